Source: an optimization exercise on an open RTL-to-GDS flow (aim: small area and a short achievable clock period). Production flows keep margins and buffers that such runs may drop.
Where RTL was checked, it was by simulation tests only, not by an equivalence proof against the original.
Order is by start time. A run may have started before the one above it ended, and the first run may already hold edits.
Not every run is shown, and edits may drop behaviour that the tests do not exercise.
The RTL of runs 2 to 6, 8, 10, 11, 13 to 17 and 21 was laid out without a check of its function.
Power is estimated from default activity; no workload was simulated.

<file path="flow/constraint.sdc">
create_clock -name core_clock -period 5.5 [get_ports {clk}]
set_input_delay 1.1000 -clock core_clock [delete_from_list [all_inputs] [get_ports {clk}]]
set_output_delay 1.1000 -clock core_clock [all_outputs]
set_load 0.01 [all_outputs]
</file>
<file path="flow/run.sh">
#!/bin/bash
# synth_recipe.tcl (not shown) runs the flow's synth.tcl, then flattens the netlist and writes it again
# the make line also repeats each setting of config.mk as NAME=value (left out here)
make -C /OpenROAD-flow-scripts/flow DESIGN_CONFIG=/design/flow/config.mk WORK_HOME=/design/flow/orfs CLKGATE_MAP_FILE= SYNTH_SCRIPT=/design/flow/synth_recipe.tcl finish
</file>
<file path="flow/config.mk">
export PLATFORM = sky130hd
export DESIGN_NAME = div_uu
export DESIGN_NICKNAME = div_uu
export VERILOG_FILES = /design/flow/design.v
export SDC_FILE = /design/flow/constraint.sdc
export NUM_CORES = 4
export LEC_CHECK = 0
export CAP_MARGIN = 20
export CORE_MARGIN = 2
export CORE_UTILIZATION = 40
export SLEW_MARGIN = 20
</file>
<file path="flow/design.v">
module div_uu(clk, rst, ena, iready, z, d, q, s, div0, ovf, oready);
	parameter z_width = 64;
	parameter d_width = z_width /2;
	input clk;                
	input rst;                
	input ena;                
	input  [z_width -1:0] z;  
	input  [d_width -1:0] d;  
	output [d_width -1:0] q;  
	output [d_width -1:0] s;  
	input iready;
	output div0;
	output ovf;
	output oready;
	reg [d_width-1:0] q;
	reg [d_width-1:0] s;
	reg div0;
	reg ovf;
	reg oready;
	function [z_width:0] gen_s;
		input [z_width:0] si;
		input [z_width:0] di;
	begin
	  if(si[z_width])
	    gen_s = {si[z_width-1:0], 1'b0} + di;
	  else
	    gen_s = {si[z_width-1:0], 1'b0} - di;
	end
	endfunction
	function [d_width-1:0] gen_q;
		input [d_width-1:0] qi;
		input [z_width:0] si;
	begin
	  gen_q = {qi[d_width-2:0], ~si[z_width]};
	end
	endfunction
	function [d_width-1:0] assign_s;
		input [z_width:0] si;
		input [z_width:0] di;
		reg [z_width:0] tmp;
	begin
	  if(si[z_width])
	    tmp = si + di;
	  else
	    tmp = si;
	  assign_s = tmp[z_width-1:z_width-d_width];
	end
	endfunction
	reg [d_width-1:0] q_pipe  [d_width-1:0];
	reg [z_width:0] s_pipe  [d_width:0];
	reg [z_width:0] d_pipe  [d_width:0];
	reg [0:0] v_pipe [d_width:0];
	reg [d_width:0] div0_pipe, ovf_pipe;
	integer v0, n0, n1, n2, n3;
	always @(posedge clk)
		if (rst)
			v_pipe[0] <= 1'b0;
		else if (ena)
			v_pipe[0] <= iready;
	always @(posedge clk)
		if (rst)
			for(v0=1; v0 < d_width; v0=v0+1)
				v_pipe[v0] <= 1'b0;
		else if (ena)
			for(v0=1; v0 < d_width; v0=v0+1)
				v_pipe[v0] <= v_pipe[v0-1];
	always @(d)
	  d_pipe[0] <= {1'b0, d, {(z_width-d_width){1'b0}} };
	always @(posedge clk)
	  if(ena)
	    for(n0=1; n0 <= d_width; n0=n0+1)
	       d_pipe[n0] <= d_pipe[n0-1];
	always @(z)
	  s_pipe[0] <= z;
	always @(posedge clk)
	  if(ena)
	    for(n1=1; n1 <= d_width; n1=n1+1)
	       s_pipe[n1] <= gen_s(s_pipe[n1-1], d_pipe[n1-1]);
	always @(posedge clk)
	  q_pipe[0] <= 0;
	always @(posedge clk)
	  if(ena)
	    for(n2=1; n2 < d_width; n2=n2+1)
	       q_pipe[n2] <= gen_q(q_pipe[n2-1], s_pipe[n2]);
	always @(z or d)
	begin
	  ovf_pipe[0]  <= !(z[z_width-1:d_width] < d);
	  div0_pipe[0] <= ~|d;
	end
	always @(posedge clk)
	  if(ena)
	    for(n3=1; n3 <= d_width; n3=n3+1)
	    begin
	        ovf_pipe[n3] <= ovf_pipe[n3-1];
	        div0_pipe[n3] <= div0_pipe[n3-1];
	    end
	always @(posedge clk)
	  if(ena)
	    ovf <= ovf_pipe[d_width];
	always @(posedge clk)
	  if(ena)
	    div0 <= div0_pipe[d_width];
	always @(posedge clk) begin
	  if(ena) begin
		oready <= v_pipe[d_width-1];
	    q <= gen_q(q_pipe[d_width-1], s_pipe[d_width]);
	  end
	  if(rst)
		oready <= 1'b0;
	end
	always @(posedge clk)
	  if(ena)
	    s <= assign_s(s_pipe[d_width], d_pipe[d_width]);
endmodule
</file>
==> results.py, run 1 <==
metrics = {
    "sta": {
        "timing.hold.ws_ns": 0.387,
        "fmax_ghz": 0.198,
        "clock-skew-final_ns": 0.0633,
        "hold_viol_final": 0,
        "setup_tns_ns": 0,
        "post-route-period-util_pct": 91.8,
        "worstMarginPinSlew_ns": 0.958,
        "slew_headroom_pct": 35.6,
        "fin_crit_ns": 5.05,
        "drv_slew": 0,
        "rsz0062_at_grt": "false",
        "finalSetupViolations": 0,
    },
    "synthesis": {
        "syn_area_um2": 171000,
        "yosys.cell_count.top_type": "edfxtp_1",
        "yosys.area.top_type_share_pct": 56.2,
        "synth.avg_cell_area_um2": 12.1,
        "yosysWarningCount": 5,
        "yosysTopAreaCell": "edfxtp_1",
        "syn-instance-count": 14100,
        "ys_ff_latch": 3235,
        "synth-edff-count": 3202,
        "ys_async_sr_fraction_pct": 0,
        "syn_nets": 15400,
        "synth_flop_cell": "edfxtp_1",
        "synth_common_cells": "3202 x edfxtp_1, 1367 x a21oi_1, 1194 x nor2_1",
        "synthTopCellsByArea": "edfxtp_1 56%, ha_1 8.4%, xor2_1 5.1%, xnor2_1 4.5%, a21oi_1 4.0%",
        "synth_cell_types": 93,
        "ys_seq_area_share_pct": 56.5,
    },
    "final_layout": {
        "final_nets": 15900,
        "finalCoreUtilization_pct": 45.3,
        "drive_gt1_share_pct": 6.05,
        "areaGrowthSynthToFinish_pct": 12.8,
        "final_cells": 20600,
    },
    "cts": {
        "clock_path_buffers": 4,
        "cts_sinks": 3235,
        "cts_setup_buffers": 0,
        "clkLatencyLatePin_ns": 0.96,
        "cts_tree": "yes",
        "path_clk_slew_ns": 0.06,
        "root_buffer": "clkbuf_16",
        "cts_buffers": 367,
        "htreeDepth": 5,
        "cts-hold-fix-buffers": 0,
    },
    "global_route": {
        "grt_use_total_pct": 17.5,
        "first_global_vias": 106000,
        "grt_max_degree": 166,
        "grtUsageMet1_pct": 23.7,
        "grt-busiest-layer": "met2",
        "antenna_found_initial": 18,
        "grt_pass1_wl_mm": 608,
        "grtUsageMet3_pct": 2.50,
        "grt_overflow": 0,
        "globalRouteMet2Util_pct": 29.3,
    },
    "detailed_routing": {
        "vias_per_cell": 5.34,
        "avgRoutedWirePerCell_um": 18.9,
        "drt_first_pass_iters": 6,
        "postRouteWirelength_mm": 390,
        "route.detailed.drc": 0,
        "final_antenna_net_count": 0,
        "routed-via-count": 110000,
        "drtIter0Drc": 8342,
    },
    "placed_design": {
        "placed_cells_incl_taps": 19900,
        "port_buffers": 166,
        "gp_congestion": 0.904,
        "dpl.hpwl_mm": 292,
    },
    "floorplanning": {
        "row_count": 240,
        "pin_count": 167,
        "die_area_um2": 433000,
        "die_w_um": 658,
        "coreArea_um2": 427000,
        "dieHeight_um": 658,
        "initial_core_util_pct": 40.1,
    },
    "critical_path": {
        "path_class": "reg2reg",
        "cp-start-kind": "register",
        "critPathArrivalTime_ns": 5.73,
        "crit_path_max_fanout": 7,
        "worstSetupEndpointType": "register",
        "worstPathRequired_ns": 6.18,
    },
    "hold_path": {
        "hp-class": "reg2reg",
    },
    "flow_run": {
        "maxCapViolations": 0,
    },
    "outcome": {
        "outcome": "no timing/DRC/antenna violations",
    },
}
==> logic make-up after synthesis <==
| family | Yosys count | synth area share (%) |
|---|---|---|
| AOI/OAI and AO/OA | 3610 | 13.3 |
| DFF | 3235 | 56.5 |
| xor gates and xnor gates | 1874 | 9.59 |
| buffers and inverters | 731 | 1.61 |
| muxes | 98 | 0.612 |
| and+or+nand+nor | 3365 | 9.59 |
| adders and majority gates | 1181 | 8.77 |
==> sequential cells by signal, indices dropped and copies added, names as in the netlist <==
name	cells
s_pipe	1552
v_pipe	32
ovf_pipe	32
oready	1
ovf	1
d_pipe	1024
q_pipe	496
s	32
q	32
div0_pipe	32
div0	1
==> stage by stage <==
stage          worst slack [ns]  instance area, um2
6_report                  0.453              193000
5_1_grt                  0.0495              193000
4_1_cts                   0.404              193000
3_5_place_dp              0.485              181000
3_3_place_gp              0.457              181000
2_1_floorplan             0.756              171000
==> path summary, 6_finish.rpt <==
path,from,end,slack (ns),cells after the start
max,d_pipe[20][41],s_pipe[21][61],0.45,16
min,s_pipe[7][30],s_pipe[8][31],0.39,0
max reg2reg,d_pipe[20][41],s_pipe[21][61],0.45,16
min reg2reg,s_pipe[7][30],s_pipe[8][31],0.39,0
==> cells in the final DEF (no fill, tap or decap), types with 61 or more instances in the layout <==
cell type,n
nor4_1,138
nand3_1,177
o21bai_1,171
a21oi_1,1367
o211ai_1,75
clkbuf_16,372
clkinv_2,61
buf_4,186
xor2_1,1000
or3_1,84
a211oi_1,103
nand2_1,557
o21ai_0,509
a21o_1,612
clkdlybuf4s50_1,164
inv_1,496
and3_1,120
nand4_1,117
nor2_1,1194
o21a_1,126
nor2b_1,107
and2_1,89
ha_1,1148
a31oi_1,183
edfxtp_1,3202
nor3_1,402
nand2b_1,142
xnor2_1,874
clkinv_1,70
==> per-layer routing <==
metal  vias up  routed length, um  share of wire, %
li1      54200                  -                 -
met1     52900             176000                45
met2      2349             184000                47
met3       566              18800               4.8
met4         4              11500               3.0
met5         -                 23            0.0059
==> critical path, stage by stage (launching register included) <==
cell	delay, ns
edfxtp_1	0.50
or3_1	0.41
nor4b_1	0.60
nand2_1	0.17
nor3b_1	0.66
a21oi_1	0.17
xor2_1	0.18
ha_1	0.22
a21o_1	0.26
a21o_1	0.20
a21o_1	0.20
a21o_1	0.18
a21o_1	0.17
a21o_1	0.18
a221o_1	0.34
a31oi_1	0.24
xnor2_1	0.09
==> timing repair <==
action,4_1_cts,5_1_grt
gates resized for setup,0,2
endpoints found under the hold margin,0,0
endpoints found under the setup margin,0,3
==> final cells by class <==
class,count,area [um2]
flip-flops and latches,3235,96800
inverters,497,1870
multi-input cells,10100,71700
fillers,38800,234000
clock buffers,428,9550
diodes,6,15.0
well taps,5687,7120
clock inverters,239,2480
repair buffers,382,3670
Power of run 1 is not shown: the default activity estimate is doubtful for this run.
==> run 2, diff against run 1 <==
==> flow/design.v (replaced) <==
module div_uu(clk, rst, ena, iready, z, d, q, s, div0, ovf, oready);
  input         clk, rst, ena, iready;
  input  [63:0] z;
  input  [31:0] d;
  output [31:0] q, s;
  output        div0, ovf, oready;
  reg    [31:0] q, s;
  reg           div0, ovf, oready;
  wire [31:0] r0 = z[63:32];
  wire [31:0] x0 = z[31:0];
  wire [31:0] d0 = d;
  wire        o0 = ~(z[63:32] < d);
  wire        v0 = iready;
  reg [31:0] r0q, x0q, d0q;
  reg        o0q, v0q;
  always @(posedge clk) begin
    if (ena) begin
      r0q <= r0; x0q <= x0; d0q <= d0; o0q <= o0;
    end
    if (rst) v0q <= 1'b0;
    else if (ena) v0q <= v0;
  end
  wire [32:0] t1 = {r0q, x0q[31]} - {1'b0, d0q};
  wire [31:0] r1 = t1[32] ? {r0q[30:0], x0q[31]} : t1[31:0];
  wire [31:0] x1 = {x0q[30:0], ~t1[32]};
  wire [31:0] d1 = d0q;
  wire        o1 = o0q;
  wire        v1 = v0q;
  reg [31:0] r1q, x1q, d1q;
  reg        o1q, v1q;
  always @(posedge clk) begin
    if (ena) begin
      r1q <= r1; x1q <= x1; d1q <= d1; o1q <= o1;
    end
    if (rst) v1q <= 1'b0;
    else if (ena) v1q <= v1;
  end
  wire [32:0] t2 = {r1q, x1q[31]} - {1'b0, d1q};
  wire [31:0] r2 = t2[32] ? {r1q[30:0], x1q[31]} : t2[31:0];
  wire [31:0] x2 = {x1q[30:0], ~t2[32]};
  wire [31:0] d2 = d1q;
  wire        o2 = o1q;
  wire        v2 = v1q;
  reg [31:0] r2q, x2q, d2q;
  reg        o2q, v2q;
  always @(posedge clk) begin
    if (ena) begin
      r2q <= r2; x2q <= x2; d2q <= d2; o2q <= o2;
    end
    if (rst) v2q <= 1'b0;
    else if (ena) v2q <= v2;
  end
  wire [32:0] t3 = {r2q, x2q[31]} - {1'b0, d2q};
  wire [31:0] r3 = t3[32] ? {r2q[30:0], x2q[31]} : t3[31:0];
  wire [31:0] x3 = {x2q[30:0], ~t3[32]};
  wire [31:0] d3 = d2q;
  wire        o3 = o2q;
  wire        v3 = v2q;
  reg [31:0] r3q, x3q, d3q;
  reg        o3q, v3q;
  always @(posedge clk) begin
    if (ena) begin
      r3q <= r3; x3q <= x3; d3q <= d3; o3q <= o3;
    end
    if (rst) v3q <= 1'b0;
    else if (ena) v3q <= v3;
  end
  wire [32:0] t4 = {r3q, x3q[31]} - {1'b0, d3q};
  wire [31:0] r4 = t4[32] ? {r3q[30:0], x3q[31]} : t4[31:0];
  wire [31:0] x4 = {x3q[30:0], ~t4[32]};
  wire [31:0] d4 = d3q;
  wire        o4 = o3q;
  wire        v4 = v3q;
  reg [31:0] r4q, x4q, d4q;
  reg        o4q, v4q;
  always @(posedge clk) begin
    if (ena) begin
      r4q <= r4; x4q <= x4; d4q <= d4; o4q <= o4;
    end
    if (rst) v4q <= 1'b0;
    else if (ena) v4q <= v4;
  end
  wire [32:0] t5 = {r4q, x4q[31]} - {1'b0, d4q};
  wire [31:0] r5 = t5[32] ? {r4q[30:0], x4q[31]} : t5[31:0];
  wire [31:0] x5 = {x4q[30:0], ~t5[32]};
  wire [31:0] d5 = d4q;
  wire        o5 = o4q;
  wire        v5 = v4q;
  reg [31:0] r5q, x5q, d5q;
  reg        o5q, v5q;
  always @(posedge clk) begin
    if (ena) begin
      r5q <= r5; x5q <= x5; d5q <= d5; o5q <= o5;
    end
    if (rst) v5q <= 1'b0;
    else if (ena) v5q <= v5;
  end
  wire [32:0] t6 = {r5q, x5q[31]} - {1'b0, d5q};
  wire [31:0] r6 = t6[32] ? {r5q[30:0], x5q[31]} : t6[31:0];
  wire [31:0] x6 = {x5q[30:0], ~t6[32]};
  wire [31:0] d6 = d5q;
  wire        o6 = o5q;
  wire        v6 = v5q;
  reg [31:0] r6q, x6q, d6q;
  reg        o6q, v6q;
  always @(posedge clk) begin
    if (ena) begin
      r6q <= r6; x6q <= x6; d6q <= d6; o6q <= o6;
    end
    if (rst) v6q <= 1'b0;
    else if (ena) v6q <= v6;
  end
  wire [32:0] t7 = {r6q, x6q[31]} - {1'b0, d6q};
  wire [31:0] r7 = t7[32] ? {r6q[30:0], x6q[31]} : t7[31:0];
  wire [31:0] x7 = {x6q[30:0], ~t7[32]};
  wire [31:0] d7 = d6q;
  wire        o7 = o6q;
  wire        v7 = v6q;
  reg [31:0] r7q, x7q, d7q;
  reg        o7q, v7q;
  always @(posedge clk) begin
    if (ena) begin
      r7q <= r7; x7q <= x7; d7q <= d7; o7q <= o7;
    end
    if (rst) v7q <= 1'b0;
    else if (ena) v7q <= v7;
  end
  wire [32:0] t8 = {r7q, x7q[31]} - {1'b0, d7q};
  wire [31:0] r8 = t8[32] ? {r7q[30:0], x7q[31]} : t8[31:0];
  wire [31:0] x8 = {x7q[30:0], ~t8[32]};
  wire [31:0] d8 = d7q;
  wire        o8 = o7q;
  wire        v8 = v7q;
  reg [31:0] r8q, x8q, d8q;
  reg        o8q, v8q;
  always @(posedge clk) begin
    if (ena) begin
      r8q <= r8; x8q <= x8; d8q <= d8; o8q <= o8;
    end
    if (rst) v8q <= 1'b0;
    else if (ena) v8q <= v8;
  end
  wire [32:0] t9 = {r8q, x8q[31]} - {1'b0, d8q};
  wire [31:0] r9 = t9[32] ? {r8q[30:0], x8q[31]} : t9[31:0];
  wire [31:0] x9 = {x8q[30:0], ~t9[32]};
  wire [31:0] d9 = d8q;
  wire        o9 = o8q;
  wire        v9 = v8q;
  reg [31:0] r9q, x9q, d9q;
  reg        o9q, v9q;
  always @(posedge clk) begin
    if (ena) begin
      r9q <= r9; x9q <= x9; d9q <= d9; o9q <= o9;
    end
    if (rst) v9q <= 1'b0;
    else if (ena) v9q <= v9;
  end
  wire [32:0] t10 = {r9q, x9q[31]} - {1'b0, d9q};
  wire [31:0] r10 = t10[32] ? {r9q[30:0], x9q[31]} : t10[31:0];
  wire [31:0] x10 = {x9q[30:0], ~t10[32]};
  wire [31:0] d10 = d9q;
  wire        o10 = o9q;
  wire        v10 = v9q;
  reg [31:0] r10q, x10q, d10q;
  reg        o10q, v10q;
  always @(posedge clk) begin
    if (ena) begin
      r10q <= r10; x10q <= x10; d10q <= d10; o10q <= o10;
    end
    if (rst) v10q <= 1'b0;
    else if (ena) v10q <= v10;
  end
  wire [32:0] t11 = {r10q, x10q[31]} - {1'b0, d10q};
  wire [31:0] r11 = t11[32] ? {r10q[30:0], x10q[31]} : t11[31:0];
  wire [31:0] x11 = {x10q[30:0], ~t11[32]};
  wire [31:0] d11 = d10q;
  wire        o11 = o10q;
  wire        v11 = v10q;
  reg [31:0] r11q, x11q, d11q;
  reg        o11q, v11q;
  always @(posedge clk) begin
    if (ena) begin
      r11q <= r11; x11q <= x11; d11q <= d11; o11q <= o11;
    end
    if (rst) v11q <= 1'b0;
    else if (ena) v11q <= v11;
  end
  wire [32:0] t12 = {r11q, x11q[31]} - {1'b0, d11q};
  wire [31:0] r12 = t12[32] ? {r11q[30:0], x11q[31]} : t12[31:0];
  wire [31:0] x12 = {x11q[30:0], ~t12[32]};
  wire [31:0] d12 = d11q;
  wire        o12 = o11q;
  wire        v12 = v11q;
  reg [31:0] r12q, x12q, d12q;
  reg        o12q, v12q;
  always @(posedge clk) begin
    if (ena) begin
      r12q <= r12; x12q <= x12; d12q <= d12; o12q <= o12;
    end
    if (rst) v12q <= 1'b0;
    else if (ena) v12q <= v12;
  end
  wire [32:0] t13 = {r12q, x12q[31]} - {1'b0, d12q};
  wire [31:0] r13 = t13[32] ? {r12q[30:0], x12q[31]} : t13[31:0];
  wire [31:0] x13 = {x12q[30:0], ~t13[32]};
  wire [31:0] d13 = d12q;
  wire        o13 = o12q;
  wire        v13 = v12q;
  reg [31:0] r13q, x13q, d13q;
  reg        o13q, v13q;
  always @(posedge clk) begin
    if (ena) begin
      r13q <= r13; x13q <= x13; d13q <= d13; o13q <= o13;
    end
    if (rst) v13q <= 1'b0;
    else if (ena) v13q <= v13;
  end
  wire [32:0] t14 = {r13q, x13q[31]} - {1'b0, d13q};
  wire [31:0] r14 = t14[32] ? {r13q[30:0], x13q[31]} : t14[31:0];
  wire [31:0] x14 = {x13q[30:0], ~t14[32]};
  wire [31:0] d14 = d13q;
  wire        o14 = o13q;
  wire        v14 = v13q;
  reg [31:0] r14q, x14q, d14q;
  reg        o14q, v14q;
  always @(posedge clk) begin
    if (ena) begin
      r14q <= r14; x14q <= x14; d14q <= d14; o14q <= o14;
    end
    if (rst) v14q <= 1'b0;
    else if (ena) v14q <= v14;
  end
  wire [32:0] t15 = {r14q, x14q[31]} - {1'b0, d14q};
  wire [31:0] r15 = t15[32] ? {r14q[30:0], x14q[31]} : t15[31:0];
  wire [31:0] x15 = {x14q[30:0], ~t15[32]};
  wire [31:0] d15 = d14q;
  wire        o15 = o14q;
  wire        v15 = v14q;
  reg [31:0] r15q, x15q, d15q;
  reg        o15q, v15q;
  always @(posedge clk) begin
    if (ena) begin
      r15q <= r15; x15q <= x15; d15q <= d15; o15q <= o15;
    end
    if (rst) v15q <= 1'b0;
    else if (ena) v15q <= v15;
  end
  wire [32:0] t16 = {r15q, x15q[31]} - {1'b0, d15q};
  wire [31:0] r16 = t16[32] ? {r15q[30:0], x15q[31]} : t16[31:0];
  wire [31:0] x16 = {x15q[30:0], ~t16[32]};
  wire [31:0] d16 = d15q;
  wire        o16 = o15q;
  wire        v16 = v15q;
  reg [31:0] r16q, x16q, d16q;
  reg        o16q, v16q;
  always @(posedge clk) begin
    if (ena) begin
      r16q <= r16; x16q <= x16; d16q <= d16; o16q <= o16;
    end
    if (rst) v16q <= 1'b0;
    else if (ena) v16q <= v16;
  end
  wire [32:0] t17 = {r16q, x16q[31]} - {1'b0, d16q};
  wire [31:0] r17 = t17[32] ? {r16q[30:0], x16q[31]} : t17[31:0];
  wire [31:0] x17 = {x16q[30:0], ~t17[32]};
  wire [31:0] d17 = d16q;
  wire        o17 = o16q;
  wire        v17 = v16q;
  reg [31:0] r17q, x17q, d17q;
  reg        o17q, v17q;
  always @(posedge clk) begin
    if (ena) begin
      r17q <= r17; x17q <= x17; d17q <= d17; o17q <= o17;
    end
    if (rst) v17q <= 1'b0;
    else if (ena) v17q <= v17;
  end
  wire [32:0] t18 = {r17q, x17q[31]} - {1'b0, d17q};
  wire [31:0] r18 = t18[32] ? {r17q[30:0], x17q[31]} : t18[31:0];
  wire [31:0] x18 = {x17q[30:0], ~t18[32]};
  wire [31:0] d18 = d17q;
  wire        o18 = o17q;
  wire        v18 = v17q;
  reg [31:0] r18q, x18q, d18q;
  reg        o18q, v18q;
  always @(posedge clk) begin
    if (ena) begin
      r18q <= r18; x18q <= x18; d18q <= d18; o18q <= o18;
    end
    if (rst) v18q <= 1'b0;
    else if (ena) v18q <= v18;
  end
  wire [32:0] t19 = {r18q, x18q[31]} - {1'b0, d18q};
  wire [31:0] r19 = t19[32] ? {r18q[30:0], x18q[31]} : t19[31:0];
  wire [31:0] x19 = {x18q[30:0], ~t19[32]};
  wire [31:0] d19 = d18q;
  wire        o19 = o18q;
  wire        v19 = v18q;
  reg [31:0] r19q, x19q, d19q;
  reg        o19q, v19q;
  always @(posedge clk) begin
    if (ena) begin
      r19q <= r19; x19q <= x19; d19q <= d19; o19q <= o19;
    end
    if (rst) v19q <= 1'b0;
    else if (ena) v19q <= v19;
  end
  wire [32:0] t20 = {r19q, x19q[31]} - {1'b0, d19q};
  wire [31:0] r20 = t20[32] ? {r19q[30:0], x19q[31]} : t20[31:0];
  wire [31:0] x20 = {x19q[30:0], ~t20[32]};
  wire [31:0] d20 = d19q;
  wire        o20 = o19q;
  wire        v20 = v19q;
  reg [31:0] r20q, x20q, d20q;
  reg        o20q, v20q;
  always @(posedge clk) begin
    if (ena) begin
      r20q <= r20; x20q <= x20; d20q <= d20; o20q <= o20;
    end
    if (rst) v20q <= 1'b0;
    else if (ena) v20q <= v20;
  end
  wire [32:0] t21 = {r20q, x20q[31]} - {1'b0, d20q};
  wire [31:0] r21 = t21[32] ? {r20q[30:0], x20q[31]} : t21[31:0];
  wire [31:0] x21 = {x20q[30:0], ~t21[32]};
  wire [31:0] d21 = d20q;
  wire        o21 = o20q;
  wire        v21 = v20q;
  reg [31:0] r21q, x21q, d21q;
  reg        o21q, v21q;
  always @(posedge clk) begin
    if (ena) begin
      r21q <= r21; x21q <= x21; d21q <= d21; o21q <= o21;
    end
    if (rst) v21q <= 1'b0;
    else if (ena) v21q <= v21;
  end
  wire [32:0] t22 = {r21q, x21q[31]} - {1'b0, d21q};
  wire [31:0] r22 = t22[32] ? {r21q[30:0], x21q[31]} : t22[31:0];
  wire [31:0] x22 = {x21q[30:0], ~t22[32]};
  wire [31:0] d22 = d21q;
  wire        o22 = o21q;
  wire        v22 = v21q;
  reg [31:0] r22q, x22q, d22q;
  reg        o22q, v22q;
  always @(posedge clk) begin
    if (ena) begin
      r22q <= r22; x22q <= x22; d22q <= d22; o22q <= o22;
    end
    if (rst) v22q <= 1'b0;
    else if (ena) v22q <= v22;
  end
  wire [32:0] t23 = {r22q, x22q[31]} - {1'b0, d22q};
  wire [31:0] r23 = t23[32] ? {r22q[30:0], x22q[31]} : t23[31:0];
  wire [31:0] x23 = {x22q[30:0], ~t23[32]};
  wire [31:0] d23 = d22q;
  wire        o23 = o22q;
  wire        v23 = v22q;
  reg [31:0] r23q, x23q, d23q;
  reg        o23q, v23q;
  always @(posedge clk) begin
    if (ena) begin
      r23q <= r23; x23q <= x23; d23q <= d23; o23q <= o23;
    end
    if (rst) v23q <= 1'b0;
    else if (ena) v23q <= v23;
  end
  wire [32:0] t24 = {r23q, x23q[31]} - {1'b0, d23q};
  wire [31:0] r24 = t24[32] ? {r23q[30:0], x23q[31]} : t24[31:0];
  wire [31:0] x24 = {x23q[30:0], ~t24[32]};
  wire [31:0] d24 = d23q;
  wire        o24 = o23q;
  wire        v24 = v23q;
  reg [31:0] r24q, x24q, d24q;
  reg        o24q, v24q;
  always @(posedge clk) begin
    if (ena) begin
      r24q <= r24; x24q <= x24; d24q <= d24; o24q <= o24;
    end
    if (rst) v24q <= 1'b0;
    else if (ena) v24q <= v24;
  end
  wire [32:0] t25 = {r24q, x24q[31]} - {1'b0, d24q};
  wire [31:0] r25 = t25[32] ? {r24q[30:0], x24q[31]} : t25[31:0];
  wire [31:0] x25 = {x24q[30:0], ~t25[32]};
  wire [31:0] d25 = d24q;
  wire        o25 = o24q;
  wire        v25 = v24q;
  reg [31:0] r25q, x25q, d25q;
  reg        o25q, v25q;
  always @(posedge clk) begin
    if (ena) begin
      r25q <= r25; x25q <= x25; d25q <= d25; o25q <= o25;
    end
    if (rst) v25q <= 1'b0;
    else if (ena) v25q <= v25;
  end
  wire [32:0] t26 = {r25q, x25q[31]} - {1'b0, d25q};
  wire [31:0] r26 = t26[32] ? {r25q[30:0], x25q[31]} : t26[31:0];
  wire [31:0] x26 = {x25q[30:0], ~t26[32]};
  wire [31:0] d26 = d25q;
  wire        o26 = o25q;
  wire        v26 = v25q;
  reg [31:0] r26q, x26q, d26q;
  reg        o26q, v26q;
  always @(posedge clk) begin
    if (ena) begin
      r26q <= r26; x26q <= x26; d26q <= d26; o26q <= o26;
    end
    if (rst) v26q <= 1'b0;
    else if (ena) v26q <= v26;
  end
  wire [32:0] t27 = {r26q, x26q[31]} - {1'b0, d26q};
  wire [31:0] r27 = t27[32] ? {r26q[30:0], x26q[31]} : t27[31:0];
  wire [31:0] x27 = {x26q[30:0], ~t27[32]};
  wire [31:0] d27 = d26q;
  wire        o27 = o26q;
  wire        v27 = v26q;
  reg [31:0] r27q, x27q, d27q;
  reg        o27q, v27q;
  always @(posedge clk) begin
    if (ena) begin
      r27q <= r27; x27q <= x27; d27q <= d27; o27q <= o27;
    end
    if (rst) v27q <= 1'b0;
    else if (ena) v27q <= v27;
  end
  wire [32:0] t28 = {r27q, x27q[31]} - {1'b0, d27q};
  wire [31:0] r28 = t28[32] ? {r27q[30:0], x27q[31]} : t28[31:0];
  wire [31:0] x28 = {x27q[30:0], ~t28[32]};
  wire [31:0] d28 = d27q;
  wire        o28 = o27q;
  wire        v28 = v27q;
  reg [31:0] r28q, x28q, d28q;
  reg        o28q, v28q;
  always @(posedge clk) begin
    if (ena) begin
      r28q <= r28; x28q <= x28; d28q <= d28; o28q <= o28;
    end
    if (rst) v28q <= 1'b0;
    else if (ena) v28q <= v28;
  end
  wire [32:0] t29 = {r28q, x28q[31]} - {1'b0, d28q};
  wire [31:0] r29 = t29[32] ? {r28q[30:0], x28q[31]} : t29[31:0];
  wire [31:0] x29 = {x28q[30:0], ~t29[32]};
  wire [31:0] d29 = d28q;
  wire        o29 = o28q;
  wire        v29 = v28q;
  reg [31:0] r29q, x29q, d29q;
  reg        o29q, v29q;
  always @(posedge clk) begin
    if (ena) begin
      r29q <= r29; x29q <= x29; d29q <= d29; o29q <= o29;
    end
    if (rst) v29q <= 1'b0;
    else if (ena) v29q <= v29;
  end
  wire [32:0] t30 = {r29q, x29q[31]} - {1'b0, d29q};
  wire [31:0] r30 = t30[32] ? {r29q[30:0], x29q[31]} : t30[31:0];
  wire [31:0] x30 = {x29q[30:0], ~t30[32]};
  wire [31:0] d30 = d29q;
  wire        o30 = o29q;
  wire        v30 = v29q;
  reg [31:0] r30q, x30q, d30q;
  reg        o30q, v30q;
  always @(posedge clk) begin
    if (ena) begin
      r30q <= r30; x30q <= x30; d30q <= d30; o30q <= o30;
    end
    if (rst) v30q <= 1'b0;
    else if (ena) v30q <= v30;
  end
  wire [32:0] t31 = {r30q, x30q[31]} - {1'b0, d30q};
  wire [31:0] r31 = t31[32] ? {r30q[30:0], x30q[31]} : t31[31:0];
  wire [31:0] x31 = {x30q[30:0], ~t31[32]};
  wire [31:0] d31 = d30q;
  wire        o31 = o30q;
  wire        v31 = v30q;
  reg [31:0] r31q, x31q, d31q;
  reg        o31q, v31q;
  always @(posedge clk) begin
    if (ena) begin
      r31q <= r31; x31q <= x31; d31q <= d31; o31q <= o31;
    end
    if (rst) v31q <= 1'b0;
    else if (ena) v31q <= v31;
  end
  wire [32:0] t32 = {r31q, x31q[31]} - {1'b0, d31q};
  wire [31:0] r32 = t32[32] ? {r31q[30:0], x31q[31]} : t32[31:0];
  wire [31:0] x32 = {x31q[30:0], ~t32[32]};
  wire [31:0] d32 = d31q;
  wire        o32 = o31q;
  wire        v32 = v31q;
  always @(posedge clk) begin
    if (ena) begin
      q <= x32; s <= r32; ovf <= o32; div0 <= ~|d32;
    end
    if (rst) oready <= 1'b0;
    else if (ena) oready <= v32;
  end
endmodule
--- a/flow/config.mk
+++ b/flow/config.mk
@@ -9,3 +9,4 @@
 export CORE_MARGIN = 2
 export CORE_UTILIZATION = 40
+export SETUP_SLACK_MARGIN = 2.5
 export SLEW_MARGIN = 20
==> results.py, run 2 <==
metrics = {
    "synthesis": {
        "synthTopCellsByArea": "edfxtp_1 58%, ha_1 8.0%, mux2_2 5.2%, xnor2_1 3.2%, inv_1 2.9%",
        "ys_ff_latch": 3203,
        "synth_common_cells": "3170 x edfxtp_1, 1287 x inv_1, 1055 x ha_1",
        "ys_seq_area_share_pct": 58.2,
        "syn-instance-count": 12800,
        "synth_flop_cell": "edfxtp_1",
        "syn_area_um2": 165000,
        "ys_async_sr_fraction_pct": 0,
        "yosys.area.top_type_share_pct": 57.8,
        "synth_cell_types": 97,
        "yosysTopAreaCell": "edfxtp_1",
        "synth.avg_cell_area_um2": 12.9,
        "yosys.cell_count.top_type": "edfxtp_1",
        "yosysWarningCount": 1,
        "synth-edff-count": 3170,
        "syn_nets": 14000,
    },
    "sta": {
        "clock-skew-final_ns": 0.0447,
        "drv_slew": 0,
        "finalSetupViolations": 0,
        "fmax_ghz": 0.242,
        "post-route-period-util_pct": 75.2,
        "slew_headroom_pct": 27.8,
        "hold_viol_final": 0,
        "worstMarginPinSlew_ns": 1.08,
        "rsz0062_at_grt": "true",
        "fin_crit_ns": 4.14,
        "setup_tns_ns": 0,
    },
    "detailed_routing": {
        "drt_first_pass_iters": 6,
        "routed-via-count": 102000,
        "vias_per_cell": 5.17,
        "postRouteWirelength_mm": 363,
        "final_antenna_net_count": 0,
        "route.detailed.drc": 0,
        "avgRoutedWirePerCell_um": 18.5,
        "drtIter0Drc": 4644,
    },
    "critical_path": {
        "worstPathRequired_ns": 6.18,
        "r2r-start": "d0q[2]",
        "rr_worst_depth": 17,
        "worstSetupEndpointType": "register",
        "critPathArrivalTime_ns": 4.82,
        "r2r_slack_ns": 1.36,
        "r2r-end": "r1q[21]",
        "path_class": "reg2reg",
        "cp-start-kind": "register",
        "crit_path_max_fanout": 7,
    },
    "floorplanning": {
        "row_count": 235,
        "pin_count": 167,
        "dieHeight_um": 645,
        "initial_core_util_pct": 40.2,
        "coreArea_um2": 410000,
        "die_area_um2": 417000,
        "die_w_um": 645,
    },
    "placed_design": {
        "gp_congestion": 0.874,
        "port_buffers": 166,
        "dpl.hpwl_mm": 232,
    },
    "cts": {
        "cts_buffers": 363,
        "path_clk_slew_ns": 0.06,
        "cts_sinks": 3203,
        "htreeDepth": 5,
        "clock_path_buffers": 4,
        "cts_tree": "yes",
        "cts-hold-fix-buffers": 0,
        "clkLatencyLatePin_ns": 0.95,
        "root_buffer": "clkbuf_16",
    },
    "final_layout": {
        "drive_gt1_share_pct": 20.8,
        "areaGrowthSynthToFinish_pct": 23.1,
        "final_nets": 15100,
        "layout_common_cells": "3170 x edfxtp_1, 1249 x inv_1, 956 x ha_1, 907 x mux2_4, 832 x a21oi_1",
        "mostFrequentLayoutCell": "edfxtp_1",
        "fillCellCount": 35100,
    },
    "hold_path": {
        "hp-class": "in2reg",
        "min-delay-start": "d[1]",
        "min_to": "d0q[1]",
        "holdPathStages": 1,
    },
    "outcome": {
        "outcome": "no timing/DRC/antenna violations",
    },
    "global_route": {
        "grt_overflow": 0,
        "grt_use_total_pct": 16.9,
        "first_global_vias": 107000,
        "grt_pass1_wl_mm": 557,
        "antenna_found_initial": 4,
        "grt_max_degree": 178,
    },
    "flow_run": {
        "maxCapViolations": 0,
    },
}
## run 2: logic make-up (layout without fill, tap and decap cells)
logic type	after synthesis	in the layout	share of synthesized area, %
flops	3203	3203	58.2
buf+inv	1565	2960	3.68
other cells	0	11	0
fa+ha+maj	1087	1087	8.41
mux	1057	1057	7.21
compound gates	2860	2860	11.3
xor+xnor	887	887	4.73
simple gates	2134	2138	6.43
## run 2: metrics by stage
step,instance area [um2],setup WS [ns],hold slack [ns],cells,util (%)
6_report,203000,1.36,0.379,19700,49.5
5_1_grt,203000,1.25,0.309,19700,49.5
4_1_cts,200000,1.32,0.389,19500,48.9
3_5_place_dp,177000,0.912,0.405,18300,43.3
3_3_place_gp,177000,0.891,0.400,18300,43.3
2_1_floorplan,169000,1.72,0.400,12800,-
## run 2: how the worst max path moves through the flow
stage	startpoint	cells past startpoint	endpoint	slack, ns
6_report	d0q[2]	17	r1q[21]	1.36
5_1_grt	d2q[0]	16	r3q[20]	1.25
4_1_cts	x0q[31]	18	r1q[23]	1.32
3_5_place_dp	d5q[0]	14	r6q[24]	0.91
3_3_place_gp	x17q[31]	16	r18q[10]	0.89
2_1_floorplan	x0q[31]	15	r1q[10]	1.72
## run 2: final cells by class
| cell class | instances | area, um2 | share of cell area, % |
|---|---|---|---|
| sequential | 3203 | 95900 | 47.3 |
| multi-input combinational | 8029 | 70500 | 34.8 |
| timing repair buffer | 1008 | 13000 | 6.40 |
| clock buffer | 444 | 9550 | 4.71 |
| tap | 5451 | 6820 | 3.37 |
| inverter | 1287 | 4830 | 2.39 |
| clock inverter | 221 | 2110 | 1.04 |
| antenna | 11 | 27.5 | 0.0136 |
## run 2: layer usage
metal | track usage (%) | vias up | wire [um]
met5 | 0 | - | 0
li1 | - | 49700 | -
met1 | 12.7 | 49100 | 106000
met3 | 2.01 | 1096 | 9060
met4 | 11.7 | 0 | 28100
met2 | 37.4 | 1665 | 220000
## run 2: timing repair
action / 4_1_cts / 5_1_grt
resized for setup: 841 / 260
cloned: 114 / 3
pin swaps: 211 / 161
buffers inserted: 461 / 141
endpoints found under the setup margin: 1069 / 1059
## run 2: critical path, cell delays in order, from the launching register on
cell and delay [ns]:
edfxtp_1 0.40, inv_2 0.09, ha_4 0.21, nor2b_2 0.15
o21a_1 0.18, o21a_1 0.21, o21a_2 0.24, a221o_2 0.42
a2111oi_4 0.39, nor2_2 0.11, o41ai_4 0.22, buf_4 0.20
o41ai_4 0.09, xor2_4 0.18, buf_12 0.17, buf_12 0.13
buf_16 0.15, mux2_4 0.29
Power of run 2 is not shown: the default activity estimate is doubtful for this run.
--- run 3: outline of the changes from run 2 ---
flow/design.v: 501 -> 6725 lines; modules unchanged: 0
  div_uu: edited, 501 -> 6725 lines, shown in part
==> module div_uu, changes in run 3, first 44 of 6896 lines <==
@@ -21,5 +21,204 @@
     else if (ena) v0q <= v0;
   end
-  wire [32:0] t1 = {r0q, x0q[31]} - {1'b0, d0q};
+  wire [32:0] a1 = {r0q, x0q[31]};
+  wire [32:0] n1 = {1'b1, ~d0q};
+  wire [32:0] gg1 = a1 & n1;
+  wire [32:0] pp1 = a1 ^ n1;
+  wire x1_g0_1 = gg1[1] | (pp1[1] & (a1[0] | n1[0]));
+  wire x1_p0_1 = pp1[1] & pp1[0];
+  wire x1_g0_3 = gg1[3] | (pp1[3] & gg1[2]);
+  wire x1_p0_3 = pp1[3] & pp1[2];
+  wire x1_g0_5 = gg1[5] | (pp1[5] & gg1[4]);
+  wire x1_p0_5 = pp1[5] & pp1[4];
+  wire x1_g0_7 = gg1[7] | (pp1[7] & gg1[6]);
+  wire x1_p0_7 = pp1[7] & pp1[6];
+  wire x1_g0_9 = gg1[9] | (pp1[9] & gg1[8]);
+  wire x1_p0_9 = pp1[9] & pp1[8];
+  wire x1_g0_11 = gg1[11] | (pp1[11] & gg1[10]);
+  wire x1_p0_11 = pp1[11] & pp1[10];
+  wire x1_g0_13 = gg1[13] | (pp1[13] & gg1[12]);
+  wire x1_p0_13 = pp1[13] & pp1[12];
+  wire x1_g0_15 = gg1[15] | (pp1[15] & gg1[14]);
+  wire x1_p0_15 = pp1[15] & pp1[14];
+  wire x1_g0_17 = gg1[17] | (pp1[17] & gg1[16]);
+  wire x1_p0_17 = pp1[17] & pp1[16];
+  wire x1_g0_19 = gg1[19] | (pp1[19] & gg1[18]);
+  wire x1_p0_19 = pp1[19] & pp1[18];
+  wire x1_g0_21 = gg1[21] | (pp1[21] & gg1[20]);
+  wire x1_p0_21 = pp1[21] & pp1[20];
+  wire x1_g0_23 = gg1[23] | (pp1[23] & gg1[22]);
+  wire x1_p0_23 = pp1[23] & pp1[22];
+  wire x1_g0_25 = gg1[25] | (pp1[25] & gg1[24]);
+  wire x1_p0_25 = pp1[25] & pp1[24];
+  wire x1_g0_27 = gg1[27] | (pp1[27] & gg1[26]);
+  wire x1_p0_27 = pp1[27] & pp1[26];
+  wire x1_g0_29 = gg1[29] | (pp1[29] & gg1[28]);
+  wire x1_p0_29 = pp1[29] & pp1[28];
+  wire x1_g0_31 = gg1[31] | (pp1[31] & gg1[30]);
+  wire x1_p0_31 = pp1[31] & pp1[30];
+  wire x1_g1_2 = gg1[2] | (pp1[2] & x1_g0_1);
+  wire x1_p1_2 = pp1[2] & x1_p0_1;
+  wire x1_g1_3 = x1_g0_3 | (x1_p0_3 & x1_g0_1);
+  wire x1_p1_3 = x1_p0_3 & x1_p0_1;
--- a/flow/config.mk
+++ b/flow/config.mk
@@ -9,4 +9,4 @@
 export CORE_MARGIN = 2
 export CORE_UTILIZATION = 40
-export SETUP_SLACK_MARGIN = 2.5
+export SETUP_SLACK_MARGIN = 1.0
 export SLEW_MARGIN = 20
==> results.py, run 3 <==
metrics = {
    "critical_path": {
        "startpoint": "x22q[31]",
        "crit_path_max_fanout": 7,
        "endpoint": "r24q[30]",
        "worstPathRequired_ns": 6.08,
        "cp-start-kind": "register",
        "r2r-end": "r24q[30]",
        "cp_slowest_stage_delay_ns": 0.39,
        "cp_num_cells": 30,
        "rr_worst_depth": 30,
        "critical_path_buf_inv_count": 7,
        "worstSetupEndpointType": "register",
        "critical_path.top_delay_family": "compound AO/OA/AOI/OAI gates",
        "path_class": "reg2reg",
        "r2r-start": "x22q[31]",
        "critPathArrivalTime_ns": 7.25,
        "critPathSlowestCell": "edfxtp_1",
        "r2r_slack_ns": -1.17,
    },
    "synthesis": {
        "synth_flop_cell": "edfxtp_1",
        "ys_seq_area_share_pct": 48.1,
        "yosysWarningCount": 1,
        "synth_cell_types": 99,
        "yosysTopAreaCell": "edfxtp_1",
        "synth-edff-count": 1618,
        "synth_common_cells": "1618 x edfxtp_1, 1023 x ha_1, 798 x inv_1",
        "syn_nets": 10000,
        "ys_ff_latch": 1635,
        "synthTopCellsByArea": "edfxtp_1 48%, ha_1 13%, mux2_2 4.8%, xnor2_1 3.9%, fa_1 3.2%",
        "yosys.cell_count.top_type": "edfxtp_1",
        "syn_area_um2": 102000,
        "synth.avg_cell_area_um2": 11.6,
        "yosys.area.top_type_share_pct": 47.8,
        "ys_async_sr_fraction_pct": 0,
        "syn-instance-count": 8752,
    },
    "final_layout": {
        "areaGrowthSynthToFinish_pct": 39.8,
        "multiInputGateArea_um2": 53000,
        "layout_common_cells": "2938 x buf_4, 1618 x edfxtp_1, 953 x ha_1, 772 x inv_1, 556 x a21oi_1",
        "fillCellCount": 20900,
        "mostFrequentLayoutCell": "buf_4",
        "final_nets": 13300,
        "drive_gt1_share_pct": 36.3,
        "seq_area_um2": 48900,
        "finalCoreUtilization_pct": 56.1,
    },
    "sta": {
        "fin_crit_ns": 6.67,
        "finalSetupViolations": 528,
        "drv_slew": 0,
        "clock-skew-final_ns": 0.0736,
        "slew_headroom_pct": 37.6,
        "fmax_ghz": 0.150,
        "worstMarginPinSlew_ns": 0.936,
        "hold_viol_final": 0,
        "timing.hold.ws_ns": 0.375,
        "setup_tns_ns": -381.81,
        "post-route-period-util_pct": 121,
        "rsz0062_at_grt": "true",
        "fin_ws_ns": -1.17,
    },
    "global_route": {
        "grt_use_total_pct": 19.1,
        "first_global_vias": 80600,
        "antenna_found_initial": 1,
        "grt_max_degree": 171,
        "grt_pass1_wl_mm": 403,
        "grt_overflow": 0,
    },
    "cts": {
        "path_clk_slew_ns": 0.06,
        "root_buffer": "clkbuf_16",
        "cts_tree": "yes",
        "cts-hold-fix-buffers": 0,
        "htreeDepth": 4,
        "clkLatencyLatePin_ns": 0.83,
        "clock_path_buffers": 3,
        "cts_buffers": 188,
        "cts_sinks": 1635,
    },
    "placed_design": {
        "dpl.hpwl_mm": 191,
        "gp_congestion": 0.897,
        "port_buffers": 166,
        "pre_cts_ws_ns": -1.44,
    },
    "floorplanning": {
        "die_area_um2": 258000,
        "initial_core_util_pct": 40.1,
        "die_w_um": 508,
        "dieHeight_um": 508,
        "coreArea_um2": 253000,
        "pin_count": 167,
        "row_count": 185,
    },
    "detailed_routing": {
        "final_antenna_net_count": 0,
        "drt_first_pass_iters": 5,
        "routed-via-count": 77500,
        "route.detailed.drc": 0,
        "avgRoutedWirePerCell_um": 16.3,
        "vias_per_cell": 4.97,
        "postRouteWirelength_mm": 254,
        "drtIter0Drc": 3762,
    },
    "flow_run": {
        "maxCapViolations": 0,
    },
    "outcome": {
        "violations": "setup timing",
        "outcome": "failed layout checks",
    },
    "hold_path": {
        "hp-class": "reg2reg",
    },
}
run 3: changes by cell type after synthesis, sizes merged, moves of 78 or more:
cell | previous run | this run
a21o | 546 | 292
xnor2 | 611 | 447
a21oi | 902 | 634
nand3 | 187 | 81
inv | 1287 | 807
a31oi | 119 | 41
clkbuf | 194 | 81
mux2 | 942 | 461
fa | 32 | 160
edfxtp | 3170 | 1618
run 3: stage by stage:
stage	cell area [um2]	instances
floorplan	104000	8752
global placement	131000	15000
detailed placement	131000	15000
CTS	140000	15500
global route	142000	15600
finish	142000	15600
run 3: layer usage:
| layer | global-route usage (%) | vias to the layer above | routed length [um] |
|---|---|---|---|
| li1 | - | 38800 | - |
| met1 | 22.3 | 37200 | 105000 |
| met2 | 35.7 | 1052 | 132000 |
| met3 | 2.14 | 446 | 7260 |
| met4 | 6.91 | 0 | 9840 |
| met5 | 0 | - | 0 |
run 3: area by class of cell:
class	count	area share (%)
Timing Repair inverter	4	0.0519
Clock inverter	128	1.02
Inverter	809	2.22
Tap cell	3366	2.96
Multi-Input combinational cell	6163	37.2
Sequential cell	1635	34.4
Timing Repair Buffer	3265	18.7
Clock buffer	218	3.40
Antenna cell	1	0.00176
run 3: logic make-up after synthesis:
kind of cell / share of synthesized area (%)
AND/OR/NAND/NOR: 7.87
multiplexers: 6.09
buffers and inverters: 3.65
XOR/XNOR: 5.92
AO/OA/AOI/OAI: 12.6
adder cells (fa/ha/maj): 15.7
flip-flops: 48.1
run 3: worst min-delay path by stage:
stage | start | to | cells after the start
floorplan | o8q | o10q | 0
global placement | o4q | o6q | 0
detailed placement | o8q | o10q | 0
CTS | x8q[26] | x10q[28] | 0
global route | x8q[26] | x10q[28] | 0
finish | x8q[26] | x10q[28] | 0
run 3: timing repair:
item	CTS	global route
setup endpoints to repair	528	528
pin swaps	162	173
cloned	16	13
gates resized for setup	332	347
setup buffers	118	82
Power of run 3 is not shown: default switching activity piles up to over one toggle a cycle in this logic, so the estimate is an artifact.
## Run 4: large edit since run 3, in outline
flow/design.v: 6725 -> 11303 lines; modules unchanged: 0
  div_uu: edited, 6725 -> 11218 lines, shown in part
  g0_ab: new, 5 lines
  g1_ab: new, 5 lines
  g2_abc: new, 5 lines
  g3_ab: new, 5 lines
  g4_a: new, 5 lines
  g5_abc: new, 5 lines
  g6_ab: new, 5 lines
  g7_a: new, 5 lines
  g8_ab: new, 5 lines
  g9_ab: new, 5 lines
  g10_acb: new, 5 lines
  g11_ab: new, 5 lines
  g12_ab: new, 5 lines
  g13_ab: new, 5 lines
  g14_abc: new, 5 lines
  g15_ab: new, 5 lines
  g16_ab: new, 5 lines
==> module div_uu, changes in run 4, first 45 of 17895 lines <==
@@ -7,6719 +7,11212 @@
   reg    [31:0] q, s;
   reg           div0, ovf, oready;
-  wire [31:0] r0 = z[63:32];
-  wire [31:0] x0 = z[31:0];
-  wire [31:0] d0 = d;
-  wire        o0 = ~(z[63:32] < d);
-  wire        v0 = iready;
-  reg [31:0] r0q, x0q, d0q;
-  reg        o0q, v0q;
+  wire n1; g0_ab un1(z[32], d[0], n1);
+  wire n2; g1_ab un2(z[33], d[1], n2);
+  wire n3; g0_ab un3(z[33], d[1], n3);
+  wire n4; g1_ab un4(z[34], d[2], n4);
+  wire n5; g0_ab un5(z[34], d[2], n5);
+  wire n6; g1_ab un6(z[35], d[3], n6);
+  wire n7; g0_ab un7(z[35], d[3], n7);
+  wire n8; g1_ab un8(z[36], d[4], n8);
+  wire n9; g0_ab un9(z[36], d[4], n9);
+  wire n10; g1_ab un10(z[37], d[5], n10);
+  wire n11; g0_ab un11(z[37], d[5], n11);
+  wire n12; g1_ab un12(z[38], d[6], n12);
+  wire n13; g0_ab un13(z[38], d[6], n13);
+  wire n14; g1_ab un14(z[39], d[7], n14);
+  wire n15; g0_ab un15(z[39], d[7], n15);
+  wire n16; g1_ab un16(z[40], d[8], n16);
+  wire n17; g0_ab un17(z[40], d[8], n17);
+  wire n18; g1_ab un18(z[41], d[9], n18);
+  wire n19; g0_ab un19(z[41], d[9], n19);
+  wire n20; g1_ab un20(z[42], d[10], n20);
+  wire n21; g0_ab un21(z[42], d[10], n21);
+  wire n22; g1_ab un22(z[43], d[11], n22);
+  wire n23; g0_ab un23(z[43], d[11], n23);
+  wire n24; g1_ab un24(z[44], d[12], n24);
+  wire n25; g0_ab un25(z[44], d[12], n25);
+  wire n26; g1_ab un26(z[45], d[13], n26);
+  wire n27; g0_ab un27(z[45], d[13], n27);
+  wire n28; g1_ab un28(z[46], d[14], n28);
+  wire n29; g0_ab un29(z[46], d[14], n29);
+  wire n30; g1_ab un30(z[47], d[15], n30);
+  wire n31; g0_ab un31(z[47], d[15], n31);
+  wire n32; g1_ab un32(z[48], d[16], n32);
+  wire n33; g0_ab un33(z[48], d[16], n33);
+  wire n34; g1_ab un34(z[49], d[17], n34);
+  wire n35; g0_ab un35(z[49], d[17], n35);
==> module g0_ab as of run 4 <==
module g0_ab(a, b, y);
  input a, b;
  output y;
  assign y = ~((a | ~b));
endmodule
==> module g1_ab as of run 4 <==
module g1_ab(a, b, y);
  input a, b;
  output y;
  assign y = ~((a & ~b));
endmodule
==> module g2_abc as of run 4 <==
module g2_abc(a, b, c, y);
  input a, b, c;
  output y;
  assign y = (~a | (~b & ~c));
endmodule
==> module g3_ab as of run 4 <==
module g3_ab(a, b, y);
  input a, b;
  output y;
  assign y = (~a & ~b);
endmodule
==> module g4_a as of run 4 <==
module g4_a(a, y);
  input a;
  output y;
  assign y = ~(a);
endmodule
==> module g5_abc as of run 4 <==
module g5_abc(a, b, c, y);
  input a, b, c;
  output y;
  assign y = ~((a | (b & c)));
endmodule
==> module g6_ab as of run 4 <==
module g6_ab(a, b, y);
  input a, b;
  output y;
  assign y = ~((a & b));
endmodule
==> module g7_a as of run 4 <==
module g7_a(a, y);
  input a;
  output y;
  assign y = ~a;
endmodule
==> module g8_ab as of run 4 <==
module g8_ab(a, b, y);
  input a, b;
  output y;
  assign y = ~((a | b));
endmodule
==> module g9_ab as of run 4 <==
module g9_ab(a, b, y);
  input a, b;
  output y;
  assign y = (a ^ ~b);
endmodule
==> module g10_acb as of run 4 <==
module g10_acb(a, b, c, y);
  input a, b, c;
  output y;
  assign y = ~((a ? c : b));
endmodule
==> module g11_ab as of run 4 <==
module g11_ab(a, b, y);
  input a, b;
  output y;
  assign y = (a ^ b);
endmodule
==> module g12_ab as of run 4 <==
module g12_ab(a, b, y);
  input a, b;
  output y;
  assign y = (~a | ~b);
endmodule
==> module g13_ab as of run 4 <==
module g13_ab(a, b, y);
  input a, b;
  output y;
  assign y = (~a ^ ~b);
endmodule
==> module g14_abc as of run 4 <==
module g14_abc(a, b, c, y);
  input a, b, c;
  output y;
  assign y = ~((a ? b : c));
endmodule
==> module g15_ab as of run 4 <==
module g15_ab(a, b, y);
  input a, b;
  output y;
  assign y = ~((a ^ ~b));
endmodule
==> module g16_ab as of run 4 <==
module g16_ab(a, b, y);
  input a, b;
  output y;
  assign y = ~((a ^ b));
endmodule
--- a/flow/config.mk
+++ b/flow/config.mk
@@ -11,2 +11,4 @@
 export SETUP_SLACK_MARGIN = 1.0
 export SLEW_MARGIN = 20
+export SYNTH_HIERARCHICAL = 1
+export SYNTH_MINIMUM_KEEP_SIZE = 0
==> results.py, run 4 <==
metrics = {
    "synthesis": {
        "synth_cell_types": 18,
        "ys_ff_latch": 1537,
        "synth.avg_cell_area_um2": 8.99,
        "yosys.area.top_type_share_pct": 40.7,
        "yosysTopAreaCell": "edfxtp_1",
        "syn_area_um2": 112000,
        "yosys.cell_count.top_type": "nor2_1",
        "yosysWarningCount": 7,
        "synth_flop_cell": "edfxtp_1",
        "syn_nets": 12600,
        "synthTopCellsByArea": "edfxtp_1 41%, a21oi_2 10%, mux2i_1 9.3%, xnor2_1 8.1%, xor2_1 7.6%",
        "ys_async_sr_fraction_pct": 0,
        "synth_common_cells": "1851 x nor2_1, 1808 x nand2_1, 1558 x inv_1",
        "ys_seq_area_share_pct": 41.0,
        "synth-edff-count": 1521,
        "syn-instance-count": 12500,
    },
    "global_route": {
        "grt_overflow": 0,
        "grt_max_degree": 151,
        "antenna_found_initial": 2,
        "grt_use_total_pct": 16.4,
        "grt_pass1_wl_mm": 390,
        "first_global_vias": 81200,
    },
    "final_layout": {
        "layout_common_cells": "1776 x nand2_1, 1707 x nor2_1, 1521 x edfxtp_1, 1509 x inv_1, 1196 x a21oi_2",
        "areaGrowthSynthToFinish_pct": 23.8,
        "drive_gt1_share_pct": 23.2,
        "final_area_um2": 139000,
        "mostFrequentLayoutCell": "nand2_1",
        "final_nets": 13800,
        "fillCellCount": 25500,
    },
    "cts": {
        "clock_path_buffers": 4,
        "root_buffer": "clkbuf_16",
        "htreeDepth": 4,
        "cts_buffers": 185,
        "path_clk_slew_ns": 0.06,
        "cts_tree": "yes",
        "clkLatencyLatePin_ns": 0.86,
        "cts-hold-fix-buffers": 0,
        "cts_sinks": 1537,
    },
    "sta": {
        "slew_headroom_pct": 9.55,
        "hold_viol_final": 0,
        "fin_crit_ns": 4.37,
        "fmax_ghz": 0.229,
        "worstMarginPinSlew_ns": 1.33,
        "post-route-period-util_pct": 79.5,
        "drv_slew": 0,
        "setup_tns_ns": 0,
        "clock-skew-final_ns": 0.0833,
        "finalSetupViolations": 0,
        "timing.hold.ws_ns": 0.370,
        "rsz0062_at_grt": "true",
    },
    "floorplanning": {
        "pin_count": 167,
        "initial_core_util_pct": 40.2,
        "die_w_um": 534,
        "row_count": 194,
        "coreArea_um2": 279000,
        "dieHeight_um": 534,
        "die_area_um2": 285000,
    },
    "detailed_routing": {
        "vias_per_cell": 4.83,
        "avgRoutedWirePerCell_um": 14.3,
        "drt_first_pass_iters": 6,
        "route.detailed.drc": 0,
        "final_antenna_net_count": 0,
        "drtIter0Drc": 3128,
        "postRouteWirelength_mm": 250,
        "routed-via-count": 84600,
    },
    "flow_run": {
        "maxCapViolations": 0,
    },
    "placed_design": {
        "gp_congestion": 0.859,
        "dpl.hpwl_mm": 169,
        "placed_area_um2": 123000,
        "port_buffers": 166,
    },
    "critical_path": {
        "worstSetupEndpointType": "register",
        "crit_path_max_fanout": 9,
        "cp-start-kind": "register",
        "path_class": "reg2reg",
        "worstPathRequired_ns": 6.02,
        "r2r_slack_ns": 1.13,
        "critPathArrivalTime_ns": 4.89,
    },
    "outcome": {
        "outcome": "no timing/DRC/antenna violations",
    },
    "hold_path": {
        "hp-class": "reg2reg",
    },
}
## run 4: cell types whose count changed after synthesis, moves of 948 or more
cell | before | now
mux2i_1 | 92 | 1040
a21oi_2 | 3 | 1282
ha_1 | 1023 | 0
o21ai_1 | 8 | 1309
nor2_1 | 583 | 1851
nand2_1 | 479 | 1808
## run 4: Yosys stat by module, one instance, submodules excluded, a selection
module	cell area (um2)	cells inside	copies in the design
g12_ab	3.75	1	512
div_uu	46400	1600	1
g13_ab	8.76	1	496
g16_ab	8.76	1	256
g1_ab	6.26	1	31
g10_acb	10.0	1	512
g9_ab	8.76	1	784
g0_ab	13.8	1	32
g8_ab	3.75	1	544
## run 4: worst max-delay path: stages, from the launching register on
cell	delay, ns
edfxtp_1	0.45
inv_1	0.12
nor2_2	0.06
inv_1	0.10
a21oi_4	0.08
o21ai_4	0.22
a21oi_4	0.11
o21ai_4	0.19
clkinv_4	0.12
o21ai_2	0.20
nor2_4	0.07
buf_12	0.13
buf_12	0.13
clkbuf_16	0.18
mux2i_2	0.18
nand2_1	0.10
inv_1	0.06
a21oi_2	0.17
o21ai_1	0.13
a21oi_4	0.23
o21ai_4	0.10
buf_12	0.15
a21oi_4	0.20
buf_6	0.20
nand2_8	0.12
mux2i_1	0.18
## run 4: worst paths after layout
| kind | end | startpoint | cells after the start |
|---|---|---|---|
| setup / recovery | R20[28] | D18[0] | 25 |
| setup reg to reg | R20[28] | D18[0] | 25 |
| hold / removal | X8[5] | X6[3] | 0 |
| hold reg to reg | X8[5] | X6[3] | 0 |
## run 4: cell families after synthesis
group | synth area share (%)
xor+xnor | 15.7
mux | 9.28
compound gates | 15.9
flops | 41.0
simple gates | 12.9
buf+inv | 5.25
## run 4: layer usage
layer	vias to the layer above	track usage, %	part of all wire (%)
met2	985	34.8	58
li1	44100	-	-
met1	39000	15.0	34
met4	0	7.34	5.5
met3	552	1.90	2.3
met5	-	0	0
## run 4: final cells by class
cell class              instances  area (um2)  area share, %
diodes                          1        2.50        0.00180
clock buffers                 225        4860           3.50
clock inverters               101         963          0.694
inverters                    1558        5910           4.25
multi-input cells            9402       66800           48.1
flip-flops and latches       1537       46000           33.1
well taps                    3724        4660           3.35
repair buffers                985        9740           7.01
## run 4: timing repair
item / in CTS / in global routing
setup buffers: 154 / 318
endpoints found under the hold margin: 0 / 0
resized for setup: 335 / 581
pin swaps: 70 / 122
endpoints found under the setup margin: 478 / 525
cloned: 33 / 24
## run 4: per-stage QoR
stage / instances / setup slack (ns) / util [%]
6_report: 17500 / 1.13 / 49.8
5_1_grt: 17500 / 0.895 / 49.8
4_1_cts: 17200 / 0.953 / 47.6
3_3_place_gp: 16700 / 0.306 / 44.0
3_5_place_dp: 16700 / 0.244 / 44.0
2_1_floorplan: 12500 / 0.653 / -
Power of run 4 is left out for the same reason.
==> run 5: too many edits to list; what changed since run 4 <==
flow/design.v: 11303 -> 11271 lines; modules unchanged: 0
  div_uu: edited, 11218 -> 11156 lines, shown in part
  g0: new, 5 lines
  g1: new, 5 lines
  g2: new, 5 lines
  g3: new, 5 lines
  g4: new, 5 lines
  g5: new, 5 lines
  g6: new, 5 lines
  g7: new, 5 lines
  g8: new, 5 lines
  g9: new, 5 lines
  g10: new, 5 lines
  g11: new, 5 lines
  g12: new, 5 lines
  g13: new, 5 lines
  g14: new, 5 lines
  g15: new, 5 lines
  g16: new, 5 lines
  g17: new, 5 lines
  g18: new, 5 lines
  g19: new, 5 lines
  g20: new, 5 lines
  g21: new, 5 lines
  g22: new, 5 lines
  removed: g0_ab, g1_ab, g2_abc, g3_ab, g4_a, g5_abc, g6_ab, g7_a, g8_ab, g9_ab, g10_acb, g11_ab, g12_ab, g13_ab, g14_abc, g15_ab, g16_ab
==> module div_uu as of run 5, first 54 of 11156 lines <==
module div_uu(clk, rst, ena, iready, z, d, q, s, div0, ovf, oready);
  input         clk, rst, ena, iready;
  input  [63:0] z;
  input  [31:0] d;
  output [31:0] q, s;
  output        div0, ovf, oready;
  reg    [31:0] q, s;
  reg           div0, ovf, oready;
  wire n1; g0 un1(d[0], n1);
  wire n2; g0 un2(d[1], n2);
  wire n3; g0 un3(d[2], n3);
  wire n4; g0 un4(d[3], n4);
  wire n5; g0 un5(d[4], n5);
  wire n6; g0 un6(d[5], n6);
  wire n7; g0 un7(d[6], n7);
  wire n8; g0 un8(d[7], n8);
  wire n9; g0 un9(d[8], n9);
  wire n10; g0 un10(d[9], n10);
  wire n11; g0 un11(d[10], n11);
  wire n12; g0 un12(d[11], n12);
  wire n13; g0 un13(d[12], n13);
  wire n14; g0 un14(d[13], n14);
  wire n15; g0 un15(d[14], n15);
  wire n16; g0 un16(d[15], n16);
  wire n17; g0 un17(d[16], n17);
  wire n18; g0 un18(d[17], n18);
  wire n19; g0 un19(d[18], n19);
  wire n20; g0 un20(d[19], n20);
  wire n21; g0 un21(d[20], n21);
  wire n22; g0 un22(d[21], n22);
  wire n23; g0 un23(d[22], n23);
  wire n24; g0 un24(d[23], n24);
  wire n25; g0 un25(d[24], n25);
  wire n26; g0 un26(d[25], n26);
  wire n27; g0 un27(d[26], n27);
  wire n28; g0 un28(d[27], n28);
  wire n29; g0 un29(d[28], n29);
  wire n30; g0 un30(d[29], n30);
  wire n31; g0 un31(d[30], n31);
  wire n32; g0 un32(d[31], n32);
  wire n33; g1 un33(z[32], d[0], n33);
  wire n34; g2 un34(z[33], n2, n34);
  wire n35; g3 un35(z[33], n2, n35);
  wire n36; g2 un36(z[34], n3, n36);
  wire n37; g3 un37(z[34], n3, n37);
  wire n38; g2 un38(z[35], n4, n38);
  wire n39; g3 un39(z[35], n4, n39);
  wire n40; g2 un40(z[36], n5, n40);
  wire n41; g3 un41(z[36], n5, n41);
  wire n42; g2 un42(z[37], n6, n42);
  wire n43; g3 un43(z[37], n6, n43);
  wire n44; g2 un44(z[38], n7, n44);
  wire n45; g3 un45(z[38], n7, n45);
  wire n46; g2 un46(z[39], n8, n46);
==> module g0 as of run 5 <==
module g0(a, y);
  input a;
  output y;
  assign y = ~(a);
endmodule
==> module g1 as of run 5 <==
module g1(a, b, y);
  input a, b;
  output y;
  assign y = ~((a | ~b));
endmodule
==> module g2 as of run 5 <==
module g2(a, b, y);
  input a, b;
  output y;
  assign y = ~((a & b));
endmodule
==> module g3 as of run 5 <==
module g3(a, b, y);
  input a, b;
  output y;
  assign y = ~((a | b));
endmodule
==> module g4 as of run 5 <==
module g4(a, b, c, y);
  input a, b, c;
  output y;
  assign y = ((~a) | ((~b) & (~c)));
endmodule
==> module g5 as of run 5 <==
module g5(a, b, y);
  input a, b;
  output y;
  assign y = ((~a) & (~b));
endmodule
==> module g6 as of run 5 <==
module g6(a, b, c, y);
  input a, b, c;
  output y;
  assign y = ~((a | (b & c)));
endmodule
==> module g7 as of run 5 <==
module g7(a, y);
  input a;
  output y;
  assign y = (~a);
endmodule
==> module g8 as of run 5 <==
module g8(a, b, y);
  input a, b;
  output y;
  assign y = (a ^ ~b);
endmodule
==> module g9 as of run 5 <==
module g9(a, b, c, y);
  input a, b, c;
  output y;
  assign y = ~((a & b) | ~(~c));
endmodule
==> module g10 as of run 5 <==
module g10(a, y);
  input a;
  output y;
  assign y = ~a;
endmodule
==> module g11 as of run 5 <==
module g11(a, b, c, y);
  input a, b, c;
  output y;
  assign y = ~((a ? c : b));
endmodule
==> module g12 as of run 5 <==
module g12(a, b, y);
  input a, b;
  output y;
  assign y = (a ^ (~b));
endmodule
==> module g13 as of run 5 <==
module g13(a, b, y);
  input a, b;
  output y;
  assign y = (a ^ b);
endmodule
==> module g14 as of run 5 <==
module g14(a, b, y);
  input a, b;
  output y;
  assign y = (a | ~b);
endmodule
==> module g15 as of run 5 <==
module g15(a, b, y);
  input a, b;
  output y;
  assign y = ((~a) & ~b);
endmodule
==> module g16 as of run 5 <==
module g16(a, b, y);
  input a, b;
  output y;
  assign y = ((~a) | ~b);
endmodule
==> module g17 as of run 5 <==
module g17(a, b, c, y);
  input a, b, c;
  output y;
  assign y = ~((c & ~((~a) & ~b)));
endmodule
==> module g18 as of run 5 <==
module g18(a, b, y);
  input a, b;
  output y;
  assign y = ((~a) | (~b));
endmodule
==> module g19 as of run 5 <==
module g19(a, y);
  input a;
  output y;
  assign y = ~(~a);
endmodule
==> module g20 as of run 5 <==
module g20(a, b, c, y);
  input a, b, c;
  output y;
  assign y = ~((a ? b : c));
endmodule
==> module g21 as of run 5 <==
module g21(a, b, y);
  input a, b;
  output y;
  assign y = ~(((~a) ^ b));
endmodule
==> module g22 as of run 5 <==
module g22(a, b, y);
  input a, b;
  output y;
  assign y = ~(((~a) ^ (~b)));
endmodule
--- a/flow/config.mk
+++ b/flow/config.mk
@@ -8,6 +8,6 @@
 export CAP_MARGIN = 20
 export CORE_MARGIN = 2
-export CORE_UTILIZATION = 40
-export SETUP_SLACK_MARGIN = 1.0
+export CORE_UTILIZATION = 55
+export SETUP_SLACK_MARGIN = 1.8
 export SLEW_MARGIN = 20
 export SYNTH_HIERARCHICAL = 1
==> results.py, run 5 <==
metrics = {
    "outcome": {
        "outcome": "no timing/DRC/antenna violations",
    },
    "floorplanning": {
        "dieHeight_um": 453,
        "row_count": 164,
        "pin_count": 167,
        "die_area_um2": 205000,
        "coreArea_um2": 200000,
        "die_w_um": 453,
        "initial_core_util_pct": 55.4,
    },
    "sta": {
        "post-route-period-util_pct": 75.4,
        "drv_slew": 0,
        "slew_headroom_pct": 22.4,
        "fmax_ghz": 0.241,
        "worstMarginPinSlew_ns": 1.13,
        "rsz0062_at_grt": "true",
        "clock-skew-final_ns": 0.0474,
        "hold_viol_final": 0,
        "fin_crit_ns": 4.14,
        "finalSetupViolations": 0,
        "setup_tns_ns": 0,
    },
    "synthesis": {
        "ys_ff_latch": 1537,
        "synth.avg_cell_area_um2": 8.84,
        "synth_flop_cell": "edfxtp_1",
        "yosysWarningCount": 7,
        "synth_xor_area_share_pct": 8.11,
        "synthTopCellsByArea": "edfxtp_1 41%, a21oi_2 15%, mux2i_1 9.4%, o21ai_1 8.3%, nor2_1 6.5%",
        "synth_top_family_by_area": "compound AO/OA/AOI/OAI gates",
        "syn_area_um2": 111000,
        "ys_async_sr_fraction_pct": 0,
        "synthSimpleGateAreaFrac_pct": 13.2,
        "ys_seq_area_share_pct": 41.6,
        "yosys.cell_count.top_type": "nor2_1",
        "synth-adder-area-share_pct": 0,
        "synth_common_cells": "1906 x nor2_1, 1879 x nand2_1, 1845 x o21ai_1",
        "synth_cell_types": 18,
        "yosysTopAreaCell": "edfxtp_1",
        "syn_nets": 12600,
        "synthMuxAreaShare_pct": 9.41,
        "synth-edff-count": 1521,
        "syn-instance-count": 12500,
        "yosys.area.top_type_share_pct": 41.3,
        "synth-compound-area-share_pct": 22.9,
    },
    "final_layout": {
        "final_nets": 15300,
        "areaGrowthSynthToFinish_pct": 41.4,
        "mostFrequentLayoutCell": "buf_4",
        "fillCellCount": 12500,
        "layout_common_cells": "2060 x buf_4, 1604 x a21oi_2, 1521 x edfxtp_1, 1439 x o21ai_1, 1429 x nand2_1",
        "drive_gt1_share_pct": 45.1,
    },
    "global_route": {
        "grt_use_total_pct": 28.7,
        "first_global_vias": 96000,
        "antenna_found_initial": 3,
        "grt_pass1_wl_mm": 482,
        "grt_overflow": 0,
        "grt_max_degree": 134,
    },
    "detailed_routing": {
        "route.detailed.drc": 0,
        "routed-via-count": 101000,
        "postRouteWirelength_mm": 327,
        "drtIter0Drc": 7164,
        "vias_per_cell": 5.60,
        "avgRoutedWirePerCell_um": 18.2,
        "drt_first_pass_iters": 8,
        "final_antenna_net_count": 0,
    },
    "critical_path": {
        "path_class": "reg2reg",
        "crit_path_max_fanout": 8,
        "critPathArrivalTime_ns": 4.71,
        "cp-start-kind": "register",
        "worstPathRequired_ns": 6.07,
        "worstSetupEndpointType": "register",
    },
    "cts": {
        "htreeDepth": 4,
        "cts_sinks": 1537,
        "cts_tree": "yes",
        "cts_buffers": 174,
        "cts-hold-fix-buffers": 0,
        "root_buffer": "clkbuf_16",
        "path_clk_slew_ns": 0.06,
        "clkLatencyLatePin_ns": 0.87,
        "clock_path_buffers": 3,
    },
    "placed_design": {
        "gp_congestion": 0.896,
        "port_buffers": 166,
        "dpl.hpwl_mm": 204,
    },
    "flow_run": {
        "maxCapViolations": 0,
    },
    "hold_path": {
        "hp-class": "reg2reg",
    },
}
==> run 5: layout make-up <==
type	count	area [um2]	area share, %
Multi-Input combinational cell	9586	74900	47.8
Tap cell	2656	3320	2.12
Antenna cell	3	7.51	0.00480
Inverter	1392	5380	3.44
Sequential cell	1537	46000	29.4
Timing Repair Buffer	2499	20900	13.4
Clock inverter	115	1480	0.948
Clock buffer	205	4470	2.86
==> run 5: modules after synthesis (local to each module, per instance), excerpt <==
module,cells,area [um2],flops+latches
div_uu,1584,46300,1537
g1,1,13.8,0
g12,1,8.76,0
g4,1,5.00,0
g2,1,3.75,0
g3,1,3.75,0
g10,1,3.75,0
g16,1,3.75,0
g15,1,3.75,0
==> run 5: path summary, 6_finish.rpt <==
path             end    start  slack (ns)  cells past startpoint
max          R16[24]  R14[25]        1.36                     19
min          X28[23]  X26[21]        0.40                      0
max reg2reg  R16[24]  R14[25]        1.36                     19
min reg2reg  X28[23]  X26[21]        0.40                      0
==> run 5: worst max-delay path, cell delays in order (launching register included) <==
cell and delay [ns]:
edfxtp_1 0.51, buf_6 0.17, nand2_1 0.09, o21ai_1 0.09, a21oi_2 0.22, o21ai_2 0.12, a21oi_4 0.24, o21ai_4 0.10
nor2_4 0.11, buf_12 0.18, mux2i_4 0.31, nand2_2 0.12, a21oi_2 0.21, o21ai_4 0.11, a21oi_4 0.30, o21ai_4 0.16
buf_6 0.15, a21oi_4 0.19, nand2_4 0.14, mux2i_4 0.27
==> run 5: timing repair <==
action	CTS	global route
pin swaps	561	548
gates cloned	15	1
setup endpoints to repair	528	528
resized for setup	2148	1305
setup buffers	1455	762
==> run 5: kinds of logic after synthesis <==
kind of cell,after synthesis
DFF,1537
buffers and inverters,1412
xor gates and xnor gates,1024
AOI/OAI and AO/OA,3679
muxes,1040
and+or+nand+nor,3828
==> run 5: metal layers <==
metal | GRT usage, % | up-vias | share of wire, % | wire (um)
met5 | 0 | - | 0 | 0
met4 | 9.34 | 0 | 3.5 | 11400
met3 | 3.49 | 760 | 4.4 | 14400
met2 | 52.4 | 2640 | 52 | 170000
met1 | 34.9 | 48700 | 40 | 131000
li1 | - | 48600 | - | -
==> run 5: per-stage QoR <==
stage	util [%]	hold slack [ns]	setup slack, ns	instances	cell area (um2)
CTS	72.7	0.410	1.56	17200	145000
floorplan	-	0.400	1.17	12500	113000
global placement	59.4	0.400	0.305	15400	119000
finish	78.3	0.403	1.36	18000	156000
global route	78.3	0.419	1.26	18000	156000
detailed placement	59.4	0.405	0.200	15400	119000
Power of run 5 is left out for the same reason.
==> run 6, diff against run 5 <==
--- a/flow/design.v
+++ b/flow/design.v
@@ -11150,5 +11150,5 @@
   always @(posedge clk) begin
     if (ena) begin
-      q <= {X30[29], X30[28], X30[27], X30[26], X30[25], X30[24], X30[23], X30[22], X30[21], X30[20], X30[19], X30[18], X30[17], X30[16], X30[15], X30[14], X30[13], X30[12], X30[11], X30[10], X30[9], X30[8], X30[7], X30[6], X30[5], X30[4], X30[3], X30[2], X30[1], X30[0], n10743, n11001}; s <= {n11066, n11064, n11062, n11060, n11058, n11056, n11054, n11052, n11050, n11048, n11046, n11044, n11042, n11040, n11038, n11036, n11034, n11032, n11030, n11028, n11026, n11024, n11022, n11020, n11018, n11016, n11014, n11012, n11010, n11008, n11006, n11004}; ovf <= O30; div0 <= &{N30[31], N30[30], N30[29], N30[28], N30[27], N30[26], N30[25], N30[24], N30[23], N30[22], N30[21], N30[20], N30[19], N30[18], N30[17], N30[16], N30[15], N30[14], N30[13], N30[12], N30[11], N30[10], N30[9], N30[8], N30[7], N30[6], N30[5], N30[4], N30[3], N30[2], N30[1], N30[0]};
+      q <= {X30[29], X30[28], X30[27], X30[26], X30[25], X30[24], X30[23], X30[22], X30[21], X30[20], X30[19], X30[18], X30[17], X30[16], X30[15], X30[14], X30[13], X30[12], X30[11], X30[10], X30[9], X30[8], X30[7], X30[6], X30[5], X30[4], X30[3], X30[2], X30[1], X30[0], n10743, n11001}; s <= {n11066, n11064, n11062, n11060, n11058, n11056, n11054, n11052, n11050, n11048, n11046, n11044, n11042, n11040, n11038, n11036, n11034, n11032, n11030, n11028, n11026, n11024, n11022, n11020, n11018, n11016, n11014, n11012, n11010, n11008, n11006, n11004}; ovf <= O30; div0 <= ~|{n10420, n10419, n10418, n10417, n10416, n10415, n10414, n10413, n10412, n10411, n10410, n10409, n10408, n10407, n10406, n10405, n10404, n10403, n10402, n10401, n10400, n10399, n10398, n10397, n10396, n10395, n10394, n10393, n10392, n10391, n10390, n10389};
     end
     if (rst) oready <= 1'b0; else if (ena) oready <= V30;
--- a/flow/config.mk
+++ b/flow/config.mk
@@ -8,6 +8,6 @@
 export CAP_MARGIN = 20
 export CORE_MARGIN = 2
-export CORE_UTILIZATION = 55
-export SETUP_SLACK_MARGIN = 1.8
+export CORE_UTILIZATION = 45
+export SETUP_SLACK_MARGIN = 1.0
 export SLEW_MARGIN = 20
 export SYNTH_HIERARCHICAL = 1
==> results.py, run 6 <==
metrics = {
    "outcome": {
        "outcome": "no timing/DRC/antenna violations",
    },
    "global_route": {
        "grt_use_total_pct": 20.6,
        "first_global_vias": 85900,
        "grt_overflow": 0,
        "grt_pass1_wl_mm": 429,
        "grt_max_degree": 149,
        "antenna_found_initial": 12,
    },
    "cts": {
        "clock_path_buffers": 3,
        "root_buffer": "clkbuf_16",
        "cts_tree": "yes",
        "cts-hold-fix-buffers": 0,
        "cts_sinks": 1537,
        "clkLatencyLatePin_ns": 0.89,
        "path_clk_slew_ns": 0.06,
        "cts_buffers": 183,
        "htreeDepth": 4,
    },
    "placed_design": {
        "port_buffers": 166,
        "gp_congestion": 0.880,
        "pre_cts_ws_ns": 0.139,
        "placed_area_um2": 120000,
        "dpl.hpwl_mm": 204,
    },
    "critical_path": {
        "cp_cell_sequence": "inv_2 > nor2b_4 > o21ai_2 > a21oi_2 > o21ai_4 > a21oi_2 > buf_6 > o21ai_1 > nor2_2 > buf_4 > buf_6 > mux2i_1 > buf_4 > nand2_1 > a21oi_2 > o21ai_1 > a21oi_2 > o21ai_4 > buf_4 > a21oi_2 > nand2_1 > buf_12 > mux2i_1 > buf_4",
        "critPathSlowestCell": "edfxtp_1",
        "crit_top_cell": "a21oi_2",
        "critPathArrivalTime_ns": 4.97,
        "worstSetupEndpointType": "register",
        "worstPathRequired_ns": 6.10,
        "path_class": "reg2reg",
        "cp-start-kind": "register",
        "cp_slowest_stage_delay_ns": 0.46,
        "crit_path_max_fanout": 8,
    },
    "synthesis": {
        "synth-compound-area-share_pct": 22.9,
        "yosysWarningCount": 7,
        "ys_ff_latch": 1537,
        "ys_async_sr_fraction_pct": 0,
        "yosys.area.top_type_share_pct": 41.3,
        "synth-edff-count": 1521,
        "synth_common_cells": "1906 x nor2_1, 1879 x nand2_1, 1845 x o21ai_1",
        "synth.avg_cell_area_um2": 8.84,
        "syn-instance-count": 12500,
        "synth-adder-area-share_pct": 0,
        "syn_area_um2": 111000,
        "synthMuxAreaShare_pct": 9.41,
        "yosysTopAreaCell": "edfxtp_1",
        "ys_seq_area_share_pct": 41.6,
        "synth_top_family_by_area": "compound AO/OA/AOI/OAI gates",
        "synth_cell_types": 19,
        "synth_xor_area_share_pct": 8.10,
        "syn_nets": 12600,
        "synthTopCellsByArea": "edfxtp_1 41%, a21oi_2 15%, mux2i_1 9.4%, o21ai_1 8.3%, nor2_1 6.5%",
        "synth_flop_cell": "edfxtp_1",
        "yosys.cell_count.top_type": "nor2_1",
        "synthSimpleGateAreaFrac_pct": 13.2,
    },
    "sta": {
        "worstMarginPinSlew_ns": 1.07,
        "rsz0062_at_grt": "true",
        "slew_headroom_pct": 27.9,
        "fmax_ghz": 0.229,
        "hold_viol_final": 0,
        "clock-skew-final_ns": 0.0618,
        "setup_tns_ns": 0,
        "fin_crit_ns": 4.37,
        "finalSetupViolations": 0,
        "fin_ws_ns": 1.13,
        "post-route-period-util_pct": 79.5,
        "drv_slew": 0,
    },
    "detailed_routing": {
        "route.detailed.drc": 0,
        "avgRoutedWirePerCell_um": 15.9,
        "postRouteWirelength_mm": 268,
        "vias_per_cell": 5.30,
        "final_antenna_net_count": 0,
        "drtIter0Drc": 5368,
        "routed-via-count": 89400,
        "drt_first_pass_iters": 6,
    },
    "final_layout": {
        "areaGrowthSynthToFinish_pct": 18.8,
        "finalCoreUtilization_pct": 53.6,
        "drive_gt1_share_pct": 25.2,
        "final_nets": 13600,
        "final_area_um2": 131000,
        "mostFrequentLayoutCell": "nand2_1",
        "layout_common_cells": "1824 x nand2_1, 1801 x a21oi_2, 1730 x o21ai_1, 1669 x nor2_1, 1521 x edfxtp_1",
    },
    "floorplanning": {
        "die_w_um": 500,
        "die_area_um2": 250000,
        "row_count": 182,
        "pin_count": 167,
        "coreArea_um2": 245000,
        "initial_core_util_pct": 45.1,
        "dieHeight_um": 500,
    },
    "hold_path": {
        "hp-class": "reg2reg",
    },
    "flow_run": {
        "maxCapViolations": 0,
    },
}
-- run 6: changes by cell type in the layout (fill, tap and decap cells not counted), moves of 325 or more --
cell     before   now
buf_4      2060   544
nand2_1    1429  1824
nand2_2     369    42
nor2_1     1007  1669
nor2_2      523   186
nor2_4      376    51
-- run 6: cells by family after synthesis --
logic type | count (synthesis)
simple gates | 3828
compound gates | 3679
flops | 1537
buf+inv | 1412
mux | 1040
xor+xnor | 1024
-- run 6: per-module statistics from Yosys (local to each module, per instance), excerpt --
module | cell area, um2 | cells | copies in the design | flops+latches
g17 | 5.00 | 1 | 496 | 0
g3 | 3.75 | 1 | 591 | 0
g1 | 13.8 | 1 | 17 | 0
g13 | 8.76 | 1 | 240 | 0
g12 | 8.76 | 1 | 256 | 0
g8 | 8.76 | 1 | 32 | 0
g22 | 8.76 | 1 | 240 | 0
g15 | 3.75 | 1 | 496 | 0
g6 | 8.76 | 1 | 1338 | 0
g21 | 8.76 | 1 | 256 | 0
g7 | 3.75 | 1 | 432 | 0
g9 | 8.76 | 1 | 496 | 0
g20 | 10.0 | 1 | 512 | 0
g14 | 6.26 | 1 | 16 | 0
-- run 6: cell type report --
class	count	area [um2]
clock buffer	211	4710
sequential	1537	46000
fill	21500	114000
inverter	1392	5310
multi-input combinational	9572	62700
clock inverter	125	1640
tap	3220	4030
antenna	6	15.0
timing repair buffer	792	7130
-- run 6: worst max-delay path: cells and delay by family, from the launching register on --
family	cells	cell delay [ns]
compound gates	10	1.50
buf+inv	8	1.28
flops	1	0.46
mux	2	0.36
simple gates	4	0.47
-- run 6: metrics by stage --
step / cells / hold WS (ns)
floorplan: 12500 / 0.400
global placement: 16300 / 0.400
detailed placement: 16300 / 0.405
CTS: 16700 / 0.392
global route: 16900 / 0.400
finish: 16900 / 0.400
-- run 6: repair_timing --
action / CTS / global route
setup endpoints to repair: 494 / 525
pin swaps: 51 / 110
cloned: 0 / 1
buffers inserted: 71 / 174
resized for setup: 277 / 586
-- run 6: routing by layer --
metal	GRT usage, %	wire length, um
met1	25.4	117000
met2	37.1	134000
met3	2.59	9330
met4	6.75	8300
met5	0	55
-- run 6: worst paths after layout --
path	from	end	slack (ns)	cells after the start
setup reg to reg	N6[0]	R8[23]	1.13	24
setup / recovery	N6[0]	R8[23]	1.13	24
hold reg to reg	X20[7]	X22[9]	0.40	0
hold / removal	X20[7]	X22[9]	0.40	0
Power of run 6 is left out for the same reason.
--- run 7: outline of the changes from run 6 ---
flow/design.v: 11271 -> 11863 lines; modules unchanged: 23
  div_uu: edited, 11156 -> 11748 lines, shown in part
==> module div_uu as of run 7, first 54 of 11748 lines <==
module div_uu(clk, rst, ena, iready, z, d, q, s, div0, ovf, oready);
  input         clk, rst, ena, iready;
  input  [63:0] z;
  input  [31:0] d;
  output [31:0] q, s;
  output        div0, ovf, oready;
  reg    [31:0] q, s;
  reg           div0, ovf, oready;
  wire n1; g0 un1(d[0], n1);
  wire n2; g0 un2(d[1], n2);
  wire n3; g0 un3(d[2], n3);
  wire n4; g0 un4(d[3], n4);
  wire n5; g0 un5(d[4], n5);
  wire n6; g0 un6(d[5], n6);
  wire n7; g0 un7(d[6], n7);
  wire n8; g0 un8(d[7], n8);
  wire n9; g0 un9(d[8], n9);
  wire n10; g0 un10(d[9], n10);
  wire n11; g0 un11(d[10], n11);
  wire n12; g0 un12(d[11], n12);
  wire n13; g0 un13(d[12], n13);
  wire n14; g0 un14(d[13], n14);
  wire n15; g0 un15(d[14], n15);
  wire n16; g0 un16(d[15], n16);
  wire n17; g0 un17(d[16], n17);
  wire n18; g0 un18(d[17], n18);
  wire n19; g0 un19(d[18], n19);
  wire n20; g0 un20(d[19], n20);
  wire n21; g0 un21(d[20], n21);
  wire n22; g0 un22(d[21], n22);
  wire n23; g0 un23(d[22], n23);
  wire n24; g0 un24(d[23], n24);
  wire n25; g0 un25(d[24], n25);
  wire n26; g0 un26(d[25], n26);
  wire n27; g0 un27(d[26], n27);
  wire n28; g0 un28(d[27], n28);
  wire n29; g0 un29(d[28], n29);
  wire n30; g0 un30(d[29], n30);
  wire n31; g0 un31(d[30], n31);
  wire n32; g0 un32(d[31], n32);
  wire n33; g1 un33(z[32], d[0], n33);
  wire n34; g2 un34(z[33], n2, n34);
  wire n35; g3 un35(z[33], n2, n35);
  wire n36; g2 un36(z[34], n3, n36);
  wire n37; g3 un37(z[34], n3, n37);
  wire n38; g2 un38(z[35], n4, n38);
  wire n39; g3 un39(z[35], n4, n39);
  wire n40; g2 un40(z[36], n5, n40);
  wire n41; g3 un41(z[36], n5, n41);
  wire n42; g2 un42(z[37], n6, n42);
  wire n43; g3 un43(z[37], n6, n43);
  wire n44; g2 un44(z[38], n7, n44);
  wire n45; g3 un45(z[38], n7, n45);
  wire n46; g2 un46(z[39], n8, n46);
--- a/flow/config.mk
+++ b/flow/config.mk
@@ -8,6 +8,6 @@
 export CAP_MARGIN = 20
 export CORE_MARGIN = 2
-export CORE_UTILIZATION = 45
-export SETUP_SLACK_MARGIN = 1.0
+export CORE_UTILIZATION = 50
+export SETUP_SLACK_MARGIN = 2.5
 export SLEW_MARGIN = 20
 export SYNTH_HIERARCHICAL = 1
==> results.py, run 7 <==
metrics = {
    "detailed_routing": {
        "routed-via-count": 103000,
        "route.detailed.drc": 0,
        "avgRoutedWirePerCell_um": 16.6,
        "drt_first_pass_iters": 6,
        "postRouteWirelength_mm": 319,
        "drtIter0Drc": 6061,
        "vias_per_cell": 5.33,
        "final_antenna_net_count": 0,
    },
    "final_layout": {
        "mostFrequentLayoutCell": "edfxtp_1",
        "drive_gt1_share_pct": 17.6,
        "final_area_um2": 179000,
        "fillCellCount": 25600,
        "layout_common_cells": "3073 x edfxtp_1, 1857 x nor2_1, 1843 x nand2_1, 1804 x o21ai_1, 1803 x a21oi_2",
        "final_nets": 14900,
        "areaGrowthSynthToFinish_pct": 13.0,
    },
    "global_route": {
        "grt_overflow": 0,
        "antenna_found_initial": 1,
        "grt_max_degree": 159,
        "grt_pass1_wl_mm": 510,
        "grt_use_total_pct": 19.3,
        "first_global_vias": 103000,
    },
    "sta": {
        "rsz0062_at_grt": "false",
        "hold_viol_final": 0,
        "drv_slew": 0,
        "fin_crit_ns": 2.91,
        "timing.hold.ws_ns": 0.404,
        "fmax_ghz": 0.344,
        "worstMarginPinSlew_ns": 0.983,
        "setup_tns_ns": 0,
        "clock-skew-final_ns": 0.0581,
        "post-route-period-util_pct": 52.9,
        "finalSetupViolations": 0,
        "slew_headroom_pct": 34.5,
    },
    "hold_path": {
        "hp-class": "reg2reg",
    },
    "synthesis": {
        "syn_nets": 14300,
        "synth_cell_types": 17,
        "synth-edff-count": 3073,
        "synth.avg_cell_area_um2": 11.1,
        "synth_flop_cell": "edfxtp_1",
        "yosys.area.top_type_share_pct": 58.4,
        "syn-instance-count": 14200,
        "synth_common_cells": "3073 x edfxtp_1, 1922 x nor2_1, 1879 x nand2_1",
        "synthTopCellsByArea": "edfxtp_1 58%, a21oi_2 10%, mux2i_1 6.7%, o21ai_1 5.8%, nor2_1 4.6%",
        "ys_seq_area_share_pct": 58.8,
        "yosys.cell_count.top_type": "edfxtp_1",
        "yosysTopAreaCell": "edfxtp_1",
        "ys_async_sr_fraction_pct": 0,
        "ys_ff_latch": 3105,
        "syn_area_um2": 158000,
        "yosysWarningCount": 7,
    },
    "cts": {
        "root_buffer": "clkbuf_16",
        "cts-hold-fix-buffers": 0,
        "cts_sinks": 3105,
        "clock_path_buffers": 4,
        "cts_tree": "yes",
        "path_clk_slew_ns": 0.06,
        "clkLatencyLatePin_ns": 0.91,
        "cts_buffers": 339,
        "htreeDepth": 5,
    },
    "critical_path": {
        "cp-start-kind": "input pin",
        "critPathArrivalTime_ns": 3.52,
        "path_class": "in2reg",
        "crit_path_max_fanout": 8,
        "worstPathRequired_ns": 6.11,
        "worstSetupEndpointType": "register",
    },
    "flow_run": {
        "maxCapViolations": 0,
    },
    "floorplanning": {
        "die_area_um2": 320000,
        "row_count": 206,
        "dieHeight_um": 566,
        "coreArea_um2": 315000,
        "pin_count": 167,
        "die_w_um": 566,
        "initial_core_util_pct": 50.2,
    },
    "placed_design": {
        "dpl.hpwl_mm": 232,
        "placed_area_um2": 166000,
        "gp_congestion": 0.883,
        "port_buffers": 166,
    },
    "outcome": {
        "outcome": "no timing/DRC/antenna violations",
    },
    "power_and_ir_drop": {
        "powerDensity_nw_per_um2": 582,
        "vdd_drop_max_uv": 263,
        "p_leak_nw": 68.0,
    },
}
## run 7: changes by cell type after synthesis, sizes merged
cell    before   now
edfxtp    1521  3073
inv       1392  1439
dfxtp       16    32
mux2i     1040  1056
nor2      1906  1922
nor4         8     0
nand4        2     8
clkbuf       0     3
or4          0     2
## run 7: final timing paths
| check | start | end | slack (ns) | cells past startpoint |
|---|---|---|---|---|
| max | z[35] | R1[16] | 2.59 | 12 |
| min | O9 | O10 | 0.40 | 0 |
| max reg2reg | X13[31] | R14[21] | 2.61 | 10 |
| min reg2reg | O9 | O10 | 0.40 | 0 |
## run 7: cell type report
| type | count | area (um2) | share of cell area [%] |
|---|---|---|---|
| Antenna cell | 1 | 2.50 | 0.00140 |
| Clock buffer | 415 | 8940 | 5.01 |
| Clock inverter | 189 | 2070 | 1.16 |
| Inverter | 1439 | 5450 | 3.05 |
| Multi-Input combinational cell | 9603 | 60400 | 33.8 |
| Sequential cell | 3105 | 92900 | 52.0 |
| Tap cell | 4160 | 5200 | 2.91 |
| Timing Repair Buffer | 353 | 3560 | 2.00 |
## run 7: critical path: stages
cell	delay (ns)
clkdlybuf4s50_1	0.59
nor2_1	0.11
nor2_1	0.25
nand2_1	0.15
o21ai_4	0.34
a21oi_4	0.10
buf_12	0.15
buf_4	0.14
o21ai_1	0.22
nor2_4	0.06
buf_12	0.17
mux2i_1	0.12
## run 7: cell families (layout without fill, tap and decap cells)
| kind of cell | Yosys count | after routing | synth area share (%) |
|---|---|---|---|
| mux | 1056 | 1056 | 6.69 |
| buf+inv | 1462 | 2396 | 3.52 |
| other cells | 0 | 1 | 0 |
| compound gates | 3679 | 3679 | 16.0 |
| xor+xnor | 1024 | 1024 | 5.68 |
| simple gates | 3844 | 3844 | 9.28 |
| flops | 3105 | 3105 | 58.8 |
## run 7: layer usage
| metal | up-vias | wire, um | global-route usage, % |
|---|---|---|---|
| met1 | 49000 | 121000 | 20.2 |
| met3 | 751 | 10100 | 2.55 |
| met5 | - | 0 | 0 |
| met4 | 0 | 13200 | 8.20 |
| li1 | 51200 | - | - |
| met2 | 1754 | 174000 | 37.9 |
## run 7: where the power goes
group	total, mW	internal [mW]	switching (mW)	leakage (nW)
registers	38.9	34.0	4.93	30.3
clock network	22.6	13.4	9.20	5.34
logic	42.5	17.1	25.4	32.4
total	104	64.5	39.5	68.0
## run 7: repair_timing
| action | in CTS | in global routing |
|---|---|---|
| setup buffers | 17 | 44 |
| gates resized for setup | 136 | 98 |
| setup endpoints to repair | 757 | 594 |
| gates cloned | 0 | 0 |
| pin swaps | 10 | 21 |
## run 7: per-stage QoR
stage               util [%]  power, mW  worst slack [ns]  std cells
floorplan                  -       69.8              2.50      14200
global placement        52.7       78.8              1.11      18600
detailed placement      52.7       80.5              1.14      18600
CTS                     56.5        104              2.50      19200
global route            56.7        111              2.48      19300
finish                  56.7        104              2.59      19300
## run 7: per-module statistics from Yosys (local to each module, per instance), a selection
module  copies in the design  cells
g0                       991      1
g16                      496      1
g8                        32      1
g19                       16      1
g10                       16      1
g17                      496      1
g11                      512      1
g6                      1338      1
g4                      1349      1
g18                       64      1
g15                      496      1
g13                      240      1
div_uu                     1   3187
g12                      256      1
## Run 8: large edit since run 7, in outline
flow/design.v: 11863 -> 11874 lines; modules unchanged: 8
  div_uu: edited, 11748 -> 11769 lines, shown in part
  g8: edited, 5 -> 5 lines
  g9: edited, 5 -> 5 lines
  g10: edited, 5 -> 5 lines
  g11: edited, 5 -> 5 lines
  g12: edited, 5 -> 5 lines
  g13: edited, 5 -> 5 lines
  g14: edited, 5 -> 5 lines
  g15: edited, 5 -> 5 lines
  g16: edited, 5 -> 5 lines
  g17: edited, 5 -> 5 lines
  g18: edited, 5 -> 5 lines
  g19: edited, 5 -> 5 lines
  g20: edited, 5 -> 5 lines
  removed: g21, g22
==> module div_uu as of run 8, first 52 of 11769 lines <==
module div_uu(clk, rst, ena, iready, z, d, q, s, div0, ovf, oready);
  input         clk, rst, ena, iready;
  input  [63:0] z;
  input  [31:0] d;
  output [31:0] q, s;
  output        div0, ovf, oready;
  reg    [31:0] q, s;
  reg           div0, ovf, oready;
  reg [63:0] Z0; reg [31:0] N0; reg V0;
  always @(posedge clk) begin
    if (ena) begin Z0 <= z; N0 <= ~d; end
    if (rst) V0 <= 1'b0; else if (ena) V0 <= iready;
  end
  wire n1; g0 un1(N0[0], n1);
  wire n2; g0 un2(N0[1], n2);
  wire n3; g0 un3(N0[2], n3);
  wire n4; g0 un4(N0[3], n4);
  wire n5; g0 un5(N0[4], n5);
  wire n6; g0 un6(N0[5], n6);
  wire n7; g0 un7(N0[6], n7);
  wire n8; g0 un8(N0[7], n8);
  wire n9; g0 un9(N0[8], n9);
  wire n10; g0 un10(N0[9], n10);
  wire n11; g0 un11(N0[10], n11);
  wire n12; g0 un12(N0[11], n12);
  wire n13; g0 un13(N0[12], n13);
  wire n14; g0 un14(N0[13], n14);
  wire n15; g0 un15(N0[14], n15);
  wire n16; g0 un16(N0[15], n16);
  wire n17; g0 un17(N0[16], n17);
  wire n18; g0 un18(N0[17], n18);
  wire n19; g0 un19(N0[18], n19);
  wire n20; g0 un20(N0[19], n20);
  wire n21; g0 un21(N0[20], n21);
  wire n22; g0 un22(N0[21], n22);
  wire n23; g0 un23(N0[22], n23);
  wire n24; g0 un24(N0[23], n24);
  wire n25; g0 un25(N0[24], n25);
  wire n26; g0 un26(N0[25], n26);
  wire n27; g0 un27(N0[26], n27);
  wire n28; g0 un28(N0[27], n28);
  wire n29; g0 un29(N0[28], n29);
  wire n30; g0 un30(N0[29], n30);
  wire n31; g0 un31(N0[30], n31);
  wire n32; g0 un32(N0[31], n32);
  wire n33; g1 un33(Z0[32], n1, n33);
  wire n34; g2 un34(Z0[33], N0[1], n34);
  wire n35; g3 un35(Z0[33], N0[1], n35);
  wire n36; g2 un36(Z0[34], N0[2], n36);
  wire n37; g3 un37(Z0[34], N0[2], n37);
  wire n38; g2 un38(Z0[35], N0[3], n38);
  wire n39; g3 un39(Z0[35], N0[3], n39);
==> module g8 as of run 8 <==
module g8(a, b, c, y);
  input a, b, c;
  output y;
  assign y = ~((a & b) | ~(~c));
endmodule
==> module g9 as of run 8 <==
module g9(a, y);
  input a;
  output y;
  assign y = ~a;
endmodule
==> module g10 as of run 8 <==
module g10(a, b, c, y);
  input a, b, c;
  output y;
  assign y = ~((a ? c : b));
endmodule
==> module g11 as of run 8 <==
module g11(a, b, y);
  input a, b;
  output y;
  assign y = (a ^ (~b));
endmodule
==> module g12 as of run 8 <==
module g12(a, b, y);
  input a, b;
  output y;
  assign y = (a ^ b);
endmodule
==> module g13 as of run 8 <==
module g13(a, b, y);
  input a, b;
  output y;
  assign y = ((~a) & ~b);
endmodule
==> module g14 as of run 8 <==
module g14(a, b, y);
  input a, b;
  output y;
  assign y = ((~a) | ~b);
endmodule
==> module g15 as of run 8 <==
module g15(a, b, c, y);
  input a, b, c;
  output y;
  assign y = ~((c & ~((~a) & ~b)));
endmodule
==> module g16 as of run 8 <==
module g16(a, b, y);
  input a, b;
  output y;
  assign y = ((~a) | (~b));
endmodule
==> module g17 as of run 8 <==
module g17(a, y);
  input a;
  output y;
  assign y = ~(~(~a));
endmodule
==> module g18 as of run 8 <==
module g18(a, b, c, y);
  input a, b, c;
  output y;
  assign y = ~((a ? b : c));
endmodule
==> module g19 as of run 8 <==
module g19(a, b, y);
  input a, b;
  output y;
  assign y = ~(((~a) ^ b));
endmodule
==> module g20 as of run 8 <==
module g20(a, b, y);
  input a, b;
  output y;
  assign y = ~(((~a) ^ (~b)));
endmodule
--- a/flow/config.mk
+++ b/flow/config.mk
@@ -9,5 +9,5 @@
 export CORE_MARGIN = 2
 export CORE_UTILIZATION = 50
-export SETUP_SLACK_MARGIN = 2.5
+export SETUP_SLACK_MARGIN = 2.9
 export SLEW_MARGIN = 20
 export SYNTH_HIERARCHICAL = 1
==> results.py, run 8 <==
metrics = {
    "synthesis": {
        "synth_common_cells": "3169 x edfxtp_1, 1939 x nor2_1, 1920 x inv_1",
        "yosysTopAreaCell": "edfxtp_1",
        "ys_ff_latch": 3202,
        "yosysWarningCount": 7,
        "ys_seq_area_share_pct": 59.0,
        "synth.avg_cell_area_um2": 11.0,
        "ys_async_sr_fraction_pct": 0,
        "syn_nets": 14800,
        "synthTopCellsByArea": "edfxtp_1 59%, a21oi_2 10%, mux2i_1 6.5%, o21ai_1 5.7%, nor2_1 4.5%",
        "yosys.area.top_type_share_pct": 58.6,
        "synth_flop_cell": "edfxtp_1",
        "yosys.cell_count.top_type": "edfxtp_1",
        "synth-edff-count": 3169,
        "syn_area_um2": 162000,
        "syn-instance-count": 14700,
        "synth_cell_types": 17,
    },
    "global_route": {
        "first_global_vias": 108000,
        "grt_use_total_pct": 19.9,
        "grt_pass1_wl_mm": 540,
        "antenna_found_initial": 3,
        "grt_overflow": 0,
        "grt_max_degree": 164,
    },
    "power_and_ir_drop": {
        "p_leak_nw": 74.0,
        "switching_share_pct": 38.4,
        "power_frac_comb_pct": 42.7,
        "seq_power_share_pct": 36.6,
        "pwr-share-clk_pct": 20.6,
        "p_sw_mw": 42.4,
        "powerDensity_nw_per_um2": 583,
        "vdd_drop_max_uv": 376,
        "power.internal_mw": 68.1,
    },
    "cts": {
        "root_buffer": "clkbuf_16",
        "cts_buffers": 351,
        "clock_path_buffers": 4,
        "cts_sinks": 3202,
        "cts-hold-fix-buffers": 0,
        "path_clk_slew_ns": 0.06,
        "htreeDepth": 5,
        "clkLatencyLatePin_ns": 0.95,
        "cts_tree": "yes",
    },
    "final_layout": {
        "final_nets": 15900,
        "finalCoreUtilization_pct": 58.6,
        "final_area_um2": 190000,
        "largest_reg_flops": 64,
        "mostFrequentLayoutCell": "edfxtp_1",
        "final_cells": 20400,
        "areaGrowthSynthToFinish_pct": 16.9,
        "layout_common_cells": "3169 x edfxtp_1, 1889 x inv_1, 1800 x a21oi_2, 1772 x nand2_1, 1637 x o21ai_1",
        "largest-register": "Z0",
        "drive_gt1_share_pct": 22.9,
    },
    "floorplanning": {
        "dieHeight_um": 574,
        "die_area_um2": 329000,
        "initial_core_util_pct": 50.2,
        "coreArea_um2": 324000,
        "pin_count": 167,
        "row_count": 209,
        "die_w_um": 574,
    },
    "critical_path": {
        "r2r-start": "R7[23]",
        "startpoint": "q[28]",
        "r2r-end": "R8[23]",
        "worstSetupEndpointType": "output pin",
        "critPathArrivalTime_ns": 1.52,
        "cp_slowest_stage_delay_ns": 0.41,
        "r2r_slack_ns": 2.93,
        "cp_cell_sequence": "buf_2",
        "worstPathRequired_ns": 4.40,
        "critical_path_buf_inv_count": 1,
        "cp-start-kind": "register",
        "critPathSlowestCell": "edfxtp_1",
        "path_class": "reg2out",
        "crit_path_max_fanout": 1,
        "endpoint": "q[28]",
        "cp_num_cells": 1,
        "rr_worst_depth": 8,
        "critical_path.top_delay_family": "flip-flops",
    },
    "detailed_routing": {
        "routed-via-count": 107000,
        "route.detailed.drc": 0,
        "final_antenna_net_count": 0,
        "drtIter0Drc": 5913,
        "avgRoutedWirePerCell_um": 16.7,
        "drt_first_pass_iters": 6,
        "postRouteWirelength_mm": 341,
        "vias_per_cell": 5.27,
    },
    "sta": {
        "fmax_ghz": 0.382,
        "timing.hold.ws_ns": 0.400,
        "slew_headroom_pct": 39.1,
        "clock-skew-final_ns": 0.0642,
        "fin_crit_ns": 2.62,
        "worstMarginPinSlew_ns": 0.914,
        "finalSetupViolations": 0,
        "drv_slew": 0,
        "rsz0062_at_grt": "true",
        "post-route-period-util_pct": 47.7,
        "hold_viol_final": 0,
        "setup_tns_ns": 0,
    },
    "outcome": {
        "outcome": "no timing/DRC/antenna violations",
    },
    "placed_design": {
        "placed_cells_incl_taps": 19300,
        "gp_congestion": 0.861,
        "dpl.hpwl_mm": 242,
        "port_buffers": 166,
        "placed_area_um2": 171000,
    },
    "flow_run": {
        "maxCapViolations": 0,
    },
    "hold_path": {
        "hp-class": "reg2reg",
    },
}
run 8: worst min-delay path by stage:
| stage | startpoint | endpoint | depth (start not counted) |
|---|---|---|---|
| 6_report | X20[3] | X21[4] | 0 |
| 5_1_grt | X28[2] | X29[3] | 0 |
| 4_1_cts | X17[0] | X18[1] | 0 |
| 3_5_place_dp | O21 | O22 | 0 |
| 3_3_place_gp | X28[2] | X29[3] | 0 |
| 2_1_floorplan | O9 | O10 | 0 |
run 8: stage by stage:
step / worst slack (ns) / total power, mW
after floorplan: 2.78 / 71.1
after detailed placement: 1.79 / 82.0
final: 2.88 / 111
after global routing: 2.79 / 118
after global placement: 1.76 / 80.6
after CTS: 2.77 / 108
run 8: modules after synthesis, one instance, submodules excluded, excerpt:
module | cell area, um2 | copies in the design
g1 | 13.8 | 1
g10 | 10.0 | 512
g14 | 3.75 | 512
g15 | 5.00 | 512
g18 | 10.0 | 512
g2 | 3.75 | 1319
g4 | 5.00 | 1349
g5 | 3.75 | 802
g7 | 3.75 | 432
g9 | 3.75 | 16
run 8: cell families (layout without fill, tap and decap cells):
family,count (synthesis),in the layout,share of synthesized area (%)
buffers and inverters,1928,3261,4.49
DFF,3202,3202,59.0
xor gates and xnor gates,992,992,5.35
muxes,1057,1057,6.52
and+or+nand+nor,3845,3847,8.91
AOI/OAI and AO/OA,3711,3711,15.7
other,0,2,0
run 8: power by group through the flow:
stage / clock network, mW / logic [mW] / registers [mW]
after floorplan: 0 / 32.2 / 38.9
after global placement: 0 / 39.9 / 40.7
after detailed placement: 0 / 41.2 / 40.8
after CTS: 23.5 / 44.4 / 40.4
after global routing: 24.5 / 51.8 / 41.3
final: 22.8 / 47.3 / 40.5
run 8: timing repair:
action                                   CTS  global route
buffers inserted                         179           281
endpoints found under the setup margin  1123           939
cloned                                     2             1
resized for setup                        728           540
pin swaps                                 90           160
run 8: final cells by class:
type | count | area, um2
repair buffers | 720 | 6960
clock inverters | 195 | 1790
diodes | 2 | 5.00
flip-flops and latches | 3202 | 95800
well taps | 4325 | 5410
fillers | 26400 | 134000
clock buffers | 426 | 9340
inverters | 1920 | 7320
multi-input cells | 9607 | 63100
run 8: routing by layer:
| layer | GRT usage [%] | vias to the layer above | share of wire (%) |
|---|---|---|---|
| li1 | - | 53400 | - |
| met1 | 22.3 | 51600 | 40 |
| met2 | 37.8 | 1771 | 53 |
| met3 | 2.64 | 749 | 3.2 |
| met4 | 7.73 | 0 | 3.9 |
| met5 | 0 | - | 0 |
==> run 9, diff against run 8 <==
--- a/flow/design.v
+++ b/flow/design.v
@@ -7,104 +7,99 @@
   reg    [31:0] q, s;
   reg           div0, ovf, oready;
-  reg [63:0] Z0; reg [31:0] N0; reg V0;
-  always @(posedge clk) begin
-    if (ena) begin Z0 <= z; N0 <= ~d; end
-    if (rst) V0 <= 1'b0; else if (ena) V0 <= iready;
-  end
-  wire n1; g0 un1(N0[0], n1);
-  wire n2; g0 un2(N0[1], n2);
-  wire n3; g0 un3(N0[2], n3);
-  wire n4; g0 un4(N0[3], n4);
-  wire n5; g0 un5(N0[4], n5);
-  wire n6; g0 un6(N0[5], n6);
-  wire n7; g0 un7(N0[6], n7);
-  wire n8; g0 un8(N0[7], n8);
-  wire n9; g0 un9(N0[8], n9);
-  wire n10; g0 un10(N0[9], n10);
-  wire n11; g0 un11(N0[10], n11);
-  wire n12; g0 un12(N0[11], n12);
-  wire n13; g0 un13(N0[12], n13);
-  wire n14; g0 un14(N0[13], n14);
-  wire n15; g0 un15(N0[14], n15);
-  wire n16; g0 un16(N0[15], n16);
-  wire n17; g0 un17(N0[16], n17);
-  wire n18; g0 un18(N0[17], n18);
-  wire n19; g0 un19(N0[18], n19);
-  wire n20; g0 un20(N0[19], n20);
-  wire n21; g0 un21(N0[20], n21);
-  wire n22; g0 un22(N0[21], n22);
-  wire n23; g0 un23(N0[22], n23);
-  wire n24; g0 un24(N0[23], n24);
-  wire n25; g0 un25(N0[24], n25);
-  wire n26; g0 un26(N0[25], n26);
-  wire n27; g0 un27(N0[26], n27);
-  wire n28; g0 un28(N0[27], n28);
-  wire n29; g0 un29(N0[28], n29);
-  wire n30; g0 un30(N0[29], n30);
-  wire n31; g0 un31(N0[30], n31);
-  wire n32; g0 un32(N0[31], n32);
-  wire n33; g1 un33(Z0[32], n1, n33);
-  wire n34; g2 un34(Z0[33], N0[1], n34);
-  wire n35; g3 un35(Z0[33], N0[1], n35);
-  wire n36; g2 un36(Z0[34], N0[2], n36);
-  wire n37; g3 un37(Z0[34], N0[2], n37);
-  wire n38; g2 un38(Z0[35], N0[3], n38);
-  wire n39; g3 un39(Z0[35], N0[3], n39);
-  wire n40; g2 un40(Z0[36], N0[4], n40);
-  wire n41; g3 un41(Z0[36], N0[4], n41);
-  wire n42; g2 un42(Z0[37], N0[5], n42);
-  wire n43; g3 un43(Z0[37], N0[5], n43);
-  wire n44; g2 un44(Z0[38], N0[6], n44);
-  wire n45; g3 un45(Z0[38], N0[6], n45);
-  wire n46; g2 un46(Z0[39], N0[7], n46);
-  wire n47; g3 un47(Z0[39], N0[7], n47);
-  wire n48; g2 un48(Z0[40], N0[8], n48);
-  wire n49; g3 un49(Z0[40], N0[8], n49);
-  wire n50; g2 un50(Z0[41], N0[9], n50);
-  wire n51; g3 un51(Z0[41], N0[9], n51);
-  wire n52; g2 un52(Z0[42], N0[10], n52);
-  wire n53; g3 un53(Z0[42], N0[10], n53);
-  wire n54; g2 un54(Z0[43], N0[11], n54);
-  wire n55; g3 un55(Z0[43], N0[11], n55);
-  wire n56; g2 un56(Z0[44], N0[12], n56);
-  wire n57; g3 un57(Z0[44], N0[12], n57);
-  wire n58; g2 un58(Z0[45], N0[13], n58);
-  wire n59; g3 un59(Z0[45], N0[13], n59);
-  wire n60; g2 un60(Z0[46], N0[14], n60);
-  wire n61; g3 un61(Z0[46], N0[14], n61);
-  wire n62; g2 un62(Z0[47], N0[15], n62);
-  wire n63; g3 un63(Z0[47], N0[15], n63);
-  wire n64; g2 un64(Z0[48], N0[16], n64);
-  wire n65; g3 un65(Z0[48], N0[16], n65);
-  wire n66; g2 un66(Z0[49], N0[17], n66);
-  wire n67; g3 un67(Z0[49], N0[17], n67);
-  wire n68; g2 un68(Z0[50], N0[18], n68);
-  wire n69; g3 un69(Z0[50], N0[18], n69);
-  wire n70; g2 un70(Z0[51], N0[19], n70);
-  wire n71; g3 un71(Z0[51], N0[19], n71);
-  wire n72; g2 un72(Z0[52], N0[20], n72);
-  wire n73; g3 un73(Z0[52], N0[20], n73);
-  wire n74; g2 un74(Z0[53], N0[21], n74);
-  wire n75; g3 un75(Z0[53], N0[21], n75);
-  wire n76; g2 un76(Z0[54], N0[22], n76);
-  wire n77; g3 un77(Z0[54], N0[22], n77);
-  wire n78; g2 un78(Z0[55], N0[23], n78);
-  wire n79; g3 un79(Z0[55], N0[23], n79);
-  wire n80; g2 un80(Z0[56], N0[24], n80);
-  wire n81; g3 un81(Z0[56], N0[24], n81);
-  wire n82; g2 un82(Z0[57], N0[25], n82);
-  wire n83; g3 un83(Z0[57], N0[25], n83);
-  wire n84; g2 un84(Z0[58], N0[26], n84);
-  wire n85; g3 un85(Z0[58], N0[26], n85);
-  wire n86; g2 un86(Z0[59], N0[27], n86);
-  wire n87; g3 un87(Z0[59], N0[27], n87);
-  wire n88; g2 un88(Z0[60], N0[28], n88);
-  wire n89; g3 un89(Z0[60], N0[28], n89);
-  wire n90; g2 un90(Z0[61], N0[29], n90);
-  wire n91; g3 un91(Z0[61], N0[29], n91);
-  wire n92; g2 un92(Z0[62], N0[30], n92);
-  wire n93; g3 un93(Z0[62], N0[30], n93);
-  wire n94; g2 un94(Z0[63], N0[31], n94);
-  wire n95; g3 un95(Z0[63], N0[31], n95);
+  wire n1; g0 un1(d[0], n1);
+  wire n2; g0 un2(d[1], n2);
+  wire n3; g0 un3(d[2], n3);
+  wire n4; g0 un4(d[3], n4);
+  wire n5; g0 un5(d[4], n5);
+  wire n6; g0 un6(d[5], n6);
+  wire n7; g0 un7(d[6], n7);
+  wire n8; g0 un8(d[7], n8);
+  wire n9; g0 un9(d[8], n9);
+  wire n10; g0 un10(d[9], n10);
+  wire n11; g0 un11(d[10], n11);
+  wire n12; g0 un12(d[11], n12);
+  wire n13; g0 un13(d[12], n13);
+  wire n14; g0 un14(d[13], n14);
+  wire n15; g0 un15(d[14], n15);
+  wire n16; g0 un16(d[15], n16);
+  wire n17; g0 un17(d[16], n17);
+  wire n18; g0 un18(d[17], n18);
+  wire n19; g0 un19(d[18], n19);
+  wire n20; g0 un20(d[19], n20);
+  wire n21; g0 un21(d[20], n21);
+  wire n22; g0 un22(d[21], n22);
+  wire n23; g0 un23(d[22], n23);
+  wire n24; g0 un24(d[23], n24);
+  wire n25; g0 un25(d[24], n25);
+  wire n26; g0 un26(d[25], n26);
+  wire n27; g0 un27(d[26], n27);
+  wire n28; g0 un28(d[27], n28);
+  wire n29; g0 un29(d[28], n29);
+  wire n30; g0 un30(d[29], n30);
+  wire n31; g0 un31(d[30], n31);
+  wire n32; g0 un32(d[31], n32);
+  wire n33; g1 un33(z[32], d[0], n33);
+  wire n34; g2 un34(z[33], n2, n34);
+  wire n35; g3 un35(z[33], n2, n35);
+  wire n36; g2 un36(z[34], n3, n36);
+  wire n37; g3 un37(z[34], n3, n37);
+  wire n38; g2 un38(z[35], n4, n38);
+  wire n39; g3 un39(z[35], n4, n39);
+  wire n40; g2 un40(z[36], n5, n40);
+  wire n41; g3 un41(z[36], n5, n41);
+  wire n42; g2 un42(z[37], n6, n42);
+  wire n43; g3 un43(z[37], n6, n43);
+  wire n44; g2 un44(z[38], n7, n44);
+  wire n45; g3 un45(z[38], n7, n45);
+  wire n46; g2 un46(z[39], n8, n46);
+  wire n47; g3 un47(z[39], n8, n47);
+  wire n48; g2 un48(z[40], n9, n48);
+  wire n49; g3 un49(z[40], n9, n49);
+  wire n50; g2 un50(z[41], n10, n50);
+  wire n51; g3 un51(z[41], n10, n51);
+  wire n52; g2 un52(z[42], n11, n52);
+  wire n53; g3 un53(z[42], n11, n53);
+  wire n54; g2 un54(z[43], n12, n54);
+  wire n55; g3 un55(z[43], n12, n55);
+  wire n56; g2 un56(z[44], n13, n56);
+  wire n57; g3 un57(z[44], n13, n57);
+  wire n58; g2 un58(z[45], n14, n58);
+  wire n59; g3 un59(z[45], n14, n59);
+  wire n60; g2 un60(z[46], n15, n60);
+  wire n61; g3 un61(z[46], n15, n61);
+  wire n62; g2 un62(z[47], n16, n62);
+  wire n63; g3 un63(z[47], n16, n63);
+  wire n64; g2 un64(z[48], n17, n64);
+  wire n65; g3 un65(z[48], n17, n65);
+  wire n66; g2 un66(z[49], n18, n66);
+  wire n67; g3 un67(z[49], n18, n67);
+  wire n68; g2 un68(z[50], n19, n68);
+  wire n69; g3 un69(z[50], n19, n69);
+  wire n70; g2 un70(z[51], n20, n70);
+  wire n71; g3 un71(z[51], n20, n71);
+  wire n72; g2 un72(z[52], n21, n72);
+  wire n73; g3 un73(z[52], n21, n73);
+  wire n74; g2 un74(z[53], n22, n74);
+  wire n75; g3 un75(z[53], n22, n75);
+  wire n76; g2 un76(z[54], n23, n76);
+  wire n77; g3 un77(z[54], n23, n77);
+  wire n78; g2 un78(z[55], n24, n78);
+  wire n79; g3 un79(z[55], n24, n79);
+  wire n80; g2 un80(z[56], n25, n80);
+  wire n81; g3 un81(z[56], n25, n81);
+  wire n82; g2 un82(z[57], n26, n82);
+  wire n83; g3 un83(z[57], n26, n83);
+  wire n84; g2 un84(z[58], n27, n84);
+  wire n85; g3 un85(z[58], n27, n85);
+  wire n86; g2 un86(z[59], n28, n86);
+  wire n87; g3 un87(z[59], n28, n87);
+  wire n88; g2 un88(z[60], n29, n88);
+  wire n89; g3 un89(z[60], n29, n89);
+  wire n90; g2 un90(z[61], n30, n90);
+  wire n91; g3 un91(z[61], n30, n91);
+  wire n92; g2 un92(z[62], n31, n92);
+  wire n93; g3 un93(z[62], n31, n93);
+  wire n94; g2 un94(z[63], n32, n94);
+  wire n95; g3 un95(z[63], n32, n95);
   wire n96; g4 un96(n34, n35, n33, n96);
   wire n97; g4 un97(n38, n39, n36, n97);
@@ -262,100 +257,100 @@
   wire n249; g6 un249(n230, n231, n235, n249);
   wire n250; g4 un250(n232, n233, n215, n250);
-  wire n251; g2 un251(Z0[31], N0[0], n251);
-  wire n252; g3 un252(Z0[31], N0[0], n252);
-  wire n253; g8 un253(Z0[31], N0[0], n252, n253);
-  wire n254; g2 un254(Z0[32], N0[1], n254);
-  wire n255; g3 un255(Z0[32], N0[1], n255);
-  wire n256; g8 un256(Z0[32], N0[1], n255, n256);
-  wire n257; g2 un257(Z0[33], N0[2], n257);
-  wire n258; g3 un258(Z0[33], N0[2], n258);
-  wire n259; g8 un259(Z0[33], N0[2], n258, n259);
-  wire n260; g2 un260(Z0[34], N0[3], n260);
-  wire n261; g3 un261(Z0[34], N0[3], n261);
-  wire n262; g8 un262(Z0[34], N0[3], n261, n262);
-  wire n263; g2 un263(Z0[35], N0[4], n263);
-  wire n264; g3 un264(Z0[35], N0[4], n264);
-  wire n265; g8 un265(Z0[35], N0[4], n264, n265);
-  wire n266; g2 un266(Z0[36], N0[5], n266);
-  wire n267; g3 un267(Z0[36], N0[5], n267);
-  wire n268; g8 un268(Z0[36], N0[5], n267, n268);
-  wire n269; g2 un269(Z0[37], N0[6], n269);
-  wire n270; g3 un270(Z0[37], N0[6], n270);
-  wire n271; g8 un271(Z0[37], N0[6], n270, n271);
-  wire n272; g2 un272(Z0[38], N0[7], n272);
-  wire n273; g3 un273(Z0[38], N0[7], n273);
-  wire n274; g8 un274(Z0[38], N0[7], n273, n274);
-  wire n275; g2 un275(Z0[39], N0[8], n275);
-  wire n276; g3 un276(Z0[39], N0[8], n276);
-  wire n277; g8 un277(Z0[39], N0[8], n276, n277);
-  wire n278; g2 un278(Z0[40], N0[9], n278);
-  wire n279; g3 un279(Z0[40], N0[9], n279);
-  wire n280; g8 un280(Z0[40], N0[9], n279, n280);
-  wire n281; g2 un281(Z0[41], N0[10], n281);
-  wire n282; g3 un282(Z0[41], N0[10], n282);
-  wire n283; g8 un283(Z0[41], N0[10], n282, n283);
-  wire n284; g2 un284(Z0[42], N0[11], n284);
-  wire n285; g3 un285(Z0[42], N0[11], n285);
-  wire n286; g8 un286(Z0[42], N0[11], n285, n286);
-  wire n287; g2 un287(Z0[43], N0[12], n287);
-  wire n288; g3 un288(Z0[43], N0[12], n288);
-  wire n289; g8 un289(Z0[43], N0[12], n288, n289);
-  wire n290; g2 un290(Z0[44], N0[13], n290);
-  wire n291; g3 un291(Z0[44], N0[13], n291);
-  wire n292; g8 un292(Z0[44], N0[13], n291, n292);
-  wire n293; g2 un293(Z0[45], N0[14], n293);
-  wire n294; g3 un294(Z0[45], N0[14], n294);
-  wire n295; g8 un295(Z0[45], N0[14], n294, n295);
-  wire n296; g2 un296(Z0[46], N0[15], n296);
-  wire n297; g3 un297(Z0[46], N0[15], n297);
-  wire n298; g8 un298(Z0[46], N0[15], n297, n298);
-  wire n299; g2 un299(Z0[47], N0[16], n299);
-  wire n300; g3 un300(Z0[47], N0[16], n300);
-  wire n301; g8 un301(Z0[47], N0[16], n300, n301);
-  wire n302; g2 un302(Z0[48], N0[17], n302);
-  wire n303; g3 un303(Z0[48], N0[17], n303);
-  wire n304; g8 un304(Z0[48], N0[17], n303, n304);
-  wire n305; g2 un305(Z0[49], N0[18], n305);
-  wire n306; g3 un306(Z0[49], N0[18], n306);
-  wire n307; g8 un307(Z0[49], N0[18], n306, n307);
-  wire n308; g2 un308(Z0[50], N0[19], n308);
-  wire n309; g3 un309(Z0[50], N0[19], n309);
-  wire n310; g8 un310(Z0[50], N0[19], n309, n310);
-  wire n311; g2 un311(Z0[51], N0[20], n311);
-  wire n312; g3 un312(Z0[51], N0[20], n312);
-  wire n313; g8 un313(Z0[51], N0[20], n312, n313);
-  wire n314; g2 un314(Z0[52], N0[21], n314);
-  wire n315; g3 un315(Z0[52], N0[21], n315);
-  wire n316; g8 un316(Z0[52], N0[21], n315, n316);
-  wire n317; g2 un317(Z0[53], N0[22], n317);
-  wire n318; g3 un318(Z0[53], N0[22], n318);
-  wire n319; g8 un319(Z0[53], N0[22], n318, n319);
-  wire n320; g2 un320(Z0[54], N0[23], n320);
-  wire n321; g3 un321(Z0[54], N0[23], n321);
-  wire n322; g8 un322(Z0[54], N0[23], n321, n322);
-  wire n323; g2 un323(Z0[55], N0[24], n323);
-  wire n324; g3 un324(Z0[55], N0[24], n324);
-  wire n325; g8 un325(Z0[55], N0[24], n324, n325);
-  wire n326; g2 un326(Z0[56], N0[25], n326);
-  wire n327; g3 un327(Z0[56], N0[25], n327);
-  wire n328; g8 un328(Z0[56], N0[25], n327, n328);
-  wire n329; g2 un329(Z0[57], N0[26], n329);
-  wire n330; g3 un330(Z0[57], N0[26], n330);
-  wire n331; g8 un331(Z0[57], N0[26], n330, n331);
-  wire n332; g2 un332(Z0[58], N0[27], n332);
-  wire n333; g3 un333(Z0[58], N0[27], n333);
-  wire n334; g8 un334(Z0[58], N0[27], n333, n334);
-  wire n335; g2 un335(Z0[59], N0[28], n335);
-  wire n336; g3 un336(Z0[59], N0[28], n336);
-  wire n337; g8 un337(Z0[59], N0[28], n336, n337);
-  wire n338; g2 un338(Z0[60], N0[29], n338);
-  wire n339; g3 un339(Z0[60], N0[29], n339);
-  wire n340; g8 un340(Z0[60], N0[29], n339, n340);
-  wire n341; g2 un341(Z0[61], N0[30], n341);
-  wire n342; g3 un342(Z0[61], N0[30], n342);
-  wire n343; g8 un343(Z0[61], N0[30], n342, n343);
-  wire n344; g2 un344(Z0[62], N0[31], n344);
-  wire n345; g3 un345(Z0[62], N0[31], n345);
-  wire n346; g8 un346(Z0[62], N0[31], n345, n346);
+  wire n251; g2 un251(z[31], n1, n251);
+  wire n252; g3 un252(z[31], n1, n252);
+  wire n253; g8 un253(z[31], n1, n252, n253);
+  wire n254; g2 un254(z[32], n2, n254);
+  wire n255; g3 un255(z[32], n2, n255);
+  wire n256; g8 un256(z[32], n2, n255, n256);
+  wire n257; g2 un257(z[33], n3, n257);
+  wire n258; g3 un258(z[33], n3, n258);
+  wire n259; g8 un259(z[33], n3, n258, n259);
+  wire n260; g2 un260(z[34], n4, n260);
+  wire n261; g3 un261(z[34], n4, n261);
+  wire n262; g8 un262(z[34], n4, n261, n262);
+  wire n263; g2 un263(z[35], n5, n263);
+  wire n264; g3 un264(z[35], n5, n264);
+  wire n265; g8 un265(z[35], n5, n264, n265);
+  wire n266; g2 un266(z[36], n6, n266);
+  wire n267; g3 un267(z[36], n6, n267);
+  wire n268; g8 un268(z[36], n6, n267, n268);
+  wire n269; g2 un269(z[37], n7, n269);
+  wire n270; g3 un270(z[37], n7, n270);
+  wire n271; g8 un271(z[37], n7, n270, n271);
+  wire n272; g2 un272(z[38], n8, n272);
+  wire n273; g3 un273(z[38], n8, n273);
+  wire n274; g8 un274(z[38], n8, n273, n274);
+  wire n275; g2 un275(z[39], n9, n275);
+  wire n276; g3 un276(z[39], n9, n276);
+  wire n277; g8 un277(z[39], n9, n276, n277);
+  wire n278; g2 un278(z[40], n10, n278);
+  wire n279; g3 un279(z[40], n10, n279);
+  wire n280; g8 un280(z[40], n10, n279, n280);
+  wire n281; g2 un281(z[41], n11, n281);
+  wire n282; g3 un282(z[41], n11, n282);
+  wire n283; g8 un283(z[41], n11, n282, n283);
+  wire n284; g2 un284(z[42], n12, n284);
+  wire n285; g3 un285(z[42], n12, n285);
+  wire n286; g8 un286(z[42], n12, n285, n286);
+  wire n287; g2 un287(z[43], n13, n287);
+  wire n288; g3 un288(z[43], n13, n288);
+  wire n289; g8 un289(z[43], n13, n288, n289);
+  wire n290; g2 un290(z[44], n14, n290);
+  wire n291; g3 un291(z[44], n14, n291);
+  wire n292; g8 un292(z[44], n14, n291, n292);
+  wire n293; g2 un293(z[45], n15, n293);
+  wire n294; g3 un294(z[45], n15, n294);
+  wire n295; g8 un295(z[45], n15, n294, n295);
+  wire n296; g2 un296(z[46], n16, n296);
+  wire n297; g3 un297(z[46], n16, n297);
+  wire n298; g8 un298(z[46], n16, n297, n298);
+  wire n299; g2 un299(z[47], n17, n299);
+  wire n300; g3 un300(z[47], n17, n300);
+  wire n301; g8 un301(z[47], n17, n300, n301);
+  wire n302; g2 un302(z[48], n18, n302);
+  wire n303; g3 un303(z[48], n18, n303);
+  wire n304; g8 un304(z[48], n18, n303, n304);
+  wire n305; g2 un305(z[49], n19, n305);
+  wire n306; g3 un306(z[49], n19, n306);
+  wire n307; g8 un307(z[49], n19, n306, n307);
+  wire n308; g2 un308(z[50], n20, n308);
+  wire n309; g3 un309(z[50], n20, n309);
+  wire n310; g8 un310(z[50], n20, n309, n310);
+  wire n311; g2 un311(z[51], n21, n311);
+  wire n312; g3 un312(z[51], n21, n312);
+  wire n313; g8 un313(z[51], n21, n312, n313);
+  wire n314; g2 un314(z[52], n22, n314);
+  wire n315; g3 un315(z[52], n22, n315);
+  wire n316; g8 un316(z[52], n22, n315, n316);
+  wire n317; g2 un317(z[53], n23, n317);
+  wire n318; g3 un318(z[53], n23, n318);
+  wire n319; g8 un319(z[53], n23, n318, n319);
+  wire n320; g2 un320(z[54], n24, n320);
+  wire n321; g3 un321(z[54], n24, n321);
+  wire n322; g8 un322(z[54], n24, n321, n322);
+  wire n323; g2 un323(z[55], n25, n323);
+  wire n324; g3 un324(z[55], n25, n324);
+  wire n325; g8 un325(z[55], n25, n324, n325);
+  wire n326; g2 un326(z[56], n26, n326);
+  wire n327; g3 un327(z[56], n26, n327);
+  wire n328; g8 un328(z[56], n26, n327, n328);
+  wire n329; g2 un329(z[57], n27, n329);
+  wire n330; g3 un330(z[57], n27, n330);
+  wire n331; g8 un331(z[57], n27, n330, n331);
+  wire n332; g2 un332(z[58], n28, n332);
+  wire n333; g3 un333(z[58], n28, n333);
+  wire n334; g8 un334(z[58], n28, n333, n334);
+  wire n335; g2 un335(z[59], n29, n335);
+  wire n336; g3 un336(z[59], n29, n336);
+  wire n337; g8 un337(z[59], n29, n336, n337);
+  wire n338; g2 un338(z[60], n30, n338);
+  wire n339; g3 un339(z[60], n30, n339);
+  wire n340; g8 un340(z[60], n30, n339, n340);
+  wire n341; g2 un341(z[61], n31, n341);
+  wire n342; g3 un342(z[61], n31, n342);
+  wire n343; g8 un343(z[61], n31, n342, n343);
+  wire n344; g2 un344(z[62], n32, n344);
+  wire n345; g3 un345(z[62], n32, n345);
+  wire n346; g8 un346(z[62], n32, n345, n346);
   wire n347; g4 un347(n254, n255, n252, n347);
   wire n348; g4 un348(n260, n261, n257, n348);
@@ -514,80 +509,80 @@
   wire n501; g4 un501(n483, n484, n466, n501);
   wire n502; g4 un502(n483, n484, n466, n502);
-  wire n503; g3 un503(Z0[63], n502, n503);
+  wire n503; g3 un503(z[63], n502, n503);
   wire n504; g4 un504(n483, n484, n466, n504);
-  wire n505; g3 un505(Z0[63], n504, n505);
+  wire n505; g3 un505(z[63], n504, n505);
   wire n506; g4 un506(n483, n484, n466, n506);
-  wire n507; g3 un507(Z0[63], n506, n507);
+  wire n507; g3 un507(z[63], n506, n507);
   wire n508; g4 un508(n483, n484, n466, n508);
-  wire n509; g3 un509(Z0[63], n508, n509);
+  wire n509; g3 un509(z[63], n508, n509);
   wire n510; g9 un510(n253, n510);
-  wire n511; g10 un511(n503, n510, Z0[31], n511);
+  wire n511; g10 un511(n503, n510, z[31], n511);
   wire n512; g11 un512(n256, n252, n512);
-  wire n513; g10 un513(n503, n512, Z0[32], n513);
+  wire n513; g10 un513(n503, n512, z[32], n513);
   wire n514; g12 un514(n259, n347, n514);
-  wire n515; g10 un515(n503, n514, Z0[33], n515);
+  wire n515; g10 un515(n503, n514, z[33], n515);
   wire n516; g12 un516(n262, n379, n516);
-  wire n517; g10 un517(n503, n516, Z0[34], n517);
+  wire n517; g10 un517(n503, n516, z[34], n517);
   wire n518; g11 un518(n265, n380, n518);
-  wire n519; g10 un519(n503, n518, Z0[35], n519);
+  wire n519; g10 un519(n503, n518, z[35], n519);
   wire n520; g12 un520(n268, n423, n520);
-  wire n521; g10 un521(n503, n520, Z0[36], n521);
+  wire n521; g10 un521(n503, n520, z[36], n521);
   wire n522; g11 un522(n271, n425, n522);
-  wire n523; g10 un523(n503, n522, Z0[37], n523);
+  wire n523; g10 un523(n503, n522, z[37], n523);
   wire n524; g11 un524(n274, n426, n524);
-  wire n525; g10 un525(n503, n524, Z0[38], n525);
+  wire n525; g10 un525(n503, n524, z[38], n525);
   wire n526; g12 un526(n277, n427, n526);
-  wire n527; g10 un527(n505, n526, Z0[39], n527);
+  wire n527; g10 un527(n505, n526, z[39], n527);
   wire n528; g12 un528(n280, n459, n528);
-  wire n529; g10 un529(n505, n528, Z0[40], n529);
+  wire n529; g10 un529(n505, n528, z[40], n529);
   wire n530; g11 un530(n283, n460, n530);
-  wire n531; g10 un531(n505, n530, Z0[41], n531);
+  wire n531; g10 un531(n505, n530, z[41], n531);
   wire n532; g11 un532(n286, n461, n532);
-  wire n533; g10 un533(n505, n532, Z0[42], n533);
+  wire n533; g10 un533(n505, n532, z[42], n533);
   wire n534; g12 un534(n289, n462, n534);
-  wire n535; g10 un535(n505, n534, Z0[43], n535);
+  wire n535; g10 un535(n505, n534, z[43], n535);
   wire n536; g11 un536(n292, n463, n536);
-  wire n537; g10 un537(n505, n536, Z0[44], n537);
+  wire n537; g10 un537(n505, n536, z[44], n537);
   wire n538; g12 un538(n295, n464, n538);
-  wire n539; g10 un539(n505, n538, Z0[45], n539);
+  wire n539; g10 un539(n505, n538, z[45], n539);
   wire n540; g12 un540(n298, n465, n540);
-  wire n541; g10 un541(n505, n540, Z0[46], n541);
+  wire n541; g10 un541(n505, n540, z[46], n541);
   wire n542; g11 un542(n301, n466, n542);
-  wire n543; g10 un543(n507, n542, Z0[47], n543);
+  wire n543; g10 un543(n507, n542, z[47], n543);
   wire n544; g12 un544(n304, n485, n544);
-  wire n545; g10 un545(n507, n544, Z0[48], n545);
+  wire n545; g10 un545(n507, n544, z[48], n545);
   wire n546; g11 un546(n307, n487, n546);
-  wire n547; g10 un547(n507, n546, Z0[49], n547);
+  wire n547; g10 un547(n507, n546, z[49], n547);
   wire n548; g11 un548(n310, n488, n548);
-  wire n549; g10 un549(n507, n548, Z0[50], n549);
+  wire n549; g10 un549(n507, n548, z[50], n549);
   wire n550; g12 un550(n313, n489, n550);
-  wire n551; g10 un551(n507, n550, Z0[51], n551);
+  wire n551; g10 un551(n507, n550, z[51], n551);
   wire n552; g11 un552(n316, n490, n552);
-  wire n553; g10 un553(n507, n552, Z0[52], n553);
+  wire n553; g10 un553(n507, n552, z[52], n553);
   wire n554; g12 un554(n319, n491, n554);
-  wire n555; g10 un555(n507, n554, Z0[53], n555);
+  wire n555; g10 un555(n507, n554, z[53], n555);
   wire n556; g12 un556(n322, n492, n556);
-  wire n557; g10 un557(n507, n556, Z0[54], n557);
+  wire n557; g10 un557(n507, n556, z[54], n557);
   wire n558; g11 un558(n325, n493, n558);
-  wire n559; g10 un559(n509, n558, Z0[55], n559);
+  wire n559; g10 un559(n509, n558, z[55], n559);
   wire n560; g11 un560(n328, n494, n560);
-  wire n561; g10 un561(n509, n560, Z0[56], n561);
+  wire n561; g10 un561(n509, n560, z[56], n561);
   wire n562; g12 un562(n331, n495, n562);
-  wire n563; g10 un563(n509, n562, Z0[57], n563);
+  wire n563; g10 un563(n509, n562, z[57], n563);
   wire n564; g12 un564(n334, n496, n564);
-  wire n565; g10 un565(n509, n564, Z0[58], n565);
+  wire n565; g10 un565(n509, n564, z[58], n565);
   wire n566; g11 un566(n337, n497, n566);
-  wire n567; g10 un567(n509, n566, Z0[59], n567);
+  wire n567; g10 un567(n509, n566, z[59], n567);
   wire n568; g12 un568(n340, n498, n568);
-  wire n569; g10 un569(n509, n568, Z0[60], n569);
+  wire n569; g10 un569(n509, n568, z[60], n569);
   wire n570; g11 un570(n343, n499, n570);
-  wire n571; g10 un571(n509, n570, Z0[61], n571);
+  wire n571; g10 un571(n509, n570, z[61], n571);
   wire n572; g11 un572(n346, n500, n572);
-  wire n573; g10 un573(n509, n572, Z0[62], n573);
+  wire n573; g10 un573(n509, n572, z[62], n573);
   wire n574; g7 un574(n509, n574);
   reg [31:0] R1, X1, N1; reg O1, V1;
   always @(posedge clk) begin
-    if (ena) begin R1 <= {n573, n571, n569, n567, n565, n563, n561, n559, n557, n555, n553, n551, n549, n547, n545, n543, n541, n539, n537, n535, n533, n531, n529, n527, n525, n523, n521, n519, n517, n515, n513, n511}; X1 <= {~Z0[30], Z0[29], Z0[28], Z0[27], Z0[26], Z0[25], Z0[24], Z0[23], Z0[22], Z0[21], Z0[20], Z0[19], Z0[18], Z0[17], Z0[16], Z0[15], Z0[14], Z0[13], Z0[12], Z0[11], Z0[10], Z0[9], Z0[8], Z0[7], Z0[6], Z0[5], Z0[4], Z0[3], Z0[2], Z0[1], Z0[0], n574}; N1 <= {n32, n31, n30, n29, n28, n27, n26, n25, n24, n23, n22, n21, n20, n19, n18, n17, n16, n15, n14, n13, n12, n11, n10, n9, n8, n7, n6, n5, n4, n3, n2, n1}; O1 <= n250; end
-    if (rst) V1 <= 1'b0; else if (ena) V1 <= V0;
+    if (ena) begin R1 <= {n573, n571, n569, n567, n565, n563, n561, n559, n557, n555, n553, n551, n549, n547, n545, n543, n541, n539, n537, n535, n533, n531, n529, n527, n525, n523, n521, n519, n517, n515, n513, n511}; X1 <= {~z[30], z[29], z[28], z[27], z[26], z[25], z[24], z[23], z[22], z[21], z[20], z[19], z[18], z[17], z[16], z[15], z[14], z[13], z[12], z[11], z[10], z[9], z[8], z[7], z[6], z[5], z[4], z[3], z[2], z[1], z[0], n574}; N1 <= {d[31], d[30], d[29], d[28], d[27], d[26], d[25], d[24], d[23], d[22], d[21], d[20], d[19], d[18], d[17], d[16], d[15], d[14], d[13], d[12], d[11], d[10], d[9], d[8], d[7], d[6], d[5], d[4], d[3], d[2], d[1], d[0]}; O1 <= n250; end
+    if (rst) V1 <= 1'b0; else if (ena) V1 <= iready;
   end
   wire n575; g0 un575(N1[0], n575);
--- a/flow/config.mk
+++ b/flow/config.mk
@@ -9,5 +9,6 @@
 export CORE_MARGIN = 2
 export CORE_UTILIZATION = 50
-export SETUP_SLACK_MARGIN = 2.9
+export CTS_BUF_LIST = sky130_fd_sc_hd__clkbuf_8
+export SETUP_SLACK_MARGIN = 2.7
 export SLEW_MARGIN = 20
 export SYNTH_HIERARCHICAL = 1
==> results.py, run 9 <==
metrics = {
    "global_route": {
        "grtUsageMet1_pct": 24.2,
        "grt_use_total_pct": 20.8,
        "grt_pass1_wl_mm": 549,
        "antenna_found_initial": 2,
        "grt_overflow": 0,
        "grt-busiest-layer": "met2",
        "globalRouteMet2Util_pct": 38.5,
        "grt_max_degree": 173,
        "first_global_vias": 107000,
        "grtUsageMet3_pct": 2.61,
    },
    "sta": {
        "fin_ws_ns": 2.69,
        "timing.hold.ws_ns": 0.383,
        "hold_viol_final": 0,
        "rsz0062_at_grt": "true",
        "post-route-period-util_pct": 51.1,
        "setup_tns_ns": 0,
        "finalSetupViolations": 0,
        "fmax_ghz": 0.356,
        "worstMarginPinSlew_ns": 1.02,
        "drv_slew": 0,
        "clock-skew-final_ns": 0.0720,
        "fin_crit_ns": 2.81,
        "slew_headroom_pct": 31.9,
    },
    "detailed_routing": {
        "postRouteWirelength_mm": 344,
        "drt_first_pass_iters": 8,
        "final_antenna_net_count": 0,
        "routed-via-count": 106000,
        "route.detailed.drc": 0,
        "drtIter0Drc": 5899,
        "vias_per_cell": 5.27,
        "avgRoutedWirePerCell_um": 17.1,
    },
    "power_and_ir_drop": {
        "power.internal_mw": 61.9,
        "seq_power_share_pct": 38.3,
        "pwr-share-clk_pct": 18.8,
        "vdd_drop_max_uv": 294,
        "p_leak_nw": 71.1,
        "powerDensity_nw_per_um2": 571,
        "switching_share_pct": 39.9,
        "p_sw_mw": 41.1,
        "power_frac_comb_pct": 42.9,
    },
    "final_layout": {
        "areaGrowthSynthToFinish_pct": 13.2,
        "mostFrequentLayoutCell": "edfxtp_1",
        "fillCellCount": 26500,
        "layout_common_cells": "3073 x edfxtp_1, 2042 x inv_1, 1828 x nand2_1, 1825 x a21oi_2, 1788 x nor2_1",
        "final_nets": 15700,
        "drive_gt1_share_pct": 20.0,
        "final_area_um2": 180000,
        "multiInputGateArea_um2": 61100,
        "finalCoreUtilization_pct": 56.8,
        "seq_area_um2": 92900,
    },
    "critical_path": {
        "worstSetupEndpointType": "output pin",
        "cp-start-kind": "register",
        "critical_path_buf_inv_count": 1,
        "critical_path.top_delay_family": "flip-flops",
        "path_class": "reg2out",
        "critPathArrivalTime_ns": 1.71,
        "critPathSlowestCell": "edfxtp_1",
        "crit_path_max_fanout": 1,
        "worstPathRequired_ns": 4.40,
        "cp_cell_sequence": "buf_6",
        "cp_slowest_stage_delay_ns": 0.45,
    },
    "synthesis": {
        "synth-edff-count": 3073,
        "yosys.area.top_type_share_pct": 57.9,
        "syn_area_um2": 159000,
        "ys_ff_latch": 3105,
        "synthTopCellsByArea": "edfxtp_1 58%, a21oi_2 10%, mux2i_1 6.6%, o21ai_1 5.8%, nor2_1 4.6%",
        "synth_flop_cell": "edfxtp_1",
        "yosys.cell_count.top_type": "edfxtp_1",
        "synth.avg_cell_area_um2": 10.9,
        "syn_nets": 14700,
        "yosysWarningCount": 7,
        "yosysTopAreaCell": "edfxtp_1",
        "synth_cell_types": 16,
        "ys_async_sr_fraction_pct": 0,
        "synth_common_cells": "3073 x edfxtp_1, 1938 x nor2_1, 1895 x nand2_1",
        "ys_seq_area_share_pct": 58.3,
        "syn-instance-count": 14600,
    },
    "cts": {
        "htreeDepth": 6,
        "cts_tree": "yes",
        "path_clk_slew_ns": 0.06,
        "clock_path_buffers": 4,
        "cts_buffers": 547,
        "clkLatencyLatePin_ns": 1.15,
        "cts_sinks": 3105,
        "root_buffer": "clkbuf_8",
    },
    "floorplanning": {
        "dieHeight_um": 568,
        "initial_core_util_pct": 50.2,
        "die_area_um2": 323000,
        "coreArea_um2": 318000,
        "pin_count": 167,
        "row_count": 207,
        "die_w_um": 568,
    },
    "flow_run": {
        "maxCapViolations": 0,
    },
    "placed_design": {
        "placed_area_um2": 167000,
        "gp_congestion": 0.861,
        "pre_cts_ws_ns": 1.34,
        "port_buffers": 166,
        "dpl.hpwl_mm": 248,
    },
    "hold_path": {
        "hp-class": "reg2reg",
    },
    "outcome": {
        "outcome": "no timing/DRC/antenna violations",
    },
}
## run 9: metrics by stage
| step | std cells | power (mW) |
|---|---|---|
| floorplan | 14600 | 69.8 |
| global placement | 19000 | 79.9 |
| detailed placement | 19000 | 81.1 |
| CTS | 20100 | 103 |
| global route | 20100 | 110 |
| finish | 20100 | 103 |
## run 9: cell type report
class | instances | area share (%)
Clock inverter | 389 | 1.13
Multi-Input combinational cell | 9603 | 33.9
Tap cell | 4180 | 2.90
Sequential cell | 3105 | 51.5
Clock buffer | 559 | 4.27
Timing Repair Buffer | 417 | 2.30
Antenna cell | 3 | 0.00416
Inverter | 1888 | 3.98
## run 9: kinds of logic after synthesis
logic type      count (synthesis)  share of synthesized area, %
xor+xnor                      992                          5.45
simple gates                 3844                          9.08
compound gates               3711                          16.0
flops                        3105                          58.3
buf+inv                      1895                          4.50
mux                          1056                          6.63
## run 9: Yosys stat by module (local to each module, per instance), a selection
module / times used / flops+latches
g18: 512 / 0
g15: 512 / 0
g10: 512 / 0
g3: 607 / 0
g0: 1408 / 0
g4: 1349 / 0
g6: 1338 / 0
g11: 256 / 0
div_uu: 1 / 3105
g14: 512 / 0
## run 9: final timing paths
kind | startpoint | endpoint | slack (ns) | cells past startpoint
hold / removal | X18[4] | X19[5] | 0.38 | 0
setup / recovery | q[6] | q[6] | 2.69 | 1
hold reg to reg | X18[4] | X19[5] | 0.38 | 0
setup reg to reg | R21[15] | R22[15] | 2.78 | 8
## run 9: timing repair
item	CTS	global route
buffers inserted	86	68
endpoints found under the setup margin	1117	788
hold buffers	0	0
cloned	0	1
pin swaps	45	36
gates resized for setup	584	190
## run 9: power groups by stage
stage	Clock [mW]	Combinational [mW]	Sequential [mW]
3_5_place_dp	0	41.3	39.9
4_1_cts	20.1	43.3	39.5
3_3_place_gp	0	40.1	39.8
2_1_floorplan	0	31.9	37.9
6_report	19.3	44.2	39.4
5_1_grt	21.1	48.7	40.2
## run 9: metal layers
layer | wire [um] | vias to the layer above
li1 | - | 52700
met1 | 141000 | 50700
met2 | 178000 | 1956
met3 | 11200 | 710
met4 | 12500 | 2
met5 | 11 | -
==> run 10, diff against run 9 <==
==> flow/design.v: back to that of run 8 <==
==> flow/flow/run.sh (new file) <==
#!/bin/bash
# Standard layout, with one change: after the standard synthesis, every
# sky130_fd_sc_hd__a21oi_2 that synthesis picked for a gate module is set
# back to sky130_fd_sc_hd__a21oi_1 (same pins and function); the later
# repair steps size up again whatever timing needs.
set -euo pipefail
bash standard.sh synth > synth.log 2>&1
R=orfs/results/${FLOW_PLATFORM}/div_uu/base
grep -c 'sky130_fd_sc_hd__a21oi_2 ' "$R/1_2_yosys.v" > downsize.log || true
sed -i 's/\bsky130_fd_sc_hd__a21oi_2 /sky130_fd_sc_hd__a21oi_1 /' "$R/1_2_yosys.v"
grep -c 'sky130_fd_sc_hd__a21oi_1 ' "$R/1_2_yosys.v" >> downsize.log || true
rm -f "$R/1_synth.odb" "$R/1_synth.sdc"
bash standard.sh finish > finish.log 2>&1
==> flow/standard.sh (new file) <==
#!/bin/bash
# synth_recipe.tcl (not shown) runs the flow's synth.tcl, then flattens the netlist and writes it again
# the make line also repeats each setting of config.mk as NAME=value (left out here)
make -C /OpenROAD-flow-scripts/flow DESIGN_CONFIG=/design/flow/config.mk WORK_HOME=/design/flow/orfs CLKGATE_MAP_FILE= SYNTH_SCRIPT=/design/flow/synth_recipe.tcl "${@:-finish}"
--- a/flow/config.mk
+++ b/flow/config.mk
@@ -9,6 +9,5 @@
 export CORE_MARGIN = 2
 export CORE_UTILIZATION = 50
-export CTS_BUF_LIST = sky130_fd_sc_hd__clkbuf_8
-export SETUP_SLACK_MARGIN = 2.7
+export SETUP_SLACK_MARGIN = 2.9
 export SLEW_MARGIN = 20
 export SYNTH_HIERARCHICAL = 1
removed: flow/run.sh
==> results.py, run 10 <==
metrics = {
    "critical_path": {
        "critical_path.top_delay_family": "flip-flops",
        "worstSetupEndpointType": "output pin",
        "cp_num_cells": 1,
        "worstPathRequired_ns": 4.40,
        "cp_slowest_stage_delay_ns": 0.41,
        "critPathArrivalTime_ns": 1.49,
        "cp-start-kind": "register",
        "crit_path_max_fanout": 1,
        "critPathSlowestCell": "edfxtp_1",
        "cp_cell_sequence": "buf_2",
        "critical_path_buf_inv_count": 1,
        "rr_worst_depth": 12,
        "path_class": "reg2out",
    },
    "final_layout": {
        "seq_area_um2": 95800,
        "final_nets": 15700,
        "layout_common_cells": "3169 x edfxtp_1, 1892 x inv_1, 1814 x nand2_1, 1726 x o21ai_1, 1724 x nor2_1",
        "drive_gt1_share_pct": 10.0,
        "areaGrowthSynthToFinish_pct": 15.9,
        "largest_reg_flops": 64,
        "largest-register": "Z0",
        "mostFrequentLayoutCell": "edfxtp_1",
        "multiInputGateArea_um2": 55500,
        "fillCellCount": 25600,
    },
    "cts": {
        "path_clk_slew_ns": 0.06,
        "clkLatencyLatePin_ns": 0.92,
        "cts-hold-fix-buffers": 0,
        "cts_sinks": 3202,
        "root_buffer": "clkbuf_16",
        "htreeDepth": 5,
        "clock_path_buffers": 4,
        "cts_buffers": 350,
        "cts_tree": "yes",
    },
    "hold_path": {
        "hp-class": "reg2reg",
        "holdPathStages": 0,
    },
    "floorplanning": {
        "dieHeight_um": 562,
        "coreArea_um2": 309000,
        "initial_core_util_pct": 50.3,
        "pin_count": 167,
        "row_count": 204,
        "die_w_um": 562,
        "die_area_um2": 315000,
    },
    "synthesis": {
        "syn_nets": 14800,
        "syn-instance-count": 14700,
        "yosysWarningCount": 7,
        "synth.avg_cell_area_um2": 10.5,
        "syn_area_um2": 155000,
    },
    "sta": {
        "rsz0062_at_grt": "true",
        "finalSetupViolations": 0,
        "worstMarginPinSlew_ns": 1.05,
        "fin_crit_ns": 2.59,
        "setup_tns_ns": 0,
        "fmax_ghz": 0.387,
        "post-route-period-util_pct": 47.0,
        "clock-skew-final_ns": 0.0527,
        "timing.hold.ws_ns": 0.397,
        "hold_viol_final": 0,
        "drv_slew": 0,
        "slew_headroom_pct": 29.8,
    },
    "power_and_ir_drop": {
        "powerDensity_nw_per_um2": 571,
        "p_leak_nw": 72.3,
        "vdd_drop_max_uv": 308,
    },
    "detailed_routing": {
        "final_antenna_net_count": 0,
        "avgRoutedWirePerCell_um": 14.8,
        "vias_per_cell": 5.10,
        "drtIter0Drc": 5427,
        "drt_first_pass_iters": 6,
        "route.detailed.drc": 0,
        "routed-via-count": 102000,
        "postRouteWirelength_mm": 296,
    },
    "global_route": {
        "grt_overflow": 0,
        "first_global_vias": 97000,
        "antenna_found_initial": 1,
        "grt_use_total_pct": 18.1,
        "grt_max_degree": 171,
        "grt_pass1_wl_mm": 470,
    },
    "placed_design": {
        "dpl.hpwl_mm": 208,
        "gp_congestion": 0.865,
        "port_buffers": 166,
    },
    "flow_run": {
        "maxCapViolations": 0,
    },
    "outcome": {
        "outcome": "no timing/DRC/antenna violations",
    },
}
[run 10: what timing repair did]
| action | in CTS | in global routing |
|---|---|---|
| pin swaps | 102 | 130 |
| endpoints found under the setup margin | 1123 | 930 |
| gates resized for setup | 683 | 392 |
| cloned | 0 | 3 |
| setup buffers | 124 | 143 |
| hold endpoints to repair | 0 | 0 |
[run 10: path summary, 6_finish.rpt]
kind | from | endpoint | slack (ns)
worst max-delay path | q[20] | q[20] | 2.91
worst min-delay path | O13 | O14 | 0.40
worst max register to register | R20[15] | R21[30] | 2.92
worst min register to register | O13 | O14 | 0.40
[run 10: per-layer routing]
layer / GRT usage, % / routed length [um] / part of all wire, %
met1: 18.9 / 113000 / 38
met3: 2.03 / 8050 / 2.7
met5: 0 / 0 / 0
met2: 36.3 / 164000 / 55
met4: 7.30 / 11200 / 3.8
[run 10: final cells by class]
type / instances / area share, %
inverters: 1920 / 4.05
flip-flops and latches: 3202 / 53.2
clock inverters: 195 / 1.01
clock buffers: 435 / 5.12
multi-input cells: 9605 / 30.8
diodes: 1 / 0.00139
well taps: 4120 / 2.86
repair buffers: 539 / 2.97
[run 10: where the power goes]
part	internal, mW	switching [mW]
combinational	17.3	23.4
clock	13.1	9.49
sequential	34.9	4.81
total	65.2	37.7
[run 10: per-stage QoR]
step           area [um2]  total power [mW]  instances  utilization (%)  worst slack (ns)
2_1_floorplan      156000              66.7      14700                -              2.81
4_1_cts            177000               102      19900             57.4              2.81
6_report           180000               103      20000             58.3              2.91
3_5_place_dp       164000              76.3      19100             52.9              1.86
3_3_place_gp       164000              75.7      19100             52.9              1.90
5_1_grt            180000               110      20000             58.3              2.83
==> run 11, diff against run 10 <==
--- a/flow/config.mk
+++ b/flow/config.mk
@@ -8,6 +8,7 @@
 export CAP_MARGIN = 20
 export CORE_MARGIN = 2
-export CORE_UTILIZATION = 50
-export SETUP_SLACK_MARGIN = 2.9
+export CORE_UTILIZATION = 55
+export CTS_CLUSTER_SIZE = 30
+export SETUP_SLACK_MARGIN = 3.0
 export SLEW_MARGIN = 20
 export SYNTH_HIERARCHICAL = 1
==> results.py, run 11 <==
metrics = {
    "outcome": {
        "outcome": "no timing/DRC/antenna violations",
    },
    "critical_path": {
        "r2r_slack_ns": 2.92,
        "rr_worst_depth": 9,
        "worstSetupEndpointType": "register",
        "path_class": "reg2reg",
        "cp_cell_sequence": "nor2_1 > a21oi_2 > o21ai_2 > a21oi_4 > o21ai_4 > buf_12 > a21oi_1 > nand2_4 > mux2i_4",
        "critPathArrivalTime_ns": 3.20,
        "critical_path.top_delay_family": "compound AO/OA/AOI/OAI gates",
        "crit_path_max_fanout": 8,
        "r2r-end": "R20[15]",
        "r2r-start": "R19[15]",
        "critical_path_buf_inv_count": 1,
        "worstPathRequired_ns": 6.12,
        "cp-start-kind": "register",
        "cp_slowest_stage_delay_ns": 0.59,
        "critPathSlowestCell": "edfxtp_1",
    },
    "power_and_ir_drop": {
        "powerDensity_nw_per_um2": 587,
        "p_leak_nw": 73.9,
        "vdd_drop_max_uv": 320,
        "power.total_mw": 108,
    },
    "final_layout": {
        "fillCellCount": 21200,
        "areaGrowthSynthToFinish_pct": 18.4,
        "largest_reg_flops": 64,
        "largest-register": "Z0",
        "final_cells": 19900,
        "final_nets": 15900,
        "finalCoreUtilization_pct": 65.4,
        "final_area_um2": 184000,
        "mostFrequentLayoutCell": "edfxtp_1",
        "layout_common_cells": "3169 x edfxtp_1, 1889 x inv_1, 1775 x nand2_1, 1635 x o21ai_1, 1585 x nor2_1",
        "drive_gt1_share_pct": 13.7,
    },
    "global_route": {
        "grt_overflow": 0,
        "first_global_vias": 105000,
        "grt_max_degree": 161,
        "grt_pass1_wl_mm": 520,
        "antenna_found_initial": 2,
        "grt_use_total_pct": 22.2,
    },
    "cts": {
        "path_clk_slew_ns": 0.06,
        "clkLatencyLatePin_ns": 0.94,
        "htreeDepth": 5,
        "clock_path_buffers": 4,
        "cts-hold-fix-buffers": 0,
        "root_buffer": "clkbuf_16",
        "cts_buffers": 344,
        "cts_tree": "yes",
        "cts_sinks": 3202,
    },
    "detailed_routing": {
        "final_antenna_net_count": 0,
        "drtIter0Drc": 6466,
        "routed-via-count": 108000,
        "avgRoutedWirePerCell_um": 16.9,
        "route.detailed.drc": 0,
        "drt_first_pass_iters": 6,
        "postRouteWirelength_mm": 335,
        "vias_per_cell": 5.43,
    },
    "floorplanning": {
        "row_count": 195,
        "die_w_um": 536,
        "die_area_um2": 287000,
        "initial_core_util_pct": 55.2,
        "coreArea_um2": 282000,
        "pin_count": 167,
        "dieHeight_um": 536,
    },
    "sta": {
        "post-route-period-util_pct": 46.8,
        "timing.hold.ws_ns": 0.391,
        "hold_viol_final": 0,
        "setup_tns_ns": 0,
        "fin_ws_ns": 2.92,
        "drv_slew": 0,
        "fin_crit_ns": 2.58,
        "fmax_ghz": 0.388,
        "clock-skew-final_ns": 0.0621,
        "finalSetupViolations": 0,
        "rsz0062_at_grt": "true",
        "slew_headroom_pct": 23.3,
        "worstMarginPinSlew_ns": 1.15,
    },
    "synthesis": {
        "syn-instance-count": 14700,
        "synth.avg_cell_area_um2": 10.5,
        "syn_nets": 14800,
        "syn_area_um2": 155000,
        "yosysWarningCount": 7,
    },
    "flow_run": {
        "maxCapViolations": 0,
    },
    "placed_design": {
        "gp_congestion": 0.881,
        "placed_area_um2": 163000,
        "dpl.hpwl_mm": 231,
        "port_buffers": 166,
        "pre_cts_ws_ns": 1.64,
        "placed_cells_incl_taps": 18700,
    },
    "hold_path": {
        "holdPathStages": 0,
        "min_to": "X2[5]",
        "hp-class": "reg2reg",
        "min-delay-start": "X1[4]",
    },
}
[run 11: timing repair]
item	CTS	global route
endpoints found under the setup margin	1123	1101
buffers inserted	242	268
pin swaps	153	258
resized for setup	810	747
cloned	1	3
[run 11: cell type report]
| type | instances | area (um2) | area share [%] |
|---|---|---|---|
| well taps | 3743 | 4680 | 2.54 |
| clock buffers | 403 | 8890 | 4.83 |
| repair buffers | 747 | 7340 | 3.99 |
| flip-flops and latches | 3202 | 95800 | 52.1 |
| multi-input cells | 9608 | 57500 | 31.2 |
| inverters | 1920 | 7320 | 3.98 |
| clock inverters | 225 | 2460 | 1.34 |
| diodes | 9 | 22.5 | 0.0122 |
[run 11: layer usage]
metal	up-vias	part of all wire (%)	global-route usage (%)
met5	-	0	0
met3	826	3.3	2.37
met4	0	4.9	11.1
met2	2286	54	42.5
met1	51300	38	24.2
li1	53400	-	-
[run 11: how the worst max path moves through the flow]
stage	startpoint	to	cells past startpoint
finish	R19[15]	R20[15]	9
floorplan	N0[0]	R1[24]	8
CTS	q[22]	q[22]	1
global route	R7[0]	R8[25]	10
global placement	R19[15]	R20[15]	8
detailed placement	R19[15]	R20[15]	8
[run 11: power breakdown]
| part | switching (mW) | leakage, nW | internal [mW] |
|---|---|---|---|
| clock network | 9.59 | 5.49 | 13.5 |
| registers | 5.12 | 31.2 | 34.9 |
| logic | 25.9 | 37.2 | 19.0 |
[run 11: worst register-to-register path, stage by stage, from the launching register on]
cell and delay, ns:
edfxtp_1 0.59, nor2_1 0.13, a21oi_2 0.24, o21ai_2 0.16, a21oi_4 0.25, o21ai_4 0.08
buf_12 0.16, a21oi_1 0.21, nand2_4 0.17, mux2i_4 0.30
==> run 12, diff against run 11 <==
==> flow/design.v: back to that of run 9 <==
==> results.py, run 12 <==
metrics = {
    "synthesis": {
        "syn-instance-count": 14600,
        "synth.avg_cell_area_um2": 10.4,
        "syn_area_um2": 152000,
        "syn_nets": 14700,
        "yosysWarningCount": 7,
    },
    "power_and_ir_drop": {
        "vdd_drop_max_uv": 356,
        "p_leak_nw": 72.8,
        "power.total_mw": 106,
        "powerDensity_nw_per_um2": 585,
    },
    "floorplanning": {
        "coreArea_um2": 276000,
        "initial_core_util_pct": 55.2,
        "row_count": 193,
        "die_area_um2": 281000,
        "pin_count": 167,
        "dieHeight_um": 530,
        "die_w_um": 530,
    },
    "hold_path": {
        "hp-class": "reg2reg",
        "min-delay-start": "X21[30]",
        "holdPathStages": 0,
        "min_to": "X22[31]",
    },
    "critical_path": {
        "critPathArrivalTime_ns": 1.54,
        "rr_worst_depth": 9,
        "critical_path_buf_inv_count": 1,
        "worstPathRequired_ns": 4.40,
        "cp_slowest_stage_delay_ns": 0.47,
        "cp_num_cells": 1,
        "cp_cell_sequence": "buf_2",
        "critical_path.top_delay_family": "flip-flops",
        "crit_path_max_fanout": 1,
        "r2r_slack_ns": 2.99,
        "r2r-end": "R16[31]",
        "critPathSlowestCell": "edfxtp_1",
        "cp-start-kind": "register",
        "r2r-start": "N15[1]",
        "worstSetupEndpointType": "output pin",
        "path_class": "reg2out",
    },
    "placed_design": {
        "dpl.hpwl_mm": 228,
        "placed_cells_incl_taps": 18500,
        "gp_congestion": 0.895,
        "port_buffers": 166,
    },
    "global_route": {
        "grt_max_degree": 162,
        "globalRouteMet2Util_pct": 42.2,
        "grtUsageMet1_pct": 23.7,
        "antenna_found_initial": 5,
        "grt_overflow": 0,
        "grt_use_total_pct": 22.3,
        "grt-busiest-layer": "met2",
        "first_global_vias": 104000,
        "grtUsageMet3_pct": 2.62,
        "grt_pass1_wl_mm": 512,
    },
    "final_layout": {
        "final_cells": 19700,
        "drive_gt1_share_pct": 14.4,
        "mostFrequentLayoutCell": "edfxtp_1",
        "final_nets": 15800,
        "layout_common_cells": "3073 x edfxtp_1, 1833 x inv_1, 1772 x nand2_1, 1628 x o21ai_1, 1548 x nor2_1",
        "areaGrowthSynthToFinish_pct": 18.7,
    },
    "sta": {
        "finalSetupViolations": 0,
        "fmax_ghz": 0.379,
        "hold_viol_final": 0,
        "post-route-period-util_pct": 47.9,
        "slew_headroom_pct": 29.0,
        "setup_tns_ns": 0,
        "rsz0062_at_grt": "true",
        "clock-skew-final_ns": 0.0548,
        "drv_slew": 0,
        "fin_crit_ns": 2.64,
        "worstMarginPinSlew_ns": 1.05,
    },
    "detailed_routing": {
        "routed-via-count": 107000,
        "postRouteWirelength_mm": 331,
        "vias_per_cell": 5.43,
        "final_antenna_net_count": 0,
        "route.detailed.drc": 0,
        "drt_first_pass_iters": 6,
        "drtIter0Drc": 6738,
        "avgRoutedWirePerCell_um": 16.8,
    },
    "cts": {
        "cts_tree": "yes",
        "cts_buffers": 337,
        "htreeDepth": 5,
        "root_buffer": "clkbuf_16",
        "cts_sinks": 3105,
        "clock_path_buffers": 4,
        "path_clk_slew_ns": 0.06,
        "clkLatencyLatePin_ns": 0.92,
    },
    "outcome": {
        "outcome": "no timing/DRC/antenna violations",
    },
    "flow_run": {
        "maxCapViolations": 0,
    },
}
## run 12: worst max path at each step
| stage | start | endpoint | slack [ns] |
|---|---|---|---|
| after floorplan | z[31] | R1[24] | 2.77 |
| after global placement | N4[18] | R5[15] | 1.54 |
| after detailed placement | X4[31] | R5[15] | 1.50 |
| after CTS | q[9] | q[9] | 2.77 |
| after global routing | q[9] | q[9] | 2.78 |
| final | q[3] | q[3] | 2.86 |
## run 12: area by class of cell
cell class | count | area (um2)
clock inverter | 207 | 2110
fill | 20900 | 95100
multi-input combinational | 9606 | 57700
timing repair buffer | 772 | 7560
antenna | 15 | 37.5
clock buffer | 403 | 8770
sequential | 3105 | 92900
inverter | 1888 | 7210
tap | 3705 | 4640
## run 12: where the power goes
part / switching [mW] / internal (mW) / leakage, nW / total [mW]
logic: 25.7 / 18.9 / 37.3 / 44.6
registers: 5.00 / 34.0 / 30.3 / 39.0
clock network: 9.28 / 12.9 / 5.27 / 22.2
## run 12: repair_timing
action	4_1_cts	5_1_grt
hold buffers	0	0
pin swaps	147	262
setup endpoints to repair	1123	1102
cloned	1	6
buffers inserted	210	319
resized for setup	783	859
## run 12: metal layers
metal  part of all wire (%)  wire (um)
met4                    5.6      18600
met1                     38     124000
met2                     53     177000
met5                  0.011         38
met3                    3.4      11100
## run 12: metrics by stage
step / instance area, um2 / hold slack, ns / util (%) / setup WS (ns)
after floorplan: 153000 / 0.400 / - / 2.77
after global placement: 160000 / 0.400 / 58.0 / 1.54
after detailed placement: 160000 / 0.405 / 58.0 / 1.50
after CTS: 175000 / 0.397 / 63.4 / 2.77
after global routing: 181000 / 0.411 / 65.5 / 2.78
final: 181000 / 0.400 / 65.5 / 2.86
--- run 13: outline of the changes from run 12 ---
flow/design.v: 11869 -> 12125 lines; modules unchanged: 21
  div_uu: edited, 11764 -> 12020 lines, shown in part
==> module div_uu as of run 13, first 54 of 12020 lines <==
module div_uu(clk, rst, ena, iready, z, d, q, s, div0, ovf, oready);
  input         clk, rst, ena, iready;
  input  [63:0] z;
  input  [31:0] d;
  output [31:0] q, s;
  output        div0, ovf, oready;
  reg    [31:0] q, s;
  reg           div0, ovf, oready;
  wire n1; g0 un1(d[0], n1);
  wire n2; g0 un2(d[1], n2);
  wire n3; g0 un3(d[2], n3);
  wire n4; g0 un4(d[3], n4);
  wire n5; g0 un5(d[4], n5);
  wire n6; g0 un6(d[5], n6);
  wire n7; g0 un7(d[6], n7);
  wire n8; g0 un8(d[7], n8);
  wire n9; g0 un9(d[8], n9);
  wire n10; g0 un10(d[9], n10);
  wire n11; g0 un11(d[10], n11);
  wire n12; g0 un12(d[11], n12);
  wire n13; g0 un13(d[12], n13);
  wire n14; g0 un14(d[13], n14);
  wire n15; g0 un15(d[14], n15);
  wire n16; g0 un16(d[15], n16);
  wire n17; g0 un17(d[16], n17);
  wire n18; g0 un18(d[17], n18);
  wire n19; g0 un19(d[18], n19);
  wire n20; g0 un20(d[19], n20);
  wire n21; g0 un21(d[20], n21);
  wire n22; g0 un22(d[21], n22);
  wire n23; g0 un23(d[22], n23);
  wire n24; g0 un24(d[23], n24);
  wire n25; g0 un25(d[24], n25);
  wire n26; g0 un26(d[25], n26);
  wire n27; g0 un27(d[26], n27);
  wire n28; g0 un28(d[27], n28);
  wire n29; g0 un29(d[28], n29);
  wire n30; g0 un30(d[29], n30);
  wire n31; g0 un31(d[30], n31);
  wire n32; g0 un32(d[31], n32);
  wire n33; g1 un33(z[32], d[0], n33);
  wire n34; g2 un34(z[33], n2, n34);
  wire n35; g3 un35(z[33], n2, n35);
  wire n36; g2 un36(z[34], n3, n36);
  wire n37; g3 un37(z[34], n3, n37);
  wire n38; g2 un38(z[35], n4, n38);
  wire n39; g3 un39(z[35], n4, n39);
  wire n40; g2 un40(z[36], n5, n40);
  wire n41; g3 un41(z[36], n5, n41);
  wire n42; g2 un42(z[37], n6, n42);
  wire n43; g3 un43(z[37], n6, n43);
  wire n44; g2 un44(z[38], n7, n44);
  wire n45; g3 un45(z[38], n7, n45);
  wire n46; g2 un46(z[39], n8, n46);
--- a/flow/config.mk
+++ b/flow/config.mk
@@ -8,6 +8,5 @@
 export CAP_MARGIN = 20
 export CORE_MARGIN = 2
-export CORE_UTILIZATION = 55
-export CTS_CLUSTER_SIZE = 30
+export CORE_UTILIZATION = 60
 export SETUP_SLACK_MARGIN = 3.0
 export SLEW_MARGIN = 20
==> results.py, run 13 <==
metrics = {
    "outcome": {
        "outcome": "no timing/DRC/antenna violations",
    },
    "synthesis": {
        "syn_area_um2": 154000,
        "synth.avg_cell_area_um2": 10.3,
        "yosysWarningCount": 7,
        "syn-instance-count": 14900,
        "syn_nets": 15000,
    },
    "final_layout": {
        "layout_common_cells": "3073 x edfxtp_1, 1853 x nand2_1, 1851 x inv_1, 1710 x o21ai_1, 1632 x a21oi_1",
        "drive_gt1_share_pct": 14.5,
        "fillCellCount": 17500,
        "finalCoreUtilization_pct": 71.3,
        "mostFrequentLayoutCell": "edfxtp_1",
        "final_area_um2": 181000,
        "areaGrowthSynthToFinish_pct": 18.1,
        "final_cells": 19600,
        "final_nets": 16100,
    },
    "global_route": {
        "grt_overflow": 0,
        "antenna_found_initial": 13,
        "grt_pass1_wl_mm": 548,
        "grt_use_total_pct": 26.1,
        "grt_max_degree": 166,
        "first_global_vias": 107000,
    },
    "critical_path": {
        "critical_path.top_delay_family": "flip-flops",
        "worstSetupEndpointType": "output pin",
        "critical_path_buf_inv_count": 1,
        "cp-start-kind": "register",
        "cp_slowest_stage_delay_ns": 0.36,
        "critPathArrivalTime_ns": 1.50,
        "path_class": "reg2out",
        "worstPathRequired_ns": 4.40,
        "cp_cell_sequence": "buf_2",
        "critPathSlowestCell": "edfxtp_1",
        "crit_path_max_fanout": 1,
    },
    "floorplanning": {
        "row_count": 185,
        "initial_core_util_pct": 60.4,
        "coreArea_um2": 254000,
        "die_w_um": 510,
        "dieHeight_um": 510,
        "die_area_um2": 260000,
        "pin_count": 167,
    },
    "power_and_ir_drop": {
        "p_leak_nw": 72.8,
        "vdd_drop_max_uv": 426,
        "powerDensity_nw_per_um2": 593,
        "power.total_mw": 108,
    },
    "detailed_routing": {
        "final_antenna_net_count": 0,
        "routed-via-count": 112000,
        "postRouteWirelength_mm": 358,
        "drtIter0Drc": 8829,
        "vias_per_cell": 5.71,
        "drt_first_pass_iters": 7,
        "route.detailed.drc": 0,
        "avgRoutedWirePerCell_um": 18.3,
    },
    "sta": {
        "hold_viol_final": 0,
        "fin_ws_ns": 2.90,
        "finalSetupViolations": 0,
        "drv_slew": 0,
        "fmax_ghz": 0.385,
        "fin_crit_ns": 2.60,
        "timing.hold.ws_ns": 0.364,
        "rsz0062_at_grt": "true",
        "clock-skew-final_ns": 0.0931,
        "worstMarginPinSlew_ns": 1.02,
        "setup_tns_ns": 0,
        "post-route-period-util_pct": 47.3,
        "slew_headroom_pct": 31.5,
    },
    "placed_design": {
        "placed_cells_incl_taps": 18500,
        "gp_congestion": 0.908,
        "port_buffers": 166,
        "dpl.hpwl_mm": 246,
        "placed_area_um2": 161000,
        "pre_cts_ws_ns": 1.33,
    },
    "cts": {
        "clock_path_buffers": 4,
        "htreeDepth": 5,
        "cts_buffers": 341,
        "cts-hold-fix-buffers": 0,
        "root_buffer": "clkbuf_16",
        "clkLatencyLatePin_ns": 1.00,
        "cts_sinks": 3105,
        "path_clk_slew_ns": 0.07,
        "cts_tree": "yes",
    },
    "flow_run": {
        "maxCapViolations": 0,
    },
    "hold_path": {
        "hp-class": "reg2reg",
    },
}
==> run 13: where the power goes <==
| part | total (mW) | internal (mW) | switching [mW] |
|---|---|---|---|
| clock network | 22.1 | 13.0 | 9.11 |
| registers | 39.5 | 34.0 | 5.56 |
| logic | 45.8 | 19.0 | 26.8 |
| total | 108 | 66.0 | 41.5 |
==> run 13: metal layers <==
layer  vias to the layer above  wire length (um)  global-route usage, %
met5                         -                51                      0
met4                         8             15400                   10.8
met3                       888             17400                   3.79
met2                      3448            185000                   47.2
met1                     53500            141000                   31.0
li1                      53900                 -                      -
==> run 13: worst paths after layout <==
kind	end	slack, ns	startpoint	depth (start not counted)
hold reg to reg	X18[5]	0.36	X17[4]	0
hold / removal	X18[5]	0.36	X17[4]	0
setup reg to reg	R31[25]	2.94	R30[4]	11
setup / recovery	q[11]	2.90	q[11]	1
==> run 13: final cells by class <==
type	count	area, um2	area share [%]
multi-input combinational	9859	59100	32.6
antenna	4	10.0	0.00552
inverter	1888	7200	3.97
tap	3366	4210	2.32
clock buffer	405	8840	4.88
timing repair buffer	766	7060	3.89
sequential	3105	92900	51.3
clock inverter	191	1910	1.06
==> run 13: what timing repair did <==
action,in CTS,in global routing
pin swaps,108,264
endpoints found under the setup margin,1123,1035
cloned,1,7
resized for setup,835,914
setup buffers,172,327
==> run 14: too many edits to list; what changed since run 13 <==
flow/design.v: 12125 -> 10483 lines; modules unchanged: 21
  div_uu: edited, 12020 -> 10378 lines, shown in part
==> module div_uu as of run 14, first 54 of 10378 lines <==
module div_uu(clk, rst, ena, iready, z, d, q, s, div0, ovf, oready);
  input         clk, rst, ena, iready;
  input  [63:0] z;
  input  [31:0] d;
  output [31:0] q, s;
  output        div0, ovf, oready;
  reg    [31:0] q, s;
  reg           div0, ovf, oready;
  wire n1; g0 un1(d[0], n1);
  wire n2; g0 un2(d[1], n2);
  wire n3; g0 un3(d[2], n3);
  wire n4; g0 un4(d[3], n4);
  wire n5; g0 un5(d[4], n5);
  wire n6; g0 un6(d[5], n6);
  wire n7; g0 un7(d[6], n7);
  wire n8; g0 un8(d[7], n8);
  wire n9; g0 un9(d[8], n9);
  wire n10; g0 un10(d[9], n10);
  wire n11; g0 un11(d[10], n11);
  wire n12; g0 un12(d[11], n12);
  wire n13; g0 un13(d[12], n13);
  wire n14; g0 un14(d[13], n14);
  wire n15; g0 un15(d[14], n15);
  wire n16; g0 un16(d[15], n16);
  wire n17; g0 un17(d[16], n17);
  wire n18; g0 un18(d[17], n18);
  wire n19; g0 un19(d[18], n19);
  wire n20; g0 un20(d[19], n20);
  wire n21; g0 un21(d[20], n21);
  wire n22; g0 un22(d[21], n22);
  wire n23; g0 un23(d[22], n23);
  wire n24; g0 un24(d[23], n24);
  wire n25; g0 un25(d[24], n25);
  wire n26; g0 un26(d[25], n26);
  wire n27; g0 un27(d[26], n27);
  wire n28; g0 un28(d[27], n28);
  wire n29; g0 un29(d[28], n29);
  wire n30; g0 un30(d[29], n30);
  wire n31; g0 un31(d[30], n31);
  wire n32; g0 un32(d[31], n32);
  wire n33; g1 un33(z[32], d[0], n33);
  wire n34; g2 un34(z[33], n2, n34);
  wire n35; g3 un35(z[33], n2, n35);
  wire n36; g2 un36(z[34], n3, n36);
  wire n37; g3 un37(z[34], n3, n37);
  wire n38; g2 un38(z[35], n4, n38);
  wire n39; g3 un39(z[35], n4, n39);
  wire n40; g2 un40(z[36], n5, n40);
  wire n41; g3 un41(z[36], n5, n41);
  wire n42; g2 un42(z[37], n6, n42);
  wire n43; g3 un43(z[37], n6, n43);
  wire n44; g2 un44(z[38], n7, n44);
  wire n45; g3 un45(z[38], n7, n45);
  wire n46; g2 un46(z[39], n8, n46);
--- a/flow/config.mk
+++ b/flow/config.mk
@@ -8,5 +8,6 @@
 export CAP_MARGIN = 20
 export CORE_MARGIN = 2
-export CORE_UTILIZATION = 60
+export CORE_UTILIZATION = 55
+export CTS_CLUSTER_SIZE = 30
 export SETUP_SLACK_MARGIN = 3.0
 export SLEW_MARGIN = 20
==> results.py, run 14 <==
metrics = {
    "sta": {
        "clock-skew-final_ns": 0.0693,
        "setup_tns_ns": 0,
        "hold_viol_final": 0,
        "fmax_ghz": 0.365,
        "fin_ws_ns": 2.76,
        "worstMarginPinSlew_ns": 1.20,
        "finalSetupViolations": 0,
        "slew_headroom_pct": 20.1,
        "fin_crit_ns": 2.74,
        "drv_slew": 0,
        "post-route-period-util_pct": 49.8,
        "rsz0062_at_grt": "true",
    },
    "power_and_ir_drop": {
        "power.total_mw": 102,
        "power_frac_comb_pct": 39.8,
        "p_sw_mw": 36.9,
        "switching_share_pct": 36.3,
        "powerDensity_nw_per_um2": 581,
        "power.internal_mw": 64.8,
        "seq_power_share_pct": 38.2,
        "pwr-share-clk_pct": 22.0,
        "p_leak_nw": 69.8,
        "vdd_drop_max_uv": 291,
    },
    "detailed_routing": {
        "vias_per_cell": 5.40,
        "drt_first_pass_iters": 8,
        "final_antenna_net_count": 0,
        "routed-via-count": 98000,
        "postRouteWirelength_mm": 303,
        "route.detailed.drc": 0,
        "avgRoutedWirePerCell_um": 16.7,
        "drtIter0Drc": 5729,
    },
    "synthesis": {
        "syn-instance-count": 13300,
        "syn_area_um2": 147000,
        "yosysWarningCount": 7,
        "syn_nets": 13400,
        "synth.avg_cell_area_um2": 11.1,
    },
    "flow_run": {
        "maxCapViolations": 0,
    },
    "critical_path": {
        "r2r_slack_ns": 2.87,
        "crit_path_max_fanout": 1,
        "worstPathRequired_ns": 4.40,
        "critical_path_buf_inv_count": 1,
        "worstSetupEndpointType": "output pin",
        "r2r-start": "R7[1]",
        "critPathSlowestCell": "edfxtp_1",
        "critPathArrivalTime_ns": 1.64,
        "cp_cell_sequence": "buf_6",
        "rr_worst_depth": 11,
        "path_class": "reg2out",
        "critical_path.top_delay_family": "flip-flops",
        "r2r-end": "R8[29]",
        "cp_slowest_stage_delay_ns": 0.54,
        "cp-start-kind": "register",
    },
    "outcome": {
        "outcome": "no timing/DRC/antenna violations",
    },
    "cts": {
        "cts-hold-fix-buffers": 0,
        "cts_buffers": 337,
        "cts_sinks": 3105,
        "path_clk_slew_ns": 0.06,
        "htreeDepth": 5,
        "clock_path_buffers": 4,
        "cts_tree": "yes",
        "clkLatencyLatePin_ns": 0.93,
        "root_buffer": "clkbuf_16",
    },
    "placed_design": {
        "gp_congestion": 0.847,
        "dpl.hpwl_mm": 206,
        "port_buffers": 166,
        "pre_cts_ws_ns": 1.67,
        "placed_area_um2": 154000,
    },
    "final_layout": {
        "final_area_um2": 175000,
        "mostFrequentLayoutCell": "edfxtp_1",
        "layout_common_cells": "3073 x edfxtp_1, 1571 x inv_1, 1515 x nand2_1, 1360 x nor2_1, 1321 x o21ai_1",
        "final_nets": 14400,
        "areaGrowthSynthToFinish_pct": 19.4,
        "drive_gt1_share_pct": 15.2,
        "finalCoreUtilization_pct": 66.1,
    },
    "hold_path": {
        "hp-class": "reg2reg",
        "min_to": "X23[13]",
        "min-delay-start": "X22[12]",
        "holdPathStages": 0,
    },
    "global_route": {
        "grt_use_total_pct": 21.2,
        "grt_pass1_wl_mm": 472,
        "antenna_found_initial": 5,
        "first_global_vias": 95400,
        "grt_max_degree": 207,
        "grt_overflow": 0,
    },
    "floorplanning": {
        "dieHeight_um": 520,
        "die_area_um2": 271000,
        "initial_core_util_pct": 55.3,
        "die_w_um": 520,
        "coreArea_um2": 265000,
        "row_count": 189,
        "pin_count": 167,
    },
}
-- run 14: worst max path at each step --
stage               startpoint  endpoint  slack, ns  cells past startpoint
global placement          d[0]    R1[31]       1.67                     12
finish                   q[27]     q[27]       2.76                      1
CTS                      q[27]     q[27]       2.69                      1
detailed placement        d[0]    R1[29]       1.67                     12
floorplan                z[31]    R1[25]       2.74                     10
global route             q[27]     q[27]       2.70                      1
-- run 14: per-stage QoR --
stage          hold WS [ns]  cells
3_3_place_gp          0.400  17000
6_report              0.375  18100
4_1_cts               0.379  17900
3_5_place_dp          0.405  17000
2_1_floorplan         0.400  13300
5_1_grt               0.364  18100
-- run 14: repair_timing --
item / 4_1_cts / 5_1_grt
buffers inserted: 222 / 262
gates cloned: 7 / 2
pin swaps: 177 / 313
gates resized for setup: 854 / 880
endpoints found under the setup margin: 1123 / 1002
-- run 14: cell type report --
class                           instances  area (um2)
Clock buffer                          405        8800
Inverter                             1632        6200
Fill cell                           19800       90000
Sequential cell                      3105       92900
Timing Repair Buffer                  734        7170
Antenna cell                            3        7.51
Multi-Input combinational cell       8521       53400
Clock inverter                        209        2190
Tap cell                             3533        4420
-- run 14: metal layers --
layer / share of wire [%] / track usage, %
met5: 0 / 0
met4: 3.4 / 7.49
met3: 3.9 / 3.04
met2: 52 / 38.7
met1: 41 / 25.4
-- run 14: power groups by stage --
stage / clock, mW / sequential, mW / combinational [mW]
after floorplan: 0 / 37.5 / 25.1
after global placement: 0 / 38.9 / 31.5
after detailed placement: 0 / 39.1 / 32.6
after CTS: 23.0 / 38.7 / 36.4
after global routing: 23.9 / 39.6 / 44.3
final: 22.4 / 38.8 / 40.5
==> run 15, diff against run 14 <==
--- a/flow/design.v
+++ b/flow/design.v
@@ -10370,9 +10370,76 @@
   wire n10207; g20 un10207(n10023, n10136, n10207);
   wire n10208; g18 un10208(n10144, n10207, R31[30], n10208);
+  wire div0n = ~|{N31[31], N31[30], N31[29], N31[28], N31[27], N31[26], N31[25], N31[24], N31[23], N31[22], N31[21], N31[20], N31[19], N31[18], N31[17], N31[16], N31[15], N31[14], N31[13], N31[12], N31[11], N31[10], N31[9], N31[8], N31[7], N31[6], N31[5], N31[4], N31[3], N31[2], N31[1], N31[0]};
+  wire ovfn = O31;
+  wire n10209; g21 un10209(ena, n10144, q[0], n10209);
+  wire n10210; g21 un10210(ena, X31[0], q[1], n10210);
+  wire n10211; g21 un10211(ena, X31[1], q[2], n10211);
+  wire n10212; g21 un10212(ena, X31[2], q[3], n10212);
+  wire n10213; g21 un10213(ena, X31[3], q[4], n10213);
+  wire n10214; g21 un10214(ena, X31[4], q[5], n10214);
+  wire n10215; g21 un10215(ena, X31[5], q[6], n10215);
+  wire n10216; g21 un10216(ena, X31[6], q[7], n10216);
+  wire n10217; g21 un10217(ena, X31[7], q[8], n10217);
+  wire n10218; g21 un10218(ena, X31[8], q[9], n10218);
+  wire n10219; g21 un10219(ena, X31[9], q[10], n10219);
+  wire n10220; g21 un10220(ena, X31[10], q[11], n10220);
+  wire n10221; g21 un10221(ena, X31[11], q[12], n10221);
+  wire n10222; g21 un10222(ena, X31[12], q[13], n10222);
+  wire n10223; g21 un10223(ena, X31[13], q[14], n10223);
+  wire n10224; g21 un10224(ena, X31[14], q[15], n10224);
+  wire n10225; g21 un10225(ena, X31[15], q[16], n10225);
+  wire n10226; g21 un10226(ena, X31[16], q[17], n10226);
+  wire n10227; g21 un10227(ena, X31[17], q[18], n10227);
+  wire n10228; g21 un10228(ena, X31[18], q[19], n10228);
+  wire n10229; g21 un10229(ena, X31[19], q[20], n10229);
+  wire n10230; g21 un10230(ena, X31[20], q[21], n10230);
+  wire n10231; g21 un10231(ena, X31[21], q[22], n10231);
+  wire n10232; g21 un10232(ena, X31[22], q[23], n10232);
+  wire n10233; g21 un10233(ena, X31[23], q[24], n10233);
+  wire n10234; g21 un10234(ena, X31[24], q[25], n10234);
+  wire n10235; g21 un10235(ena, X31[25], q[26], n10235);
+  wire n10236; g21 un10236(ena, X31[26], q[27], n10236);
+  wire n10237; g21 un10237(ena, X31[27], q[28], n10237);
+  wire n10238; g21 un10238(ena, X31[28], q[29], n10238);
+  wire n10239; g21 un10239(ena, X31[29], q[30], n10239);
+  wire n10240; g21 un10240(ena, X31[30], q[31], n10240);
+  wire n10241; g21 un10241(ena, n10146, s[0], n10241);
+  wire n10242; g21 un10242(ena, n10148, s[1], n10242);
+  wire n10243; g21 un10243(ena, n10150, s[2], n10243);
+  wire n10244; g21 un10244(ena, n10152, s[3], n10244);
+  wire n10245; g21 un10245(ena, n10154, s[4], n10245);
+  wire n10246; g21 un10246(ena, n10156, s[5], n10246);
+  wire n10247; g21 un10247(ena, n10158, s[6], n10247);
+  wire n10248; g21 un10248(ena, n10160, s[7], n10248);
+  wire n10249; g21 un10249(ena, n10162, s[8], n10249);
+  wire n10250; g21 un10250(ena, n10164, s[9], n10250);
+  wire n10251; g21 un10251(ena, n10166, s[10], n10251);
+  wire n10252; g21 un10252(ena, n10168, s[11], n10252);
+  wire n10253; g21 un10253(ena, n10170, s[12], n10253);
+  wire n10254; g21 un10254(ena, n10172, s[13], n10254);
+  wire n10255; g21 un10255(ena, n10174, s[14], n10255);
+  wire n10256; g21 un10256(ena, n10176, s[15], n10256);
+  wire n10257; g21 un10257(ena, n10178, s[16], n10257);
+  wire n10258; g21 un10258(ena, n10180, s[17], n10258);
+  wire n10259; g21 un10259(ena, n10182, s[18], n10259);
+  wire n10260; g21 un10260(ena, n10184, s[19], n10260);
+  wire n10261; g21 un10261(ena, n10186, s[20], n10261);
+  wire n10262; g21 un10262(ena, n10188, s[21], n10262);
+  wire n10263; g21 un10263(ena, n10190, s[22], n10263);
+  wire n10264; g21 un10264(ena, n10192, s[23], n10264);
+  wire n10265; g21 un10265(ena, n10194, s[24], n10265);
+  wire n10266; g21 un10266(ena, n10196, s[25], n10266);
+  wire n10267; g21 un10267(ena, n10198, s[26], n10267);
+  wire n10268; g21 un10268(ena, n10200, s[27], n10268);
+  wire n10269; g21 un10269(ena, n10202, s[28], n10269);
+  wire n10270; g21 un10270(ena, n10204, s[29], n10270);
+  wire n10271; g21 un10271(ena, n10206, s[30], n10271);
+  wire n10272; g21 un10272(ena, n10208, s[31], n10272);
+  wire n10273; g21 un10273(ena, ovfn, ovf, n10273);
+  wire n10274; g21 un10274(ena, div0n, div0, n10274);
+  wire n10275; g21 un10275(ena, V31, oready, n10275);
   always @(posedge clk) begin
-    if (ena) begin
-      q <= {X31[30], X31[29], X31[28], X31[27], X31[26], X31[25], X31[24], X31[23], X31[22], X31[21], X31[20], X31[19], X31[18], X31[17], X31[16], X31[15], X31[14], X31[13], X31[12], X31[11], X31[10], X31[9], X31[8], X31[7], X31[6], X31[5], X31[4], X31[3], X31[2], X31[1], X31[0], n10144}; s <= {n10208, n10206, n10204, n10202, n10200, n10198, n10196, n10194, n10192, n10190, n10188, n10186, n10184, n10182, n10180, n10178, n10176, n10174, n10172, n10170, n10168, n10166, n10164, n10162, n10160, n10158, n10156, n10154, n10152, n10150, n10148, n10146}; ovf <= O31; div0 <= ~|{N31[31], N31[30], N31[29], N31[28], N31[27], N31[26], N31[25], N31[24], N31[23], N31[22], N31[21], N31[20], N31[19], N31[18], N31[17], N31[16], N31[15], N31[14], N31[13], N31[12], N31[11], N31[10], N31[9], N31[8], N31[7], N31[6], N31[5], N31[4], N31[3], N31[2], N31[1], N31[0]};
-    end
-    if (rst) oready <= 1'b0; else if (ena) oready <= V31;
+    q <= {n10240, n10239, n10238, n10237, n10236, n10235, n10234, n10233, n10232, n10231, n10230, n10229, n10228, n10227, n10226, n10225, n10224, n10223, n10222, n10221, n10220, n10219, n10218, n10217, n10216, n10215, n10214, n10213, n10212, n10211, n10210, n10209}; s <= {n10272, n10271, n10270, n10269, n10268, n10267, n10266, n10265, n10264, n10263, n10262, n10261, n10260, n10259, n10258, n10257, n10256, n10255, n10254, n10253, n10252, n10251, n10250, n10249, n10248, n10247, n10246, n10245, n10244, n10243, n10242, n10241}; ovf <= n10273; div0 <= n10274;
+    if (rst) oready <= 1'b0; else oready <= n10275;
   end
 endmodule
@@ -10482,2 +10549,7 @@
   assign y = ~(((~a) ^ (~b)));
 endmodule
+module g21(a, b, c, y);
+  input a, b, c;
+  output y;
+  assign y = (a ? b : c);
+endmodule
==> flow/flow/run.sh (replaced) <==
#!/bin/bash
# Standard layout, with one change: after the standard synthesis, the gate
# cells that synthesis sized up for each small gate module
# (sky130_fd_sc_hd__a21oi_2, mux2_4, nor2b_4) are set back to size 1 (same
# pins and function); the later repair steps size up again whatever timing
# needs.
set -euo pipefail
bash standard.sh synth > synth.log 2>&1
R=orfs/results/${FLOW_PLATFORM}/div_uu/base
for c in a21oi_2 mux2_4 nor2b_4; do
  echo "$c $(grep -c "sky130_fd_sc_hd__$c " "$R/1_2_yosys.v" || true)" >> downsize.log
done
sed -i -e 's/\bsky130_fd_sc_hd__a21oi_2 /sky130_fd_sc_hd__a21oi_1 /' \
       -e 's/\bsky130_fd_sc_hd__mux2_4 /sky130_fd_sc_hd__mux2_1 /' \
       -e 's/\bsky130_fd_sc_hd__nor2b_4 /sky130_fd_sc_hd__nor2b_1 /' "$R/1_2_yosys.v"
rm -f "$R/1_synth.odb" "$R/1_synth.sdc"
bash standard.sh finish > finish.log 2>&1
--- a/flow/config.mk
+++ b/flow/config.mk
@@ -9,5 +9,4 @@
 export CORE_MARGIN = 2
 export CORE_UTILIZATION = 55
-export CTS_CLUSTER_SIZE = 30
 export SETUP_SLACK_MARGIN = 3.0
 export SLEW_MARGIN = 20
==> results.py, run 15 <==
metrics = {
    "cts": {
        "clock_path_buffers": 4,
        "path_clk_slew_ns": 0.06,
        "cts-hold-fix-buffers": 0,
        "htreeDepth": 5,
        "cts_tree": "yes",
        "cts_sinks": 3105,
        "clkLatencyLatePin_ns": 0.93,
        "root_buffer": "clkbuf_16",
        "cts_buffers": 335,
    },
    "global_route": {
        "antenna_found_initial": 1,
        "grt_overflow": 0,
        "grt_pass1_wl_mm": 471,
        "grt_use_total_pct": 21.1,
        "grt_max_degree": 177,
        "first_global_vias": 95300,
    },
    "critical_path": {
        "r2r-end": "R25[31]",
        "worstPathRequired_ns": 6.17,
        "startpoint": "N24[2]",
        "r2r-start": "N24[2]",
        "worstSetupEndpointType": "register",
        "critical_path_buf_inv_count": 3,
        "cp-start-kind": "register",
        "rr_worst_depth": 12,
        "path_class": "reg2reg",
        "critPathSlowestCell": "edfxtp_1",
        "crit_path_max_fanout": 7,
        "cp_cell_sequence": "nor2_2 > nor2_2 > a21oi_2 > buf_6 > o21ai_4 > a21oi_4 > buf_8 > clkinvlp_4 > a21oi_4 > o21ai_2 > xor2_1 > mux2i_2",
        "critical_path.top_delay_family": "compound AO/OA/AOI/OAI gates",
        "r2r_slack_ns": 2.87,
        "critPathArrivalTime_ns": 3.30,
        "cp_slowest_stage_delay_ns": 0.44,
    },
    "final_layout": {
        "fillCellCount": 19600,
        "final_nets": 14600,
        "drive_gt1_share_pct": 16.5,
        "layout_common_cells": "3007 x edfxtp_1, 1571 x inv_1, 1494 x nand2_1, 1346 x nor2_1, 1271 x o21ai_1",
        "areaGrowthSynthToFinish_pct": 20.5,
        "mostFrequentLayoutCell": "edfxtp_1",
    },
    "floorplanning": {
        "pin_count": 167,
        "die_w_um": 521,
        "dieHeight_um": 521,
        "die_area_um2": 271000,
        "coreArea_um2": 265000,
        "initial_core_util_pct": 55.3,
        "row_count": 189,
    },
    "hold_path": {
        "min_to": "X17[10]",
        "hp-class": "reg2reg",
        "min-delay-start": "X16[9]",
        "holdPathStages": 0,
    },
    "detailed_routing": {
        "drt_first_pass_iters": 7,
        "met2_length_mm": 156,
        "top_layer_used": "met4",
        "vias_per_cell": 5.37,
        "routed-via-count": 98300,
        "route.detailed.drc": 0,
        "postRouteWirelength_mm": 303,
        "drt-met1-wl_mm": 124,
        "drtIter0Drc": 5900,
        "wl_met3_mm": 10.2,
        "final_antenna_net_count": 0,
        "avgRoutedWirePerCell_um": 16.5,
    },
    "sta": {
        "post-route-period-util_pct": 47.8,
        "clock-skew-final_ns": 0.0574,
        "hold_viol_final": 0,
        "finalSetupViolations": 0,
        "fin_ws_ns": 2.87,
        "drv_slew": 0,
        "fmax_ghz": 0.381,
        "setup_tns_ns": 0,
        "fin_crit_ns": 2.63,
        "slew_headroom_pct": 14.8,
        "worstMarginPinSlew_ns": 1.28,
        "rsz0062_at_grt": "true",
    },
    "placed_design": {
        "port_buffers": 166,
        "pre_cts_ws_ns": 1.64,
        "dpl.hpwl_mm": 205,
        "gp_congestion": 0.856,
    },
    "power_and_ir_drop": {
        "p_leak_nw": 70.7,
        "vdd_drop_max_uv": 428,
        "powerDensity_nw_per_um2": 580,
    },
    "outcome": {
        "outcome": "no timing/DRC/antenna violations",
    },
    "synthesis": {
        "yosysWarningCount": 7,
        "syn-instance-count": 13300,
        "synth.avg_cell_area_um2": 11.0,
        "syn_area_um2": 147000,
        "syn_nets": 13400,
    },
    "flow_run": {
        "maxCapViolations": 0,
    },
}
==> run 15: metal layers <==
layer  global-route usage, %  vias to the layer above
met3                    2.49                      609
li1                        -                    48900
met1                    25.3                    47100
met4                    8.28                        0
met2                    38.5                     1725
met5                       0                        -
==> run 15: through the flow <==
| stage | hold slack [ns] | instances | area [um2] | power, mW | utilization, % |
|---|---|---|---|---|---|
| after floorplan | 0.400 | 13300 | 147000 | 62.7 | - |
| after global placement | 0.400 | 17100 | 154000 | 70.4 | 58.0 |
| after detailed placement | 0.405 | 17100 | 154000 | 71.8 | 58.0 |
| after CTS | 0.386 | 17900 | 170000 | 98.2 | 64.0 |
| after global routing | 0.388 | 18300 | 177000 | 109 | 66.6 |
| final | 0.390 | 18300 | 177000 | 103 | 66.6 |
==> run 15: layout make-up <==
cell class              instances  area (um2)  share of cell area (%)
flip-flops and latches       3105       92300                    52.2
multi-input cells            8589       54500                    30.8
clock buffers                 426        8980                    5.08
repair buffers                825        8410                    4.75
inverters                    1632        6210                    3.51
well taps                    3533        4420                    2.50
clock inverters               187        1900                    1.07
diodes                          2        5.00                 0.00283
==> run 15: how the worst max path moves through the flow <==
| stage | to | slack, ns | cells after the start |
|---|---|---|---|
| finish | R25[31] | 2.87 | 12 |
| global route | R25[25] | 2.75 | 13 |
| CTS | R25[31] | 2.84 | 12 |
| detailed placement | R1[7] | 1.64 | 10 |
| global placement | R1[29] | 1.67 | 12 |
| floorplan | R1[25] | 2.74 | 10 |
==> run 15: power breakdown <==
part	internal [mW]	switching, mW	leakage (nW)
Combinational	18.6	23.2	35.3
Sequential	33.8	4.97	30.2
Clock	12.8	9.27	5.27
==> run 15: what timing repair did <==
action                                 in CTS  in global routing
pin swaps                                 188                377
gates resized for setup                   977                996
endpoints found under the hold margin       0                  0
setup buffers                             224                353
cloned                                      9                  6
setup endpoints to repair                1123                984
==> run 16: too many edits to list; what changed since run 15 <==
flow/design.v: 10555 -> 11941 lines; modules unchanged: 22
  div_uu: edited, 10445 -> 11831 lines, shown in part
==> module div_uu as of run 16, first 54 of 11831 lines <==
module div_uu(clk, rst, ena, iready, z, d, q, s, div0, ovf, oready);
  input         clk, rst, ena, iready;
  input  [63:0] z;
  input  [31:0] d;
  output [31:0] q, s;
  output        div0, ovf, oready;
  reg    [31:0] q, s;
  reg           div0, ovf, oready;
  wire n1; g0 un1(d[0], n1);
  wire n2; g0 un2(d[1], n2);
  wire n3; g0 un3(d[2], n3);
  wire n4; g0 un4(d[3], n4);
  wire n5; g0 un5(d[4], n5);
  wire n6; g0 un6(d[5], n6);
  wire n7; g0 un7(d[6], n7);
  wire n8; g0 un8(d[7], n8);
  wire n9; g0 un9(d[8], n9);
  wire n10; g0 un10(d[9], n10);
  wire n11; g0 un11(d[10], n11);
  wire n12; g0 un12(d[11], n12);
  wire n13; g0 un13(d[12], n13);
  wire n14; g0 un14(d[13], n14);
  wire n15; g0 un15(d[14], n15);
  wire n16; g0 un16(d[15], n16);
  wire n17; g0 un17(d[16], n17);
  wire n18; g0 un18(d[17], n18);
  wire n19; g0 un19(d[18], n19);
  wire n20; g0 un20(d[19], n20);
  wire n21; g0 un21(d[20], n21);
  wire n22; g0 un22(d[21], n22);
  wire n23; g0 un23(d[22], n23);
  wire n24; g0 un24(d[23], n24);
  wire n25; g0 un25(d[24], n25);
  wire n26; g0 un26(d[25], n26);
  wire n27; g0 un27(d[26], n27);
  wire n28; g0 un28(d[27], n28);
  wire n29; g0 un29(d[28], n29);
  wire n30; g0 un30(d[29], n30);
  wire n31; g0 un31(d[30], n31);
  wire n32; g0 un32(d[31], n32);
  wire n33; g1 un33(z[32], d[0], n33);
  wire n34; g2 un34(z[33], n2, n34);
  wire n35; g3 un35(z[33], n2, n35);
  wire n36; g2 un36(z[34], n3, n36);
  wire n37; g3 un37(z[34], n3, n37);
  wire n38; g2 un38(z[35], n4, n38);
  wire n39; g3 un39(z[35], n4, n39);
  wire n40; g2 un40(z[36], n5, n40);
  wire n41; g3 un41(z[36], n5, n41);
  wire n42; g2 un42(z[37], n6, n42);
  wire n43; g3 un43(z[37], n6, n43);
  wire n44; g2 un44(z[38], n7, n44);
  wire n45; g3 un45(z[38], n7, n45);
  wire n46; g2 un46(z[39], n8, n46);
==> results.py, run 16 <==
metrics = {
    "critical_path": {
        "crit_path_max_fanout": 7,
        "worstSetupEndpointType": "register",
        "cp_slowest_stage_delay_ns": 0.45,
        "worstPathRequired_ns": 6.27,
        "critPathArrivalTime_ns": 3.30,
        "path_class": "reg2reg",
        "cp_cell_sequence": "nand2_1 > nand2_1 > nor2_2 > a21oi_4 > o21ai_4 > buf_4 > buf_4 > a21oi_2 > xnor2_1 > mux2i_2 > mux2_1",
        "critPathSlowestCell": "edfxtp_1",
        "cp-start-kind": "register",
        "critical_path_buf_inv_count": 2,
        "critical_path.top_delay_family": "simple AND/OR/NAND/NOR gates",
    },
    "synthesis": {
        "synth.avg_cell_area_um2": 10.4,
        "syn_area_um2": 152000,
        "yosysWarningCount": 7,
        "syn-instance-count": 14700,
        "syn_nets": 14800,
    },
    "cts": {
        "root_buffer": "clkbuf_16",
        "cts_tree": "yes",
        "cts-hold-fix-buffers": 0,
        "clock_path_buffers": 4,
        "cts_buffers": 336,
        "cts_sinks": 3105,
        "path_clk_slew_ns": 0.06,
        "htreeDepth": 5,
        "clkLatencyLatePin_ns": 0.92,
    },
    "global_route": {
        "grt_pass1_wl_mm": 521,
        "grt_overflow": 0,
        "grt_max_degree": 146,
        "first_global_vias": 105000,
        "grt_use_total_pct": 22.7,
        "antenna_found_initial": 3,
    },
    "detailed_routing": {
        "vias_per_cell": 5.44,
        "drt_first_pass_iters": 9,
        "routed-via-count": 107000,
        "avgRoutedWirePerCell_um": 16.9,
        "route.detailed.drc": 0,
        "postRouteWirelength_mm": 334,
        "drtIter0Drc": 6850,
        "final_antenna_net_count": 0,
    },
    "placed_design": {
        "dpl.hpwl_mm": 233,
        "gp_congestion": 0.884,
        "port_buffers": 166,
    },
    "floorplanning": {
        "dieHeight_um": 531,
        "die_area_um2": 281000,
        "pin_count": 167,
        "initial_core_util_pct": 55.2,
        "coreArea_um2": 276000,
        "die_w_um": 531,
        "row_count": 193,
    },
    "sta": {
        "setup_tns_ns": 0,
        "rsz0062_at_grt": "true",
        "worstMarginPinSlew_ns": 1.05,
        "fin_crit_ns": 2.53,
        "finalSetupViolations": 0,
        "hold_viol_final": 0,
        "clock-skew-final_ns": 0.0567,
        "drv_slew": 0,
        "post-route-period-util_pct": 46.0,
        "slew_headroom_pct": 29.9,
        "fmax_ghz": 0.395,
    },
    "outcome": {
        "outcome": "no timing/DRC/antenna violations",
    },
    "final_layout": {
        "areaGrowthSynthToFinish_pct": 18.9,
        "fillCellCount": 20800,
        "mostFrequentLayoutCell": "edfxtp_1",
        "final_nets": 15900,
        "drive_gt1_share_pct": 14.4,
        "layout_common_cells": "3007 x edfxtp_1, 1847 x inv_1, 1762 x nand2_1, 1631 x o21ai_1, 1548 x nor2_1",
    },
    "power_and_ir_drop": {
        "powerDensity_nw_per_um2": 586,
        "vdd_drop_max_uv": 331,
        "power.total_mw": 106,
        "p_leak_nw": 73.0,
    },
    "flow_run": {
        "maxCapViolations": 0,
    },
    "hold_path": {
        "hp-class": "reg2reg",
    },
}
[run 16: path summary, 6_finish.rpt]
check            to  startpoint  slack [ns]  depth (start not counted)
max           s[20]      R31[3]        2.97                         11
min          X20[5]      X19[4]        0.39                          0
max reg2reg   s[20]      R31[3]        2.97                         11
min reg2reg  X20[5]      X19[4]        0.39                          0
[run 16: what timing repair did]
item	4_1_cts	5_1_grt
pin swaps	145	244
cloned	0	3
buffers inserted	226	282
gates resized for setup	951	788
setup endpoints to repair	1123	1029
[run 16: area by class of cell]
class	instances	area, um2	area share, %
Antenna cell	10	25.0	0.0138
Clock buffer	419	8850	4.89
Clock inverter	187	2000	1.10
Inverter	1888	7200	3.97
Multi-Input combinational cell	9669	58400	32.2
Sequential cell	3105	92400	51.0
Tap cell	3705	4640	2.56
Timing Repair Buffer	754	7780	4.29
[run 16: metal layers]
metal | global-route usage (%) | vias to the layer above | share of wire (%)
met5 | 0 | - | 0.0048
met4 | 10.1 | 2 | 4.5
met3 | 3.05 | 757 | 3.7
met2 | 43.2 | 2281 | 53
met1 | 24.9 | 51200 | 38
li1 | - | 53200 | -
[run 16: where the power goes]
group	switching (mW)	internal, mW
sequential	5.14	33.9
clock	9.17	13.1
combinational	25.8	19.1
total	40.1	66.1
[run 16: metrics by stage]
step	util (%)	std cells	instance area [um2]	setup slack [ns]	hold WS (ns)
6_report	65.7	19700	181000	2.97	0.394
5_1_grt	65.7	19700	181000	2.85	0.406
4_1_cts	63.7	19400	176000	2.93	0.401
3_5_place_dp	58.0	18600	160000	1.62	0.405
3_3_place_gp	58.0	18600	160000	1.63	0.400
2_1_floorplan	-	14700	153000	2.77	0.400
[run 16: worst reg2reg max path: cells and delay by family (launching register included)]
family | cells | cell delay, ns
AOI/OAI and AO/OA | 3 | 0.43
xor gates and xnor gates | 1 | 0.21
buffers and inverters | 2 | 0.36
DFF | 1 | 0.45
muxes | 2 | 0.48
and+or+nand+nor | 3 | 0.49
--- run 17: outline of the changes from run 16 ---
flow/design.v: 11941 -> 12601 lines; modules unchanged: 20
  div_uu: edited, 11831 -> 12491 lines, shown in part
  g6: edited, 5 -> 5 lines
  g7: edited, 5 -> 5 lines
==> module div_uu as of run 17, first 54 of 12491 lines <==
module div_uu(clk, rst, ena, iready, z, d, q, s, div0, ovf, oready);
  input         clk, rst, ena, iready;
  input  [63:0] z;
  input  [31:0] d;
  output [31:0] q, s;
  output        div0, ovf, oready;
  reg    [31:0] q, s;
  reg           div0, ovf, oready;
  wire n1; g0 un1(d[0], n1);
  wire n2; g0 un2(d[1], n2);
  wire n3; g0 un3(d[2], n3);
  wire n4; g0 un4(d[3], n4);
  wire n5; g0 un5(d[4], n5);
  wire n6; g0 un6(d[5], n6);
  wire n7; g0 un7(d[6], n7);
  wire n8; g0 un8(d[7], n8);
  wire n9; g0 un9(d[8], n9);
  wire n10; g0 un10(d[9], n10);
  wire n11; g0 un11(d[10], n11);
  wire n12; g0 un12(d[11], n12);
  wire n13; g0 un13(d[12], n13);
  wire n14; g0 un14(d[13], n14);
  wire n15; g0 un15(d[14], n15);
  wire n16; g0 un16(d[15], n16);
  wire n17; g0 un17(d[16], n17);
  wire n18; g0 un18(d[17], n18);
  wire n19; g0 un19(d[18], n19);
  wire n20; g0 un20(d[19], n20);
  wire n21; g0 un21(d[20], n21);
  wire n22; g0 un22(d[21], n22);
  wire n23; g0 un23(d[22], n23);
  wire n24; g0 un24(d[23], n24);
  wire n25; g0 un25(d[24], n25);
  wire n26; g0 un26(d[25], n26);
  wire n27; g0 un27(d[26], n27);
  wire n28; g0 un28(d[27], n28);
  wire n29; g0 un29(d[28], n29);
  wire n30; g0 un30(d[29], n30);
  wire n31; g0 un31(d[30], n31);
  wire n32; g0 un32(d[31], n32);
  wire n33; g1 un33(z[32], d[0], n33);
  wire n34; g2 un34(z[33], n2, n34);
  wire n35; g3 un35(z[33], n2, n35);
  wire n36; g2 un36(z[34], n3, n36);
  wire n37; g3 un37(z[34], n3, n37);
  wire n38; g2 un38(z[35], n4, n38);
  wire n39; g3 un39(z[35], n4, n39);
  wire n40; g2 un40(z[36], n5, n40);
  wire n41; g3 un41(z[36], n5, n41);
  wire n42; g2 un42(z[37], n6, n42);
  wire n43; g3 un43(z[37], n6, n43);
  wire n44; g2 un44(z[38], n7, n44);
  wire n45; g3 un45(z[38], n7, n45);
  wire n46; g2 un46(z[39], n8, n46);
==> module g6 as of run 17 <==
module g6(a, y);
  input a;
  output y;
  assign y = (~a);
endmodule
==> module g7 as of run 17 <==
module g7(a, b, c, y);
  input a, b, c;
  output y;
  assign y = ~((a | (b & c)));
endmodule
==> results.py, run 17 <==
metrics = {
    "critical_path": {
        "r2r-start": "N20[19]",
        "worstSetupEndpointType": "register",
        "cp-start-kind": "input pin",
        "r2r-end": "R21[15]",
        "crit_path_max_fanout": 8,
        "path_class": "in2reg",
        "rr_worst_depth": 8,
        "worstPathRequired_ns": 6.24,
        "critPathArrivalTime_ns": 3.24,
        "r2r_slack_ns": 3.01,
    },
    "global_route": {
        "grt_overflow": 0,
        "grt_pass1_wl_mm": 532,
        "antenna_found_initial": 4,
        "grt_use_total_pct": 22.8,
        "first_global_vias": 108000,
        "grt_max_degree": 149,
    },
    "detailed_routing": {
        "avgRoutedWirePerCell_um": 16.7,
        "postRouteWirelength_mm": 340,
        "routed-via-count": 110000,
        "final_antenna_net_count": 0,
        "route.detailed.drc": 0,
        "drt_first_pass_iters": 10,
        "drtIter0Drc": 6428,
        "vias_per_cell": 5.39,
    },
    "power_and_ir_drop": {
        "vdd_drop_max_uv": 425,
        "power.total_mw": 107,
        "p_leak_nw": 76.4,
        "powerDensity_nw_per_um2": 585,
    },
    "hold_path": {
        "holdPathStages": 0,
        "min-delay-start": "X21[24]",
        "min_to": "X22[25]",
        "hp-class": "reg2reg",
    },
    "synthesis": {
        "yosysWarningCount": 7,
        "syn_nets": 15400,
        "syn-instance-count": 15300,
        "syn_area_um2": 155000,
        "synth.avg_cell_area_um2": 10.1,
    },
    "floorplanning": {
        "die_area_um2": 286000,
        "die_w_um": 535,
        "initial_core_util_pct": 55.4,
        "coreArea_um2": 280000,
        "dieHeight_um": 535,
        "row_count": 194,
        "pin_count": 167,
    },
    "sta": {
        "hold_viol_final": 0,
        "fin_crit_ns": 2.50,
        "finalSetupViolations": 0,
        "setup_tns_ns": 0,
        "worstMarginPinSlew_ns": 0.962,
        "slew_headroom_pct": 35.9,
        "fmax_ghz": 0.400,
        "post-route-period-util_pct": 45.5,
        "drv_slew": 0,
        "rsz0062_at_grt": "true",
        "clock-skew-final_ns": 0.0367,
    },
    "cts": {
        "clkLatencyLatePin_ns": 0.91,
        "cts_tree": "yes",
        "path_clk_slew_ns": 0.06,
        "htreeDepth": 5,
        "clock_path_buffers": 4,
        "cts_sinks": 3105,
        "cts_buffers": 337,
        "root_buffer": "clkbuf_16",
    },
    "final_layout": {
        "layout_common_cells": "3007 x edfxtp_1, 2514 x inv_1, 1784 x nand2_1, 1698 x o21ai_1, 1677 x nor2_1",
        "areaGrowthSynthToFinish_pct": 18.0,
        "drive_gt1_share_pct": 11.5,
        "mostFrequentLayoutCell": "edfxtp_1",
        "final_nets": 16400,
    },
    "flow_run": {
        "maxCapViolations": 0,
    },
    "placed_design": {
        "port_buffers": 166,
        "gp_congestion": 0.869,
        "dpl.hpwl_mm": 227,
    },
    "outcome": {
        "outcome": "no timing/DRC/antenna violations",
    },
}
run 17: final cells by class:
| class | count | area (um2) |
|---|---|---|
| Clock inverter | 186 | 2090 |
| Clock buffer | 431 | 9060 |
| Multi-Input combinational cell | 9699 | 57900 |
| Antenna cell | 1 | 2.50 |
| Inverter | 2528 | 9500 |
| Fill cell | 21200 | 96900 |
| Timing Repair Buffer | 657 | 7150 |
| Sequential cell | 3105 | 92300 |
| Tap cell | 3724 | 4660 |
run 17: worst max path at each step:
| stage | from | end | cells after the start |
|---|---|---|---|
| 6_report | d[11] | R1[1] | 12 |
| 5_1_grt | N22[20] | R23[5] | 11 |
| 4_1_cts | N20[17] | R21[15] | 8 |
| 3_5_place_dp | z[47] | R1[1] | 9 |
| 3_3_place_gp | d[0] | R1[3] | 10 |
| 2_1_floorplan | z[31] | R1[24] | 8 |
run 17: metal layers:
metal	global-route usage [%]	up-vias	part of all wire [%]
met3	2.59	934	3.4
met4	12.9	2	6.0
met2	44.8	2462	54
met5	0	-	0.0038
met1	23.1	51800	36
li1	-	54300	-
run 17: timing repair:
action | 4_1_cts | 5_1_grt
setup endpoints to repair | 1123 | 1020
gates resized for setup | 890 | 412
pin swaps | 155 | 159
gates cloned | 28 | 3
buffers inserted | 231 | 184
hold buffers | 0 | 0
run 17: per-stage QoR:
step	util (%)	instance area, um2	cells	setup slack [ns]	hold WS (ns)
after global placement	58.3	163000	19300	1.64	0.400
after detailed placement	58.3	163000	19300	1.55	0.405
after floorplan	-	156000	15300	2.72	0.400
after global routing	65.3	183000	20300	2.90	0.409
after CTS	64.2	179000	20100	2.92	0.399
final	65.3	183000	20300	3.00	0.403
run 17: critical path: stages:
cell	delay, ns
clkdlybuf4s50_1	0.50
inv_1	0.10
nor2_2	0.19
o21ai_1	0.09
a21oi_2	0.22
o21ai_4	0.11
a21oi_4	0.17
buf_12	0.16
o21ai_2	0.07
nor2_4	0.13
buf_12	0.16
mux2i_2	0.22
run 17: power breakdown:
part           switching (mW)  internal, mW  total [mW]
Combinational            26.2          19.2        45.4
Clock                    9.27          13.4        22.7
Sequential               5.00          33.9        38.9
Total                    40.5          66.4         107
==> run 18: too many edits to list; what changed since run 17 <==
flow/design.v: 12601 -> 11215 lines; modules unchanged: 20
  div_uu: edited, 12491 -> 11105 lines, shown in part
  g6: edited, 5 -> 5 lines
  g7: edited, 5 -> 5 lines
==> module div_uu as of run 18, first 54 of 11105 lines <==
module div_uu(clk, rst, ena, iready, z, d, q, s, div0, ovf, oready);
  input         clk, rst, ena, iready;
  input  [63:0] z;
  input  [31:0] d;
  output [31:0] q, s;
  output        div0, ovf, oready;
  reg    [31:0] q, s;
  reg           div0, ovf, oready;
  wire n1; g0 un1(d[0], n1);
  wire n2; g0 un2(d[1], n2);
  wire n3; g0 un3(d[2], n3);
  wire n4; g0 un4(d[3], n4);
  wire n5; g0 un5(d[4], n5);
  wire n6; g0 un6(d[5], n6);
  wire n7; g0 un7(d[6], n7);
  wire n8; g0 un8(d[7], n8);
  wire n9; g0 un9(d[8], n9);
  wire n10; g0 un10(d[9], n10);
  wire n11; g0 un11(d[10], n11);
  wire n12; g0 un12(d[11], n12);
  wire n13; g0 un13(d[12], n13);
  wire n14; g0 un14(d[13], n14);
  wire n15; g0 un15(d[14], n15);
  wire n16; g0 un16(d[15], n16);
  wire n17; g0 un17(d[16], n17);
  wire n18; g0 un18(d[17], n18);
  wire n19; g0 un19(d[18], n19);
  wire n20; g0 un20(d[19], n20);
  wire n21; g0 un21(d[20], n21);
  wire n22; g0 un22(d[21], n22);
  wire n23; g0 un23(d[22], n23);
  wire n24; g0 un24(d[23], n24);
  wire n25; g0 un25(d[24], n25);
  wire n26; g0 un26(d[25], n26);
  wire n27; g0 un27(d[26], n27);
  wire n28; g0 un28(d[27], n28);
  wire n29; g0 un29(d[28], n29);
  wire n30; g0 un30(d[29], n30);
  wire n31; g0 un31(d[30], n31);
  wire n32; g0 un32(d[31], n32);
  wire n33; g1 un33(z[32], d[0], n33);
  wire n34; g2 un34(z[33], n2, n34);
  wire n35; g3 un35(z[33], n2, n35);
  wire n36; g2 un36(z[34], n3, n36);
  wire n37; g3 un37(z[34], n3, n37);
  wire n38; g2 un38(z[35], n4, n38);
  wire n39; g3 un39(z[35], n4, n39);
  wire n40; g2 un40(z[36], n5, n40);
  wire n41; g3 un41(z[36], n5, n41);
  wire n42; g2 un42(z[37], n6, n42);
  wire n43; g3 un43(z[37], n6, n43);
  wire n44; g2 un44(z[38], n7, n44);
  wire n45; g3 un45(z[38], n7, n45);
  wire n46; g2 un46(z[39], n8, n46);
==> module g6 as of run 18 <==
module g6(a, b, c, y);
  input a, b, c;
  output y;
  assign y = ~((a | (b & c)));
endmodule
==> module g7 as of run 18 <==
module g7(a, y);
  input a;
  output y;
  assign y = (~a);
endmodule
==> results.py, run 18 <==
metrics = {
    "outcome": {
        "outcome": "no timing/DRC/antenna violations",
    },
    "cts": {
        "clock_path_buffers": 4,
        "htreeDepth": 5,
        "cts_sinks": 3105,
        "cts_tree": "yes",
        "clkLatencyLatePin_ns": 0.94,
        "cts_buffers": 336,
        "root_buffer": "clkbuf_16",
        "path_clk_slew_ns": 0.05,
    },
    "detailed_routing": {
        "avgRoutedWirePerCell_um": 15.6,
        "postRouteWirelength_mm": 292,
        "route.detailed.drc": 0,
        "final_antenna_net_count": 0,
        "vias_per_cell": 5.27,
        "drt_first_pass_iters": 6,
        "routed-via-count": 98400,
        "drtIter0Drc": 5139,
    },
    "power_and_ir_drop": {
        "powerDensity_nw_per_um2": 571,
        "power.total_mw": 99.6,
        "p_leak_nw": 72.4,
        "vdd_drop_max_uv": 312,
    },
    "global_route": {
        "grt_use_total_pct": 20.3,
        "grt_pass1_wl_mm": 463,
        "grt_overflow": 0,
        "antenna_found_initial": 5,
        "first_global_vias": 97700,
        "grt_max_degree": 150,
    },
    "critical_path": {
        "critical_path.top_delay_family": "flip-flops",
        "path_class": "reg2out",
        "cp_slowest_stage_delay_ns": 0.33,
        "worstPathRequired_ns": 4.40,
        "critical_path_buf_inv_count": 1,
        "critPathArrivalTime_ns": 1.39,
        "cp-start-kind": "register",
        "r2r-start": "N4[2]",
        "cp_cell_sequence": "buf_6",
        "critPathSlowestCell": "dfxtp_2",
        "crit_path_max_fanout": 2,
        "worstSetupEndpointType": "output pin",
        "startpoint": "ovf",
    },
    "floorplanning": {
        "coreArea_um2": 270000,
        "initial_core_util_pct": 55.2,
        "die_w_um": 525,
        "die_area_um2": 275000,
        "dieHeight_um": 525,
        "row_count": 191,
        "pin_count": 167,
    },
    "sta": {
        "post-route-period-util_pct": 45.2,
        "fmax_ghz": 0.402,
        "setup_tns_ns": 0,
        "slew_headroom_pct": 36.1,
        "fin_crit_ns": 2.49,
        "clock-skew-final_ns": 0.0577,
        "hold_viol_final": 0,
        "worstMarginPinSlew_ns": 0.950,
        "finalSetupViolations": 0,
        "rsz0062_at_grt": "true",
        "drv_slew": 0,
    },
    "final_layout": {
        "layout_common_cells": "3007 x edfxtp_1, 2254 x inv_1, 1537 x nand2_1, 1456 x nor2_1, 1452 x o21ai_1",
        "areaGrowthSynthToFinish_pct": 16.9,
        "mostFrequentLayoutCell": "edfxtp_1",
        "final_area_um2": 174000,
        "final_cells": 18700,
        "drive_gt1_share_pct": 11.0,
        "fillCellCount": 20300,
        "final_nets": 14900,
        "finalCoreUtilization_pct": 64.5,
    },
    "flow_run": {
        "maxCapViolations": 0,
    },
    "synthesis": {
        "syn_nets": 14100,
        "syn-instance-count": 14000,
        "yosysWarningCount": 7,
        "synth.avg_cell_area_um2": 10.7,
        "syn_area_um2": 149000,
    },
    "placed_design": {
        "placed_cells_incl_taps": 17800,
        "placed_area_um2": 157000,
        "dpl.hpwl_mm": 206,
        "port_buffers": 166,
        "gp_congestion": 0.857,
    },
    "hold_path": {
        "hp-class": "reg2reg",
        "min-delay-start": "X27[29]",
    },
}
[run 18: report_power, final]
part / switching [mW] / total (mW) / internal, mW / leakage, nW
clock network: 9.13 / 22.8 / 13.6 / 5.46
registers: 4.83 / 38.6 / 33.8 / 30.2
logic: 21.5 / 38.1 / 16.6 / 36.8
total: 35.5 / 99.6 / 64.1 / 72.4
[run 18: through the flow]
stage	hold WS (ns)	worst slack (ns)
after global routing	0.401	2.93
after detailed placement	0.405	1.50
after CTS	0.404	2.94
final	0.401	3.01
after floorplan	0.400	2.72
after global placement	0.400	1.51
[run 18: worst paths after layout]
| kind | to | slack, ns | cells after the start |
|---|---|---|---|
| max reg2reg | R5[27] | 3.03 | 11 |
| min reg2reg | X28[30] | 0.40 | 0 |
| max | ovf | 3.01 | 1 |
| min | X28[30] | 0.40 | 0 |
[run 18: cell type report]
type / count / area (um2) / share of cell area (%)
antenna: 3 / 7.51 / 0.00430
clock inverter: 193 / 2210 / 1.27
timing repair buffer: 528 / 5950 / 3.41
inverter: 2272 / 8540 / 4.90
tap: 3570 / 4470 / 2.56
multi-input combinational: 8583 / 51900 / 29.7
sequential: 3105 / 92300 / 52.9
clock buffer: 417 / 9020 / 5.17
[run 18: repair_timing]
item,4_1_cts,5_1_grt
cloned,3,5
resized for setup,751,465
hold buffers,0,0
buffers inserted,155,106
setup endpoints to repair,1123,985
pin swaps,127,118
[run 18: routing by layer]
layer | up-vias | global-route usage, % | wire (um)
met4 | 0 | 10.4 | 15100
met3 | 767 | 2.31 | 8540
met5 | - | 0 | 0
li1 | 49600 | - | -
met1 | 46400 | 21.1 | 110000
met2 | 1617 | 39.8 | 159000
==> run 19, diff against run 18 <==
--- a/flow/config.mk
+++ b/flow/config.mk
@@ -9,5 +9,5 @@
 export CORE_MARGIN = 2
 export CORE_UTILIZATION = 55
-export SETUP_SLACK_MARGIN = 3.0
+export SETUP_SLACK_MARGIN = 3.2
 export SLEW_MARGIN = 20
 export SYNTH_HIERARCHICAL = 1
==> results.py, run 19 <==
metrics = {
    "synthesis": {
        "synth.avg_cell_area_um2": 10.7,
        "syn_area_um2": 149000,
        "yosysWarningCount": 7,
        "syn-instance-count": 14000,
        "syn_nets": 14100,
    },
    "sta": {
        "fin_ws_ns": 3.02,
        "worstMarginPinSlew_ns": 1.04,
        "hold_viol_final": 0,
        "clock-skew-final_ns": 0.0585,
        "slew_headroom_pct": 30.5,
        "finalSetupViolations": 0,
        "fmax_ghz": 0.404,
        "fin_crit_ns": 2.48,
        "setup_tns_ns": 0,
        "rsz0062_at_grt": "true",
        "post-route-period-util_pct": 45.0,
        "drv_slew": 0,
    },
    "cts": {
        "root_buffer": "clkbuf_16",
        "htreeDepth": 5,
        "cts_tree": "yes",
        "path_clk_slew_ns": 0.06,
        "cts_buffers": 334,
        "clock_path_buffers": 4,
        "cts_sinks": 3105,
        "cts-hold-fix-buffers": 0,
        "clkLatencyLatePin_ns": 0.94,
    },
    "final_layout": {
        "areaGrowthSynthToFinish_pct": 23.8,
        "final_nets": 15400,
        "final_cells": 19100,
        "drive_gt1_share_pct": 20.4,
        "layout_common_cells": "3007 x edfxtp_1, 2234 x inv_1, 1447 x nand2_1, 1199 x nor2_1, 1181 x o21ai_1",
        "final_area_um2": 185000,
        "mostFrequentLayoutCell": "edfxtp_1",
    },
    "power_and_ir_drop": {
        "power.internal_mw": 67.6,
        "p_leak_nw": 76.0,
        "seq_power_share_pct": 36.3,
        "pwr-share-clk_pct": 20.6,
        "p_sw_mw": 39.6,
        "vdd_drop_max_uv": 310,
        "switching_share_pct": 36.9,
        "powerDensity_nw_per_um2": 581,
        "power.total_mw": 107,
        "power_frac_comb_pct": 43.1,
    },
    "placed_design": {
        "pre_cts_ws_ns": 1.52,
        "dpl.hpwl_mm": 205,
        "port_buffers": 166,
        "gp_congestion": 0.864,
        "placed_cells_incl_taps": 17800,
        "placed_area_um2": 157000,
    },
    "floorplanning": {
        "die_area_um2": 275000,
        "dieHeight_um": 525,
        "row_count": 191,
        "pin_count": 167,
        "coreArea_um2": 270000,
        "die_w_um": 525,
        "initial_core_util_pct": 55.2,
    },
    "detailed_routing": {
        "routed-via-count": 102000,
        "met2_length_mm": 170,
        "avgRoutedWirePerCell_um": 16.3,
        "vias_per_cell": 5.32,
        "drtIter0Drc": 5716,
        "wl_met3_mm": 9.25,
        "route.detailed.drc": 0,
        "drt-met1-wl_mm": 118,
        "postRouteWirelength_mm": 312,
        "final_antenna_net_count": 0,
        "top_layer_used": "met4",
        "drt_first_pass_iters": 6,
    },
    "global_route": {
        "grt_pass1_wl_mm": 479,
        "antenna_found_initial": 2,
        "grt_max_degree": 163,
        "grt_use_total_pct": 21.0,
        "grt_overflow": 0,
        "first_global_vias": 100000,
    },
    "critical_path": {
        "critPathArrivalTime_ns": 3.10,
        "cp-start-kind": "register",
        "path_class": "reg2reg",
        "worstPathRequired_ns": 6.12,
        "worstSetupEndpointType": "register",
        "crit_path_max_fanout": 7,
    },
    "outcome": {
        "outcome": "no timing/DRC/antenna violations",
    },
    "hold_path": {
        "hp-class": "in2reg",
    },
    "flow_run": {
        "maxCapViolations": 0,
    },
}
## run 19: changes by cell type in the layout (fill, tap and decap cells not counted), sizes merged
cell / before / now
buf: 429 / 877
clkbuf: 419 / 453
clkdlybuf4s50: 63 / 39
bufinv: 42 / 26
dlygate4sd2: 1 / 11
nand2: 1623 / 1632
clkinvlp: 13 / 17
diode: 3 / 7
dlymetal6s2s: 33 / 37
clkdlybuf4s15: 0 / 2
inv: 2281 / 2283
clkinv: 129 / 128
nor2: 1666 / 1665
o21ai: 1590 / 1591
## run 19: worst paths after layout
kind / from / end / slack (ns) / cells after the start
setup / recovery: R16[1] / R17[31] / 3.02 / 12
setup reg to reg: R16[1] / R17[31] / 3.02 / 12
hold / removal: d[22] / N1[22] / 0.39 / 1
hold reg to reg: X30[20] / X31[21] / 0.40 / 0
## run 19: what timing repair did
item / 4_1_cts / 5_1_grt
cloned: 11 / 17
endpoints found under the hold margin: 0 / 0
setup buffers: 330 / 414
gates resized for setup: 1256 / 1437
pin swaps: 305 / 543
endpoints found under the setup margin: 1123 / 1099
## run 19: metal layers
| metal | vias to the layer above | global-route usage, % |
|---|---|---|
| li1 | 50600 | - |
| met1 | 48600 | 22.7 |
| met2 | 1854 | 40.2 |
| met3 | 750 | 2.41 |
| met4 | 0 | 10.6 |
| met5 | - | 0 |
## run 19: through the flow
step           util (%)  hold slack (ns)
2_1_floorplan         -            0.400
3_3_place_gp       58.0            0.400
3_5_place_dp       58.0            0.405
4_1_cts            64.8            0.384
5_1_grt            68.3            0.373
6_report           68.3            0.391
## run 19: critical path: stages (launching register included)
cell      delay (ns)
edfxtp_1        0.49
nor2_4          0.18
nor2_2          0.06
a21oi_2         0.16
buf_6           0.14
o21ai_4         0.09
a21oi_4         0.32
buf_8           0.20
buf_6           0.11
o21ai_4         0.06
a21oi_2         0.14
xnor2_1         0.12
mux2i_1         0.11
## run 19: final cells by class
type,instances,area [um2]
diodes,7,17.5
repair buffers,990,10500
multi-input cells,8592,57800
clock buffers,429,9010
clock inverters,182,1860
well taps,3570,4470
flip-flops and latches,3105,92300
fillers,19300,85700
inverters,2272,8560
## run 19: power groups by stage
stage	clock, mW	combinational [mW]	sequential, mW
2_1_floorplan	0	26.0	37.5
3_3_place_gp	0	32.2	38.7
3_5_place_dp	0	33.5	39.0
4_1_cts	22.7	39.1	38.6
5_1_grt	23.6	50.2	39.6
6_report	22.1	46.2	38.9
==> run 20, diff against run 19 <==
--- a/flow/config.mk
+++ b/flow/config.mk
@@ -8,6 +8,6 @@
 export CAP_MARGIN = 20
 export CORE_MARGIN = 2
-export CORE_UTILIZATION = 55
-export SETUP_SLACK_MARGIN = 3.2
+export CORE_UTILIZATION = 62
+export SETUP_SLACK_MARGIN = 3.0
 export SLEW_MARGIN = 20
 export SYNTH_HIERARCHICAL = 1
==> results.py, run 20 <==
metrics = {
    "sta": {
        "post-route-period-util_pct": 46.1,
        "fin_crit_ns": 2.54,
        "drv_slew": 0,
        "slew_headroom_pct": 20.8,
        "clock-skew-final_ns": 0.0846,
        "worstMarginPinSlew_ns": 1.19,
        "setup_tns_ns": 0,
        "hold_viol_final": 0,
        "fmax_ghz": 0.394,
        "fin_ws_ns": 2.96,
        "rsz0062_at_grt": "true",
        "finalSetupViolations": 0,
    },
    "floorplanning": {
        "pin_count": 167,
        "die_w_um": 494,
        "row_count": 180,
        "coreArea_um2": 240000,
        "die_area_um2": 244000,
        "dieHeight_um": 494,
        "initial_core_util_pct": 62.2,
    },
    "cts": {
        "clock_path_buffers": 4,
        "cts-hold-fix-buffers": 0,
        "cts_buffers": 342,
        "clkLatencyLatePin_ns": 0.99,
        "htreeDepth": 5,
        "cts_sinks": 3105,
        "path_clk_slew_ns": 0.06,
        "cts_tree": "yes",
        "root_buffer": "clkbuf_16",
    },
    "synthesis": {
        "syn-instance-count": 14000,
        "yosysWarningCount": 7,
        "syn_nets": 14100,
        "synth.avg_cell_area_um2": 10.7,
        "syn_area_um2": 149000,
    },
    "placed_design": {
        "placed_area_um2": 156000,
        "gp_congestion": 0.861,
        "pre_cts_ws_ns": 1.48,
        "port_buffers": 166,
        "dpl.hpwl_mm": 201,
    },
    "final_layout": {
        "finalCoreUtilization_pct": 72.3,
        "final_nets": 14900,
        "final_area_um2": 173000,
        "multiInputGateArea_um2": 52000,
        "areaGrowthSynthToFinish_pct": 16.3,
        "seq_area_um2": 92300,
        "fillCellCount": 16200,
        "mostFrequentLayoutCell": "edfxtp_1",
        "layout_common_cells": "3007 x edfxtp_1, 2258 x inv_1, 1530 x nand2_1, 1450 x o21ai_1, 1437 x nor2_1",
        "drive_gt1_share_pct": 11.2,
    },
    "global_route": {
        "grt_max_degree": 171,
        "antenna_found_initial": 2,
        "grt_overflow": 0,
        "globalRouteMet2Util_pct": 45.4,
        "grt_pass1_wl_mm": 460,
        "first_global_vias": 99000,
        "grt-busiest-layer": "met2",
        "grt_use_total_pct": 22.9,
        "grtUsageMet3_pct": 3.33,
        "grtUsageMet1_pct": 23.0,
    },
    "critical_path": {
        "cp_cell_sequence": "buf_6",
        "critical_path.top_delay_family": "flip-flops",
        "worstSetupEndpointType": "output pin",
        "cp-start-kind": "register",
        "critical_path_buf_inv_count": 1,
        "crit_path_max_fanout": 2,
        "worstPathRequired_ns": 4.40,
        "critPathSlowestCell": "dfxtp_2",
        "critPathArrivalTime_ns": 1.44,
        "path_class": "reg2out",
        "cp_slowest_stage_delay_ns": 0.33,
    },
    "hold_path": {
        "hp-class": "reg2reg",
    },
    "detailed_routing": {
        "route.detailed.drc": 0,
        "drt_first_pass_iters": 6,
        "final_antenna_net_count": 0,
        "postRouteWirelength_mm": 293,
        "drtIter0Drc": 5606,
        "avgRoutedWirePerCell_um": 16.0,
        "vias_per_cell": 5.44,
        "routed-via-count": 99500,
    },
    "power_and_ir_drop": {
        "vdd_drop_max_uv": 297,
        "p_leak_nw": 72.0,
        "powerDensity_nw_per_um2": 569,
    },
    "outcome": {
        "outcome": "no timing/DRC/antenna violations",
    },
    "flow_run": {
        "maxCapViolations": 0,
    },
}
## run 20: worst paths after layout
check,slack [ns],cells past startpoint,endpoint,startpoint
worst max-delay path,2.96,1,q[31],q[31]
worst min-delay path,0.37,0,X26[9],X25[8]
worst max register to register,2.99,10,R5[27],R4[2]
worst min register to register,0.37,0,X26[9],X25[8]
## run 20: per-layer routing
layer / part of all wire, % / vias to the layer above / routed length, um
met3: 3.5 / 786 / 10200
met2: 55 / 1962 / 162000
met4: 5.1 / 0 / 14800
met5: 0 / - / 0
li1: - / 49600 / -
met1: 36 / 47200 / 105000
## run 20: layout make-up
cell class              instances  area share, %
multi-input cells            8583           30.0
flip-flops and latches       3105           53.2
inverters                    2272           4.92
diodes                          2        0.00288
clock buffers                 433           5.27
well taps                    3185           2.30
repair buffers                543           3.45
clock inverters               166          0.834
## run 20: per-stage QoR
stage / std cells / hold slack, ns / total power, mW
floorplan: 14000 / 0.400 / 63.0
global placement: 17400 / 0.400 / 70.2
detailed placement: 17400 / 0.405 / 72.0
CTS: 18100 / 0.361 / 96.7
global route: 18300 / 0.327 / 105
finish: 18300 / 0.371 / 98.6
## run 20: where the power goes
group	internal, mW	switching (mW)	total, mW	leakage, nW
sequential	33.8	4.84	38.7	30.2
clock	12.7	8.92	21.7	5.17
combinational	16.6	21.7	38.3	36.7
total	63.2	35.5	98.6	72.0
## run 20: worst register-to-register path: cells and delay by family (launching register included)
kind / cells / cell delay (ns)
compound gates: 5 / 1.00
flops: 1 / 0.47
simple gates: 2 / 0.28
buf+inv: 1 / 0.21
mux: 1 / 0.08
xor+xnor: 1 / 0.14
## run 20: what timing repair did
action | 4_1_cts | 5_1_grt
buffers inserted | 132 | 149
pin swaps | 102 | 136
cloned | 0 | 10
endpoints found under the setup margin | 1123 | 1035
gates resized for setup | 775 | 505
--- run 21: outline of the changes from run 20 ---
flow/design.v: 11215 -> 11151 lines; modules unchanged: 22
  div_uu: edited, 11105 -> 11041 lines, shown in part
==> module div_uu as of run 21, first 54 of 11041 lines <==
module div_uu(clk, rst, ena, iready, z, d, q, s, div0, ovf, oready);
  input         clk, rst, ena, iready;
  input  [63:0] z;
  input  [31:0] d;
  output [31:0] q, s;
  output        div0, ovf, oready;
  reg    [31:0] q, s;
  reg           div0, ovf, oready;
  wire n1; g0 un1(d[0], n1);
  wire n2; g0 un2(d[1], n2);
  wire n3; g0 un3(d[2], n3);
  wire n4; g0 un4(d[3], n4);
  wire n5; g0 un5(d[4], n5);
  wire n6; g0 un6(d[5], n6);
  wire n7; g0 un7(d[6], n7);
  wire n8; g0 un8(d[7], n8);
  wire n9; g0 un9(d[8], n9);
  wire n10; g0 un10(d[9], n10);
  wire n11; g0 un11(d[10], n11);
  wire n12; g0 un12(d[11], n12);
  wire n13; g0 un13(d[12], n13);
  wire n14; g0 un14(d[13], n14);
  wire n15; g0 un15(d[14], n15);
  wire n16; g0 un16(d[15], n16);
  wire n17; g0 un17(d[16], n17);
  wire n18; g0 un18(d[17], n18);
  wire n19; g0 un19(d[18], n19);
  wire n20; g0 un20(d[19], n20);
  wire n21; g0 un21(d[20], n21);
  wire n22; g0 un22(d[21], n22);
  wire n23; g0 un23(d[22], n23);
  wire n24; g0 un24(d[23], n24);
  wire n25; g0 un25(d[24], n25);
  wire n26; g0 un26(d[25], n26);
  wire n27; g0 un27(d[26], n27);
  wire n28; g0 un28(d[27], n28);
  wire n29; g0 un29(d[28], n29);
  wire n30; g0 un30(d[29], n30);
  wire n31; g0 un31(d[30], n31);
  wire n32; g0 un32(d[31], n32);
  wire n33; g1 un33(z[32], d[0], n33);
  wire n34; g2 un34(z[33], n2, n34);
  wire n35; g3 un35(z[33], n2, n35);
  wire n36; g2 un36(z[34], n3, n36);
  wire n37; g3 un37(z[34], n3, n37);
  wire n38; g2 un38(z[35], n4, n38);
  wire n39; g3 un39(z[35], n4, n39);
  wire n40; g2 un40(z[36], n5, n40);
  wire n41; g3 un41(z[36], n5, n41);
  wire n42; g2 un42(z[37], n6, n42);
  wire n43; g3 un43(z[37], n6, n43);
  wire n44; g2 un44(z[38], n7, n44);
  wire n45; g3 un45(z[38], n7, n45);
  wire n46; g2 un46(z[39], n8, n46);
--- a/flow/config.mk
+++ b/flow/config.mk
@@ -8,5 +8,5 @@
 export CAP_MARGIN = 20
 export CORE_MARGIN = 2
-export CORE_UTILIZATION = 62
+export CORE_UTILIZATION = 55
 export SETUP_SLACK_MARGIN = 3.0
 export SLEW_MARGIN = 20
==> results.py, run 21 <==
metrics = {
    "detailed_routing": {
        "postRouteWirelength_mm": 284,
        "final_antenna_net_count": 0,
        "vias_per_cell": 5.24,
        "avgRoutedWirePerCell_um": 15.3,
        "drt_first_pass_iters": 5,
        "route.detailed.drc": 0,
        "routed-via-count": 97200,
        "drtIter0Drc": 4895,
    },
    "sta": {
        "slew_headroom_pct": 37.5,
        "worstMarginPinSlew_ns": 0.938,
        "clock-skew-final_ns": 0.0465,
        "fmax_ghz": 0.394,
        "rsz0062_at_grt": "true",
        "fin_crit_ns": 2.54,
        "finalSetupViolations": 0,
        "hold_viol_final": 0,
        "post-route-period-util_pct": 46.1,
        "drv_slew": 0,
        "setup_tns_ns": 0,
    },
    "global_route": {
        "grtUsageMet3_pct": 2.32,
        "grt_overflow": 0,
        "grtUsageMet1_pct": 19.0,
        "grt_pass1_wl_mm": 446,
        "first_global_vias": 96700,
        "antenna_found_initial": 2,
        "grt_max_degree": 143,
        "grt-busiest-layer": "met2",
        "globalRouteMet2Util_pct": 40.1,
        "grt_use_total_pct": 19.7,
    },
    "placed_design": {
        "dpl.hpwl_mm": 194,
        "gp_congestion": 0.864,
        "port_buffers": 166,
    },
    "flow_run": {
        "maxCapViolations": 0,
    },
    "floorplanning": {
        "coreArea_um2": 270000,
        "die_w_um": 524,
        "pin_count": 167,
        "initial_core_util_pct": 55.1,
        "die_area_um2": 275000,
        "dieHeight_um": 524,
        "row_count": 191,
    },
    "critical_path": {
        "critical_path.top_delay_family": "simple AND/OR/NAND/NOR gates",
        "crit_top_cell": "nor2_4",
        "critPathSlowestCell": "clkdlybuf4s50_1",
        "cp_slowest_stage_delay_ns": 0.42,
        "worstPathRequired_ns": 6.14,
        "r2r-start": "R25[22]",
        "critical_path_buf_inv_count": 3,
        "startpoint": "d[18]",
        "rr_worst_depth": 8,
        "cp_num_cells": 11,
        "worstSetupEndpointType": "register",
        "crit_path_max_fanout": 11,
        "cp_cell_sequence": "clkdlybuf4s50_1 > inv_1 > nor2_4 > nor2_1 > nand2_2 > nor2_4 > nand2_1 > o21ai_2 > nor2_4 > buf_12 > mux2i_2",
        "critPathArrivalTime_ns": 3.18,
        "path_class": "in2reg",
        "cp-start-kind": "input pin",
    },
    "final_layout": {
        "mostFrequentLayoutCell": "edfxtp_1",
        "drive_gt1_share_pct": 10.3,
        "finalCoreUtilization_pct": 64.0,
        "areaGrowthSynthToFinish_pct": 16.1,
        "layout_common_cells": "3007 x edfxtp_1, 2259 x inv_1, 1545 x nand2_1, 1465 x nor2_1, 1435 x o21ai_1",
        "final_nets": 14800,
    },
    "synthesis": {
        "synth.avg_cell_area_um2": 10.7,
        "syn_area_um2": 149000,
        "yosysWarningCount": 7,
        "syn-instance-count": 13900,
        "syn_nets": 14000,
    },
    "hold_path": {
        "holdPathStages": 0,
        "min-delay-start": "O16",
        "hp-class": "reg2reg",
    },
    "cts": {
        "htreeDepth": 5,
        "cts_sinks": 3105,
        "cts-hold-fix-buffers": 0,
        "clkLatencyLatePin_ns": 0.90,
        "path_clk_slew_ns": 0.06,
        "cts_tree": "yes",
        "root_buffer": "clkbuf_16",
        "cts_buffers": 336,
        "clock_path_buffers": 4,
    },
    "outcome": {
        "outcome": "no timing/DRC/antenna violations",
    },
    "power_and_ir_drop": {
        "vdd_drop_max_uv": 309,
        "power.total_mw": 97.9,
        "p_leak_nw": 71.7,
        "powerDensity_nw_per_um2": 566,
    },
}
run 21: path summary, 6_finish.rpt:
kind | to | slack [ns]
worst max-delay path | R1[1] | 2.96
worst min-delay path | O17 | 0.38
worst max register to register | R26[19] | 3.04
worst min register to register | O17 | 0.38
run 21: stage by stage:
step	std cells	area [um2]	hold slack, ns	setup WS (ns)
global route	18600	173000	0.398	2.93
floorplan	13900	149000	0.400	2.76
CTS	18500	170000	0.387	2.95
global placement	17700	156000	0.400	1.62
finish	18600	173000	0.385	2.96
detailed placement	17700	156000	0.405	1.51
run 21: layout make-up:
class	instances	area, um2
clock buffers	434	9060
well taps	3570	4470
multi-input cells	8534	51700
fillers	20600	97100
inverters	2272	8540
flip-flops and latches	3105	92300
repair buffers	470	5170
diodes	3	7.51
clock inverters	166	1610
run 21: repair_timing:
item / in CTS / in global routing
endpoints found under the setup margin: 1123 / 954
hold endpoints to repair: 0 / 0
pin swaps: 110 / 107
setup buffers: 133 / 77
gates resized for setup: 693 / 463
gates cloned: 8 / 13
run 21: power by group:
part / leakage (nW) / switching (mW) / internal [mW] / total, mW
registers: 30.2 / 4.59 / 33.8 / 38.4
clock network: 5.22 / 9.11 / 12.7 / 21.8
logic: 36.3 / 21.5 / 16.2 / 37.7
total: 71.7 / 35.2 / 62.7 / 97.9
run 21: routing by layer:
layer | share of wire (%) | vias up
li1 | - | 49300
met1 | 35 | 45700
met2 | 57 | 1506
met3 | 2.8 | 755
met4 | 5.0 | 0
met5 | 0 | -

==> port drivers added, routing unchanged <==
The results above use ideal ports. As a check the final layouts listed here were re-extracted and re-timed, cells and wires unchanged.
Step 1: set_driving_cell puts a clkbuf_16 on clk and a buf_2 on each other input, an assumption about the parent block.
Step 2 also shifts input and output timing later by t, the mid clock arrival at the registers, as if the neighbouring blocks saw the same clock.
Three values: no drivers, after step 1, after step 2; two values: the first two.
run	t (ns)	slack for setup (ns)	worst hold slack (ns)	slew at the worst register clock pin (ns)
run 1	1.054	0.453 / 0.453 / 0.453	0.387 / 0.387 / 0.387	0.06 / 0.06
run 2	1.038	1.363 / 1.363 / 1.363	0.379 / 0.292 / 0.380	0.06 / 0.06
run 3	0.898	-1.173 / -1.173 / -1.173	0.375 / 0.375 / 0.375	0.06 / 0.06
run 4	0.917	1.129 / 1.129 / 0.333	0.370 / 0.370 / 0.370	0.06 / 0.06
run 5	0.939	1.355 / 1.355 / 1.023	0.403 / 0.403 / 0.403	0.07 / 0.07
run 6	0.931	1.126 / 1.126 / 0.308	0.400 / 0.400 / 0.400	0.07 / 0.07
run 7	0.982	2.590 / 2.495 / 1.683	0.404 / 0.404 / 0.404	0.06 / 0.06
run 8	1.019	2.879 / 2.776 / 2.395	0.400 / 0.400 / 0.400	0.07 / 0.07
run 9	1.213	2.692 / 2.597 / 1.731	0.383 / 0.355 / 0.383	0.07 / 0.07
run 10	0.997	2.914 / 2.813 / 2.330	0.397 / 0.397 / 0.397	0.06 / 0.06
run 11	1.006	2.925 / 2.864 / 2.278	0.391 / 0.391 / 0.391	0.07 / 0.07
run 12	0.989	2.864 / 2.764 / 2.168	0.400 / 0.400 / 0.400	0.06 / 0.06
run 13	1.057	2.899 / 2.794 / 2.073	0.364 / 0.326 / 0.364	0.07 / 0.07
run 14	0.995	2.764 / 2.663 / 2.140	0.375 / 0.327 / 0.375	0.07 / 0.07
run 15	0.996	2.874 / 2.874 / 2.112	0.390 / 0.345 / 0.390	0.07 / 0.07
run 16	0.986	2.970 / 2.937 / 2.104	0.394 / 0.394 / 0.394	0.06 / 0.06
run 17	0.989	2.998 / 2.938 / 2.084	0.403 / 0.403 / 0.403	0.06 / 0.06
run 18	0.992	3.014 / 2.921 / 2.140	0.401 / 0.356 / 0.401	0.07 / 0.07
run 19	0.993	3.023 / 2.930 / 2.319	0.391 / 0.314 / 0.397	0.07 / 0.07
run 20	1.024	2.965 / 2.876 / 2.065	0.371 / 0.304 / 0.371	0.07 / 0.07
run 21	0.968	2.963 / 2.959 / 2.065	0.385 / 0.371 / 0.385	0.06 / 0.06
The setup slack of run 9, which loses most, moves by -0.095 ns with the drivers and by -0.961 ns with both steps.
